Context: an optimization exercise on an open-source flow, tuned for small area. The choices shown serve that exercise and are no tape-out recipe. At most, simulation tests tie the RTL to the original design; equivalence was not proved. The runs stand in the order in which they began. Some may have run side by side, so a run need not build on the results above it, and the first need not be the original design. Some runs may be left out. An edit can pass the tests and still lose a function that they never use. For run 1, only the layout was checked, not whether the RTL still works. Power figures rest on the tool's default switching activity, not on a simulated workload.

$ cat flow/config.mk
export PLATFORM = sky130hd
export DESIGN_NAME = pc_rx_deframe
export DESIGN_NICKNAME = pc_rx_deframe
export VERILOG_FILES = /design/flow/design.v
export SDC_FILE = /design/flow/constraint.sdc
export NUM_CORES = 4
export LEC_CHECK = 0
export CAP_MARGIN = 20
export CORE_MARGIN = 2
export CORE_UTILIZATION = 40
export PLACE_DENSITY = 0.6
export SLEW_MARGIN = 20
$ cat flow/constraint.sdc
create_clock -name core_clock -period 6.0 [get_ports {clk_sys}]
set_input_delay 1.2000 -clock core_clock [delete_from_list [all_inputs] [get_ports {clk_sys}]]
set_output_delay 1.2000 -clock core_clock [all_outputs]
set_load 0.01 [all_outputs]
$ cat flow/design.v
`timescale 1ns/1ns
module cb_crc32 #
(
    parameter               U_DLY = 1
)
(
    input                           clk_sys                     , 
    input                           rst_n                       , 
    input                           crc_clear                   , 
    input                     [7:0] src_data                    , 
    input                           src_data_valid              , 
    output reg               [31:0] crc_data                    , 
    output reg                      crc_data_valid                
);
reg                          [31:0] lfsr_c                      ; 
reg                          [31:0] lfsr_q                      ; 
always @ (*)
begin
    lfsr_c[0] = lfsr_q[24] ^ lfsr_q[30] ^ src_data[0] ^ src_data[6];
    lfsr_c[1] = lfsr_q[24] ^ lfsr_q[25] ^ lfsr_q[30] ^ lfsr_q[31] ^ src_data[0] ^ src_data[1] ^ src_data[6] ^ src_data[7];
    lfsr_c[2] = lfsr_q[24] ^ lfsr_q[25] ^ lfsr_q[26] ^ lfsr_q[30] ^ lfsr_q[31] ^ src_data[0] ^ src_data[1] ^ src_data[2] ^ src_data[6] ^ src_data[7];
    lfsr_c[3] = lfsr_q[25] ^ lfsr_q[26] ^ lfsr_q[27] ^ lfsr_q[31] ^ src_data[1] ^ src_data[2] ^ src_data[3] ^ src_data[7];
    lfsr_c[4] = lfsr_q[24] ^ lfsr_q[26] ^ lfsr_q[27] ^ lfsr_q[28] ^ lfsr_q[30] ^ src_data[0] ^ src_data[2] ^ src_data[3] ^ src_data[4] ^ src_data[6];
    lfsr_c[5] = lfsr_q[24] ^ lfsr_q[25] ^ lfsr_q[27] ^ lfsr_q[28] ^ lfsr_q[29] ^ lfsr_q[30] ^ lfsr_q[31] ^ src_data[0] ^ src_data[1] ^ src_data[3] ^ src_data[4] ^ src_data[5] ^ src_data[6] ^ src_data[7];
    lfsr_c[6] = lfsr_q[25] ^ lfsr_q[26] ^ lfsr_q[28] ^ lfsr_q[29] ^ lfsr_q[30] ^ lfsr_q[31] ^ src_data[1] ^ src_data[2] ^ src_data[4] ^ src_data[5] ^ src_data[6] ^ src_data[7];
    lfsr_c[7] = lfsr_q[24] ^ lfsr_q[26] ^ lfsr_q[27] ^ lfsr_q[29] ^ lfsr_q[31] ^ src_data[0] ^ src_data[2] ^ src_data[3] ^ src_data[5] ^ src_data[7];
    lfsr_c[8] = lfsr_q[0] ^ lfsr_q[24] ^ lfsr_q[25] ^ lfsr_q[27] ^ lfsr_q[28] ^ src_data[0] ^ src_data[1] ^ src_data[3] ^ src_data[4];
    lfsr_c[9] = lfsr_q[1] ^ lfsr_q[25] ^ lfsr_q[26] ^ lfsr_q[28] ^ lfsr_q[29] ^ src_data[1] ^ src_data[2] ^ src_data[4] ^ src_data[5];
    lfsr_c[10] = lfsr_q[2] ^ lfsr_q[24] ^ lfsr_q[26] ^ lfsr_q[27] ^ lfsr_q[29] ^ src_data[0] ^ src_data[2] ^ src_data[3] ^ src_data[5];
    lfsr_c[11] = lfsr_q[3] ^ lfsr_q[24] ^ lfsr_q[25] ^ lfsr_q[27] ^ lfsr_q[28] ^ src_data[0] ^ src_data[1] ^ src_data[3] ^ src_data[4];
    lfsr_c[12] = lfsr_q[4] ^ lfsr_q[24] ^ lfsr_q[25] ^ lfsr_q[26] ^ lfsr_q[28] ^ lfsr_q[29] ^ lfsr_q[30] ^ src_data[0] ^ src_data[1] ^ src_data[2] ^ src_data[4] ^ src_data[5] ^ src_data[6];
    lfsr_c[13] = lfsr_q[5] ^ lfsr_q[25] ^ lfsr_q[26] ^ lfsr_q[27] ^ lfsr_q[29] ^ lfsr_q[30] ^ lfsr_q[31] ^ src_data[1] ^ src_data[2] ^ src_data[3] ^ src_data[5] ^ src_data[6] ^ src_data[7];
    lfsr_c[14] = lfsr_q[6] ^ lfsr_q[26] ^ lfsr_q[27] ^ lfsr_q[28] ^ lfsr_q[30] ^ lfsr_q[31] ^ src_data[2] ^ src_data[3] ^ src_data[4] ^ src_data[6] ^ src_data[7];
    lfsr_c[15] = lfsr_q[7] ^ lfsr_q[27] ^ lfsr_q[28] ^ lfsr_q[29] ^ lfsr_q[31] ^ src_data[3] ^ src_data[4] ^ src_data[5] ^ src_data[7];
    lfsr_c[16] = lfsr_q[8] ^ lfsr_q[24] ^ lfsr_q[28] ^ lfsr_q[29] ^ src_data[0] ^ src_data[4] ^ src_data[5];
    lfsr_c[17] = lfsr_q[9] ^ lfsr_q[25] ^ lfsr_q[29] ^ lfsr_q[30] ^ src_data[1] ^ src_data[5] ^ src_data[6];
    lfsr_c[18] = lfsr_q[10] ^ lfsr_q[26] ^ lfsr_q[30] ^ lfsr_q[31] ^ src_data[2] ^ src_data[6] ^ src_data[7];
    lfsr_c[19] = lfsr_q[11] ^ lfsr_q[27] ^ lfsr_q[31] ^ src_data[3] ^ src_data[7];
    lfsr_c[20] = lfsr_q[12] ^ lfsr_q[28] ^ src_data[4];
    lfsr_c[21] = lfsr_q[13] ^ lfsr_q[29] ^ src_data[5];
    lfsr_c[22] = lfsr_q[14] ^ lfsr_q[24] ^ src_data[0];
    lfsr_c[23] = lfsr_q[15] ^ lfsr_q[24] ^ lfsr_q[25] ^ lfsr_q[30] ^ src_data[0] ^ src_data[1] ^ src_data[6];
    lfsr_c[24] = lfsr_q[16] ^ lfsr_q[25] ^ lfsr_q[26] ^ lfsr_q[31] ^ src_data[1] ^ src_data[2] ^ src_data[7];
    lfsr_c[25] = lfsr_q[17] ^ lfsr_q[26] ^ lfsr_q[27] ^ src_data[2] ^ src_data[3];
    lfsr_c[26] = lfsr_q[18] ^ lfsr_q[24] ^ lfsr_q[27] ^ lfsr_q[28] ^ lfsr_q[30] ^ src_data[0] ^ src_data[3] ^ src_data[4] ^ src_data[6];
    lfsr_c[27] = lfsr_q[19] ^ lfsr_q[25] ^ lfsr_q[28] ^ lfsr_q[29] ^ lfsr_q[31] ^ src_data[1] ^ src_data[4] ^ src_data[5] ^ src_data[7];
    lfsr_c[28] = lfsr_q[20] ^ lfsr_q[26] ^ lfsr_q[29] ^ lfsr_q[30] ^ src_data[2] ^ src_data[5] ^ src_data[6];
    lfsr_c[29] = lfsr_q[21] ^ lfsr_q[27] ^ lfsr_q[30] ^ lfsr_q[31] ^ src_data[3] ^ src_data[6] ^ src_data[7];
    lfsr_c[30] = lfsr_q[22] ^ lfsr_q[28] ^ lfsr_q[31] ^ src_data[4] ^ src_data[7];
    lfsr_c[31] = lfsr_q[23] ^ lfsr_q[29] ^ src_data[5];
end 
always @ (posedge clk_sys or negedge rst_n)
begin
    if(rst_n == 1'b0)
        lfsr_q <= {32{1'b1}};
    else
        begin
            if(crc_clear == 1'b1)
                lfsr_q <= {32{1'b1}};
            else if(src_data_valid == 1'b1)
                lfsr_q <= lfsr_c;
            else
                ;
        end
end
always @ (posedge clk_sys or negedge rst_n)
begin
    if(rst_n == 1'b0)
        crc_data <= 32'd0;
    else
        begin
            if(src_data_valid == 1'b1)
                crc_data <= lfsr_c;
            else
                ;
        end
end
always @ (posedge clk_sys or negedge rst_n)
begin
    if(rst_n == 1'b0)
        crc_data_valid <= 1'b0;
    else
        crc_data_valid <= src_data_valid;
end
endmodule
`timescale 1ns/1ns
module pc_rx_deframe #
(
    parameter                       U_DLY = 1
)
(
    input                           clk_sys                     , 
    input                           rst_n                       , 
    input                     [7:0] pc_rx_data                  , 
    input                           pc_rx_data_valid            , 
    output reg                      fdram_wr_en                 , 
    output reg               [11:0] fdram_wr_addr               , 
    output reg                [7:0] fdram_wr_data               , 
    output reg                [3:0] fififo_wr_en                , 
    output reg               [71:0] fififo_wr_data              , 
    output reg               [19:0] resp_info                   , 
    output reg                      resp_info_valid               
);
reg                           [7:0] pc_rx_data_1dly             ; 
reg                                 pc_rx_data_valid_1dly       ; 
reg                           [7:0] pc_rx_data_2dly             ; 
reg                                 pc_rx_data_valid_2dly       ; 
reg                          [31:0] rx_shift_reg                ; 
reg                                 frame_busy                  ; 
reg                          [31:0] frame_cnt                   ; 
reg                          [11:0] frame_start_addr            ; 
reg                          [31:0] frame_length                ; 
reg                           [3:0] frame_type                  ; 
reg                          [15:0] frame_function              ; 
reg                                 crc_clear                   ; 
wire                         [31:0] crc_data_tmp                ; 
reg                                 crc_data_latch              ; 
reg                          [31:0] crc_data                    ; 
always @ (posedge clk_sys or negedge rst_n)
begin
    if(rst_n == 1'b0)
        begin
            pc_rx_data_1dly <= 8'd0;
            pc_rx_data_2dly <= 8'd0;
        end
    else
        begin
            pc_rx_data_1dly <= pc_rx_data;
            pc_rx_data_2dly <= pc_rx_data_1dly;
        end
end
always @ (posedge clk_sys or negedge rst_n)
begin
    if(rst_n == 1'b0)
        begin
            pc_rx_data_valid_1dly <= 1'b0;
            pc_rx_data_valid_2dly <= 1'b0;
        end
    else
        begin
            pc_rx_data_valid_1dly <= pc_rx_data_valid;
            pc_rx_data_valid_2dly <= pc_rx_data_valid_1dly;
        end
end
always @ (posedge clk_sys or negedge rst_n)
begin
    if(rst_n == 1'b0)
        rx_shift_reg <= 32'd0;
    else
        begin
            if(pc_rx_data_valid == 1'b1)
                rx_shift_reg <= {rx_shift_reg[23:0],pc_rx_data};
            else
                ;
        end
end
always @ (posedge clk_sys or  negedge rst_n)
begin
    if(rst_n == 1'b0)
        frame_busy <= 1'b0;
    else
        begin
            if((pc_rx_data_valid == 1'b1) && ({rx_shift_reg[23:0],pc_rx_data} == 32'hef9119fe))
                frame_busy <= 1'b1;
            else if((frame_cnt >= 32'd9) && (frame_cnt >= frame_length))
                frame_busy <= 1'b0;
            else
                ;
        end
end
always @ (posedge clk_sys or  negedge rst_n)
begin
    if(rst_n == 1'b0)
        frame_cnt <= 32'd0;
    else
        begin
            if(frame_busy == 1'b1)
                begin
                    if(pc_rx_data_valid == 1'b1)
                        frame_cnt <= frame_cnt + 32'd1;
                    else
                        ;
                end 
            else
                frame_cnt <= 32'd0;
        end
end
always @ (posedge clk_sys or  negedge rst_n)
begin
    if(rst_n == 1'b0)
        frame_start_addr <= 12'd0;
    else
        begin
            if((frame_busy == 1'b1) && (pc_rx_data_valid == 1'b1) && (frame_cnt == 32'd10))
                frame_start_addr <= fdram_wr_addr;
            else
                ;
        end
end
always @ (posedge clk_sys or  negedge rst_n)
begin
    if(rst_n == 1'b0)
        frame_length <= 32'd0;
    else
        begin
            if((pc_rx_data_valid == 1'b1) && (frame_cnt == 32'd5))
                frame_length <= {rx_shift_reg[27:0],pc_rx_data};
            else
                ;
        end
end
always @ (posedge clk_sys or negedge rst_n)
begin
    if(rst_n == 1'b0)
        frame_type <= 4'd0;
    else
        begin
            if((pc_rx_data_valid == 1'b1) && (frame_cnt == 32'd1))
                case({rx_shift_reg[7:0],pc_rx_data})
                    16'h0001    : frame_type <= 4'b0010;
                    16'h0002    : frame_type <= 4'b0100;
                    16'h0003    : frame_type <= 4'b0100;
                    default     : frame_type <= 4'b0;
                endcase
            else
                ;
        end
end
always @ (posedge clk_sys or  negedge rst_n)
begin
    if(rst_n == 1'b0)
        frame_function <= 16'd0;
    else
        begin
            if((frame_cnt == 32'd11) && (pc_rx_data_valid == 1'b1))
                frame_function <= {rx_shift_reg[7:0],pc_rx_data};
            else
                ;
        end
end
always @ (posedge clk_sys or negedge rst_n)
begin
    if(rst_n == 1'b0)
        crc_data_latch <= 1'b0;
    else
        begin
            if((pc_rx_data_valid_2dly == 1'b1) && (frame_cnt == frame_length - 32'd4))
                crc_data_latch <= 1'b1;
            else
                crc_data_latch <= 1'b0;
        end
end
always @ (posedge clk_sys or negedge rst_n)
begin
    if(rst_n == 1'b0)
        crc_data <= 32'd0;
    else
        begin
            if(crc_data_latch==1'b1)
                crc_data <= crc_data_tmp;
            else
                ;
        end
end
always @ (posedge clk_sys or negedge rst_n)
begin
    if(rst_n == 1'b0)
        fdram_wr_en <= 1'b0;
    else
        begin
            if((pc_rx_data_valid == 1'b1) && (frame_cnt >= 32'd10) && (frame_cnt < frame_length - 32'd4))
                fdram_wr_en <= 1'b1;
            else
                fdram_wr_en <= 1'b0;
        end
end
always @ (posedge clk_sys or negedge rst_n)
begin
    if(rst_n == 1'b0)
        fdram_wr_addr <= 12'd0;
    else
        begin
            if(fdram_wr_en == 1'b1)
                fdram_wr_addr <= fdram_wr_addr + 12'd1;
            else
                ;
        end
end
always @ (posedge clk_sys or negedge rst_n)
begin
    if(rst_n == 1'b0)
        fdram_wr_data <= 8'd0;
    else
        fdram_wr_data <= pc_rx_data;
end
always @ (posedge clk_sys or negedge rst_n)
begin
    if(rst_n == 1'b0)
        fififo_wr_data <= 72'd0;
    else
        begin
            if((frame_busy == 1'b1) && (pc_rx_data_valid == 1'b1) && (frame_cnt == frame_length - 32'd1))
                begin
                    fififo_wr_data[71:56] <= frame_function;
                    fififo_wr_data[55:40] <= frame_start_addr;
                    if(crc_data == {rx_shift_reg[23:0],pc_rx_data})
                        fififo_wr_data[39:32] <= 8'h80;
                    else
                        fififo_wr_data[39:32] <= 8'h00;
                    fififo_wr_data[31:0] <= frame_length;
                end
            else
                ;
        end
end
always @ (posedge clk_sys or negedge rst_n)
begin
    if(rst_n == 1'b0)
        fififo_wr_en <= 4'd0;
    else
        begin
            if((frame_busy == 1'b1) && (pc_rx_data_valid == 1'b1) && (frame_cnt == frame_length - 1'b1) && ((crc_data == {rx_shift_reg[23:0],pc_rx_data})))
                fififo_wr_en <= frame_type;
            else
                fififo_wr_en <= 4'd0;
        end
end
always @ (posedge clk_sys or negedge rst_n)
begin
    if(rst_n == 1'b0)
        resp_info <= 20'd0;
    else
        begin
            if((frame_busy == 1'b1) && (pc_rx_data_valid == 1'b1) && (frame_cnt == frame_length - 32'd1))
                begin
                    resp_info[15:0] <= frame_function;  
                    if(crc_data == {rx_shift_reg[23:0],pc_rx_data})
                        resp_info[18:16] <= 3'd1;
                    else
                        resp_info[18:16] <= 3'd0;
                end
            else
                ;
        end
end
always @ (posedge clk_sys or negedge rst_n)
begin
    if(rst_n == 1'b0)
        resp_info_valid <= 1'b0;
    else
        begin
            if((frame_busy == 1'b1) && (pc_rx_data_valid == 1'b1) && (frame_cnt == frame_length - 32'd1) && (|frame_type == 1'b1))
                resp_info_valid <= 1'b1;
            else
                resp_info_valid <= 1'b0;
        end
end
always @ (posedge clk_sys or negedge rst_n)
begin
    if(rst_n == 1'b0)
        crc_clear <= 1'b0;
    else
        begin
            if((frame_busy == 1'b0) && (pc_rx_data_valid == 1'b1) && (pc_rx_data == 8'hef))
                crc_clear <= 1'b1;
            else
                crc_clear <= 1'b0;
        end
end
cb_crc32 #
(
    .U_DLY                          (U_DLY                      )  
)
u_cb_crc32
(
    .clk_sys                        (clk_sys                    ),  
    .rst_n                          (rst_n                      ),  
    .crc_clear                      (crc_clear                  ),  
    .src_data                       (pc_rx_data_2dly[7:0]       ),  
    .src_data_valid                 (pc_rx_data_valid_2dly      ),  
    .crc_data                       (crc_data_tmp[31:0]         ),  
    .crc_data_valid                 (                           )   
);
endmodule
$ cat flow/run.sh
#!/bin/bash
# synth_recipe.tcl (not shown) runs the flow's synth.tcl, then flattens the netlist and writes it again
# the make line also repeats each setting of config.mk as NAME=value (left out here)
make -C /OpenROAD-flow-scripts/flow DESIGN_CONFIG=/design/flow/config.mk WORK_HOME=/design/flow/orfs CLKGATE_MAP_FILE= SYNTH_SCRIPT=/design/flow/synth_recipe.tcl finish
==> results of run 1 <==
## through the flow
stage	util [%]	area, sq um
after floorplan	-	16700
after global placement	44.0	18000
after detailed placement	44.0	18000
after CTS	46.9	19200
after global routing	46.9	19200
final	46.9	19200
## final cells by class
class,count,area share [%]
Clock inverter,10,0.495
Sequential cell,312,40.9
Inverter,69,1.35
Timing Repair Buffer,128,6.49
Clock buffer,56,5.77
Tap cell,532,3.47
Multi-Input combinational cell,1004,41.6
## path summary, 6_finish.rpt
check | endpoint | slack (ns)
worst min register to register | pc_rx_data_valid_2dly$_DFF_PN0_ | 0.35
min in group asynchronous | fififo_wr_data[21]$_DFFE_PN0P_ | 0.66
worst max register to register | fififo_wr_data[12]$_DFFE_PN0P_ | 1.85
worst max-delay path | fififo_wr_data[12]$_DFFE_PN0P_ | 1.85
max in group asynchronous | pc_rx_data_2dly[3]$_DFF_PN0_ | 3.99
worst min-delay path | pc_rx_data_valid_2dly$_DFF_PN0_ | 0.35
## per-layer routing
layer	wire, um	part of all wire, %	GRT usage [%]
met5	0	0	0
met1	19200	46	26.6
met4	877	2.1	5.36
met3	1760	4.2	3.48
met2	19700	47	31.5
## power by group
group	total (uW)	internal, uW	switching, uW
combinational	3180	1470	1710
sequential	3330	2660	673
clock	2200	1320	882
## placed cells by master, fill, tap and decap left out, drive strengths merged, types with 5 or more instances in the layout
| cell type | count |
|---|---|
| a211oi | 5 |
| a21boi | 8 |
| a21o | 20 |
| a21oi | 50 |
| and2 | 27 |
| and3 | 17 |
| buf | 17 |
| clkbuf | 56 |
| clkdlybuf4s50 | 111 |
| clkinv | 7 |
| conb | 16 |
| dfrtp | 280 |
| dfstp | 32 |
| ha | 69 |
| inv | 69 |
| mux2 | 175 |
| nand2 | 103 |
| nand2b | 11 |
| nand3 | 31 |
| nand4 | 40 |
| nor2 | 34 |
| nor2b | 7 |
| nor3 | 24 |
| nor4 | 34 |
| o21a | 10 |
| o21ai | 62 |
| or3 | 10 |
| or4 | 6 |
| xnor2 | 150 |
| xor2 | 59 |
## Yosys cell counts (5+ instances only)
cell type    n  share of area (%)
dfrtp_1    280                 42
xnor2_1    150                7.9
mux2_2     116                7.9
nand2_1    103                2.3
ha_1        69                5.2
inv_1       68                1.5
o21ai_0     62                1.9
mux2_4      59                5.3
xor2_1      59                3.1
clkbuf_1    54                1.2
a21oi_1     50                1.5
nand4_1     38                1.4
buf_4       34                1.5
nor2_1      34               0.77
dfstp_2     32                5.1
nand3_1     30               0.90
nor4_1      30                1.1
and2_1      26               0.98
nor3_1      21               0.63
a21o_1      20               0.90
and3_1      17               0.64
nand2b_1    11               0.41
o21a_1      10               0.45
a21boi_0     8               0.36
or3_1        8               0.30
buf_6        7               0.47
nor2b_1      7               0.26
or4_1        6               0.27
a211oi_1     5               0.23
buf_1        5               0.11
## cell families (layout without fill, tap and decap cells)
kind of cell	after synthesis	count (layout)	synth area share, %
flip-flops	312	312	47.2
multiplexers	177	177	13.3
AND/OR/NAND/NOR	364	364	12.2
XOR/XNOR	209	209	11.0
adder cells (fa/ha/maj)	69	69	5.20
AO/OA/AOI/OAI	169	169	6.00
other	1	16	0.0226
buffers and inverters	173	263	5.02
==> results.py, run 1 <==
metrics = {
    "cells_and_area": {
        "largest-register": "fififo_wr_data",
        "instances_no_fill": 2111,
        "fill_cells": 3845,
        "register_area_sq_mm": 0.00785,
        "area_growth_pct": 15.6,
        "nNetsFinal": 1631,
        "n_antenna_cell": 0,
        "largest_reg_flops": 45,
        "multi_input_area_sq_mm": 0.00798,
        "final_layout_size_suffix_gt1_share_pct": 19.1,
    },
    "logic_synthesis": {
        "netlist_instances": 1474,
        "yosys_warnings": 2,
        "ys_types": 61,
        "synth_edf_count": 0,
        "seq_area_frac_synth_pct": 47.2,
        "synth.cell_area_sq_mm": 0.0166,
        "synthFlopType": "dfrtp_1",
        "syn_avg_cell_area_sq_um": 11.3,
        "async_flop_share_pct": 100,
        "ys_seq_elements": 312,
    },
    "route": {
        "drtIter0Drc": 704,
        "postRouteAntennaNets": 0,
        "remaining_drc_errors": 0,
        "via_per_inst": 5.26,
        "num_vias": 11100,
        "firstDrtPassIters": 5,
        "routed_wl_mm": 41.6,
        "detail_route.wl_per_cell_um": 19.7,
    },
    "setup_path": {
        "crit_type": "register to register",
        "cp_top_family": "simple AND/OR/NAND/NOR gates",
        "reg2reg_from": "frame_length[15]$_DFFE_PN0P_",
        "crit_top_cell": "nor4_4",
        "reg2regPathDepth": 9,
        "critPathCaptureType": "register",
        "crit_path_start": "frame_length[15]$_DFFE_PN0P_",
        "cp-start-kind": "register",
        "crit_arrival_ns": 4.57,
        "cp_data_required_time_ns": 6.42,
        "crit_cells": 9,
        "worstPathCellList": "nor4_1 -> and4_1 -> nand2_1 -> nor4_4 -> xnor2_1 -> a31oi_2 -> nor4_4 -> buf_4 -> mux2_2",
        "cp_max_fo": 47,
        "crit_buf_inv": 1,
        "max_stage_delay_ns": 0.77,
        "slowest_stage": "buf_4",
    },
    "global_route": {
        "grt_pass1_wl_mm": 66.2,
        "overflow": 0,
        "grt_pass1_vias": 11200,
        "track_usage_pct": 19.4,
        "antenna_found_initial": 0,
        "grt_max_degree": 117,
    },
    "place": {
        "dp.cells": 2045,
        "dpl.hpwl_mm": 29.3,
        "port-buffer-count": 112,
        "pre_cts_slack_ns": 1.46,
        "place_congestion": 0.861,
    },
    "pwr": {
        "total_power_uw": 8710,
        "powerDensity_mw_per_mm2": 454,
        "leakage_uw": 0.00859,
        "peakVddDrop_mv": 0.372,
    },
    "cts": {
        "worstSkewPairLatency_ns": 0.55,
        "cts.clk_slew.worst_paths_ns": 0.06,
        "cts_tree": "built",
        "postCtsResizedCells": 0,
        "clockRootBuffer": "clkbuf_16",
        "cts_setup_buffers": 0,
        "ctsHoldBuffers": 0,
        "clockBufferDepth": 3,
        "htree_num_levels": 2,
        "numCtsBuffers": 36,
        "clock-sinks": 312,
    },
    "flow_run": {
        "drv_cap": 0,
    },
    "timing": {
        "finalHoldViolCount": 0,
        "final_max_slew_viol_count": 0,
        "fin_crit_ns": 4.15,
        "timing.fmax_ghz": 0.241,
        "worstMarginPinSlew_ns": 1.00,
        "fin_ws_ns": 1.85,
        "hold_slack_ns": 0.353,
        "period_share_pct": 69.2,
        "clock_skew_ns": 0.0124,
        "slew_headroom_pct": 32.9,
        "fin_tns_setup_ns": 0,
        "setup_viol": 0,
        "rsz0062_at_grt": "no",
    },
    "min_path": {
        "hold_start": "pc_rx_data_valid_1dly$_DFF_PN0_",
        "hold_path_depth": 0,
        "hp-class": "register to register",
    },
    "outcome": {
        "status": "no timing/DRC/antenna violations",
    },
    "die": {
        "die_h_um": 208,
        "start_util_pct": 40.6,
        "core-area_sq_mm": 0.0409,
        "io_pins": 129,
        "die_x_um": 208,
        "die-area_sq_mm": 0.0432,
        "rows": 74,
    },
}
==> inputs of run 2 (changes only) <==
==> flow/design.v (replaced) <==
`timescale 1ns/1ns
module cb_crc32
(
    input                    [31:0] q                           ,
    input                     [7:0] d                           ,
    output                   [31:0] c
);
    assign c[0] = q[24] ^ q[30] ^ d[0] ^ d[6];
    assign c[1] = q[24] ^ q[25] ^ q[30] ^ q[31] ^ d[0] ^ d[1] ^ d[6] ^ d[7];
    assign c[2] = q[24] ^ q[25] ^ q[26] ^ q[30] ^ q[31] ^ d[0] ^ d[1] ^ d[2] ^ d[6] ^ d[7];
    assign c[3] = q[25] ^ q[26] ^ q[27] ^ q[31] ^ d[1] ^ d[2] ^ d[3] ^ d[7];
    assign c[4] = q[24] ^ q[26] ^ q[27] ^ q[28] ^ q[30] ^ d[0] ^ d[2] ^ d[3] ^ d[4] ^ d[6];
    assign c[5] = q[24] ^ q[25] ^ q[27] ^ q[28] ^ q[29] ^ q[30] ^ q[31] ^ d[0] ^ d[1] ^ d[3] ^ d[4] ^ d[5] ^ d[6] ^ d[7];
    assign c[6] = q[25] ^ q[26] ^ q[28] ^ q[29] ^ q[30] ^ q[31] ^ d[1] ^ d[2] ^ d[4] ^ d[5] ^ d[6] ^ d[7];
    assign c[7] = q[24] ^ q[26] ^ q[27] ^ q[29] ^ q[31] ^ d[0] ^ d[2] ^ d[3] ^ d[5] ^ d[7];
    assign c[8] = q[0] ^ q[24] ^ q[25] ^ q[27] ^ q[28] ^ d[0] ^ d[1] ^ d[3] ^ d[4];
    assign c[9] = q[1] ^ q[25] ^ q[26] ^ q[28] ^ q[29] ^ d[1] ^ d[2] ^ d[4] ^ d[5];
    assign c[10] = q[2] ^ q[24] ^ q[26] ^ q[27] ^ q[29] ^ d[0] ^ d[2] ^ d[3] ^ d[5];
    assign c[11] = q[3] ^ q[24] ^ q[25] ^ q[27] ^ q[28] ^ d[0] ^ d[1] ^ d[3] ^ d[4];
    assign c[12] = q[4] ^ q[24] ^ q[25] ^ q[26] ^ q[28] ^ q[29] ^ q[30] ^ d[0] ^ d[1] ^ d[2] ^ d[4] ^ d[5] ^ d[6];
    assign c[13] = q[5] ^ q[25] ^ q[26] ^ q[27] ^ q[29] ^ q[30] ^ q[31] ^ d[1] ^ d[2] ^ d[3] ^ d[5] ^ d[6] ^ d[7];
    assign c[14] = q[6] ^ q[26] ^ q[27] ^ q[28] ^ q[30] ^ q[31] ^ d[2] ^ d[3] ^ d[4] ^ d[6] ^ d[7];
    assign c[15] = q[7] ^ q[27] ^ q[28] ^ q[29] ^ q[31] ^ d[3] ^ d[4] ^ d[5] ^ d[7];
    assign c[16] = q[8] ^ q[24] ^ q[28] ^ q[29] ^ d[0] ^ d[4] ^ d[5];
    assign c[17] = q[9] ^ q[25] ^ q[29] ^ q[30] ^ d[1] ^ d[5] ^ d[6];
    assign c[18] = q[10] ^ q[26] ^ q[30] ^ q[31] ^ d[2] ^ d[6] ^ d[7];
    assign c[19] = q[11] ^ q[27] ^ q[31] ^ d[3] ^ d[7];
    assign c[20] = q[12] ^ q[28] ^ d[4];
    assign c[21] = q[13] ^ q[29] ^ d[5];
    assign c[22] = q[14] ^ q[24] ^ d[0];
    assign c[23] = q[15] ^ q[24] ^ q[25] ^ q[30] ^ d[0] ^ d[1] ^ d[6];
    assign c[24] = q[16] ^ q[25] ^ q[26] ^ q[31] ^ d[1] ^ d[2] ^ d[7];
    assign c[25] = q[17] ^ q[26] ^ q[27] ^ d[2] ^ d[3];
    assign c[26] = q[18] ^ q[24] ^ q[27] ^ q[28] ^ q[30] ^ d[0] ^ d[3] ^ d[4] ^ d[6];
    assign c[27] = q[19] ^ q[25] ^ q[28] ^ q[29] ^ q[31] ^ d[1] ^ d[4] ^ d[5] ^ d[7];
    assign c[28] = q[20] ^ q[26] ^ q[29] ^ q[30] ^ d[2] ^ d[5] ^ d[6];
    assign c[29] = q[21] ^ q[27] ^ q[30] ^ q[31] ^ d[3] ^ d[6] ^ d[7];
    assign c[30] = q[22] ^ q[28] ^ q[31] ^ d[4] ^ d[7];
    assign c[31] = q[23] ^ q[29] ^ d[5];
endmodule
`timescale 1ns/1ns
module pc_rx_deframe #
(
    parameter                       U_DLY = 1
)
(
    input                           clk_sys                     ,
    input                           rst_n                       ,
    input                     [7:0] pc_rx_data                  ,
    input                           pc_rx_data_valid            ,
    output reg                      fdram_wr_en                 ,
    output reg               [11:0] fdram_wr_addr               ,
    output reg                [7:0] fdram_wr_data               ,
    output                    [3:0] fififo_wr_en                ,
    output                   [71:0] fififo_wr_data              ,
    output                   [19:0] resp_info                   ,
    output reg                      resp_info_valid
);
wire                                v = pc_rx_data_valid        ;
wire                          [7:0] d = pc_rx_data              ;
reg                                 v1                          ;
reg                                 v2                          ;
reg                          [23:8] sr_hi                       ;
reg                           [7:0] sr_lo                       ;
wire                         [23:0] sr = {sr_hi, sr_lo}         ;
wire                         [31:0] w = {sr, d}                 ;
reg                                 busy                        ;
reg                           [3:0] s                           ;
reg                          [31:0] r                           ;
reg                          [31:0] len                         ;
reg                                 type1                       ;
reg                                 type2                       ;
reg                          [15:0] func                        ;
reg                                 p11                         ;
reg                          [11:0] start                       ;
reg                                 latch                       ;
reg                          [31:0] crcd                        ;
reg                                 clear                       ;
reg                                 pc                          ;
reg                          [31:0] lfsr                        ;
wire                         [31:0] lfsr_c                      ;
reg                           [1:0] ffen                        ;
reg                                 m                           ;
wire                                rz4  = ~|r[31:4]            ;
wire                                r7   = rz4 & (r[3:0] == 4'd7);
wire                                r10  = rz4 & (r[3:0] == 4'd10);
wire                                rle6 = rz4 & ~r[3] & ~&r[2:0];
wire                                rgt10 = ~(rz4 & (r[3:0] <= 4'd10));
wire                                lz4  = ~|len[31:4]          ;
wire                                lz3  = lz4 & ~len[3]        ;
wire                                llt4 = lz3 & ~len[2]        ;
wire                                llt6 = lz3 & ~(len[2] & len[1]);
wire                                leq4 = lz3 & (len[2:0] == 3'd4);
wire                                reg1 = (s <= 4'd5)          ;
wire                                e1 = reg1 ? (lz4 & (len[3:0] == s + 4'd1)) : r7;
wire                                e4 = reg1 ? (lz4 & (len[3:0] == s + 4'd4)) : r10;
wire                                ge = rle6 | llt6            ;
wire                                lt4 = llt4 | (~leq4 & rgt10);
wire                                sync = v & (w == 32'hef9119fe);
wire                                chk = busy & v & e1         ;
wire                                match = (crcd == w)         ;
always @ (posedge clk_sys or negedge rst_n)
begin
    if(rst_n == 1'b0)
        begin
            v1 <= 1'b0;
            v2 <= 1'b0;
            fdram_wr_data <= 8'd0;
            sr_lo <= 8'd0;
        end
    else
        begin
            v1 <= v;
            v2 <= v1;
            fdram_wr_data <= d;
            if(v == 1'b1)
                sr_lo <= d;
        end
end
always @ (posedge clk_sys)
begin
    if(v == 1'b1)
        sr_hi <= sr[15:0];
end
always @ (posedge clk_sys or negedge rst_n)
begin
    if(rst_n == 1'b0)
        begin
            busy <= 1'b0;
            s <= 4'd0;
        end
    else
        begin
            if(sync == 1'b1)
                busy <= 1'b1;
            else if((s >= 4'd9) && (ge == 1'b1))
                busy <= 1'b0;
            if(busy == 1'b0)
                s <= 4'd0;
            else if((v == 1'b1) && (s != 4'd15))
                s <= s + 4'd1;
        end
end
always @ (posedge clk_sys)
begin
    if((v == 1'b1) && (s == 4'd5))
        r <= w;
    else if((busy == 1'b1) && (v == 1'b1))
        r <= r - 32'd1;
end
always @ (posedge clk_sys)
begin
    if((v == 1'b1) && (s == 4'd1))
        begin
            type1 <= (w[15:0] == 16'h0001);
            type2 <= (w[15:0] == 16'h0002) | (w[15:0] == 16'h0003);
        end
end
always @ (posedge clk_sys or negedge rst_n)
begin
    if(rst_n == 1'b0)
        begin
            len <= 32'd0;
            p11 <= 1'b0;
            func <= 16'd0;
            start <= 12'd0;
        end
    else
        begin
            if((v1 == 1'b1) && (s == 4'd6))
                len <= r;
            p11 <= v & (s == 4'd11);
            if(p11 == 1'b1)
                func <= sr[15:0];
            if((v1 == 1'b1) && (s == 4'd11))
                start <= fdram_wr_addr;
        end
end
cb_crc32 u_cb_crc32
(
    .q                              (lfsr | {32{pc}}            ),
    .d                              (v1 ? sr[15:8] : sr[7:0]    ),
    .c                              (lfsr_c                     )
);
always @ (posedge clk_sys)
begin
    if(v2 == 1'b1)
        lfsr <= lfsr_c;
end
always @ (posedge clk_sys or negedge rst_n)
begin
    if(rst_n == 1'b0)
        begin
            clear <= 1'b0;
            pc <= 1'b1;
            latch <= 1'b0;
            crcd <= 32'd0;
        end
    else
        begin
            clear <= ~busy & v & (d == 8'hef);
            if(clear == 1'b1)
                pc <= 1'b1;
            else if(v2 == 1'b1)
                pc <= 1'b0;
            latch <= v2 & e4;
            if(latch == 1'b1)
                crcd <= lfsr;
        end
end
always @ (posedge clk_sys or negedge rst_n)
begin
    if(rst_n == 1'b0)
        begin
            fdram_wr_en <= 1'b0;
            fdram_wr_addr <= 12'd0;
            ffen <= 2'd0;
            resp_info_valid <= 1'b0;
            m <= 1'b0;
        end
    else
        begin
            fdram_wr_en <= v & (s >= 4'd10) & lt4;
            if(fdram_wr_en == 1'b1)
                fdram_wr_addr <= fdram_wr_addr + 12'd1;
            ffen <= {chk & match & type2, chk & match & type1};
            resp_info_valid <= chk & (type1 | type2);
            m <= match;
        end
end
assign fififo_wr_en = {1'b0, ffen, 1'b0};
assign fififo_wr_data = {func, 4'd0, start, m, 7'd0, len};
assign resp_info = {3'd0, m, func};
endmodule
==> run 2 against run 1 <==
Flip-flop and latch count is 94 lower; design area is 32% lower; first-iteration DRC count is 31% lower; still clean; register-to-register slack gained 1.0 ns; largest power group is now combinational logic.
==> results.py, run 2 <==
metrics = {
    "setup_path": {
        "cp_data_required_time_ns": 6.20,
        "crit_buf_inv": 3,
        "crit_top_cell": "buf_4",
        "worstPathCellList": "clkdlybuf4s50_1 -> buf_4 -> nand3_1 -> nand2_1 -> buf_4",
        "cp_top_family": "simple AND/OR/NAND/NOR gates",
        "crit_type": "input pin to register",
        "crit_arrival_ns": 3.72,
        "slowest_stage": "nand2_1",
        "cp-start-kind": "input pin",
        "cp_max_fo": 35,
        "max_stage_delay_ns": 0.76,
        "critPathCaptureType": "register",
    },
    "timing": {
        "setup_viol": 0,
        "clock_skew_ns": 0.0229,
        "slew_headroom_pct": 25.3,
        "fin_crit_ns": 3.52,
        "timing.fmax_ghz": 0.284,
        "worstMarginPinSlew_ns": 1.09,
        "fin_tns_setup_ns": 0,
        "period_share_pct": 58.7,
        "hold_slack_ns": 0.445,
        "finalHoldViolCount": 0,
        "rsz0062_at_grt": "no",
        "final_max_slew_viol_count": 0,
    },
    "pwr": {
        "combPwrFrac_pct": 41.9,
        "switching_power_uw": 2550,
        "netSwitchingFraction_pct": 34.7,
        "peakVddDrop_mv": 0.406,
        "leakage_uw": 0.00512,
        "clockPowerShare_pct": 19.5,
        "p_seq_share_pct": 38.6,
        "powerDensity_mw_per_mm2": 561,
        "p_int_uw": 4790,
    },
    "route": {
        "via_per_inst": 5.20,
        "drtIter0Drc": 484,
        "remaining_drc_errors": 0,
        "firstDrtPassIters": 4,
        "routed_wl_mm": 27.4,
        "detail_route.wl_per_cell_um": 20.2,
        "num_vias": 7042,
        "postRouteAntennaNets": 0,
    },
    "cts": {
        "clock-sinks": 218,
        "ctsHoldBuffers": 0,
        "cts.clk_slew.worst_paths_ns": 0.06,
        "cts_setup_buffers": 0,
        "numCtsBuffers": 25,
        "postCtsResizedCells": 0,
        "clockBufferDepth": 3,
        "clockRootBuffer": "clkbuf_16",
        "cts_tree": "built",
        "worstSkewPairLatency_ns": 0.53,
        "htree_num_levels": 1,
    },
    "logic_synthesis": {
        "yosys.area.top_type": "dfrtp_1",
        "synth_fa_ha_area_share_pct": 1.36,
        "synth_top_family_by_area": "XOR/XNOR gates",
        "synth_common_cells": "160 x xnor2_1, 135 x dfrtp_1, 101 x mux2_2",
        "ys_seq_elements": 218,
        "yosys_warnings": 1,
        "synth-simple-area-share_pct": 9.80,
        "synth_xor_area_share_pct": 17.3,
        "synth_mux_area_share_pct": 11.2,
        "synth_top_area_share_pct": 30.5,
        "synth_compound_area_share_pct": 3.00,
        "async_flop_share_pct": 62.4,
        "synthFlopType": "dfrtp_1",
        "ys_types": 53,
        "synth_area_leaders": "dfrtp_1 31%, edfxtp_1 22%, xnor2_1 13%, mux2_2 10%, xor2_1 3.8%",
        "synth.cell_area_sq_mm": 0.0111,
        "synth.most_common_cell": "xnor2_1",
        "syn_avg_cell_area_sq_um": 12.2,
        "netlist_instances": 909,
        "synth_edf_count": 82,
        "seq_area_frac_synth_pct": 53.0,
    },
    "global_route": {
        "grt_pass1_wl_mm": 42.0,
        "grt_pass1_vias": 6972,
        "track_usage_pct": 18.8,
        "antenna_found_initial": 0,
        "overflow": 0,
        "grt_max_degree": 57,
    },
    "cells_and_area": {
        "final_layout_size_suffix_gt1_share_pct": 15.1,
        "area_growth_pct": 18.2,
        "n_antenna_cell": 0,
        "final_cell_mix": "160 x xnor2_1, 134 x dfrtp_1, 111 x clkdlybuf4s50_1",
        "nNetsFinal": 1018,
        "mostFrequentLayoutCell": "xnor2_1",
        "fill_cells": 2412,
        "instances_no_fill": 1355,
    },
    "place": {
        "port-buffer-count": 112,
        "dpl.hpwl_mm": 19.0,
        "place_congestion": 0.810,
        "dp.cells": 1309,
    },
    "die": {
        "die_h_um": 170,
        "core-area_sq_mm": 0.0270,
        "start_util_pct": 41.0,
        "die_x_um": 170,
        "die-area_sq_mm": 0.0290,
        "io_pins": 129,
        "rows": 60,
    },
    "outcome": {
        "status": "no timing/DRC/antenna violations",
    },
    "flow_run": {
        "drv_cap": 0,
    },
    "min_path": {
        "hp-class": "register to register",
    },
}
run 2: final timing paths:
kind                             startpoint                  end  slack (ns)  cells past startpoint
max reg2reg                    v1$_DFF_PN0_    lfsr[5]$_DFFE_PP_        2.88                      5
max in group asynchronous             rst_n         v2$_DFF_PN0_        4.25                      2
min in group asynchronous             rst_n  len[19]$_DFFE_PN0P_        0.64                      1
max                        pc_rx_data_valid      r[27]$_DFFE_PP_        2.48                      5
min                         clear$_DFF_PN0_       pc$_DFFE_PN1P_        0.45                      1
min reg2reg                 clear$_DFF_PN0_       pc$_DFFE_PN1P_        0.45                      1
run 2: cell type report:
type,instances,area (sq um),share of cell area [%]
clock inverter,5,32.5,0.249
tap,341,427,3.26
clock buffer,41,736,5.62
timing repair buffer,122,1200,9.15
multi-input combinational,616,4780,36.5
inverter,12,45.0,0.344
sequential,218,5870,44.9
run 2: stage by stage:
| stage | util, % | cell area (sq um) | setup WS [ns] | power (uW) |
|---|---|---|---|---|
| 2_1_floorplan | - | 11100 | 2.96 | 4950 |
| 3_3_place_gp | 45.6 | 12300 | 2.01 | 5880 |
| 3_5_place_dp | 45.6 | 12300 | 1.98 | 5940 |
| 4_1_cts | 48.4 | 13100 | 2.52 | 7410 |
| 5_1_grt | 48.4 | 13100 | 2.27 | 7810 |
| 6_report | 48.4 | 13100 | 2.48 | 7340 |
run 2: layer usage:
| metal | vias to the layer above | part of all wire (%) | global-route usage (%) |
|---|---|---|---|
| li1 | 3278 | - | - |
| met1 | 3537 | 46 | 26.4 |
| met2 | 175 | 48 | 30.8 |
| met3 | 52 | 4.3 | 2.26 |
| met4 | 0 | 2.5 | 5.24 |
| met5 | - | 0 | 0 |
run 2: kinds of logic after synthesis:
family                     after synthesis
AOI/OAI and AO/OA                       58
xor gates and xnor gates               212
adders and majority gates               12
buffers and inverters                   90
DFF                                    218
muxes                                  111
other                                    1
and+or+nand+nor                        207
run 2: power groups by stage:
stage | logic [uW] | registers, uW | clock network (uW)
6_report | 3080 | 2830 | 1430
5_1_grt | 3380 | 2910 | 1520
3_3_place_gp | 3030 | 2850 | 0
2_1_floorplan | 2320 | 2640 | 0
3_5_place_dp | 3080 | 2870 | 0
4_1_cts | 3100 | 2840 | 1470
==> inputs of run 3 (changes only) <==
--- a/flow/config.mk
+++ b/flow/config.mk
@@ -8,5 +8,8 @@
 export CAP_MARGIN = 20
 export CORE_MARGIN = 2
 export CORE_UTILIZATION = 40
+export CTS_BUF_LIST = sky130_fd_sc_hd__clkbuf_8
+export CTS_CLUSTER_DIAMETER = 60
+export CTS_CLUSTER_SIZE = 18
 export PLACE_DENSITY = 0.6
 export SLEW_MARGIN = 20
==> run 3 against run 2 <==
Register-to-register slack better by 0.06 ns; clock-buffer cell count down 15; fmax increased by 1.8%; design area fell by 1.4%; setup slack better by 0.062 ns; core utilization fell by 0.69 points; sequential power is essentially flat; wire length down 0.64%; non-clock buffer count did not move; global-route usage hardly changed; synthesized cell count is the same; critical endpoint is now r[4]$_DFFE_PP_.
==> results.py, run 3 <==
metrics = {
    "timing": {
        "final_max_slew_viol_count": 0,
        "finalHoldViolCount": 0,
        "setup_viol": 0,
        "hold_slack_ns": 0.455,
        "rsz0062_at_grt": "no",
        "clock_skew_ns": 0.0435,
        "worstMarginPinSlew_ns": 1.10,
        "fin_ws_ns": 2.54,
        "period_share_pct": 57.7,
        "fin_tns_setup_ns": 0,
        "slew_headroom_pct": 24.9,
        "fin_crit_ns": 3.46,
        "timing.fmax_ghz": 0.289,
    },
    "pwr": {
        "peakVddDrop_mv": 0.433,
        "leakage_uw": 0.00503,
        "powerDensity_mw_per_mm2": 549,
    },
    "global_route": {
        "grt_pass1_vias": 6963,
        "grt_pass1_wl_mm": 41.9,
        "antenna_found_initial": 0,
        "grt_max_degree": 57,
        "overflow": 0,
        "track_usage_pct": 18.8,
    },
    "place": {
        "dpl.hpwl_mm": 19.0,
        "pre_cts_slack_ns": 1.98,
        "port-buffer-count": 112,
        "place_congestion": 0.810,
    },
    "setup_path": {
        "reg2regPathDepth": 5,
        "worstPathCellList": "clkdlybuf4s50_1 -> buf_4 -> nand3_1 -> nand2_1 -> buf_4",
        "cp_max_fo": 35,
        "crit_path_start": "pc_rx_data_valid",
        "cp_data_required_time_ns": 6.25,
        "max_stage_delay_ns": 0.74,
        "r2r_end": "lfsr[5]$_DFFE_PP_",
        "critPathCaptureType": "register",
        "cp-start-kind": "input pin",
        "crit_top_cell": "buf_4",
        "reg2reg_from": "v1$_DFF_PN0_",
        "slowest_stage": "nand2_1",
        "endpoint": "r[4]$_DFFE_PP_",
        "r2r_slack_ns": 2.94,
        "crit_arrival_ns": 3.70,
        "crit_buf_inv": 3,
        "cp_top_family": "simple AND/OR/NAND/NOR gates",
        "crit_type": "input pin to register",
        "crit_cells": 5,
    },
    "logic_synthesis": {
        "yosys_warnings": 1,
        "ys_types": 53,
        "seq_area_frac_synth_pct": 53.0,
        "synth_common_cells": "160 x xnor2_1, 135 x dfrtp_1, 101 x mux2_2",
        "synth_mux_area_share_pct": 11.2,
        "synth.cell_area_sq_mm": 0.0111,
        "synthFlopType": "dfrtp_1",
        "netlist_instances": 909,
        "synth_area_leaders": "dfrtp_1 31%, edfxtp_1 22%, xnor2_1 13%, mux2_2 10%, xor2_1 3.8%",
        "synth_top_area_share_pct": 30.5,
        "synth_compound_area_share_pct": 3.00,
        "ys_seq_elements": 218,
        "synth.most_common_cell": "xnor2_1",
        "synth_xor_area_share_pct": 17.3,
        "async_flop_share_pct": 62.4,
        "syn_avg_cell_area_sq_um": 12.2,
        "yosys.area.top_type": "dfrtp_1",
        "synth-simple-area-share_pct": 9.80,
        "synth_top_family_by_area": "XOR/XNOR gates",
        "synth_fa_ha_area_share_pct": 1.36,
        "synth_edf_count": 82,
    },
    "die": {
        "rows": 60,
        "core-area_sq_mm": 0.0270,
        "die-area_sq_mm": 0.0290,
        "die_x_um": 170,
        "io_pins": 129,
        "die_h_um": 170,
        "start_util_pct": 41.0,
    },
    "route": {
        "postRouteAntennaNets": 0,
        "detail_route.wl_per_cell_um": 20.1,
        "num_vias": 7059,
        "remaining_drc_errors": 0,
        "routed_wl_mm": 27.2,
        "firstDrtPassIters": 5,
        "drtIter0Drc": 482,
        "via_per_inst": 5.21,
    },
    "cells_and_area": {
        "area_growth_pct": 16.5,
        "final_layout_size_suffix_gt1_share_pct": 16.2,
        "multi_input_area_sq_mm": 0.00478,
        "fill_cells": 2432,
        "register_area_sq_mm": 0.00587,
        "nNetsFinal": 1018,
        "final_cell_mix": "160 x xnor2_1, 134 x dfrtp_1, 111 x clkdlybuf4s50_1",
        "mostFrequentLayoutCell": "xnor2_1",
        "n_antenna_cell": 0,
    },
    "cts": {
        "worstSkewPairLatency_ns": 0.57,
        "cts.clk_slew.worst_paths_ns": 0.10,
        "cts_setup_buffers": 0,
        "clock-sinks": 218,
        "cts_tree": "built",
        "htree_num_levels": 1,
        "postCtsResizedCells": 0,
        "numCtsBuffers": 25,
        "clockBufferDepth": 3,
        "clockRootBuffer": "clkbuf_8",
        "ctsHoldBuffers": 0,
    },
    "min_path": {
        "hp-class": "register to register",
        "hold_path_depth": 1,
    },
    "outcome": {
        "status": "no timing/DRC/antenna violations",
    },
    "flow_run": {
        "drv_cap": 0,
    },
}
## run 3: final cells by class
type                            count  area share (%)
Sequential cell                   218            45.5
Timing Repair Buffer              122            9.28
Multi-Input combinational cell    616            37.0
Tap cell                          341            3.31
Clock inverter                     20            1.75
Clock buffer                       26            2.77
Inverter                           12           0.349
## run 3: cell families (layout without fill, tap and decap cells)
logic type                 after synthesis  in the layout
DFF                                    218            218
muxes                                  111            111
and+or+nand+nor                        207            207
xor gates and xnor gates               212            212
AOI/OAI and AO/OA                       58             58
other                                    1             16
adders and majority gates               12             12
buffers and inverters                   90            180
## run 3: routing by layer
layer / GRT usage (%) / share of wire, %
met5: 0 / 0
met1: 26.2 / 45
met3: 2.51 / 5.3
met4: 5.28 / 2.0
met2: 30.7 / 48
## run 3: worst register-to-register path: stages (launching register included)
cell	delay [ns]
dfrtp_1	0.84
mux2i_1	0.72
xnor2_1	0.39
xor2_1	0.26
xnor2_1	0.40
xnor2_1	0.16
## run 3: where the power goes
part | internal [uW] | switching, uW | total, uW | leakage (uW)
registers | 2230 | 597 | 2830 | 0.00256
clock network | 509 | 670 | 1180 | 0.000289
logic | 1720 | 1350 | 3070 | 0.00217
total | 4460 | 2620 | 7080 | 0.00503
## run 3: stage by stage
stage	cells	cell area (sq um)	util, %	power (uW)
after CTS	1355	12900	47.7	7150
after detailed placement	1309	12300	45.6	5940
after global routing	1355	12900	47.7	7540
final	1355	12900	47.7	7080
after global placement	1309	12300	45.6	5880
after floorplan	924	11100	-	4950
## run 3: how the worst min path moves through the flow
| stage | startpoint | endpoint | slack, ns |
|---|---|---|---|
| floorplan | v1$_DFF_PN0_ | v2$_DFF_PN0_ | 0.35 |
| global placement | clear$_DFF_PN0_ | pc$_DFFE_PN1P_ | 0.42 |
| detailed placement | clear$_DFF_PN0_ | pc$_DFFE_PN1P_ | 0.42 |
| CTS | clear$_DFF_PN0_ | pc$_DFFE_PN1P_ | 0.45 |
| global route | clear$_DFF_PN0_ | pc$_DFFE_PN1P_ | 0.47 |
| finish | clear$_DFF_PN0_ | pc$_DFFE_PN1P_ | 0.46 |
==> inputs of run 4 (changes only) <==
--- a/flow/config.mk
+++ b/flow/config.mk
@@ -8,8 +8,8 @@
 export CAP_MARGIN = 20
 export CORE_MARGIN = 2
 export CORE_UTILIZATION = 40
-export CTS_BUF_LIST = sky130_fd_sc_hd__clkbuf_8
-export CTS_CLUSTER_DIAMETER = 60
-export CTS_CLUSTER_SIZE = 18
+export CTS_BUF_LIST = sky130_fd_sc_hd__clkbuf_4
+export CTS_CLUSTER_DIAMETER = 50
+export CTS_CLUSTER_SIZE = 10
 export PLACE_DENSITY = 0.6
 export SLEW_MARGIN = 20
==> run 4 against run 3 <==
Synthesized cell count is the same; critical path depth unchanged; via count up 0.16%; flip-flop and latch count is the same; final cell count is 0.37% higher; sequential share of layout area is 0.74 points higher; clock-buffer cell count grew 15; total power fell by 4.4%; largest cell class unchanged.
==> results.py, run 4 <==
metrics = {
    "flow_run": {
        "drv_cap": 0,
    },
    "route": {
        "num_vias": 7070,
        "via_per_inst": 5.20,
        "remaining_drc_errors": 0,
        "firstDrtPassIters": 5,
        "drtIter0Drc": 434,
        "detail_route.wl_per_cell_um": 19.9,
        "routed_wl_mm": 27.1,
        "postRouteAntennaNets": 0,
    },
    "logic_synthesis": {
        "synth_area_leaders": "dfrtp_1 31%, edfxtp_1 22%, xnor2_1 13%, mux2_2 10%, xor2_1 3.8%",
        "seq_area_frac_synth_pct": 53.0,
        "synth_fa_ha_area_share_pct": 1.36,
        "synthFlopType": "dfrtp_1",
        "synth_compound_area_share_pct": 3.00,
        "ys_seq_elements": 218,
        "synth.cell_area_sq_mm": 0.0111,
        "netlist_instances": 909,
        "synth_xor_area_share_pct": 17.3,
        "yosys.area.top_type": "dfrtp_1",
        "syn_avg_cell_area_sq_um": 12.2,
        "synth_common_cells": "160 x xnor2_1, 135 x dfrtp_1, 101 x mux2_2",
        "synth_top_area_share_pct": 30.5,
        "synth_mux_area_share_pct": 11.2,
        "synth_top_family_by_area": "XOR/XNOR gates",
        "ys_types": 53,
        "async_flop_share_pct": 62.4,
        "yosys_warnings": 1,
        "synth.most_common_cell": "xnor2_1",
        "synth_edf_count": 82,
        "synth-simple-area-share_pct": 9.80,
    },
    "timing": {
        "timing.fmax_ghz": 0.305,
        "period_share_pct": 54.7,
        "clock_skew_ns": 0.106,
        "setup_viol": 0,
        "slew_headroom_pct": 24.4,
        "finalHoldViolCount": 0,
        "fin_tns_setup_ns": 0,
        "rsz0062_at_grt": "no",
        "fin_crit_ns": 3.28,
        "final_max_slew_viol_count": 0,
        "worstMarginPinSlew_ns": 1.10,
    },
    "setup_path": {
        "slowest_stage": "nand2_1",
        "cp_data_required_time_ns": 6.43,
        "crit_arrival_ns": 3.71,
        "crit_top_cell": "buf_4",
        "worstPathCellList": "clkdlybuf4s50_1 -> buf_4 -> nand3_1 -> nand2_1 -> buf_4",
        "max_stage_delay_ns": 0.75,
        "crit_type": "input pin to register",
        "cp-start-kind": "input pin",
        "critPathCaptureType": "register",
        "crit_buf_inv": 3,
        "cp_max_fo": 35,
        "cp_top_family": "simple AND/OR/NAND/NOR gates",
    },
    "global_route": {
        "grt_max_degree": 57,
        "antenna_found_initial": 1,
        "grt_pass1_vias": 7003,
        "overflow": 0,
        "grt_pass1_wl_mm": 41.7,
        "track_usage_pct": 18.7,
    },
    "cts": {
        "cts.clk_slew.worst_paths_ns": 0.12,
        "worstSkewPairLatency_ns": 0.74,
        "clockBufferDepth": 3,
        "cts_setup_buffers": 0,
        "ctsHoldBuffers": 0,
        "numCtsBuffers": 29,
        "postCtsResizedCells": 0,
        "clock-sinks": 218,
        "clockRootBuffer": "clkbuf_4",
        "cts_tree": "built",
        "htree_num_levels": 1,
    },
    "outcome": {
        "status": "no timing/DRC/antenna violations",
    },
    "pwr": {
        "powerDensity_mw_per_mm2": 533,
        "peakVddDrop_mv": 0.409,
        "leakage_uw": 0.00496,
    },
    "place": {
        "port-buffer-count": 112,
        "dpl.hpwl_mm": 19.0,
        "place_congestion": 0.810,
        "place_area_sq_mm": 0.0123,
    },
    "die": {
        "start_util_pct": 41.0,
        "die_x_um": 170,
        "rows": 60,
        "core-area_sq_mm": 0.0270,
        "die-area_sq_mm": 0.0290,
        "die_h_um": 170,
        "io_pins": 129,
    },
    "cells_and_area": {
        "nNetsFinal": 1022,
        "mostFrequentLayoutCell": "xnor2_1",
        "final_cell_mix": "160 x xnor2_1, 134 x dfrtp_1, 111 x clkdlybuf4s50_1",
        "fill_cells": 2460,
        "final_layout_size_suffix_gt1_share_pct": 16.5,
        "area_growth_pct": 14.6,
        "fin_area_sq_mm": 0.0127,
    },
    "min_path": {
        "hp-class": "input pin to asynchronous set/reset pin",
    },
}
-- run 4: cell types whose count changed in the layout (fill, tap and decap cells not counted), moves of 2 or more --
cell / before / now
inv_8: 7 / 0
inv_6: 6 / 2
clkbuf_8: 26 / 0
inv_4: 0 / 2
clkinvlp_4: 3 / 1
clkbuf_4: 0 / 41
clkinv_2: 0 / 2
-- run 4: stage by stage --
stage / hold WS [ns] / instances / utilization (%) / power (uW) / setup WS [ns]
5_1_grt: 0.412 / 1360 / 47.0 / 7230 / 2.54
4_1_cts: 0.407 / 1359 / 46.9 / 6830 / 2.77
3_5_place_dp: 0.417 / 1309 / 45.6 / 5940 / 1.98
6_report: 0.421 / 1360 / 47.0 / 6770 / 2.72
2_1_floorplan: 0.349 / 924 / - / 4950 / 2.96
3_3_place_gp: 0.417 / 1309 / 45.6 / 5880 / 2.01
-- run 4: per-layer routing --
layer / up-vias / track usage (%) / share of wire [%]
li1: 3286 / - / -
met1: 3553 / 25.8 / 45
met2: 178 / 30.6 / 47
met3: 53 / 2.81 / 4.7
met4: 0 / 5.28 / 2.4
met5: - / 0 / 0
-- run 4: power by group --
group | total, uW | switching [uW] | internal (uW)
registers | 2830 | 598 | 2230
clock network | 863 | 535 | 328
logic | 3080 | 1350 | 1720
total | 6770 | 2490 | 4280
-- run 4: cell type report --
| cell class | instances | area, sq um | area share [%] |
|---|---|---|---|
| Clock inverter | 9 | 65.1 | 0.513 |
| Antenna cell | 1 | 2.50 | 0.0197 |
| Multi-Input combinational cell | 616 | 4780 | 37.6 |
| Timing Repair Buffer | 122 | 1200 | 9.44 |
| Sequential cell | 218 | 5870 | 46.2 |
| Clock buffer | 41 | 308 | 2.43 |
| Tap cell | 341 | 427 | 3.36 |
| Inverter | 12 | 45.0 | 0.355 |
-- run 4: cells by family (layout without fill, tap and decap cells) --
kind of cell / Yosys count / after routing
and+or+nand+nor: 207 / 207
adders and majority gates: 12 / 12
DFF: 218 / 218
AOI/OAI and AO/OA: 58 / 58
buffers and inverters: 90 / 184
xor gates and xnor gates: 212 / 212
other: 1 / 17
muxes: 111 / 111
-- run 4: path summary, 6_finish.rpt --
check / start / endpoint / slack [ns] / depth (start not counted)
worst max-delay path: pc_rx_data_valid / r[20]$_DFFE_PP_ / 2.72 / 5
worst min-delay path: rst_n / len[7]$_DFFE_PN0P_ / 0.42 / 1
worst max register to register: v1$_DFF_PN0_ / lfsr[5]$_DFFE_PP_ / 2.83 / 5
worst min register to register: clear$_DFF_PN0_ / pc$_DFFE_PN1P_ / 0.45 / 1
max in group asynchronous: rst_n / v2$_DFF_PN0_ / 4.41 / 2
min in group core_clock: clear$_DFF_PN0_ / pc$_DFFE_PN1P_ / 0.45 / 1
==> inputs of run 5 (changes only) <==
--- a/flow/design.v
+++ b/flow/design.v
@@ -5,38 +5,63 @@
     input                     [7:0] d                           ,
     output                   [31:0] c
 );
-    assign c[0] = q[24] ^ q[30] ^ d[0] ^ d[6];
-    assign c[1] = q[24] ^ q[25] ^ q[30] ^ q[31] ^ d[0] ^ d[1] ^ d[6] ^ d[7];
-    assign c[2] = q[24] ^ q[25] ^ q[26] ^ q[30] ^ q[31] ^ d[0] ^ d[1] ^ d[2] ^ d[6] ^ d[7];
-    assign c[3] = q[25] ^ q[26] ^ q[27] ^ q[31] ^ d[1] ^ d[2] ^ d[3] ^ d[7];
-    assign c[4] = q[24] ^ q[26] ^ q[27] ^ q[28] ^ q[30] ^ d[0] ^ d[2] ^ d[3] ^ d[4] ^ d[6];
-    assign c[5] = q[24] ^ q[25] ^ q[27] ^ q[28] ^ q[29] ^ q[30] ^ q[31] ^ d[0] ^ d[1] ^ d[3] ^ d[4] ^ d[5] ^ d[6] ^ d[7];
-    assign c[6] = q[25] ^ q[26] ^ q[28] ^ q[29] ^ q[30] ^ q[31] ^ d[1] ^ d[2] ^ d[4] ^ d[5] ^ d[6] ^ d[7];
-    assign c[7] = q[24] ^ q[26] ^ q[27] ^ q[29] ^ q[31] ^ d[0] ^ d[2] ^ d[3] ^ d[5] ^ d[7];
-    assign c[8] = q[0] ^ q[24] ^ q[25] ^ q[27] ^ q[28] ^ d[0] ^ d[1] ^ d[3] ^ d[4];
-    assign c[9] = q[1] ^ q[25] ^ q[26] ^ q[28] ^ q[29] ^ d[1] ^ d[2] ^ d[4] ^ d[5];
-    assign c[10] = q[2] ^ q[24] ^ q[26] ^ q[27] ^ q[29] ^ d[0] ^ d[2] ^ d[3] ^ d[5];
-    assign c[11] = q[3] ^ q[24] ^ q[25] ^ q[27] ^ q[28] ^ d[0] ^ d[1] ^ d[3] ^ d[4];
-    assign c[12] = q[4] ^ q[24] ^ q[25] ^ q[26] ^ q[28] ^ q[29] ^ q[30] ^ d[0] ^ d[1] ^ d[2] ^ d[4] ^ d[5] ^ d[6];
-    assign c[13] = q[5] ^ q[25] ^ q[26] ^ q[27] ^ q[29] ^ q[30] ^ q[31] ^ d[1] ^ d[2] ^ d[3] ^ d[5] ^ d[6] ^ d[7];
-    assign c[14] = q[6] ^ q[26] ^ q[27] ^ q[28] ^ q[30] ^ q[31] ^ d[2] ^ d[3] ^ d[4] ^ d[6] ^ d[7];
-    assign c[15] = q[7] ^ q[27] ^ q[28] ^ q[29] ^ q[31] ^ d[3] ^ d[4] ^ d[5] ^ d[7];
-    assign c[16] = q[8] ^ q[24] ^ q[28] ^ q[29] ^ d[0] ^ d[4] ^ d[5];
-    assign c[17] = q[9] ^ q[25] ^ q[29] ^ q[30] ^ d[1] ^ d[5] ^ d[6];
-    assign c[18] = q[10] ^ q[26] ^ q[30] ^ q[31] ^ d[2] ^ d[6] ^ d[7];
-    assign c[19] = q[11] ^ q[27] ^ q[31] ^ d[3] ^ d[7];
-    assign c[20] = q[12] ^ q[28] ^ d[4];
-    assign c[21] = q[13] ^ q[29] ^ d[5];
-    assign c[22] = q[14] ^ q[24] ^ d[0];
-    assign c[23] = q[15] ^ q[24] ^ q[25] ^ q[30] ^ d[0] ^ d[1] ^ d[6];
-    assign c[24] = q[16] ^ q[25] ^ q[26] ^ q[31] ^ d[1] ^ d[2] ^ d[7];
-    assign c[25] = q[17] ^ q[26] ^ q[27] ^ d[2] ^ d[3];
-    assign c[26] = q[18] ^ q[24] ^ q[27] ^ q[28] ^ q[30] ^ d[0] ^ d[3] ^ d[4] ^ d[6];
-    assign c[27] = q[19] ^ q[25] ^ q[28] ^ q[29] ^ q[31] ^ d[1] ^ d[4] ^ d[5] ^ d[7];
-    assign c[28] = q[20] ^ q[26] ^ q[29] ^ q[30] ^ d[2] ^ d[5] ^ d[6];
-    assign c[29] = q[21] ^ q[27] ^ q[30] ^ q[31] ^ d[3] ^ d[6] ^ d[7];
-    assign c[30] = q[22] ^ q[28] ^ q[31] ^ d[4] ^ d[7];
-    assign c[31] = q[23] ^ q[29] ^ d[5];
+    wire t0 = q[24] ^ d[0];
+    wire t1 = q[25] ^ d[1];
+    wire t2 = q[26] ^ d[2];
+    wire t3 = q[27] ^ d[3];
+    wire t4 = q[28] ^ d[4];
+    wire t5 = q[29] ^ d[5];
+    wire t6 = q[30] ^ d[6];
+    wire t7 = q[31] ^ d[7];
+    wire x0 = t2 ^ t7;
+    wire x1 = t0 ^ t6;
+    wire x2 = t1 ^ t4;
+    wire x3 = t5 ^ x2;
+    wire x4 = t0 ^ t3;
+    wire x5 = t3 ^ t7;
+    wire x6 = t1 ^ x0;
+    wire x7 = t6 ^ x0;
+    wire x8 = t3 ^ t4;
+    wire x9 = t5 ^ t6;
+    wire x10 = t3 ^ x6;
+    wire x11 = x1 ^ x8;
+    wire x12 = t2 ^ x3;
+    wire x13 = x2 ^ x4;
+    wire x14 = t4 ^ t5;
+    wire x15 = t5 ^ x4;
+    wire x16 = t1 ^ x1;
+    assign c[0] = x1;
+    assign c[1] = t7 ^ x16;
+    assign c[2] = x1 ^ x6;
+    assign c[3] = x10;
+    assign c[4] = t2 ^ x11;
+    assign c[5] = x1 ^ x3 ^ x5;
+    assign c[6] = x3 ^ x7;
+    assign c[7] = x0 ^ x15;
+    assign c[8] = q[0] ^ x13;
+    assign c[9] = q[1] ^ x12;
+    assign c[10] = q[2] ^ t2 ^ x15;
+    assign c[11] = q[3] ^ x13;
+    assign c[12] = q[4] ^ x1 ^ x12;
+    assign c[13] = q[5] ^ x10 ^ x9;
+    assign c[14] = q[6] ^ x7 ^ x8;
+    assign c[15] = q[7] ^ x14 ^ x5;
+    assign c[16] = q[8] ^ t0 ^ x14;
+    assign c[17] = q[9] ^ t1 ^ x9;
+    assign c[18] = q[10] ^ x7;
+    assign c[19] = q[11] ^ x5;
+    assign c[20] = q[12] ^ t4;
+    assign c[21] = q[13] ^ t5;
+    assign c[22] = q[14] ^ t0;
+    assign c[23] = q[15] ^ x16;
+    assign c[24] = q[16] ^ x6;
+    assign c[25] = q[17] ^ t2 ^ t3;
+    assign c[26] = q[18] ^ x11;
+    assign c[27] = q[19] ^ t7 ^ x3;
+    assign c[28] = q[20] ^ t2 ^ x9;
+    assign c[29] = q[21] ^ t6 ^ x5;
+    assign c[30] = q[22] ^ t4 ^ t7;
+    assign c[31] = q[23] ^ t5;
 endmodule
 `timescale 1ns/1ns
 module pc_rx_deframe #
@@ -50,7 +75,7 @@
     input                           pc_rx_data_valid            ,
     output reg                      fdram_wr_en                 ,
     output reg               [11:0] fdram_wr_addr               ,
-    output reg                [7:0] fdram_wr_data               ,
+    output                    [7:0] fdram_wr_data               ,
     output                    [3:0] fififo_wr_en                ,
     output                   [71:0] fififo_wr_data              ,
     output                   [19:0] resp_info                   ,
@@ -75,6 +100,7 @@
 reg                          [11:0] start                       ;
 reg                                 latch                       ;
 reg                          [31:0] crcd                        ;
+reg                                 cv                          ;
 reg                                 clear                       ;
 reg                                 pc                          ;
 reg                          [31:0] lfsr                        ;
@@ -98,21 +124,19 @@
 wire                                lt4 = llt4 | (~leq4 & rgt10);
 wire                                sync = v & (w == 32'hef9119fe);
 wire                                chk = busy & v & e1         ;
-wire                                match = (crcd == w)         ;
+wire                                match = cv ? (crcd == w) : (w == 32'd0);
 always @ (posedge clk_sys or negedge rst_n)
 begin
     if(rst_n == 1'b0)
         begin
             v1 <= 1'b0;
             v2 <= 1'b0;
-            fdram_wr_data <= 8'd0;
             sr_lo <= 8'd0;
         end
     else
         begin
             v1 <= v;
             v2 <= v1;
-            fdram_wr_data <= d;
             if(v == 1'b1)
                 sr_lo <= d;
         end
@@ -194,7 +218,7 @@
             clear <= 1'b0;
             pc <= 1'b1;
             latch <= 1'b0;
-            crcd <= 32'd0;
+            cv <= 1'b0;
         end
     else
         begin
@@ -205,8 +229,13 @@
                 pc <= 1'b0;
             latch <= v2 & e4;
             if(latch == 1'b1)
-                crcd <= lfsr;
-        end
+                cv <= 1'b1;
+        end
+end
+always @ (posedge clk_sys)
+begin
+    if(latch == 1'b1)
+        crcd <= lfsr;
 end
 always @ (posedge clk_sys or negedge rst_n)
 begin
@@ -228,6 +257,7 @@
             m <= match;
         end
 end
+assign fdram_wr_data = sr_lo;
 assign fififo_wr_en = {1'b0, ffen, 1'b0};
 assign fififo_wr_data = {func, 4'd0, start, m, 7'd0, len};
 assign resp_info = {3'd0, m, func};
--- a/flow/config.mk
+++ b/flow/config.mk
@@ -8,8 +8,8 @@
 export CAP_MARGIN = 20
 export CORE_MARGIN = 2
 export CORE_UTILIZATION = 40
-export CTS_BUF_LIST = sky130_fd_sc_hd__clkbuf_4
-export CTS_CLUSTER_DIAMETER = 50
-export CTS_CLUSTER_SIZE = 10
+export CTS_BUF_LIST = sky130_fd_sc_hd__clkbuf_8
+export CTS_CLUSTER_DIAMETER = 60
+export CTS_CLUSTER_SIZE = 18
 export PLACE_DENSITY = 0.6
 export SLEW_MARGIN = 20
==> run 5 against run 4 <==
Area after synthesis down 7.1%; critical path depth down 4; hold slack better by 0.024 ns; flip-flop and latch count down 7; setup slack better by 0.17 ns; die area down 6.9%; wire length down 11%; via count down 10%; clock-buffer cell count down 20; critical endpoint is now fdram_wr_data[0]; largest power group is now registers.
==> results.py, run 5 <==
metrics = {
    "outcome": {
        "status": "no timing/DRC/antenna violations",
    },
    "global_route": {
        "antenna_found_initial": 0,
        "grt_pass1_wl_mm": 37.3,
        "grt_pass1_vias": 6296,
        "track_usage_pct": 18.1,
        "grt_max_degree": 72,
        "overflow": 0,
    },
    "place": {
        "port-buffer-count": 112,
        "place_congestion": 0.832,
        "dpl.hpwl_mm": 17.1,
        "dp.cells": 1199,
        "pre_cts_slack_ns": 2.40,
    },
    "die": {
        "rows": 58,
        "start_util_pct": 40.9,
        "die_x_um": 164,
        "io_pins": 129,
        "core-area_sq_mm": 0.0252,
        "die-area_sq_mm": 0.0270,
        "die_h_um": 164,
    },
    "setup_path": {
        "reg2reg_from": "v1$_DFF_PN0_",
        "r2r_end": "lfsr[12]$_DFFE_PP_",
        "critPathCaptureType": "output port",
        "cp-start-kind": "register",
        "crit_buf_inv": 1,
        "crit_type": "register to output port",
        "reg2regPathDepth": 5,
        "slowest_stage": "dfrtp_1",
        "cp_top_family": "flip-flops",
        "crit_arrival_ns": 1.91,
        "r2r_slack_ns": 2.97,
        "cp_data_required_time_ns": 4.80,
        "max_stage_delay_ns": 0.72,
        "worstPathCellList": "clkdlybuf4s50_1",
        "cp_max_fo": 9,
    },
    "min_path": {
        "hold_start": "lfsr[16]$_DFFE_PP_",
        "hold_end": "crcd[16]$_DFFE_PP_",
        "hold_path_depth": 0,
        "hp-class": "register to register",
    },
    "cells_and_area": {
        "n_antenna_cell": 0,
        "final_cell_mix": "114 x edfxtp_1, 111 x clkdlybuf4s50_1, 101 x xnor2_1",
        "nNetsFinal": 914,
        "instances_no_fill": 1235,
        "area_growth_pct": 16.6,
        "mostFrequentLayoutCell": "edfxtp_1",
        "final_layout_size_suffix_gt1_share_pct": 15.1,
    },
    "timing": {
        "final_max_slew_viol_count": 0,
        "worstMarginPinSlew_ns": 1.07,
        "clock_skew_ns": 0.0391,
        "period_share_pct": 51.9,
        "rsz0062_at_grt": "no",
        "fin_crit_ns": 3.11,
        "finalHoldViolCount": 0,
        "hold_slack_ns": 0.445,
        "timing.fmax_ghz": 0.321,
        "fin_ws_ns": 2.89,
        "slew_headroom_pct": 27.8,
        "setup_viol": 0,
        "fin_tns_setup_ns": 0,
    },
    "logic_synthesis": {
        "synth_area_leaders": "edfxtp_1 33%, dfrtp_1 23%, xnor2_1 8.6%, mux2_2 7.2%, buf_4 3.1%",
        "yosys.area.top_type": "edfxtp_1",
        "synth.most_common_cell": "edfxtp_1",
        "async_flop_share_pct": 46.0,
        "syn_avg_cell_area_sq_um": 12.8,
        "netlist_instances": 802,
        "synth.cell_area_sq_mm": 0.0103,
        "synth_top_area_share_pct": 33.3,
        "ys_types": 59,
        "ys_seq_elements": 211,
        "synthFlopType": "edfxtp_1",
        "synth_common_cells": "114 x edfxtp_1, 101 x xnor2_1, 96 x dfrtp_1",
        "yosys_warnings": 1,
        "seq_area_frac_synth_pct": 56.9,
        "synth_edf_count": 114,
    },
    "pwr": {
        "total_power_uw": 6170,
        "netSwitchingFraction_pct": 34.8,
        "clockPowerShare_pct": 16.9,
        "powerDensity_mw_per_mm2": 514,
        "switching_power_uw": 2150,
        "peakVddDrop_mv": 0.424,
        "combPwrFrac_pct": 40.9,
        "p_int_uw": 4020,
        "p_seq_share_pct": 42.2,
        "leakage_uw": 0.00444,
    },
    "route": {
        "postRouteAntennaNets": 0,
        "via_per_inst": 5.14,
        "detail_route.wl_per_cell_um": 19.6,
        "routed_wl_mm": 24.2,
        "firstDrtPassIters": 4,
        "drtIter0Drc": 481,
        "remaining_drc_errors": 0,
        "num_vias": 6350,
    },
    "cts": {
        "htree_num_levels": 1,
        "numCtsBuffers": 20,
        "clockBufferDepth": 3,
        "cts.clk_slew.worst_paths_ns": 0.12,
        "clockRootBuffer": "clkbuf_8",
        "clock-sinks": 211,
        "ctsHoldBuffers": 0,
        "cts_tree": "built",
        "postCtsResizedCells": 0,
        "cts_setup_buffers": 0,
        "worstSkewPairLatency_ns": 0.54,
    },
    "flow_run": {
        "drv_cap": 0,
    },
}
[run 5: layout make-up]
type | instances | area, sq um
clock buffer | 21 | 289
clock inverter | 15 | 200
fill | 2252 | 13200
inverter | 14 | 52.6
multi-input combinational | 526 | 4030
sequential | 211 | 5850
tap | 330 | 413
timing repair buffer | 118 | 1160
[run 5: per-layer routing]
layer	routed length, um	track usage [%]	up-vias	part of all wire, %
met5	0	0	-	0
met4	472	4.51	0	1.9
met3	1110	2.39	43	4.6
met2	11900	30.5	182	49
met1	10700	24.9	3167	44
li1	-	-	2958	-
[run 5: power groups by stage]
| stage | clock, uW | combinational, uW | sequential (uW) |
|---|---|---|---|
| after floorplan | 0 | 1740 | 2560 |
| after global placement | 0 | 2500 | 2630 |
| after detailed placement | 0 | 2540 | 2640 |
| after CTS | 1080 | 2550 | 2610 |
| after global routing | 1130 | 2770 | 2670 |
| final | 1040 | 2520 | 2600 |
[run 5: per-stage QoR]
| step | cell area [sq um] | util (%) |
|---|---|---|
| floorplan | 10300 | - |
| finish | 12000 | 47.6 |
| global route | 12000 | 47.6 |
| CTS | 12000 | 47.6 |
| detailed placement | 11500 | 45.7 |
| global placement | 11500 | 45.7 |
[run 5: kinds of logic (layout without fill, tap and decap cells)]
logic type                 count (synthesis)  after routing  share of synthesized area, %
other                                      1             16                        0.0365
buffers and inverters                     80            168                          4.54
DFF                                      211            211                          56.9
adders and majority gates                 12             12                          1.46
AOI/OAI and AO/OA                         63             63                          3.65
xor gates and xnor gates                 147            147                          14.4
and+or+nand+nor                          214            214                          10.7
muxes                                     74             74                          8.39
[run 5: worst max-delay path by stage]
stage	start	end	cells after the start
3_5_place_dp	pc_rx_data_valid	r[25]$_DFFE_PP_	4
4_1_cts	sr_lo[3]$_DFFE_PN0P_	fdram_wr_data[3]	1
3_3_place_gp	pc_rx_data_valid	r[17]$_DFFE_PP_	4
2_1_floorplan	pc_rx_data_valid	r[0]$_DFFE_PP_	4
6_report	sr_lo[0]$_DFFE_PN0P_	fdram_wr_data[0]	1
5_1_grt	sr_lo[3]$_DFFE_PN0P_	fdram_wr_data[3]	1
==> inputs of run 6 (changes only) <==
==> flow/flow/run.sh (new file) <==
#!/bin/bash
# Standard ORFS layout with smaller port buffers and a lighter clock tree.
set -euo pipefail
cat >> config.mk <<'EOC'
export BUFFER_PORTS_ARGS = -buffer_cell sky130_fd_sc_hd__buf_1
export CTS_ARGS = -sink_clustering_enable -repair_clock_nets -buf_list sky130_fd_sc_hd__clkbuf_8 -sink_clustering_size 18 -sink_clustering_max_diameter 60 -dont_use_dummy_load
EOC
bash standard.sh finish > flow.log 2>&1
==> flow/standard.sh (new file) <==
#!/bin/bash
# synth_recipe.tcl (not shown) runs the flow's synth.tcl, then flattens the netlist and writes it again
# the make line also repeats each setting of config.mk as NAME=value (left out here)
make -C /OpenROAD-flow-scripts/flow DESIGN_CONFIG=/design/flow/config.mk WORK_HOME=/design/flow/orfs CLKGATE_MAP_FILE= SYNTH_SCRIPT=/design/flow/synth_recipe.tcl "${@:-finish}"
--- a/flow/config.mk
+++ b/flow/config.mk
@@ -8,8 +8,7 @@
 export CAP_MARGIN = 20
 export CORE_MARGIN = 2
 export CORE_UTILIZATION = 40
-export CTS_BUF_LIST = sky130_fd_sc_hd__clkbuf_8
-export CTS_CLUSTER_DIAMETER = 60
-export CTS_CLUSTER_SIZE = 18
 export PLACE_DENSITY = 0.6
 export SLEW_MARGIN = 20
+export BUFFER_PORTS_ARGS = -buffer_cell sky130_fd_sc_hd__buf_1
+export CTS_ARGS = -sink_clustering_enable -repair_clock_nets -buf_list sky130_fd_sc_hd__clkbuf_8 -sink_clustering_size 18 -sink_clustering_max_diameter 60 -dont_use_dummy_load
removed: flow/run.sh
==> run 6 against run 5 <==
Critical path depth rose by 4; design area fell by 7.7%; wire length fell by 1.7%; clock-buffer cell count fell by 3; combinational power fell by 12%; clock skew rose by 0.020 ns; final cell count fell by 1.4%; total power fell by 10%; largest cell class unchanged; sequential share of layout area rose by 4.1 points; non-clock buffer count rose by 1; hold slack improved by 0.0051 ns; critical path type is now input pin to register.
==> results.py, run 6 <==
metrics = {
    "outcome": {
        "status": "no timing/DRC/antenna violations",
    },
    "cells_and_area": {
        "fill_cells": 2382,
        "area_growth_pct": 7.59,
        "final_layout_size_suffix_gt1_share_pct": 13.7,
        "instances_no_fill": 1218,
        "final_cell_mix": "114 x edfxtp_1, 111 x buf_1, 101 x xnor2_1",
        "mostFrequentLayoutCell": "edfxtp_1",
        "nNetsFinal": 913,
        "n_antenna_cell": 0,
    },
    "cts": {
        "htree_num_levels": 1,
        "ctsHoldBuffers": 0,
        "cts_tree": "built",
        "cts.clk_slew.worst_paths_ns": 0.11,
        "cts_setup_buffers": 0,
        "worstSkewPairLatency_ns": 0.54,
        "clockRootBuffer": "clkbuf_8",
        "postCtsResizedCells": 0,
        "clock-sinks": 211,
        "clockBufferDepth": 3,
        "numCtsBuffers": 18,
    },
    "setup_path": {
        "crit_path_start": "pc_rx_data_valid",
        "worstPathCellList": "buf_1 -> buf_4 -> and3_2 -> nand2b_1 -> buf_4",
        "critPathCaptureType": "register",
        "cp_max_fo": 65,
        "reg2reg_from": "s[3]$_DFFE_PN0P_",
        "crit_type": "input pin to register",
        "crit_top_cell": "buf_4",
        "crit_arrival_ns": 3.57,
        "slowest_stage": "and3_2",
        "max_stage_delay_ns": 0.91,
        "cp_data_required_time_ns": 6.16,
        "cp-start-kind": "input pin",
    },
    "die": {
        "io_pins": 129,
        "start_util_pct": 40.9,
        "core-area_sq_mm": 0.0252,
        "rows": 58,
        "die_h_um": 164,
        "die_x_um": 164,
        "die-area_sq_mm": 0.0270,
    },
    "logic_synthesis": {
        "synth_area_leaders": "edfxtp_1 33%, dfrtp_1 23%, xnor2_1 8.6%, mux2_2 7.2%, buf_4 3.1%",
        "yosys_warnings": 1,
        "synth_top_area_share_pct": 33.3,
        "synthFlopType": "edfxtp_1",
        "synth_common_cells": "114 x edfxtp_1, 101 x xnor2_1, 96 x dfrtp_1",
        "synth.cell_area_sq_mm": 0.0103,
        "seq_area_frac_synth_pct": 56.9,
        "ys_types": 59,
        "async_flop_share_pct": 46.0,
        "ys_seq_elements": 211,
        "synth_edf_count": 114,
        "yosys.area.top_type": "edfxtp_1",
        "synth.most_common_cell": "edfxtp_1",
        "netlist_instances": 802,
        "syn_avg_cell_area_sq_um": 12.8,
    },
    "timing": {
        "slew_headroom_pct": 35.6,
        "period_share_pct": 56.8,
        "finalHoldViolCount": 0,
        "fin_crit_ns": 3.41,
        "hold_slack_ns": 0.450,
        "fin_ws_ns": 2.59,
        "final_max_slew_viol_count": 0,
        "setup_viol": 0,
        "timing.fmax_ghz": 0.293,
        "fin_tns_setup_ns": 0,
        "worstMarginPinSlew_ns": 0.966,
        "clock_skew_ns": 0.0592,
        "rsz0062_at_grt": "no",
    },
    "route": {
        "num_vias": 6305,
        "dr_wl_met2_mm": 11.4,
        "top_layer": "met4",
        "wl_met3_mm": 1.05,
        "postRouteAntennaNets": 0,
        "routed_wl_mm": 23.8,
        "detail_route.wl_per_cell_um": 19.6,
        "firstDrtPassIters": 5,
        "via_per_inst": 5.18,
        "remaining_drc_errors": 0,
        "drtIter0Drc": 482,
        "met1_length_mm": 10.8,
    },
    "global_route": {
        "overflow": 0,
        "grt_pass1_wl_mm": 36.3,
        "grt_max_degree": 66,
        "track_usage_pct": 17.5,
        "grt_pass1_vias": 6150,
        "antenna_found_initial": 0,
    },
    "pwr": {
        "combPwrFrac_pct": 40.0,
        "leakage_uw": 0.00404,
        "p_int_uw": 3510,
        "clockPowerShare_pct": 13.1,
        "powerDensity_mw_per_mm2": 501,
        "peakVddDrop_mv": 0.255,
        "p_seq_share_pct": 46.9,
        "switching_power_uw": 2040,
        "netSwitchingFraction_pct": 36.8,
    },
    "min_path": {
        "hold_start": "clear$_DFF_PN0_",
        "hp-class": "register to register",
    },
    "place": {
        "dp.cells": 1200,
        "pre_cts_slack_ns": 2.09,
        "dpl.hpwl_mm": 16.7,
        "place_congestion": 0.834,
        "port-buffer-count": 112,
    },
    "flow_run": {
        "drv_cap": 0,
    },
}
run 6: changes by cell type in the layout (fill, tap and decap cells not counted), sizes merged:
cell	before	now
clkinv	4	0
buf	7	118
clkbuf	21	19
inv	22	14
bufinv	3	0
clkdlybuf4s50	111	0
run 6: power groups by stage:
stage / clock (uW) / sequential, uW / combinational, uW
floorplan: 0 / 2560 / 1740
finish: 724 / 2600 / 2220
global placement: 0 / 2620 / 2200
detailed placement: 0 / 2640 / 2220
global route: 807 / 2660 / 2460
CTS: 748 / 2600 / 2240
run 6: area by class of cell:
cell class,count,area [sq um],area share (%)
clock buffers,18,248,2.24
inverters,14,52.6,0.475
multi-input cells,526,4030,36.4
flip-flops and latches,211,5850,52.9
well taps,330,413,3.73
repair buffers,119,477,4.31
run 6: worst paths after layout:
path                                      endpoint  slack (ns)  cells after the start
worst min register to register      pc$_DFFE_PN1P_        0.45                      1
worst min-delay path                pc$_DFFE_PN1P_        0.45                      1
worst max-delay path               r[27]$_DFFE_PP_        2.59                      5
min in group asynchronous       len[3]$_DFFE_PN0P_        0.72                      1
worst max register to register     r[27]$_DFFE_PP_        2.90                      5
max in group asynchronous         s[2]$_DFFE_PN0P_        4.15                      2
run 6: worst max-delay path: cells and delay by family:
kind	cells	cell delay, ns
simple gates	2	1.50
buf+inv	3	0.83
run 6: kinds of logic (layout without fill, tap and decap cells):
family | Yosys count | count (layout) | share of synthesized area, %
buf+inv | 80 | 151 | 4.54
xor+xnor | 147 | 147 | 14.4
compound gates | 63 | 63 | 3.65
fa+ha+maj | 12 | 12 | 1.46
flops | 211 | 211 | 56.9
mux | 74 | 74 | 8.39
other cells | 1 | 16 | 0.0365
simple gates | 214 | 214 | 10.7
run 6: metal layers:
metal / vias to the layer above / GRT usage, %
met5: - / 0
met3: 39 / 2.66
met2: 155 / 28.8
li1: 2953 / -
met1: 3158 / 23.9
met4: 0 / 5.65
run 6: through the flow:
stage / utilization, % / power [uW] / instance area (sq um)
floorplan: - / 4300 / 10300
global placement: 43.0 / 4820 / 10800
detailed placement: 43.0 / 4860 / 10800
CTS: 44.0 / 5590 / 11100
global route: 44.0 / 5930 / 11100
finish: 44.0 / 5540 / 11100
==> inputs of run 7 (changes only) <==
==> flow/flow/run.sh (replaced) <==
#!/bin/bash
# Standard ORFS layout with smaller port buffers, a lighter clock tree and
# combinational cells taken down to their smallest drive after floorplan.
set -euo pipefail
HERE=$(pwd)
cat >> config.mk <<EOC
export BUFFER_PORTS_ARGS = -buffer_cell sky130_fd_sc_hd__buf_1
export CTS_ARGS = -sink_clustering_enable -repair_clock_nets -buf_list sky130_fd_sc_hd__clkbuf_16 -sink_clustering_size 34 -sink_clustering_max_diameter 100 -dont_use_dummy_load
export POST_FLOORPLAN_TCL = $HERE/flow/downsize.tcl
EOC
bash standard.sh finish > flow.log 2>&1
==> flow/flow/downsize.tcl (new file) <==
# Swap every combinational cell to the smallest drive strength of the same
# function (the later repair steps size up again where timing needs it).
set dont_use [split $::env(DONT_USE_CELLS)]
set db [ord::get_db]
array set best {}
foreach lib [$db getLibs] {
  foreach m [$lib getMasters] {
    set n [$m getName]
    if {[$m getType] ne "CORE"} { continue }
    if {[lsearch -exact $dont_use $n] >= 0} { continue }
    if {![regexp {^(sky130_fd_sc_hd__[a-z0-9]+)_([0-9]+)$} $n -> base drive]} { continue }
    set a [expr {[$m getWidth] * [$m getHeight]}]
    if {![info exists best($base)] || $a < [lindex $best($base) 0]} {
      set best($base) [list $a $m]
    }
  }
}
set n 0
foreach inst [[ord::get_db_block] getInsts] {
  set m [$inst getMaster]
  set name [$m getName]
  if {![regexp {^(sky130_fd_sc_hd__([a-z0-9]+))_([0-9]+)$} $name -> base short drive]} { continue }
  if {[regexp {^(df|edf|sdf|sedf|dl|conb|tap|fill|decap|clkdly|dlygate)} $short]} { continue }
  if {![info exists best($base)]} { continue }
  set bm [lindex $best($base) 1]
  if {$bm eq $m} { continue }
  if {[lindex $best($base) 0] < [expr {[$m getWidth] * [$m getHeight]}]} {
    $inst swapMaster $bm
    incr n
  }
}
puts "downsize: swapped $n cells"
--- a/flow/config.mk
+++ b/flow/config.mk
@@ -11,4 +11,5 @@
 export PLACE_DENSITY = 0.6
 export SLEW_MARGIN = 20
 export BUFFER_PORTS_ARGS = -buffer_cell sky130_fd_sc_hd__buf_1
-export CTS_ARGS = -sink_clustering_enable -repair_clock_nets -buf_list sky130_fd_sc_hd__clkbuf_8 -sink_clustering_size 18 -sink_clustering_max_diameter 60 -dont_use_dummy_load
+export CTS_ARGS = -sink_clustering_enable -repair_clock_nets -buf_list sky130_fd_sc_hd__clkbuf_16 -sink_clustering_size 34 -sink_clustering_max_diameter 100 -dont_use_dummy_load
+export POST_FLOORPLAN_TCL = /design/flow/flow/downsize.tcl
==> run 7 against run 6 <==
Still clean on timing, DRC and antenna; final cell count decreased by 0.49%; setup slack got worse by 0.047 ns; fmax decreased by 1.3%; core utilization decreased by 0.72 points; register-to-register slack got worse by 0.20 ns; wire length decreased by 3.4%; largest cell class unchanged; highest routed layer unchanged.
==> results.py, run 7 <==
metrics = {
    "cts": {
        "htree_num_levels": 1,
        "clockRootBuffer": "clkbuf_16",
        "cts_tree": "built",
        "ctsHoldBuffers": 0,
        "clock-sinks": 211,
        "worstSkewPairLatency_ns": 0.48,
        "postCtsResizedCells": 0,
        "cts.clk_slew.worst_paths_ns": 0.12,
        "cts_setup_buffers": 0,
        "clockBufferDepth": 3,
        "numCtsBuffers": 11,
    },
    "timing": {
        "final_max_slew_viol_count": 0,
        "fin_crit_ns": 3.46,
        "clock_skew_ns": 0.0479,
        "setup_viol": 0,
        "fin_tns_setup_ns": 0,
        "hold_slack_ns": 0.415,
        "rsz0062_at_grt": "no",
        "timing.fmax_ghz": 0.289,
        "period_share_pct": 57.6,
        "worstMarginPinSlew_ns": 0.951,
        "finalHoldViolCount": 0,
        "slew_headroom_pct": 36.0,
    },
    "pwr": {
        "p_seq_share_pct": 47.5,
        "clockPowerShare_pct": 14.1,
        "combPwrFrac_pct": 38.4,
        "netSwitchingFraction_pct": 35.7,
        "p_int_uw": 3510,
        "powerDensity_mw_per_mm2": 501,
        "peakVddDrop_mv": 0.353,
        "switching_power_uw": 1950,
        "leakage_uw": 0.00402,
    },
    "die": {
        "io_pins": 129,
        "die_x_um": 164,
        "rows": 58,
        "core-area_sq_mm": 0.0252,
        "start_util_pct": 40.9,
        "die_h_um": 164,
        "die-area_sq_mm": 0.0270,
    },
    "cells_and_area": {
        "final_cell_mix": "114 x edfxtp_1, 111 x buf_1, 103 x xnor2_1",
        "mostFrequentLayoutCell": "edfxtp_1",
        "area_growth_pct": 5.83,
        "n_antenna_cell": 0,
        "nNetsFinal": 907,
        "fill_cells": 2406,
        "fin_area_sq_mm": 0.0109,
        "instances_no_fill": 1212,
        "final_layout_size_suffix_gt1_share_pct": 10.4,
    },
    "setup_path": {
        "crit_arrival_ns": 3.57,
        "slowest_stage": "and3_2",
        "critPathCaptureType": "register",
        "max_stage_delay_ns": 0.91,
        "crit_top_cell": "buf_4",
        "cp_data_required_time_ns": 6.12,
        "worstPathCellList": "buf_1 -> buf_4 -> and3_2 -> nand2b_1 -> buf_4",
        "cp_top_family": "simple AND/OR/NAND/NOR gates",
        "crit_buf_inv": 3,
        "cp-start-kind": "input pin",
        "cp_max_fo": 65,
        "crit_type": "input pin to register",
    },
    "logic_synthesis": {
        "synth_area_leaders": "edfxtp_1 33%, dfrtp_1 23%, xnor2_1 8.6%, mux2_2 7.2%, buf_4 3.1%",
        "synth.most_common_cell": "edfxtp_1",
        "synth.cell_area_sq_mm": 0.0103,
        "synth_edf_count": 114,
        "synth_top_area_share_pct": 33.3,
        "yosys.area.top_type": "edfxtp_1",
        "synth_common_cells": "114 x edfxtp_1, 101 x xnor2_1, 96 x dfrtp_1",
        "syn_avg_cell_area_sq_um": 12.8,
        "yosys_warnings": 1,
        "seq_area_frac_synth_pct": 56.9,
        "ys_seq_elements": 211,
        "async_flop_share_pct": 46.0,
        "ys_types": 59,
        "synthFlopType": "edfxtp_1",
        "netlist_instances": 802,
    },
    "global_route": {
        "grt_pass1_vias": 5929,
        "overflow": 0,
        "grt_max_degree": 71,
        "grt_pass1_wl_mm": 35.1,
        "antenna_found_initial": 0,
        "track_usage_pct": 16.9,
    },
    "route": {
        "num_vias": 6249,
        "via_per_inst": 5.16,
        "remaining_drc_errors": 0,
        "detail_route.wl_per_cell_um": 19.0,
        "drtIter0Drc": 540,
        "postRouteAntennaNets": 0,
        "firstDrtPassIters": 4,
        "routed_wl_mm": 23.0,
    },
    "flow_run": {
        "drv_cap": 0,
    },
    "place": {
        "place_congestion": 0.816,
        "place_area_sq_mm": 0.0106,
        "dpl.hpwl_mm": 16.5,
        "dp.cells": 1201,
        "port-buffer-count": 112,
    },
    "min_path": {
        "hp-class": "register to register",
    },
    "outcome": {
        "status": "no timing/DRC/antenna violations",
    },
}
==> run 7: cell counts after synthesis <==
No cell type changed its count.
==> run 7: power by group through the flow <==
stage          logic (uW)  registers [uW]  clock network (uW)
2_1_floorplan        1740            2560                   0
3_3_place_gp         2070            2610                   0
3_5_place_dp         2110            2630                   0
4_1_cts              2120            2590                 794
5_1_grt              2330            2650                 833
6_report             2090            2590                 768
==> run 7: kinds of logic after synthesis <==
| logic type | synth area share (%) |
|---|---|
| adder cells (fa/ha/maj) | 1.46 |
| flip-flops | 56.9 |
| buffers and inverters | 4.54 |
| multiplexers | 8.39 |
| AO/OA/AOI/OAI | 3.65 |
| AND/OR/NAND/NOR | 10.7 |
| XOR/XNOR | 14.4 |
| other | 0.0365 |
==> run 7: through the flow <==
step | utilization (%) | worst slack [ns] | total power (uW)
after global routing | 43.2 | 2.33 | 5820
after floorplan | - | 2.89 | 4300
after detailed placement | 42.1 | 2.09 | 4740
after CTS | 43.2 | 2.56 | 5510
after global placement | 42.1 | 2.11 | 4680
final | 43.2 | 2.54 | 5450
==> run 7: final timing paths <==
kind	start	end	slack (ns)	cells past startpoint
setup reg to reg	pc$_DFFE_PN1P_	lfsr[12]$_DFFE_PP_	2.70	5
setup / recovery	pc_rx_data_valid	r[28]$_DFFE_PP_	2.54	5
hold / removal	lfsr[27]$_DFFE_PP_	crcd[27]$_DFFE_PP_	0.42	0
min in group asynchronous	rst_n	len[31]$_DFFE_PN0P_	0.66	1
hold reg to reg	lfsr[27]$_DFFE_PP_	crcd[27]$_DFFE_PP_	0.42	0
max in group asynchronous	rst_n	func[12]$_DFFE_PN0P_	4.10	2
==> run 7: cell type report <==
class	instances	area [sq um]	share of cell area, %
Clock buffer	11	275	2.53
Multi-Input combinational cell	526	3810	35.0
Timing Repair Buffer	120	484	4.45
Inverter	14	52.6	0.483
Sequential cell	211	5850	53.8
Tap cell	330	413	3.79
==> run 7: per-layer routing <==
metal / up-vias / global-route usage, % / part of all wire, %
met4: 0 / 4.11 / 1.9
met2: 140 / 28.3 / 49
met5: - / 0 / 0
met3: 28 / 1.66 / 3.6
met1: 3142 / 23.7 / 46
li1: 2939 / - / -
==> run 7: worst reg2reg max path, stage by stage (launching register included) <==
cell     delay (ns)
dfstp_2        0.96
nor2_1         0.14
xor2_1         0.62
xor2_1         0.22
xnor2_1        0.69
xnor3_1        0.44
==> inputs of run 8 (changes only) <==
==> flow/flow/run.sh (replaced) <==
#!/bin/bash
# Standard ORFS layout with smaller port buffers, a lighter clock tree and
# combinational cells taken down to their smallest drive after floorplan.
set -euo pipefail
HERE=$(pwd)
cat >> config.mk <<EOC
export BUFFER_PORTS_ARGS = -buffer_cell sky130_fd_sc_hd__buf_1
export CTS_ARGS = -sink_clustering_enable -repair_clock_nets -buf_list sky130_fd_sc_hd__clkbuf_4 -sink_clustering_size 9 -sink_clustering_max_diameter 40 -dont_use_dummy_load
export POST_FLOORPLAN_TCL = $HERE/flow/downsize.tcl
EOC
bash standard.sh finish > flow.log 2>&1
--- a/flow/config.mk
+++ b/flow/config.mk
@@ -11,5 +11,5 @@
 export PLACE_DENSITY = 0.6
 export SLEW_MARGIN = 20
 export BUFFER_PORTS_ARGS = -buffer_cell sky130_fd_sc_hd__buf_1
-export CTS_ARGS = -sink_clustering_enable -repair_clock_nets -buf_list sky130_fd_sc_hd__clkbuf_16 -sink_clustering_size 34 -sink_clustering_max_diameter 100 -dont_use_dummy_load
+export CTS_ARGS = -sink_clustering_enable -repair_clock_nets -buf_list sky130_fd_sc_hd__clkbuf_4 -sink_clustering_size 9 -sink_clustering_max_diameter 40 -dont_use_dummy_load
 export POST_FLOORPLAN_TCL = /design/flow/flow/downsize.tcl
==> run 8 against run 7 <==
Still clean; hold slack improved by 0.026 ns; core utilization down 0.070 points; non-clock buffer count stayed put; first-iteration DRC count is 10% lower; design area decreased by 0.16%; register-to-register slack lost 0.07 ns; area after synthesis did not move; flip-flop and latch count stayed put; global-route usage rose by 0.47 points; critical path depth unchanged; clock skew up 0.062 ns; final cell count up 2.0%; critical path type is now register to register; largest power group unchanged; highest routed layer unchanged.
==> results.py, run 8 <==
metrics = {
    "outcome": {
        "status": "no timing/DRC/antenna violations",
    },
    "setup_path": {
        "cp_data_required_time_ns": 6.34,
        "critPathCaptureType": "register",
        "cp-start-kind": "register",
        "cp_max_fo": 33,
        "max_stage_delay_ns": 0.96,
        "crit_arrival_ns": 3.72,
        "slowest_stage": "dfstp_2",
        "worstPathCellList": "nor2_1 -> xor2_1 -> xor2_1 -> xnor2_1 -> xnor3_1",
        "crit_type": "register to register",
        "crit_top_cell": "xor2_1",
    },
    "cells_and_area": {
        "fin_area_sq_mm": 0.0109,
        "register_area_sq_mm": 0.00585,
        "multi_input_area_sq_mm": 0.00381,
        "mostFrequentLayoutCell": "edfxtp_1",
        "final_cell_mix": "114 x edfxtp_1, 111 x buf_1, 103 x xnor2_1",
        "final_layout_size_suffix_gt1_share_pct": 12.7,
        "instances_no_fill": 1236,
        "fill_cells": 2419,
        "area_growth_pct": 5.66,
        "nNetsFinal": 930,
    },
    "min_path": {
        "hp-class": "register to register",
    },
    "route": {
        "via_per_inst": 5.11,
        "postRouteAntennaNets": 0,
        "num_vias": 6313,
        "routed_wl_mm": 23.3,
        "drtIter0Drc": 486,
        "detail_route.wl_per_cell_um": 18.8,
        "firstDrtPassIters": 4,
        "remaining_drc_errors": 0,
    },
    "logic_synthesis": {
        "synth.cell_area_sq_mm": 0.0103,
        "synth_top_area_share_pct": 33.3,
        "synth_top_family_by_area": "XOR/XNOR gates",
        "synth_common_cells": "114 x edfxtp_1, 101 x xnor2_1, 96 x dfrtp_1",
        "ys_types": 59,
        "synth_mux_area_share_pct": 8.39,
        "async_flop_share_pct": 46.0,
        "yosys_warnings": 1,
        "netlist_instances": 802,
        "synth_fa_ha_area_share_pct": 1.46,
        "synth.most_common_cell": "edfxtp_1",
        "synthFlopType": "edfxtp_1",
        "synth-simple-area-share_pct": 10.7,
        "syn_avg_cell_area_sq_um": 12.8,
        "seq_area_frac_synth_pct": 56.9,
        "synth_xor_area_share_pct": 14.4,
        "synth_edf_count": 114,
        "synth_compound_area_share_pct": 3.65,
        "ys_seq_elements": 211,
        "yosys.area.top_type": "edfxtp_1",
        "synth_area_leaders": "edfxtp_1 33%, dfrtp_1 23%, xnor2_1 8.6%, mux2_2 7.2%, buf_4 3.1%",
    },
    "cts": {
        "cts_setup_buffers": 0,
        "clockBufferDepth": 3,
        "clock-sinks": 211,
        "htree_num_levels": 2,
        "numCtsBuffers": 34,
        "clockRootBuffer": "clkbuf_4",
        "postCtsResizedCells": 0,
        "cts_tree": "built",
        "cts.clk_slew.worst_paths_ns": 0.10,
        "ctsHoldBuffers": 0,
        "worstSkewPairLatency_ns": 0.65,
    },
    "global_route": {
        "track_usage_pct": 17.4,
        "grt_pass1_vias": 6142,
        "grt_max_degree": 71,
        "overflow": 0,
        "busiest_layer": "met2",
        "grt_pass1_wl_mm": 35.6,
        "use_met3_pct": 3.01,
        "antenna_found_initial": 1,
        "use_met1_pct": 23.6,
        "met2_usage_pct": 27.9,
    },
    "timing": {
        "finalHoldViolCount": 0,
        "timing.fmax_ghz": 0.296,
        "hold_slack_ns": 0.441,
        "setup_viol": 0,
        "period_share_pct": 56.2,
        "fin_tns_setup_ns": 0,
        "worstMarginPinSlew_ns": 0.945,
        "fin_crit_ns": 3.37,
        "rsz0062_at_grt": "no",
        "slew_headroom_pct": 37.0,
        "clock_skew_ns": 0.110,
        "final_max_slew_viol_count": 0,
    },
    "pwr": {
        "total_power_uw": 5410,
        "leakage_uw": 0.00404,
        "peakVddDrop_mv": 0.321,
        "powerDensity_mw_per_mm2": 497,
    },
    "place": {
        "port-buffer-count": 112,
        "place_area_sq_mm": 0.0106,
        "place_congestion": 0.816,
        "dp.cells": 1201,
        "dpl.hpwl_mm": 16.5,
    },
    "die": {
        "start_util_pct": 40.9,
        "die_h_um": 164,
        "die_x_um": 164,
        "rows": 58,
        "core-area_sq_mm": 0.0252,
        "io_pins": 129,
        "die-area_sq_mm": 0.0270,
    },
    "flow_run": {
        "drv_cap": 0,
    },
}
## run 8: metrics by stage
step	setup WS [ns]	utilization, %
2_1_floorplan	2.89	-
3_3_place_gp	2.11	42.1
3_5_place_dp	2.09	42.1
4_1_cts	2.54	43.2
5_1_grt	2.36	43.2
6_report	2.63	43.2
## run 8: final timing paths
path                                        start                   to  slack (ns)  depth (start not counted)
worst max-delay path               pc$_DFFE_PN1P_   lfsr[12]$_DFFE_PP_        2.63                          5
worst min-delay path            lfsr[6]$_DFFE_PP_    crcd[6]$_DFFE_PP_        0.44                          0
worst max register to register     pc$_DFFE_PN1P_   lfsr[12]$_DFFE_PP_        2.63                          5
worst min register to register  lfsr[6]$_DFFE_PP_    crcd[6]$_DFFE_PP_        0.44                          0
max in group asynchronous                   rst_n       cv$_DFFE_PN0P_        4.25                          2
min in group asynchronous                   rst_n  len[17]$_DFFE_PN0P_        0.49                          1
## run 8: layout make-up
cell class	count	share of cell area, %
flip-flops and latches	211	53.8
diodes	1	0.0230
clock buffers	34	2.35
inverters	14	0.483
multi-input cells	526	35.1
repair buffers	120	4.45
well taps	330	3.80
## run 8: cells by family after synthesis
| kind of cell | after synthesis |
|---|---|
| compound gates | 63 |
| xor+xnor | 147 |
| fa+ha+maj | 12 |
| buf+inv | 80 |
| flops | 211 |
| mux | 74 |
| other cells | 1 |
| simple gates | 214 |
## run 8: worst max-delay path, delay by kind of cell, from the launching register on
kind / cells / cell delay, ns
flops: 1 / 0.96
xor+xnor: 4 / 1.97
simple gates: 1 / 0.13
## run 8: power breakdown
group,switching [uW],internal [uW]
clock,462,261
sequential,409,2180
combinational,1100,993
## run 8: routing by layer
layer | vias to the layer above | share of wire [%]
li1 | 3000 | -
met1 | 3109 | 45
met2 | 164 | 48
met3 | 40 | 4.4
met4 | 0 | 2.5
met5 | - | 0
==> inputs of run 9 (changes only) <==
==> flow/flow/run.sh (replaced) <==
#!/bin/bash
# Standard ORFS layout with smaller port buffers, a lighter clock tree and
# combinational cells taken down to their smallest drive after floorplan.
set -euo pipefail
HERE=$(pwd)
cat >> config.mk <<EOC
export BUFFER_PORTS_ARGS = -buffer_cell sky130_fd_sc_hd__buf_1
export CTS_ARGS = -sink_clustering_enable -repair_clock_nets -buf_list sky130_fd_sc_hd__clkbuf_8 -sink_clustering_size 18 -sink_clustering_max_diameter 60 -dont_use_dummy_load
export POST_FLOORPLAN_TCL = $HERE/flow/downsize.tcl
EOC
bash standard.sh finish > flow.log 2>&1
--- a/flow/config.mk
+++ b/flow/config.mk
@@ -11,5 +11,5 @@
 export PLACE_DENSITY = 0.6
 export SLEW_MARGIN = 20
 export BUFFER_PORTS_ARGS = -buffer_cell sky130_fd_sc_hd__buf_1
-export CTS_ARGS = -sink_clustering_enable -repair_clock_nets -buf_list sky130_fd_sc_hd__clkbuf_4 -sink_clustering_size 9 -sink_clustering_max_diameter 40 -dont_use_dummy_load
+export CTS_ARGS = -sink_clustering_enable -repair_clock_nets -buf_list sky130_fd_sc_hd__clkbuf_8 -sink_clustering_size 18 -sink_clustering_max_diameter 60 -dont_use_dummy_load
 export POST_FLOORPLAN_TCL = /design/flow/flow/downsize.tcl
==> run 9 against run 8 <==
Still clean; synthesized cell count unchanged; clock skew down 0.025 ns; sequential power about the same; sequential share of layout area about the same; clock power down 2%; final cell count down 1.4%; clock-buffer cell count down 16; flip-flop and latch count unchanged; wire length down 1.0%; critical endpoint unchanged; largest cell class unchanged; largest power group unchanged; highest routed layer unchanged.
==> results.py, run 9 <==
metrics = {
    "cells_and_area": {
        "fin_area_sq_mm": 0.0109,
        "final_cell_mix": "114 x edfxtp_1, 111 x buf_1, 103 x xnor2_1",
        "n_antenna_cell": 0,
        "final_layout_size_suffix_gt1_share_pct": 11.1,
        "area_growth_pct": 5.56,
        "fill_cells": 2417,
        "multi_input_area_sq_mm": 0.00381,
        "mostFrequentLayoutCell": "edfxtp_1",
        "nNetsFinal": 914,
        "register_area_sq_mm": 0.00585,
    },
    "global_route": {
        "overflow": 0,
        "grt_pass1_wl_mm": 35.3,
        "grt_pass1_vias": 5997,
        "grt_max_degree": 71,
        "antenna_found_initial": 0,
        "track_usage_pct": 17.1,
    },
    "min_path": {
        "hold_end": "crcd[7]$_DFFE_PP_",
        "hp-class": "register to register",
        "hold_start": "lfsr[7]$_DFFE_PP_",
        "hold_path_depth": 0,
    },
    "timing": {
        "timing.fmax_ghz": 0.293,
        "finalHoldViolCount": 0,
        "worstMarginPinSlew_ns": 0.969,
        "final_max_slew_viol_count": 0,
        "rsz0062_at_grt": "no",
        "hold_slack_ns": 0.371,
        "period_share_pct": 56.9,
        "fin_ws_ns": 2.59,
        "setup_viol": 0,
        "fin_tns_setup_ns": 0,
        "slew_headroom_pct": 34.8,
        "fin_crit_ns": 3.41,
        "clock_skew_ns": 0.0852,
    },
    "place": {
        "port-buffer-count": 112,
        "dpl.hpwl_mm": 16.5,
        "place_congestion": 0.816,
        "place_area_sq_mm": 0.0106,
        "pre_cts_slack_ns": 2.09,
    },
    "logic_synthesis": {
        "synth_edf_count": 114,
        "syn_avg_cell_area_sq_um": 12.8,
        "yosys_warnings": 1,
        "ys_seq_elements": 211,
        "synthFlopType": "edfxtp_1",
        "netlist_instances": 802,
        "async_flop_share_pct": 46.0,
        "synth_area_leaders": "edfxtp_1 33%, dfrtp_1 23%, xnor2_1 8.6%, mux2_2 7.2%, buf_4 3.1%",
        "yosys.area.top_type": "edfxtp_1",
        "synth_common_cells": "114 x edfxtp_1, 101 x xnor2_1, 96 x dfrtp_1",
        "synth.cell_area_sq_mm": 0.0103,
        "synth_top_area_share_pct": 33.3,
        "seq_area_frac_synth_pct": 56.9,
        "ys_types": 59,
        "synth.most_common_cell": "edfxtp_1",
    },
    "setup_path": {
        "cp_max_fo": 33,
        "r2r_slack_ns": 2.59,
        "reg2reg_from": "pc$_DFFE_PN1P_",
        "crit_type": "register to register",
        "reg2regPathDepth": 5,
        "cp-start-kind": "register",
        "cp_data_required_time_ns": 6.18,
        "r2r_end": "lfsr[12]$_DFFE_PP_",
        "critPathCaptureType": "register",
        "crit_arrival_ns": 3.60,
    },
    "route": {
        "detail_route.wl_per_cell_um": 18.9,
        "postRouteAntennaNets": 0,
        "drtIter0Drc": 568,
        "remaining_drc_errors": 0,
        "routed_wl_mm": 23.1,
        "via_per_inst": 5.14,
        "firstDrtPassIters": 4,
        "num_vias": 6261,
    },
    "cts": {
        "postCtsResizedCells": 0,
        "clockBufferDepth": 3,
        "clockRootBuffer": "clkbuf_8",
        "htree_num_levels": 1,
        "numCtsBuffers": 18,
        "cts_tree": "built",
        "worstSkewPairLatency_ns": 0.53,
        "cts_setup_buffers": 0,
        "ctsHoldBuffers": 0,
        "cts.clk_slew.worst_paths_ns": 0.11,
        "clock-sinks": 211,
    },
    "outcome": {
        "status": "no timing/DRC/antenna violations",
    },
    "die": {
        "core-area_sq_mm": 0.0252,
        "die_h_um": 164,
        "die_x_um": 164,
        "rows": 58,
        "io_pins": 129,
        "die-area_sq_mm": 0.0270,
        "start_util_pct": 40.9,
    },
    "pwr": {
        "peakVddDrop_mv": 0.316,
        "leakage_uw": 0.00401,
        "powerDensity_mw_per_mm2": 496,
    },
    "flow_run": {
        "drv_cap": 0,
    },
}
## run 9: cell count changes in the layout (fill, tap and decap cells not counted)
cell      previous run  this run
clkbuf_4            35         1
clkbuf_8             0        18
diode_2              1         0
## run 9: power by group
group	switching, uW	internal [uW]
clock network	441	270
registers	408	2180
logic	1100	993
## run 9: logic make-up after synthesis
kind of cell	after synthesis	share of synthesized area, %
fa+ha+maj	12	1.46
flops	211	56.9
mux	74	8.39
compound gates	63	3.65
buf+inv	80	4.54
xor+xnor	147	14.4
other cells	1	0.0365
simple gates	214	10.7
## run 9: worst max path at each step
stage                     startpoint            endpoint  slack (ns)  cells after the start
floorplan           pc_rx_data_valid      r[0]$_DFFE_PP_        2.89                      4
finish                pc$_DFFE_PN1P_  lfsr[12]$_DFFE_PP_        2.59                      5
CTS                   pc$_DFFE_PN1P_  lfsr[12]$_DFFE_PP_        2.51                      5
global placement    pc_rx_data_valid      r[0]$_DFFE_PP_        2.11                      5
detailed placement  pc_rx_data_valid      r[0]$_DFFE_PP_        2.09                      5
global route          pc$_DFFE_PN1P_  lfsr[12]$_DFFE_PP_        2.33                      5
## run 9: layout make-up
type                    count  share of cell area [%]
flip-flops and latches    211                    53.9
multi-input cells         526                    35.1
repair buffers            120                    4.46
well taps                 330                    3.80
clock buffers              18                    2.28
inverters                  14                   0.484
## run 9: stage by stage
step                      utilization, %  total power [uW]  std cells
final                               43.1              5390       1219
after global routing                43.1              5780       1219
after CTS                           43.1              5460       1219
after detailed placement            42.1              4740       1201
after global placement              42.1              4680       1201
after floorplan                        -              4300        817
## run 9: metal layers
metal | GRT usage, % | vias to the layer above | wire (um)
met4 | 4.66 | 0 | 534
met1 | 23.8 | 3117 | 10400
met3 | 2.39 | 38 | 1060
li1 | - | 2947 | -
met5 | 0 | - | 0
met2 | 28.0 | 159 | 11100
## run 9: worst max-delay path: stages (launching register included)
cell and delay, ns:
dfstp_2 0.95, nor2_1 0.13, xor2_1 0.62, xor2_1 0.22
xnor2_1 0.69, xnor3_1 0.44
==> inputs of run 10 (changes only) <==
--- a/flow/config.mk
+++ b/flow/config.mk
@@ -7,8 +7,8 @@
 export LEC_CHECK = 0
 export CAP_MARGIN = 20
 export CORE_MARGIN = 2
-export CORE_UTILIZATION = 40
-export PLACE_DENSITY = 0.6
+export CORE_UTILIZATION = 65
+export PLACE_DENSITY = 0.8
 export SLEW_MARGIN = 20
 export BUFFER_PORTS_ARGS = -buffer_cell sky130_fd_sc_hd__buf_1
 export CTS_ARGS = -sink_clustering_enable -repair_clock_nets -buf_list sky130_fd_sc_hd__clkbuf_8 -sink_clustering_size 18 -sink_clustering_max_diameter 60 -dont_use_dummy_load
==> run 10 against run 9 <==
Total power decreased by 0.25%; hold slack better by 0.046 ns; clock-buffer cell count is 2 lower; combinational power about the same; global-route usage increased by 9.4 points; wire length shrank 4.7%; register-to-register slack gained 0.20 ns; final cell count down 10%; critical path type is now input pin to register.
==> results.py, run 10 <==
metrics = {
    "outcome": {
        "status": "no timing/DRC/antenna violations",
    },
    "cts": {
        "cts.clk_slew.worst_paths_ns": 0.11,
        "clock-sinks": 211,
        "numCtsBuffers": 16,
        "htree_num_levels": 1,
        "cts_setup_buffers": 0,
        "postCtsResizedCells": 0,
        "ctsHoldBuffers": 0,
        "cts_tree": "built",
        "clockBufferDepth": 3,
        "clockRootBuffer": "clkbuf_8",
        "worstSkewPairLatency_ns": 0.50,
    },
    "logic_synthesis": {
        "ys_seq_elements": 211,
        "netlist_instances": 802,
        "syn_avg_cell_area_sq_um": 12.8,
        "synth_edf_count": 114,
        "synth.most_common_cell": "edfxtp_1",
        "synthFlopType": "edfxtp_1",
        "ys_types": 59,
        "synth_top_area_share_pct": 33.3,
        "async_flop_share_pct": 46.0,
        "synth_mux_area_share_pct": 8.39,
        "synth_common_cells": "114 x edfxtp_1, 101 x xnor2_1, 96 x dfrtp_1",
        "seq_area_frac_synth_pct": 56.9,
        "synth_compound_area_share_pct": 3.65,
        "synth_top_family_by_area": "XOR/XNOR gates",
        "yosys.area.top_type": "edfxtp_1",
        "yosys_warnings": 1,
        "synth_fa_ha_area_share_pct": 1.46,
        "synth_xor_area_share_pct": 14.4,
        "synth_area_leaders": "edfxtp_1 33%, dfrtp_1 23%, xnor2_1 8.6%, mux2_2 7.2%, buf_4 3.1%",
        "synth-simple-area-share_pct": 10.7,
        "synth.cell_area_sq_mm": 0.0103,
    },
    "timing": {
        "timing.fmax_ghz": 0.291,
        "fin_crit_ns": 3.44,
        "finalHoldViolCount": 0,
        "period_share_pct": 57.4,
        "final_max_slew_viol_count": 0,
        "fin_tns_setup_ns": 0,
        "clock_skew_ns": 0.0408,
        "worstMarginPinSlew_ns": 0.950,
        "setup_viol": 0,
        "slew_headroom_pct": 36.7,
        "rsz0062_at_grt": "no",
    },
    "die": {
        "io_pins": 129,
        "start_util_pct": 67.2,
        "core-area_sq_mm": 0.0153,
        "die-area_sq_mm": 0.0168,
        "die_x_um": 130,
        "die_h_um": 130,
        "rows": 45,
    },
    "route": {
        "remaining_drc_errors": 0,
        "postRouteAntennaNets": 0,
        "via_per_inst": 5.86,
        "drtIter0Drc": 511,
        "detail_route.wl_per_cell_um": 20.0,
        "firstDrtPassIters": 5,
        "routed_wl_mm": 22.0,
        "num_vias": 6425,
    },
    "setup_path": {
        "slowest_stage": "and3_2",
        "cp_max_fo": 65,
        "crit_type": "input pin to register",
        "crit_arrival_ns": 3.59,
        "cp_data_required_time_ns": 6.15,
        "crit_top_cell": "buf_4",
        "max_stage_delay_ns": 0.91,
        "cp-start-kind": "input pin",
        "critPathCaptureType": "register",
        "worstPathCellList": "buf_1 -> buf_4 -> and3_2 -> nand2b_1 -> buf_4",
    },
    "pwr": {
        "peakVddDrop_mv": 0.741,
        "clockPowerShare_pct": 12.3,
        "switching_power_uw": 1960,
        "netSwitchingFraction_pct": 36.5,
        "powerDensity_mw_per_mm2": 504,
        "total_power_uw": 5380,
        "leakage_uw": 0.00399,
        "p_int_uw": 3420,
        "combPwrFrac_pct": 39.3,
        "p_seq_share_pct": 48.4,
    },
    "global_route": {
        "antenna_found_initial": 0,
        "grt_max_degree": 69,
        "grt_pass1_wl_mm": 34.5,
        "track_usage_pct": 26.5,
        "grt_pass1_vias": 6375,
        "overflow": 0,
    },
    "cells_and_area": {
        "n_antenna_cell": 0,
        "mostFrequentLayoutCell": "edfxtp_1",
        "nNetsFinal": 910,
        "final_util_pct": 69.7,
        "fill_cells": 1099,
        "area_growth_pct": 3.70,
        "final_cell_mix": "114 x edfxtp_1, 111 x buf_1, 103 x xnor2_1",
        "final_layout_size_suffix_gt1_share_pct": 10.7,
    },
    "place": {
        "port-buffer-count": 112,
        "dpl.hpwl_mm": 15.7,
        "place_congestion": 0.911,
    },
    "min_path": {
        "hp-class": "register to register",
    },
    "flow_run": {
        "drv_cap": 0,
    },
}
-- run 10: cell counts after synthesis --
No cell type changed its count.
-- run 10: layout make-up --
class / instances / area, sq um / area share (%)
Timing Repair Buffer: 118 / 469 / 4.40
Clock buffer: 16 / 220 / 2.06
Multi-Input combinational cell: 526 / 3810 / 35.7
Sequential cell: 211 / 5850 / 54.9
Tap cell: 211 / 264 / 2.47
Inverter: 14 / 52.6 / 0.493
-- run 10: cell families after synthesis --
logic type,after synthesis
adder cells (fa/ha/maj),12
multiplexers,74
XOR/XNOR,147
other,1
AO/OA/AOI/OAI,63
AND/OR/NAND/NOR,214
flip-flops,211
buffers and inverters,80
-- run 10: stage by stage --
| stage | hold WS, ns | std cells | area (sq um) | worst slack [ns] |
|---|---|---|---|---|
| final | 0.417 | 1096 | 10700 | 2.56 |
| after global routing | 0.431 | 1096 | 10700 | 2.37 |
| after CTS | 0.425 | 1096 | 10700 | 2.60 |
| after detailed placement | 0.436 | 1080 | 10400 | 2.11 |
| after global placement | 0.437 | 1080 | 10400 | 2.16 |
| after floorplan | 0.374 | 817 | 10300 | 2.89 |
-- run 10: worst paths after layout --
path,from,to,slack (ns),depth (start not counted)
worst max-delay path,pc_rx_data_valid,r[17]$_DFFE_PP_,2.56,5
worst min-delay path,lfsr[25]$_DFFE_PP_,crcd[25]$_DFFE_PP_,0.42,0
worst max register to register,pc$_DFFE_PN1P_,lfsr[12]$_DFFE_PP_,2.79,5
worst min register to register,lfsr[25]$_DFFE_PP_,crcd[25]$_DFFE_PP_,0.42,0
max in group asynchronous,rst_n,func[4]$_DFFE_PN0P_,4.15,2
min in group asynchronous,rst_n,len[3]$_DFFE_PN0P_,0.65,1
-- run 10: worst max-delay path: cells and delay by family --
kind	cells	cell delay (ns)
buf+inv	3	0.82
simple gates	2	1.56
-- run 10: layer usage --
layer  global-route usage [%]  share of wire (%)  up-vias
li1                         -                  -     2938
met5                        0                  0        -
met4                     8.10                2.9        0
met2                     45.0                 50      271
met3                     3.94                6.9       40
met1                     35.7                 40     3176
-- run 10: power groups by stage --
stage / Combinational [uW] / Clock [uW] / Sequential [uW]
floorplan: 1740 / 0 / 2560
global placement: 2040 / 0 / 2590
detailed placement: 2100 / 0 / 2620
CTS: 2130 / 680 / 2590
global route: 2350 / 727 / 2650
finish: 2110 / 664 / 2600
==> inputs of run 11 (changes only) <==
--- a/flow/config.mk
+++ b/flow/config.mk
@@ -7,8 +7,8 @@
 export LEC_CHECK = 0
 export CAP_MARGIN = 20
 export CORE_MARGIN = 2
-export CORE_UTILIZATION = 65
-export PLACE_DENSITY = 0.8
+export CORE_UTILIZATION = 80
+export PLACE_DENSITY = 0.9
 export SLEW_MARGIN = 20
 export BUFFER_PORTS_ARGS = -buffer_cell sky130_fd_sc_hd__buf_1
 export CTS_ARGS = -sink_clustering_enable -repair_clock_nets -buf_list sky130_fd_sc_hd__clkbuf_8 -sink_clustering_size 18 -sink_clustering_max_diameter 60 -dont_use_dummy_load
==> run 11 against run 10 <==
Clock skew is 0.012 ns higher; hold slack better by 0.045 ns; combinational power is 3% higher; total power is 1.5% higher; sequential power hardly changed; final cell count is 3.4% lower; via count is 4.7% higher; largest power group unchanged.
==> results.py, run 11 <==
metrics = {
    "outcome": {
        "status": "no timing/DRC/antenna violations",
    },
    "flow_run": {
        "drv_cap": 0,
    },
    "logic_synthesis": {
        "synth-simple-area-share_pct": 10.7,
        "syn_avg_cell_area_sq_um": 12.8,
        "synth_top_area_share_pct": 33.3,
        "synth_edf_count": 114,
        "yosys.area.top_type": "edfxtp_1",
        "synthFlopType": "edfxtp_1",
        "synth.cell_area_sq_mm": 0.0103,
        "synth_xor_area_share_pct": 14.4,
        "synth_top_family_by_area": "XOR/XNOR gates",
        "synth_common_cells": "114 x edfxtp_1, 101 x xnor2_1, 96 x dfrtp_1",
        "synth_area_leaders": "edfxtp_1 33%, dfrtp_1 23%, xnor2_1 8.6%, mux2_2 7.2%, buf_4 3.1%",
        "ys_seq_elements": 211,
        "yosys_warnings": 1,
        "seq_area_frac_synth_pct": 56.9,
        "synth_fa_ha_area_share_pct": 1.46,
        "ys_types": 59,
        "async_flop_share_pct": 46.0,
        "synth.most_common_cell": "edfxtp_1",
        "synth_mux_area_share_pct": 8.39,
        "netlist_instances": 802,
        "synth_compound_area_share_pct": 3.65,
    },
    "place": {
        "dpl.hpwl_mm": 16.5,
        "place_congestion": 0.922,
        "place_area_sq_mm": 0.0104,
        "port-buffer-count": 112,
    },
    "cts": {
        "cts.clk_slew.worst_paths_ns": 0.11,
        "clock-sinks": 211,
        "worstSkewPairLatency_ns": 0.52,
        "htree_num_levels": 1,
        "postCtsResizedCells": 0,
        "cts_tree": "built",
        "cts_setup_buffers": 0,
        "clockBufferDepth": 3,
        "clockRootBuffer": "clkbuf_8",
        "numCtsBuffers": 16,
        "ctsHoldBuffers": 0,
    },
    "min_path": {
        "hold_end": "crcd[2]$_DFFE_PP_",
        "hp-class": "register to register",
        "hold_start": "lfsr[2]$_DFFE_PP_",
        "hold_path_depth": 0,
    },
    "pwr": {
        "leakage_uw": 0.00400,
        "peakVddDrop_mv": 0.688,
        "powerDensity_mw_per_mm2": 513,
    },
    "route": {
        "postRouteAntennaNets": 0,
        "top_layer": "met4",
        "via_per_inst": 6.35,
        "routed_wl_mm": 23.1,
        "drtIter0Drc": 672,
        "firstDrtPassIters": 6,
        "wl_met3_mm": 2.09,
        "num_vias": 6725,
        "remaining_drc_errors": 0,
        "dr_wl_met2_mm": 11.3,
        "met1_length_mm": 8.94,
        "detail_route.wl_per_cell_um": 21.8,
    },
    "timing": {
        "slew_headroom_pct": 37.3,
        "timing.fmax_ghz": 0.313,
        "clock_skew_ns": 0.0528,
        "final_max_slew_viol_count": 0,
        "worstMarginPinSlew_ns": 0.933,
        "fin_tns_setup_ns": 0,
        "hold_slack_ns": 0.462,
        "setup_viol": 0,
        "period_share_pct": 53.3,
        "finalHoldViolCount": 0,
        "fin_crit_ns": 3.20,
        "rsz0062_at_grt": "no",
    },
    "setup_path": {
        "cp-start-kind": "register",
        "crit_type": "register to register",
        "cp_max_fo": 33,
        "crit_buf_inv": 0,
        "r2r_slack_ns": 2.80,
        "worstPathCellList": "nor2_1 -> xor2_1 -> xor2_1 -> xnor2_1 -> xnor3_1",
        "max_stage_delay_ns": 0.92,
        "r2r_end": "lfsr[12]$_DFFE_PP_",
        "cp_data_required_time_ns": 6.25,
        "critPathCaptureType": "register",
        "slowest_stage": "dfstp_2",
        "cp_top_family": "XOR/XNOR gates",
        "reg2regPathDepth": 5,
        "crit_top_cell": "xor2_1",
        "crit_arrival_ns": 3.45,
        "crit_path_start": "pc$_DFFE_PN1P_",
        "reg2reg_from": "pc$_DFFE_PN1P_",
    },
    "die": {
        "core-area_sq_mm": 0.0126,
        "io_pins": 129,
        "rows": 41,
        "die-area_sq_mm": 0.0138,
        "die_x_um": 117,
        "start_util_pct": 81.9,
        "die_h_um": 117,
    },
    "cells_and_area": {
        "final_layout_size_suffix_gt1_share_pct": 10.8,
        "multi_input_area_sq_mm": 0.00381,
        "area_growth_pct": 3.36,
        "final_cell_mix": "114 x edfxtp_1, 111 x buf_1, 103 x xnor2_1",
        "n_antenna_cell": 0,
        "register_area_sq_mm": 0.00585,
        "fill_cells": 704,
        "mostFrequentLayoutCell": "edfxtp_1",
        "fin_area_sq_mm": 0.0106,
        "nNetsFinal": 912,
    },
    "global_route": {
        "grt_max_degree": 73,
        "track_usage_pct": 34.0,
        "antenna_found_initial": 0,
        "overflow": 0,
        "grt_pass1_wl_mm": 36.6,
        "grt_pass1_vias": 6575,
    },
}
run 11: cell counts after synthesis:
Identical to the previous run, type by type.
run 11: how the worst max path moves through the flow:
| stage | to | slack, ns | depth (start not counted) |
|---|---|---|---|
| floorplan | r[0]$_DFFE_PP_ | 2.89 | 4 |
| global placement | r[21]$_DFFE_PP_ | 2.80 | 6 |
| detailed placement | r[22]$_DFFE_PP_ | 2.79 | 6 |
| CTS | lfsr[12]$_DFFE_PP_ | 2.79 | 5 |
| global route | lfsr[12]$_DFFE_PP_ | 2.65 | 5 |
| finish | lfsr[12]$_DFFE_PP_ | 2.80 | 5 |
run 11: cell families after synthesis:
| family | Yosys count |
|---|---|
| other | 1 |
| flip-flops | 211 |
| multiplexers | 74 |
| buffers and inverters | 80 |
| AO/OA/AOI/OAI | 63 |
| XOR/XNOR | 147 |
| adder cells (fa/ha/maj) | 12 |
| AND/OR/NAND/NOR | 214 |
run 11: area by class of cell:
cell class / count / area share, %
sequential: 211 / 55.0
multi-input combinational: 526 / 35.8
timing repair buffer: 120 / 4.55
clock buffer: 16 / 2.07
tap: 172 / 2.02
inverter: 14 / 0.494
run 11: through the flow:
| step | total power (uW) | util, % | setup WS (ns) | instances |
|---|---|---|---|---|
| CTS | 5440 | 84.6 | 2.79 | 1059 |
| global route | 5730 | 84.6 | 2.65 | 1059 |
| global placement | 4630 | 82.8 | 2.80 | 1043 |
| finish | 5460 | 84.6 | 2.80 | 1059 |
| floorplan | 4300 | - | 2.89 | 817 |
| detailed placement | 4780 | 82.8 | 2.79 | 1043 |
run 11: power by group:
group | internal, uW | switching, uW | total, uW
clock network | 242 | 427 | 669
logic | 996 | 1180 | 2170
registers | 2180 | 433 | 2610
total | 3420 | 2040 | 5460
run 11: routing by layer:
| metal | GRT usage, % | vias up |
|---|---|---|
| met3 | 4.77 | 68 |
| met1 | 47.8 | 3289 |
| met5 | 0 | - |
| met4 | 11.2 | 0 |
| li1 | - | 2952 |
| met2 | 55.8 | 416 |
run 11: worst register-to-register path, delay by kind of cell, from the launching register on:
family | cells | cell delay, ns
XOR/XNOR | 4 | 1.89
flip-flops | 1 | 0.92
AND/OR/NAND/NOR | 1 | 0.16
==> inputs of run 12 (changes only) <==
--- a/flow/design.v
+++ b/flow/design.v
@@ -165,13 +165,32 @@
                 s <= s + 4'd1;
         end
 end
-always @ (posedge clk_sys)
-begin
-    if((v == 1'b1) && (s == 4'd5))
-        r <= w;
-    else if((busy == 1'b1) && (v == 1'b1))
-        r <= r - 32'd1;
-end
+genvar gi;
+wire                         [11:0] fa_t                        ;
+assign fa_t[0] = 1'b1;
+generate
+    for (gi = 1; gi < 12; gi = gi + 1) begin : g_fa
+        assign fa_t[gi] = fa_t[gi-1] & fdram_wr_addr[gi-1];
+    end
+endgenerate
+wire                                r_ld = v & (s == 4'd5)      ;
+wire                                r_dec = busy & v            ;
+wire                         [31:0] rzc                         ;
+assign rzc[0] = 1'b1;
+generate
+    for (gi = 1; gi < 32; gi = gi + 1) begin : g_rz
+        assign rzc[gi] = rzc[gi-1] & ~r[gi-1];
+    end
+    for (gi = 0; gi < 32; gi = gi + 1) begin : g_r
+        always @ (posedge clk_sys)
+        begin
+            if(r_ld == 1'b1)
+                r[gi] <= w[gi];
+            else if((r_dec == 1'b1) && (rzc[gi] == 1'b1))
+                r[gi] <= ~r[gi];
+        end
+    end
+endgenerate
 always @ (posedge clk_sys)
 begin
     if((v == 1'b1) && (s == 4'd1))
@@ -250,8 +269,7 @@
     else
         begin
             fdram_wr_en <= v & (s >= 4'd10) & lt4;
-            if(fdram_wr_en == 1'b1)
-                fdram_wr_addr <= fdram_wr_addr + 12'd1;
+            fdram_wr_addr <= fdram_wr_addr ^ (fa_t & {12{fdram_wr_en}});
             ffen <= {chk & match & type2, chk & match & type1};
             resp_info_valid <= chk & (type1 | type2);
             m <= match;
--- a/flow/config.mk
+++ b/flow/config.mk
@@ -7,8 +7,8 @@
 export LEC_CHECK = 0
 export CAP_MARGIN = 20
 export CORE_MARGIN = 2
-export CORE_UTILIZATION = 80
-export PLACE_DENSITY = 0.9
+export CORE_UTILIZATION = 40
+export PLACE_DENSITY = 0.6
 export SLEW_MARGIN = 20
 export BUFFER_PORTS_ARGS = -buffer_cell sky130_fd_sc_hd__buf_1
 export CTS_ARGS = -sink_clustering_enable -repair_clock_nets -buf_list sky130_fd_sc_hd__clkbuf_8 -sink_clustering_size 18 -sink_clustering_max_diameter 60 -dont_use_dummy_load
==> run 12 against run 11 <==
Still clean; fmax down 0.77%; clock skew up 0.027 ns; core utilization down 41 points; hold slack worse by 0.033 ns; global-route usage down 17 points; area after synthesis down 4.1%; critical path depth up 2.
==> results.py, run 12 <==
metrics = {
    "setup_path": {
        "crit_path_start": "pc_rx_data_valid",
        "cp-start-kind": "input pin",
        "crit_buf_inv": 2,
        "r2r_end": "lfsr[4]$_DFFE_PP_",
        "endpoint": "r[22]$_DFFE_PP_",
        "cp_data_required_time_ns": 6.24,
        "crit_type": "input pin to register",
        "reg2reg_from": "pc$_DFFE_PN1P_",
        "reg2regPathDepth": 5,
        "crit_arrival_ns": 3.46,
        "cp_top_family": "simple AND/OR/NAND/NOR gates",
        "max_stage_delay_ns": 0.55,
        "cp_max_fo": 34,
        "r2r_slack_ns": 2.92,
        "critPathCaptureType": "register",
        "crit_cells": 7,
        "slowest_stage": "or4b_1",
        "worstPathCellList": "buf_1 -> buf_4 -> nand2_1 -> or3_1 -> or2_0 -> or4b_1 -> o21ai_0",
    },
    "cells_and_area": {
        "final_cell_mix": "114 x edfxtp_1, 111 x buf_1, 96 x dfrtp_1",
        "fin_area_sq_mm": 0.0106,
        "nNetsFinal": 883,
        "mostFrequentLayoutCell": "edfxtp_1",
        "instances_no_fill": 1185,
        "n_antenna_cell": 0,
        "area_growth_pct": 7.28,
        "final_layout_size_suffix_gt1_share_pct": 11.7,
    },
    "cts": {
        "numCtsBuffers": 18,
        "cts_tree": "built",
        "clockBufferDepth": 3,
        "worstSkewPairLatency_ns": 0.53,
        "cts.clk_slew.worst_paths_ns": 0.11,
        "ctsHoldBuffers": 0,
        "clockRootBuffer": "clkbuf_8",
        "clock-sinks": 211,
        "postCtsResizedCells": 0,
        "cts_setup_buffers": 0,
        "htree_num_levels": 1,
    },
    "logic_synthesis": {
        "synth_compound_area_share_pct": 4.56,
        "ys_seq_elements": 211,
        "synth_xor_area_share_pct": 11.9,
        "synth.cell_area_sq_mm": 0.00987,
        "synth.most_common_cell": "edfxtp_1",
        "netlist_instances": 770,
        "synth_area_leaders": "edfxtp_1 35%, dfrtp_1 24%, mux2_2 7.6%, xnor2_1 7.2%, buf_4 3.2%",
        "synth-simple-area-share_pct": 9.94,
        "ys_types": 54,
        "async_flop_share_pct": 46.0,
        "synth_common_cells": "114 x edfxtp_1, 96 x dfrtp_1, 82 x nor2_1",
        "syn_avg_cell_area_sq_um": 12.8,
        "synth_edf_count": 114,
        "seq_area_frac_synth_pct": 59.3,
        "synth_top_area_share_pct": 34.7,
        "synth_mux_area_share_pct": 8.49,
        "yosys.area.top_type": "edfxtp_1",
        "synth_top_family_by_area": "XOR/XNOR gates",
        "yosys_warnings": 1,
        "synth_fa_ha_area_share_pct": 1.14,
        "synthFlopType": "edfxtp_1",
    },
    "global_route": {
        "antenna_found_initial": 0,
        "grt_max_degree": 64,
        "overflow": 0,
        "grt_pass1_vias": 5814,
        "track_usage_pct": 16.6,
        "grt_pass1_wl_mm": 33.8,
    },
    "timing": {
        "setup_viol": 0,
        "fin_tns_setup_ns": 0,
        "final_max_slew_viol_count": 0,
        "worstMarginPinSlew_ns": 0.848,
        "finalHoldViolCount": 0,
        "period_share_pct": 53.7,
        "fin_crit_ns": 3.22,
        "rsz0062_at_grt": "no",
        "timing.fmax_ghz": 0.310,
        "clock_skew_ns": 0.0803,
        "slew_headroom_pct": 43.3,
    },
    "route": {
        "firstDrtPassIters": 5,
        "via_per_inst": 5.06,
        "drtIter0Drc": 485,
        "routed_wl_mm": 21.3,
        "remaining_drc_errors": 0,
        "num_vias": 5998,
        "detail_route.wl_per_cell_um": 18.0,
        "postRouteAntennaNets": 0,
    },
    "flow_run": {
        "drv_cap": 0,
    },
    "pwr": {
        "peakVddDrop_mv": 0.201,
        "leakage_uw": 0.00406,
        "powerDensity_mw_per_mm2": 480,
    },
    "die": {
        "rows": 57,
        "io_pins": 129,
        "die-area_sq_mm": 0.0259,
        "start_util_pct": 40.7,
        "core-area_sq_mm": 0.0242,
        "die_h_um": 161,
        "die_x_um": 161,
    },
    "place": {
        "port-buffer-count": 112,
        "dpl.hpwl_mm": 15.1,
        "place_area_sq_mm": 0.0103,
        "place_congestion": 0.834,
        "dp.cells": 1167,
    },
    "outcome": {
        "status": "no timing/DRC/antenna violations",
    },
    "min_path": {
        "hp-class": "register to register",
    },
}
## run 12: cell count changes in the layout (fill, tap and decap cells not counted), moves of 12 or more
cell	change
nand2_1	-31
xnor2_1	-20
nor2_1	+37
nor4_1	-12
o21ai_0	-22
a21oi_1	+38
## run 12: metal layers
layer	part of all wire [%]	track usage [%]	wire (um)	vias up
met5	0	0	0	-
met4	1.8	3.94	383	0
met3	4.6	2.21	972	27
met2	47	26.9	10100	160
met1	46	23.7	9850	2965
li1	-	-	-	2846
## run 12: cell type report
cell class | instances | area (sq um)
tap | 324 | 405
sequential | 211 | 5850
fill | 2313 | 13700
inverter | 12 | 45.0
clock buffer | 18 | 248
multi-input combinational | 498 | 3540
timing repair buffer | 122 | 499
## run 12: power breakdown
part / total, uW / internal [uW] / switching (uW)
clock: 712 / 270 / 442
sequential: 2410 / 2100 / 310
combinational: 1960 / 927 / 1030
## run 12: worst min-delay path by stage
stage | slack, ns | start | cells past startpoint | end
global route | 0.46 | lfsr[10]$_DFFE_PP_ | 0 | crcd[10]$_DFFE_PP_
floorplan | 0.37 | v1$_DFF_PN0_ | 0 | v2$_DFF_PN0_
CTS | 0.44 | lfsr[26]$_DFFE_PP_ | 0 | crcd[26]$_DFFE_PP_
global placement | 0.43 | lfsr[5]$_DFFE_PP_ | 0 | crcd[5]$_DFFE_PP_
finish | 0.43 | lfsr[26]$_DFFE_PP_ | 0 | crcd[26]$_DFFE_PP_
detailed placement | 0.43 | clear$_DFF_PN0_ | 1 | pc$_DFFE_PN1P_
## run 12: kinds of logic (layout without fill, tap and decap cells)
group | Yosys count | after routing
flip-flops | 211 | 211
AND/OR/NAND/NOR | 198 | 198
XOR/XNOR | 123 | 123
AO/OA/AOI/OAI | 77 | 77
buffers and inverters | 76 | 152
multiplexers | 75 | 75
adder cells (fa/ha/maj) | 9 | 9
other | 1 | 16
## run 12: metrics by stage
stage	util, %	setup WS (ns)	power, uW	hold slack, ns
5_1_grt	43.7	2.68	5450	0.455
4_1_cts	43.7	2.81	5160	0.436
3_5_place_dp	42.6	2.23	4430	0.426
2_1_floorplan	-	2.88	3970	0.374
6_report	43.7	2.78	5080	0.429
3_3_place_gp	42.6	2.25	4390	0.430
## run 12: worst reg2reg max path: stages (launching register included)
cell,delay (ns)
dfstp_2,0.95
nor2_1,0.15
xor2_1,0.51
xor2_1,0.68
xnor2_1,0.31
xnor2_1,0.20
==> inputs of run 13 (changes only) <==
--- a/flow/design.v
+++ b/flow/design.v
@@ -183,12 +183,7 @@
     end
     for (gi = 0; gi < 32; gi = gi + 1) begin : g_r
         always @ (posedge clk_sys)
-        begin
-            if(r_ld == 1'b1)
-                r[gi] <= w[gi];
-            else if((r_dec == 1'b1) && (rzc[gi] == 1'b1))
-                r[gi] <= ~r[gi];
-        end
+            r[gi] <= r_ld ? w[gi] : (r[gi] ^ (r_dec & rzc[gi]));
     end
 endgenerate
 always @ (posedge clk_sys)
==> run 13 against run 12 <==
Sequential share of layout area shrank 2.5 points; first-iteration DRC count is 3.1% higher; hold slack lost 0.011 ns; via count grew 3.6%; sequential power decreased by 13%; design area decreased by 1.0%; synthesized cell count rose by 3.6%; wire length rose by 2.0%; clock power rose by 0.6%; critical endpoint is now lfsr[2]$_DFFE_PP_.
==> results.py, run 13 <==
metrics = {
    "outcome": {
        "status": "no timing/DRC/antenna violations",
    },
    "setup_path": {
        "critPathCaptureType": "register",
        "reg2reg_from": "pc$_DFFE_PN1P_",
        "cp_max_fo": 33,
        "reg2regPathDepth": 5,
        "r2r_end": "lfsr[2]$_DFFE_PP_",
        "cp_top_family": "XOR/XNOR gates",
        "crit_arrival_ns": 3.31,
        "r2r_slack_ns": 2.93,
        "crit_path_start": "pc$_DFFE_PN1P_",
        "endpoint": "lfsr[2]$_DFFE_PP_",
        "cp_data_required_time_ns": 6.24,
        "slowest_stage": "dfstp_2",
        "crit_type": "register to register",
        "cp-start-kind": "register",
        "crit_cells": 5,
        "worstPathCellList": "nor2_1 -> xor2_1 -> xor2_1 -> xnor2_1 -> xnor2_1",
        "crit_buf_inv": 0,
        "max_stage_delay_ns": 0.94,
    },
    "logic_synthesis": {
        "ys_types": 62,
        "synthFlopType": "dfrtp_1",
        "synth.cell_area_sq_mm": 0.00979,
        "seq_area_frac_synth_pct": 56.5,
        "async_flop_share_pct": 46.0,
        "synth_edf_count": 82,
        "synth_top_area_share_pct": 25.2,
        "synth_common_cells": "96 x dfrtp_1, 88 x xnor2_1, 82 x edfxtp_1",
        "ys_seq_elements": 211,
        "synth_area_leaders": "edfxtp_1 25%, dfrtp_1 25%, xnor2_1 7.9%, mux2_2 7.4%, dfxtp_1 6.5%",
        "syn_avg_cell_area_sq_um": 12.3,
        "synth.most_common_cell": "dfrtp_1",
        "yosys.area.top_type": "edfxtp_1",
        "yosys_warnings": 1,
        "netlist_instances": 798,
    },
    "timing": {
        "final_max_slew_viol_count": 0,
        "finalHoldViolCount": 0,
        "clock_skew_ns": 0.0680,
        "slew_headroom_pct": 33.4,
        "worstMarginPinSlew_ns": 0.990,
        "fin_crit_ns": 3.07,
        "timing.fmax_ghz": 0.326,
        "period_share_pct": 51.2,
        "rsz0062_at_grt": "no",
        "setup_viol": 0,
        "fin_tns_setup_ns": 0,
    },
    "route": {
        "drtIter0Drc": 500,
        "remaining_drc_errors": 0,
        "postRouteAntennaNets": 0,
        "firstDrtPassIters": 4,
        "detail_route.wl_per_cell_um": 18.0,
        "via_per_inst": 5.15,
        "routed_wl_mm": 21.7,
        "num_vias": 6211,
    },
    "cts": {
        "clockRootBuffer": "clkbuf_8",
        "numCtsBuffers": 18,
        "clockBufferDepth": 3,
        "ctsHoldBuffers": 0,
        "cts_tree": "built",
        "postCtsResizedCells": 0,
        "worstSkewPairLatency_ns": 0.53,
        "cts_setup_buffers": 0,
        "clock-sinks": 211,
        "cts.clk_slew.worst_paths_ns": 0.11,
        "htree_num_levels": 1,
    },
    "global_route": {
        "grt_max_degree": 54,
        "antenna_found_initial": 0,
        "grt_pass1_wl_mm": 34.2,
        "grt_pass1_vias": 5981,
        "overflow": 0,
        "track_usage_pct": 16.8,
    },
    "die": {
        "io_pins": 129,
        "die-area_sq_mm": 0.0257,
        "die_h_um": 160,
        "die_x_um": 160,
        "core-area_sq_mm": 0.0242,
        "start_util_pct": 40.5,
        "rows": 57,
    },
    "cells_and_area": {
        "n_antenna_cell": 0,
        "final_cell_mix": "110 x buf_1, 96 x dfrtp_1, 89 x xnor2_1",
        "final_layout_size_suffix_gt1_share_pct": 11.2,
        "area_growth_pct": 7.10,
        "nNetsFinal": 904,
        "mostFrequentLayoutCell": "buf_1",
    },
    "flow_run": {
        "drv_cap": 0,
    },
    "place": {
        "port-buffer-count": 112,
        "place_congestion": 0.795,
        "dpl.hpwl_mm": 15.2,
    },
    "pwr": {
        "total_power_uw": 4200,
        "powerDensity_mw_per_mm2": 401,
        "peakVddDrop_mv": 0.225,
        "leakage_uw": 0.00421,
    },
    "min_path": {
        "hp-class": "register to register",
    },
}
==> run 13: cells by family (layout without fill, tap and decap cells) <==
logic type,Yosys count,count (layout),share of synthesized area [%]
and+or+nand+nor,206,206,11.0
other,1,16,0.0383
adders and majority gates,10,10,1.28
AOI/OAI and AO/OA,82,82,5.38
muxes,72,72,8.18
xor gates and xnor gates,133,133,12.4
buffers and inverters,83,151,5.15
DFF,211,211,56.5
==> run 13: layout make-up <==
cell class	count	area [sq um]
sequential	211	5530
tap	324	405
multi-input combinational	519	3760
fill	2269	13700
timing repair buffer	119	478
inverter	14	52.6
clock buffer	18	248
==> run 13: worst min path at each step <==
stage                            start                 end  slack (ns)  depth (start not counted)
finish              lfsr[22]$_DFFE_PP_  crcd[22]$_DFFE_PP_        0.42                          0
global placement       clear$_DFF_PN0_      pc$_DFFE_PN1P_        0.42                          1
detailed placement     clear$_DFF_PN0_      pc$_DFFE_PN1P_        0.43                          1
floorplan                 v1$_DFF_PN0_        v2$_DFF_PN0_        0.37                          0
CTS                 lfsr[22]$_DFFE_PP_  crcd[22]$_DFFE_PP_        0.43                          0
global route        lfsr[22]$_DFFE_PP_  crcd[22]$_DFFE_PP_        0.43                          0
==> run 13: worst reg2reg max path: stages, from the launching register on <==
cell and delay (ns):
dfstp_2 0.94, nor2_1 0.12, xor2_1 0.61, xor2_1 0.66
xnor2_1 0.30, xnor2_1 0.19
==> run 13: routing by layer <==
metal / track usage (%) / vias to the layer above / wire (um)
met3: 2.56 / 30 / 1150
met4: 4.79 / 0 / 473
met2: 27.7 / 169 / 10400
li1: - / 2951 / -
met1: 23.2 / 3061 / 9700
met5: 0 / - / 0
==> run 13: per-stage QoR <==
stage / util, % / cells / area [sq um] / hold WS, ns / setup slack, ns
after global routing: 43.3 / 1205 / 10500 / 0.432 / 2.67
after detailed placement: 42.3 / 1187 / 10200 / 0.428 / 2.40
after global placement: 42.3 / 1187 / 10200 / 0.423 / 2.47
after CTS: 43.3 / 1205 / 10500 / 0.428 / 2.84
after floorplan: - / 813 / 9840 / 0.374 / 3.00
final: 43.3 / 1205 / 10500 / 0.418 / 2.93
==> run 13: power breakdown <==
| group | internal [uW] | total [uW] | leakage [uW] | switching, uW |
|---|---|---|---|---|
| sequential | 1900 | 2090 | 0.00235 | 184 |
| clock | 270 | 716 | 0.000129 | 445 |
| combinational | 652 | 1400 | 0.00172 | 744 |
==> inputs of run 14 (changes only) <==
--- a/flow/design.v
+++ b/flow/design.v
@@ -13,54 +13,70 @@
     wire t5 = q[29] ^ d[5];
     wire t6 = q[30] ^ d[6];
     wire t7 = q[31] ^ d[7];
-    wire x0 = t2 ^ t7;
-    wire x1 = t0 ^ t6;
-    wire x2 = t1 ^ t4;
-    wire x3 = t5 ^ x2;
-    wire x4 = t0 ^ t3;
-    wire x5 = t3 ^ t7;
-    wire x6 = t1 ^ x0;
-    wire x7 = t6 ^ x0;
-    wire x8 = t3 ^ t4;
-    wire x9 = t5 ^ t6;
-    wire x10 = t3 ^ x6;
-    wire x11 = x1 ^ x8;
-    wire x12 = t2 ^ x3;
-    wire x13 = x2 ^ x4;
-    wire x14 = t4 ^ t5;
-    wire x15 = t5 ^ x4;
-    wire x16 = t1 ^ x1;
-    assign c[0] = x1;
-    assign c[1] = t7 ^ x16;
-    assign c[2] = x1 ^ x6;
-    assign c[3] = x10;
-    assign c[4] = t2 ^ x11;
-    assign c[5] = x1 ^ x3 ^ x5;
-    assign c[6] = x3 ^ x7;
-    assign c[7] = x0 ^ x15;
-    assign c[8] = q[0] ^ x13;
-    assign c[9] = q[1] ^ x12;
-    assign c[10] = q[2] ^ t2 ^ x15;
-    assign c[11] = q[3] ^ x13;
-    assign c[12] = q[4] ^ x1 ^ x12;
-    assign c[13] = q[5] ^ x10 ^ x9;
-    assign c[14] = q[6] ^ x7 ^ x8;
-    assign c[15] = q[7] ^ x14 ^ x5;
-    assign c[16] = q[8] ^ t0 ^ x14;
-    assign c[17] = q[9] ^ t1 ^ x9;
-    assign c[18] = q[10] ^ x7;
-    assign c[19] = q[11] ^ x5;
+    wire x0 = t2 ^ t3;
+    wire x1 = t1 ^ t7;
+    wire x2 = t4 ^ t5;
+    wire x3 = t0 ^ t6;
+    wire x4 = t2 ^ x2;
+    wire x5 = x0 ^ x1;
+    wire x6 = t1 ^ x4;
+    wire x7 = t6 ^ t7;
+    wire x8 = t0 ^ t5;
+    wire x9 = x0 ^ x8;
+    wire x10 = x1 ^ x3;
+    wire x11 = t1 ^ x3;
+    wire x12 = t4 ^ x3;
+    wire x13 = x5 ^ x6;
+    wire x14 = x6 ^ x9;
+    wire x15 = t2 ^ x10;
+    wire x16 = x14 ^ x15;
+    wire x17 = x9 ^ x10;
+    wire x18 = t0 ^ x2;
+    wire x19 = x13 ^ x16;
+    wire x20 = x0 ^ x12;
+    wire x21 = x1 ^ x2;
+    wire x22 = x4 ^ x21;
+    wire x23 = t3 ^ x7;
+    wire x24 = t6 ^ x23;
+    wire x25 = t2 ^ x20;
+    wire x26 = x11 ^ x17;
+    wire x27 = x15 ^ x18;
+    wire x28 = x8 ^ x11;
+    wire x29 = x4 ^ x11;
+    wire x30 = t2 ^ x7;
+    wire x31 = x11 ^ x13;
+    wire x32 = t4 ^ t7;
+    assign c[0] = x3;
+    assign c[1] = x10;
+    assign c[2] = x15;
+    assign c[3] = x5;
+    assign c[4] = x20;
+    assign c[5] = x31;
+    assign c[6] = x27;
+    assign c[7] = x26;
+    assign c[8] = q[0] ^ x14;
+    assign c[9] = q[1] ^ x6;
+    assign c[10] = q[2] ^ x9;
+    assign c[11] = q[3] ^ x14;
+    assign c[12] = q[4] ^ x29;
+    assign c[13] = q[5] ^ x17;
+    assign c[14] = q[6] ^ x16;
+    assign c[15] = q[7] ^ x13;
+    assign c[16] = q[8] ^ x18;
+    assign c[17] = q[9] ^ x28;
+    assign c[18] = q[10] ^ x30;
+    assign c[19] = q[11] ^ x24;
     assign c[20] = q[12] ^ t4;
     assign c[21] = q[13] ^ t5;
     assign c[22] = q[14] ^ t0;
-    assign c[23] = q[15] ^ x16;
-    assign c[24] = q[16] ^ x6;
-    assign c[25] = q[17] ^ t2 ^ t3;
-    assign c[26] = q[18] ^ x11;
-    assign c[27] = q[19] ^ t7 ^ x3;
-    assign c[28] = q[20] ^ t2 ^ x9;
-    assign c[29] = q[21] ^ t6 ^ x5;
-    assign c[30] = q[22] ^ t4 ^ t7;
+    assign c[23] = q[15] ^ x11;
+    assign c[24] = q[16] ^ x22;
+    assign c[25] = q[17] ^ x0;
+    assign c[26] = q[18] ^ x25;
+    assign c[27] = q[19] ^ x21;
+    assign c[28] = q[20] ^ x19;
+    assign c[29] = q[21] ^ x23;
+    assign c[30] = q[22] ^ x32;
     assign c[31] = q[23] ^ t5;
 endmodule
 `timescale 1ns/1ns
@@ -230,17 +246,14 @@
     if(rst_n == 1'b0)
         begin
             clear <= 1'b0;
-            pc <= 1'b1;
+            pc <= 1'b0;
             latch <= 1'b0;
             cv <= 1'b0;
         end
     else
         begin
             clear <= ~busy & v & (d == 8'hef);
-            if(clear == 1'b1)
-                pc <= 1'b1;
-            else if(v2 == 1'b1)
-                pc <= 1'b0;
+            pc <= clear;
             latch <= v2 & e4;
             if(latch == 1'b1)
                 cv <= 1'b1;
==> run 14 against run 13 <==
Hold slack worse by 0.0094 ns; design area down 1.3%; core utilization down 0.43 points; clock power down 2%; global-route usage down 0.18 points; final cell count down 1.5%; critical path depth up 1; sequential share of layout area up 0.67 points; sequential power up 19%; wire length down 1.5%; fmax down 4.1%.
==> results.py, run 14 <==
metrics = {
    "logic_synthesis": {
        "synth.most_common_cell": "dfrtp_1",
        "synth_top_area_share_pct": 25.3,
        "synth-simple-area-share_pct": 11.2,
        "synth_compound_area_share_pct": 3.30,
        "synth_edf_count": 82,
        "ys_seq_elements": 211,
        "synth_mux_area_share_pct": 8.51,
        "synth_xor_area_share_pct": 14.1,
        "ys_types": 56,
        "synthFlopType": "dfrtp_1",
        "synth.cell_area_sq_mm": 0.00972,
        "synth_common_cells": "97 x dfrtp_1, 84 x xnor2_1, 82 x edfxtp_1",
        "yosys_warnings": 1,
        "synth_fa_ha_area_share_pct": 1.29,
        "netlist_instances": 774,
        "synth_area_leaders": "edfxtp_1 25%, dfrtp_1 25%, mux2_2 7.6%, xnor2_1 7.6%, dfxtp_1 6.6%",
        "async_flop_share_pct": 46.0,
        "yosys.area.top_type": "edfxtp_1",
        "seq_area_frac_synth_pct": 56.9,
        "syn_avg_cell_area_sq_um": 12.6,
        "synth_top_family_by_area": "XOR/XNOR gates",
    },
    "pwr": {
        "switching_power_uw": 1950,
        "combPwrFrac_pct": 39.7,
        "p_int_uw": 3350,
        "total_power_uw": 5300,
        "p_seq_share_pct": 47.0,
        "clockPowerShare_pct": 13.2,
        "peakVddDrop_mv": 0.234,
        "powerDensity_mw_per_mm2": 512,
        "netSwitchingFraction_pct": 36.8,
        "leakage_uw": 0.00410,
    },
    "setup_path": {
        "r2r_end": "lfsr[14]$_DFFE_PP_",
        "critPathCaptureType": "register",
        "cp_top_family": "XOR/XNOR gates",
        "r2r_slack_ns": 2.80,
        "reg2regPathDepth": 6,
        "crit_type": "register to register",
        "slowest_stage": "dfrtp_1",
        "cp_max_fo": 11,
        "crit_path_start": "v1$_DFF_PN0_",
        "worstPathCellList": "mux2i_1 -> xor2_1 -> xnor3_1 -> xnor2_1 -> xor2_1 -> xnor2_1",
        "cp_data_required_time_ns": 6.24,
        "crit_arrival_ns": 3.45,
        "endpoint": "lfsr[14]$_DFFE_PP_",
        "crit_cells": 6,
        "cp-start-kind": "register",
        "max_stage_delay_ns": 0.72,
        "reg2reg_from": "v1$_DFF_PN0_",
        "crit_buf_inv": 0,
    },
    "cells_and_area": {
        "final_cell_mix": "110 x buf_1, 97 x dfrtp_1, 85 x xnor2_1",
        "fill_cells": 2335,
        "instances_no_fill": 1187,
        "nNetsFinal": 886,
        "final_util_pct": 42.9,
        "mostFrequentLayoutCell": "buf_1",
        "n_antenna_cell": 0,
        "final_layout_size_suffix_gt1_share_pct": 11.1,
        "area_growth_pct": 6.48,
        "multi_input_area_sq_mm": 0.00365,
        "register_area_sq_mm": 0.00553,
    },
    "timing": {
        "final_max_slew_viol_count": 0,
        "timing.fmax_ghz": 0.312,
        "setup_viol": 0,
        "slew_headroom_pct": 43.8,
        "fin_tns_setup_ns": 0,
        "rsz0062_at_grt": "no",
        "hold_slack_ns": 0.408,
        "finalHoldViolCount": 0,
        "worstMarginPinSlew_ns": 0.840,
        "period_share_pct": 53.4,
        "fin_crit_ns": 3.20,
        "clock_skew_ns": 0.0781,
    },
    "route": {
        "firstDrtPassIters": 4,
        "detail_route.wl_per_cell_um": 18.0,
        "remaining_drc_errors": 0,
        "routed_wl_mm": 21.4,
        "postRouteAntennaNets": 0,
        "num_vias": 5891,
        "drtIter0Drc": 388,
        "via_per_inst": 4.96,
    },
    "flow_run": {
        "drv_cap": 0,
    },
    "cts": {
        "numCtsBuffers": 17,
        "cts_setup_buffers": 0,
        "clock-sinks": 211,
        "worstSkewPairLatency_ns": 0.54,
        "postCtsResizedCells": 0,
        "clockRootBuffer": "clkbuf_8",
        "htree_num_levels": 1,
        "cts_tree": "built",
        "ctsHoldBuffers": 0,
        "clockBufferDepth": 3,
        "cts.clk_slew.worst_paths_ns": 0.10,
    },
    "outcome": {
        "status": "no timing/DRC/antenna violations",
    },
    "min_path": {
        "hold_path_depth": 0,
        "hp-class": "register to register",
    },
    "global_route": {
        "grt_max_degree": 57,
        "overflow": 0,
        "grt_pass1_wl_mm": 33.7,
        "track_usage_pct": 16.6,
        "grt_pass1_vias": 5806,
        "antenna_found_initial": 0,
    },
    "die": {
        "die_x_um": 160,
        "start_util_pct": 40.3,
        "io_pins": 129,
        "die_h_um": 160,
        "rows": 57,
        "die-area_sq_mm": 0.0256,
        "core-area_sq_mm": 0.0241,
    },
    "place": {
        "dpl.hpwl_mm": 15.0,
        "dp.cells": 1170,
        "port-buffer-count": 112,
        "place_congestion": 0.812,
    },
}
run 14: logic make-up (layout without fill, tap and decap cells):
group,Yosys count,in the layout
buf+inv,73,147
compound gates,56,56
simple gates,204,204
other cells,1,16
fa+ha+maj,10,10
xor+xnor,145,145
mux,74,74
flops,211,211
run 14: metal layers:
metal | GRT usage [%] | vias to the layer above | share of wire [%]
met3 | 2.05 | 38 | 3.8
met4 | 4.42 | 0 | 2.2
met1 | 22.7 | 2906 | 45
met5 | 0 | - | 0
met2 | 28.2 | 138 | 49
li1 | - | 2809 | -
run 14: through the flow:
step | area (sq um) | setup WS, ns
floorplan | 9770 | 3.05
global placement | 10100 | 2.68
detailed placement | 10100 | 2.66
CTS | 10300 | 2.82
global route | 10300 | 2.53
finish | 10300 | 2.80
run 14: final cells by class:
class                      count  area share, %
sequential                   211           53.5
multi-input combinational    505           35.3
timing repair buffer         121           4.76
tap                          324           3.92
clock buffer                  17           2.26
inverter                       9          0.327
run 14: how the worst min path moves through the flow:
stage | startpoint | end | slack, ns
3_3_place_gp | clear$_DFF_PN0_ | pc$_DFF_PN0_ | 0.37
2_1_floorplan | clear$_DFF_PN0_ | pc$_DFF_PN0_ | 0.33
5_1_grt | lfsr[14]$_DFFE_PP_ | crcd[14]$_DFFE_PP_ | 0.41
6_report | lfsr[21]$_DFFE_PP_ | crcd[21]$_DFFE_PP_ | 0.41
4_1_cts | lfsr[14]$_DFFE_PP_ | crcd[14]$_DFFE_PP_ | 0.42
3_5_place_dp | clear$_DFF_PN0_ | pc$_DFF_PN0_ | 0.35
run 14: power groups by stage:
| stage | registers (uW) | clock network [uW] | logic [uW] |
|---|---|---|---|
| after detailed placement | 2530 | 0 | 2110 |
| after global routing | 2550 | 778 | 2320 |
| final | 2490 | 701 | 2100 |
| after global placement | 2520 | 0 | 2090 |
| after floorplan | 2450 | 0 | 1720 |
| after CTS | 2500 | 728 | 2130 |
run 14: worst reg2reg max path, cell delays in order, from the launching register on:
cell and delay (ns):
dfrtp_1 0.72, mux2i_1 0.28, xor2_1 0.66, xnor3_1 0.58
xnor2_1 0.33, xor2_1 0.29, xnor2_1 0.11
==> inputs of run 15 (changes only) <==
--- a/flow/config.mk
+++ b/flow/config.mk
@@ -7,8 +7,9 @@
 export LEC_CHECK = 0
 export CAP_MARGIN = 20
 export CORE_MARGIN = 2
-export CORE_UTILIZATION = 40
-export PLACE_DENSITY = 0.6
+export CORE_UTILIZATION = 70
+export GPL_TIMING_DRIVEN = 0
+export PLACE_DENSITY = 0.85
 export SLEW_MARGIN = 20
 export BUFFER_PORTS_ARGS = -buffer_cell sky130_fd_sc_hd__buf_1
 export CTS_ARGS = -sink_clustering_enable -repair_clock_nets -buf_list sky130_fd_sc_hd__clkbuf_8 -sink_clustering_size 18 -sink_clustering_max_diameter 60 -dont_use_dummy_load
==> run 15 against run 14 <==
Still clean on timing, DRC and antenna; flip-flop and latch count unchanged; area after synthesis unchanged; setup slack got worse by 0.66 ns; clock skew decreased by 0.064 ns; core utilization increased by 33 points; via count up 6.5%; critical path depth up 3; critical path type is now input pin to register; largest cell class unchanged; largest power group unchanged.
==> results.py, run 15 <==
metrics = {
    "route": {
        "drtIter0Drc": 603,
        "num_vias": 6274,
        "routed_wl_mm": 20.5,
        "postRouteAntennaNets": 0,
        "detail_route.wl_per_cell_um": 18.6,
        "firstDrtPassIters": 5,
        "via_per_inst": 5.71,
        "remaining_drc_errors": 0,
    },
    "cells_and_area": {
        "final_util_pct": 75.6,
        "register_area_sq_mm": 0.00553,
        "mostFrequentLayoutCell": "buf_1",
        "fill_cells": 915,
        "nNetsFinal": 942,
        "final_layout_size_suffix_gt1_share_pct": 9.68,
        "n_antenna_cell": 0,
        "final_cell_mix": "161 x buf_1, 95 x dfrtp_1, 85 x xnor2_1",
        "area_growth_pct": 6.72,
        "multi_input_area_sq_mm": 0.00365,
    },
    "logic_synthesis": {
        "ys_seq_elements": 211,
        "synthFlopType": "dfrtp_1",
        "synth_area_leaders": "edfxtp_1 25%, dfrtp_1 25%, mux2_2 7.6%, xnor2_1 7.6%, dfxtp_1 6.6%",
        "synth.cell_area_sq_mm": 0.00972,
        "synth_edf_count": 82,
        "synth.most_common_cell": "dfrtp_1",
        "synth_top_area_share_pct": 25.3,
        "yosys.area.top_type": "edfxtp_1",
        "seq_area_frac_synth_pct": 56.9,
        "synth_common_cells": "97 x dfrtp_1, 84 x xnor2_1, 82 x edfxtp_1",
        "async_flop_share_pct": 46.0,
        "yosys_warnings": 1,
        "syn_avg_cell_area_sq_um": 12.6,
        "ys_types": 56,
        "netlist_instances": 774,
    },
    "die": {
        "start_util_pct": 70.8,
        "die_h_um": 122,
        "rows": 43,
        "core-area_sq_mm": 0.0137,
        "die-area_sq_mm": 0.0148,
        "die_x_um": 122,
        "io_pins": 129,
    },
    "timing": {
        "rsz0062_at_grt": "no",
        "worstMarginPinSlew_ns": 0.926,
        "finalHoldViolCount": 0,
        "final_max_slew_viol_count": 0,
        "slew_headroom_pct": 38.2,
        "fin_crit_ns": 3.86,
        "timing.fmax_ghz": 0.259,
        "hold_slack_ns": 0.373,
        "fin_ws_ns": 2.14,
        "setup_viol": 0,
        "period_share_pct": 64.4,
        "clock_skew_ns": 0.0145,
    },
    "cts": {
        "ctsHoldBuffers": 0,
        "clockRootBuffer": "clkbuf_8",
        "worstSkewPairLatency_ns": 0.49,
        "htree_num_levels": 1,
        "postCtsResizedCells": 0,
        "cts_tree": "built",
        "clock-sinks": 211,
        "clockBufferDepth": 3,
        "cts_setup_buffers": 0,
        "numCtsBuffers": 15,
        "cts.clk_slew.worst_paths_ns": 0.11,
    },
    "pwr": {
        "peakVddDrop_mv": 0.728,
        "combPwrFrac_pct": 40.7,
        "leakage_uw": 0.00414,
        "p_seq_share_pct": 47.3,
        "netSwitchingFraction_pct": 36.9,
        "p_int_uw": 3340,
        "switching_power_uw": 1950,
        "powerDensity_mw_per_mm2": 510,
        "clockPowerShare_pct": 12.0,
    },
    "global_route": {
        "grt_max_degree": 34,
        "antenna_found_initial": 0,
        "grt_pass1_wl_mm": 32.2,
        "track_usage_pct": 28.2,
        "grt_pass1_vias": 6141,
        "overflow": 0,
    },
    "flow_run": {
        "drv_cap": 0,
    },
    "setup_path": {
        "reg2regPathDepth": 7,
        "critPathCaptureType": "register",
        "cp-start-kind": "input pin",
        "cp_data_required_time_ns": 6.37,
        "crit_arrival_ns": 4.23,
        "crit_type": "input pin to register",
        "cp_max_fo": 18,
    },
    "place": {
        "place_congestion": 0.881,
        "port-buffer-count": 112,
        "pre_cts_slack_ns": 1.69,
        "dpl.hpwl_mm": 14.8,
    },
    "min_path": {
        "hold_path_depth": 0,
        "hp-class": "register to register",
    },
    "outcome": {
        "status": "no timing/DRC/antenna violations",
    },
}
==> run 15: cell counts after synthesis <==
Identical to the previous run, type by type.
==> run 15: path summary, 6_finish.rpt <==
path,slack [ns],end,from
setup / recovery,2.14,r[26]$_DFF_P_,pc_rx_data_valid
hold / removal,0.37,pc$_DFF_PN0_,clear$_DFF_PN0_
setup reg to reg,2.56,lfsr[14]$_DFFE_PP_,v1$_DFF_PN0_
hold reg to reg,0.37,pc$_DFF_PN0_,clear$_DFF_PN0_
max in group asynchronous,4.73,func[3]$_DFFE_PN0P_,rst_n
min in group asynchronous,0.57,len[15]$_DFFE_PN0P_,rst_n
==> run 15: cell type report <==
| class | instances | area share (%) |
|---|---|---|
| Clock buffer | 15 | 1.99 |
| Tap cell | 180 | 2.17 |
| Multi-Input combinational cell | 505 | 35.2 |
| Timing Repair Buffer | 115 | 4.65 |
| Sequential cell | 211 | 53.4 |
| Buffer | 64 | 2.32 |
| Inverter | 9 | 0.326 |
==> run 15: power by group through the flow <==
stage               Combinational, uW  Clock, uW  Sequential, uW
floorplan                        1720          0            2450
global placement                 2050          0            2500
detailed placement               2140          0            2530
CTS                              2150        644            2490
global route                     2360        693            2550
finish                           2150        636            2500
==> run 15: worst max-delay path, cell delays in order <==
cell and delay (ns):
buf_1 0.67, clkbuf_1 0.38, nor4bb_1 0.58, nand4_1 0.20, or3_1 0.37, buf_1 0.23, nor3_1 0.35, xnor2_1 0.18
o21ai_1 0.08
==> run 15: metal layers <==
layer | vias up | global-route usage (%) | wire length, um
li1 | 2920 | - | -
met1 | 3040 | 38.0 | 8370
met2 | 252 | 46.6 | 10000
met3 | 62 | 3.93 | 1310
met4 | 0 | 10.8 | 735
met5 | - | 1.39 | 0
==> run 15: per-stage QoR <==
step | std cells | power (uW) | cell area [sq um] | setup TNS [ns]
floorplan | 789 | 4170 | 9770 | 0
CTS | 1099 | 5290 | 10400 | 0
global placement | 1081 | 4550 | 10100 | -17.12
detailed placement | 1084 | 4660 | 10200 | 0
finish | 1099 | 5290 | 10400 | 0
global route | 1099 | 5600 | 10400 | 0
==> run 15: cell families (layout without fill, tap and decap cells) <==
logic type                 count (synthesis)  in the layout  share of synthesized area, %
DFF                                      211            211                          56.9
muxes                                     74             74                          8.51
AOI/OAI and AO/OA                         56             56                          3.30
xor gates and xnor gates                 145            145                          14.1
and+or+nand+nor                          204            204                          11.2
buffers and inverters                     73            203                          4.61
adders and majority gates                 10             10                          1.29
other                                      1             16                        0.0386
==> inputs of run 16 (changes only) <==
--- a/flow/config.mk
+++ b/flow/config.mk
@@ -7,9 +7,8 @@
 export LEC_CHECK = 0
 export CAP_MARGIN = 20
 export CORE_MARGIN = 2
-export CORE_UTILIZATION = 70
-export GPL_TIMING_DRIVEN = 0
-export PLACE_DENSITY = 0.85
+export CORE_UTILIZATION = 60
+export PLACE_DENSITY = 0.75
 export SLEW_MARGIN = 20
 export BUFFER_PORTS_ARGS = -buffer_cell sky130_fd_sc_hd__buf_1
 export CTS_ARGS = -sink_clustering_enable -repair_clock_nets -buf_list sky130_fd_sc_hd__clkbuf_8 -sink_clustering_size 18 -sink_clustering_max_diameter 60 -dont_use_dummy_load
==> run 16 against run 15 <==
Setup slack improved by 0.29 ns; fmax rose by 8.2%; hold slack improved by 0.041 ns.
==> results.py, run 16 <==
metrics = {
    "outcome": {
        "status": "no timing/DRC/antenna violations",
    },
    "timing": {
        "fin_tns_setup_ns": 0,
        "final_max_slew_viol_count": 0,
        "fin_crit_ns": 3.57,
        "worstMarginPinSlew_ns": 1.07,
        "setup_viol": 0,
        "clock_skew_ns": 0.0228,
        "finalHoldViolCount": 0,
        "period_share_pct": 59.5,
        "timing.fmax_ghz": 0.280,
        "rsz0062_at_grt": "no",
        "slew_headroom_pct": 28.9,
    },
    "logic_synthesis": {
        "syn_avg_cell_area_sq_um": 12.6,
        "yosys.area.top_type": "edfxtp_1",
        "synth-simple-area-share_pct": 11.2,
        "synth.most_common_cell": "dfrtp_1",
        "seq_area_frac_synth_pct": 56.9,
        "synth_xor_area_share_pct": 14.1,
        "synth_area_leaders": "edfxtp_1 25%, dfrtp_1 25%, mux2_2 7.6%, xnor2_1 7.6%, dfxtp_1 6.6%",
        "synth_top_family_by_area": "XOR/XNOR gates",
        "netlist_instances": 774,
        "synth_mux_area_share_pct": 8.51,
        "synth_fa_ha_area_share_pct": 1.29,
        "synth_top_area_share_pct": 25.3,
        "synth_compound_area_share_pct": 3.30,
        "synth_common_cells": "97 x dfrtp_1, 84 x xnor2_1, 82 x edfxtp_1",
        "ys_types": 56,
        "yosys_warnings": 1,
        "synthFlopType": "dfrtp_1",
        "async_flop_share_pct": 46.0,
        "synth.cell_area_sq_mm": 0.00972,
        "synth_edf_count": 82,
        "ys_seq_elements": 211,
    },
    "die": {
        "core-area_sq_mm": 0.0159,
        "rows": 46,
        "io_pins": 129,
        "die_x_um": 131,
        "die_h_um": 131,
        "die-area_sq_mm": 0.0172,
        "start_util_pct": 61.2,
    },
    "setup_path": {
        "crit_buf_inv": 2,
        "critPathCaptureType": "register",
        "crit_path_start": "pc_rx_data_valid",
        "cp-start-kind": "input pin",
        "worstPathCellList": "buf_1 -> buf_4 -> nor4bb_1 -> nand4_1 -> or3_1 -> nor3_1 -> xnor2_1 -> o21ai_1",
        "max_stage_delay_ns": 0.63,
        "cp_max_fo": 35,
        "cp_top_family": "simple AND/OR/NAND/NOR gates",
        "cp_data_required_time_ns": 6.37,
        "reg2regPathDepth": 6,
        "crit_type": "input pin to register",
        "slowest_stage": "or3_1",
        "reg2reg_from": "pc$_DFF_PN0_",
        "r2r_slack_ns": 2.57,
        "r2r_end": "lfsr[28]$_DFFE_PP_",
        "crit_arrival_ns": 3.94,
    },
    "cts": {
        "clock-sinks": 211,
        "clockBufferDepth": 3,
        "cts.clk_slew.worst_paths_ns": 0.11,
        "cts_tree": "built",
        "ctsHoldBuffers": 0,
        "htree_num_levels": 1,
        "numCtsBuffers": 15,
        "worstSkewPairLatency_ns": 0.50,
        "postCtsResizedCells": 0,
        "clockRootBuffer": "clkbuf_8",
        "cts_setup_buffers": 0,
    },
    "route": {
        "postRouteAntennaNets": 0,
        "via_per_inst": 5.67,
        "num_vias": 6090,
        "routed_wl_mm": 20.4,
        "firstDrtPassIters": 5,
        "detail_route.wl_per_cell_um": 19.0,
        "remaining_drc_errors": 0,
        "drtIter0Drc": 524,
    },
    "cells_and_area": {
        "final_layout_size_suffix_gt1_share_pct": 10.5,
        "n_antenna_cell": 0,
        "nNetsFinal": 881,
        "final_cell_mix": "111 x buf_1, 97 x dfrtp_1, 85 x xnor2_1",
        "mostFrequentLayoutCell": "buf_1",
        "fill_cells": 1260,
        "area_growth_pct": 4.56,
    },
    "pwr": {
        "p_int_uw": 3320,
        "switching_power_uw": 1940,
        "leakage_uw": 0.00407,
        "clockPowerShare_pct": 12.3,
        "total_power_uw": 5250,
        "peakVddDrop_mv": 0.577,
        "powerDensity_mw_per_mm2": 517,
        "combPwrFrac_pct": 40.3,
        "netSwitchingFraction_pct": 36.9,
        "p_seq_share_pct": 47.4,
    },
    "min_path": {
        "hp-class": "register to register",
        "hold_path_depth": 0,
        "hold_end": "pc$_DFF_PN0_",
        "hold_start": "clear$_DFF_PN0_",
    },
    "global_route": {
        "antenna_found_initial": 0,
        "grt_pass1_vias": 6109,
        "overflow": 0,
        "grt_pass1_wl_mm": 33.2,
        "track_usage_pct": 24.0,
        "grt_max_degree": 79,
    },
    "place": {
        "dpl.hpwl_mm": 14.6,
        "port-buffer-count": 112,
        "place_congestion": 0.874,
    },
    "flow_run": {
        "drv_cap": 0,
    },
}
run 16: cell counts after synthesis:
Identical to the previous run, type by type.
run 16: kinds of logic (layout without fill, tap and decap cells):
kind of cell	after synthesis	count (layout)
flops	211	211
simple gates	204	204
xor+xnor	145	145
mux	74	74
buf+inv	73	142
compound gates	56	56
fa+ha+maj	10	10
other cells	1	16
run 16: layer usage:
| metal | up-vias | GRT usage (%) | part of all wire (%) |
|---|---|---|---|
| met4 | 0 | 8.45 | 3.7 |
| met3 | 56 | 3.01 | 5.5 |
| met2 | 231 | 40.6 | 49 |
| met5 | - | 0 | 0 |
| li1 | 2799 | - | - |
| met1 | 3004 | 32.3 | 42 |
run 16: area by class of cell:
cell class                 count  area [sq um]  area share [%]
timing repair buffer         118           469            4.62
clock buffer                  15           206            2.03
sequential                   211          5530            54.4
tap                          216           270            2.66
multi-input combinational    505          3650            35.9
inverter                       9          33.8           0.333
run 16: worst reg2reg max path, cell delays in order (launching register included):
cell and delay, ns:
dfrtp_1 1.06, nor2_1 0.15, xor2_1 0.65, xnor3_1 0.57, xnor2_1 0.33, xor2_1 0.29
xnor2_1 0.12
run 16: how the worst max path moves through the flow:
stage | endpoint | slack [ns] | cells after the start
after detailed placement | r[26]$_DFF_P_ | 1.94 | 8
after floorplan | r[20]$_DFF_P_ | 3.05 | 8
final | r[26]$_DFF_P_ | 2.43 | 8
after CTS | r[26]$_DFF_P_ | 2.48 | 8
after global placement | r[26]$_DFF_P_ | 2.13 | 8
after global routing | r[26]$_DFF_P_ | 2.20 | 8
run 16: per-stage QoR:
step / std cells / util (%) / hold slack (ns) / cell area (sq um) / setup slack, ns
finish: 1074 / 64.0 / 0.414 / 10200 / 2.43
global route: 1074 / 64.0 / 0.428 / 10200 / 2.20
CTS: 1074 / 64.0 / 0.417 / 10200 / 2.48
detailed placement: 1059 / 62.7 / 0.369 / 9950 / 1.94
global placement: 1059 / 62.7 / 0.388 / 9950 / 2.13
floorplan: 789 / - / 0.331 / 9770 / 3.05
run 16: power groups by stage:
stage / clock network [uW] / logic [uW] / registers, uW
finish: 646 / 2120 / 2490
global route: 705 / 2340 / 2550
CTS: 659 / 2120 / 2490
detailed placement: 0 / 2100 / 2520
global placement: 0 / 2040 / 2490
floorplan: 0 / 1720 / 2450
==> inputs of run 17 (changes only) <==
==> flow/config.mk (replaced) <==
export PLATFORM = sky130hd
export DESIGN_NAME = pc_rx_deframe
export DESIGN_NICKNAME = pc_rx_deframe
export VERILOG_FILES = /design/flow/design.v
export SDC_FILE = /design/flow/constraint.sdc
export NUM_CORES = 4
export LEC_CHECK = 0
export CAP_MARGIN = 0
export CORE_MARGIN = 2
export CORE_UTILIZATION = 40
export PLACE_DENSITY = 0.6
export SLEW_MARGIN = 0
export BUFFER_PORTS_ARGS = -buffer_cell sky130_fd_sc_hd__buf_1
export CTS_ARGS = -sink_clustering_enable -repair_clock_nets -buf_list sky130_fd_sc_hd__clkbuf_8 -sink_clustering_size 18 -sink_clustering_max_diameter 60 -dont_use_dummy_load
export POST_FLOORPLAN_TCL = /design/flow/flow/downsize.tcl
==> run 17 against run 16 <==
Highest routed layer unchanged; sequential power barely moved; first-iteration DRC count fell by 26%; final cell count grew 11%; sequential share of layout area down 0.98 points; register-to-register slack better by 0.23 ns; critical path type is now register to register; setup slack gained 0.36 ns; via count shrank 3.3%; die area grew 48%; critical endpoint is now lfsr[14]$_DFFE_PP_; non-clock buffer count increased by 3; combinational power about the same; synthesized cell count stayed put; clock skew increased by 0.055 ns.
==> results.py, run 17 <==
metrics = {
    "cts": {
        "clockBufferDepth": 3,
        "ctsHoldBuffers": 0,
        "worstSkewPairLatency_ns": 0.54,
        "htree_num_levels": 1,
        "cts_setup_buffers": 0,
        "cts_tree": "built",
        "clock-sinks": 211,
        "numCtsBuffers": 17,
        "cts.clk_slew.worst_paths_ns": 0.10,
        "postCtsResizedCells": 0,
        "clockRootBuffer": "clkbuf_8",
    },
    "setup_path": {
        "worstPathCellList": "mux2i_1 -> xor2_1 -> xnor3_1 -> xnor2_1 -> xor2_1 -> xnor2_1",
        "cp_max_fo": 11,
        "cp_data_required_time_ns": 6.24,
        "cp_top_family": "XOR/XNOR gates",
        "reg2reg_from": "v1$_DFF_PN0_",
        "r2r_end": "lfsr[14]$_DFFE_PP_",
        "crit_type": "register to register",
        "cp-start-kind": "register",
        "reg2regPathDepth": 6,
        "slowest_stage": "dfrtp_1",
        "r2r_slack_ns": 2.80,
        "crit_buf_inv": 0,
        "crit_arrival_ns": 3.45,
        "critPathCaptureType": "register",
        "max_stage_delay_ns": 0.72,
    },
    "logic_synthesis": {
        "synth.most_common_cell": "dfrtp_1",
        "synth.cell_area_sq_mm": 0.00972,
        "async_flop_share_pct": 46.0,
        "synthFlopType": "dfrtp_1",
        "seq_area_frac_synth_pct": 56.9,
        "yosys.area.top_type": "edfxtp_1",
        "synth_area_leaders": "edfxtp_1 25%, dfrtp_1 25%, mux2_2 7.6%, xnor2_1 7.6%, dfxtp_1 6.6%",
        "ys_types": 56,
        "ys_seq_elements": 211,
        "syn_avg_cell_area_sq_um": 12.6,
        "yosys_warnings": 1,
        "synth_top_area_share_pct": 25.3,
        "synth_common_cells": "97 x dfrtp_1, 84 x xnor2_1, 82 x edfxtp_1",
        "synth_edf_count": 82,
        "netlist_instances": 774,
    },
    "route": {
        "postRouteAntennaNets": 0,
        "drtIter0Drc": 388,
        "remaining_drc_errors": 0,
        "detail_route.wl_per_cell_um": 18.0,
        "firstDrtPassIters": 4,
        "num_vias": 5891,
        "routed_wl_mm": 21.4,
        "via_per_inst": 4.96,
    },
    "cells_and_area": {
        "final_cell_mix": "110 x buf_1, 97 x dfrtp_1, 85 x xnor2_1",
        "n_antenna_cell": 0,
        "mostFrequentLayoutCell": "buf_1",
        "final_layout_size_suffix_gt1_share_pct": 11.1,
        "area_growth_pct": 6.48,
        "fill_cells": 2335,
        "instances_no_fill": 1187,
        "nNetsFinal": 886,
    },
    "timing": {
        "clock_skew_ns": 0.0781,
        "rsz0062_at_grt": "no",
        "fin_crit_ns": 3.20,
        "worstMarginPinSlew_ns": 0.840,
        "period_share_pct": 53.4,
        "timing.fmax_ghz": 0.312,
        "slew_headroom_pct": 43.8,
        "fin_tns_setup_ns": 0,
        "setup_viol": 0,
        "hold_slack_ns": 0.408,
        "finalHoldViolCount": 0,
        "final_max_slew_viol_count": 0,
    },
    "outcome": {
        "status": "no timing/DRC/antenna violations",
    },
    "die": {
        "io_pins": 129,
        "die_h_um": 160,
        "core-area_sq_mm": 0.0241,
        "die-area_sq_mm": 0.0256,
        "start_util_pct": 40.3,
        "rows": 57,
        "die_x_um": 160,
    },
    "pwr": {
        "total_power_uw": 5300,
        "leakage_uw": 0.00410,
        "powerDensity_mw_per_mm2": 512,
        "peakVddDrop_mv": 0.234,
    },
    "global_route": {
        "antenna_found_initial": 0,
        "overflow": 0,
        "track_usage_pct": 16.6,
        "grt_max_degree": 57,
        "grt_pass1_wl_mm": 33.7,
        "grt_pass1_vias": 5806,
    },
    "place": {
        "dp.cells": 1170,
        "dpl.hpwl_mm": 15.0,
        "port-buffer-count": 112,
        "place_congestion": 0.812,
    },
    "min_path": {
        "hold_end": "crcd[21]$_DFFE_PP_",
        "hold_path_depth": 0,
        "hp-class": "register to register",
        "hold_start": "lfsr[21]$_DFFE_PP_",
    },
    "flow_run": {
        "drv_cap": 0,
    },
}
run 17: cell counts after synthesis:
Identical to the previous run, type by type.
run 17: cell families after synthesis:
| logic type | Yosys count | share of synthesized area (%) |
|---|---|---|
| AOI/OAI and AO/OA | 56 | 3.30 |
| adders and majority gates | 10 | 1.29 |
| other | 1 | 0.0386 |
| and+or+nand+nor | 204 | 11.2 |
| xor gates and xnor gates | 145 | 14.1 |
| buffers and inverters | 73 | 4.61 |
| muxes | 74 | 8.51 |
| DFF | 211 | 56.9 |
run 17: layer usage:
metal	vias to the layer above	global-route usage (%)	wire length [um]
met5	-	0	0
met4	0	4.42	464
met3	38	2.05	823
met2	138	28.2	10400
met1	2906	22.7	9700
li1	2809	-	-
run 17: cell type report:
cell class / instances / area, sq um / share of cell area, %
clock buffer: 17 / 234 / 2.26
inverter: 9 / 33.8 / 0.327
multi-input combinational: 505 / 3650 / 35.3
sequential: 211 / 5530 / 53.5
tap: 324 / 405 / 3.92
timing repair buffer: 121 / 493 / 4.76
run 17: worst max path at each step:
stage | cells after the start | slack, ns | start | to
final | 6 | 2.80 | v1$_DFF_PN0_ | lfsr[14]$_DFFE_PP_
after detailed placement | 8 | 2.66 | pc_rx_data_valid | r[27]$_DFF_P_
after CTS | 6 | 2.82 | v1$_DFF_PN0_ | lfsr[14]$_DFFE_PP_
after global placement | 8 | 2.68 | pc_rx_data_valid | r[26]$_DFF_P_
after floorplan | 8 | 3.05 | pc_rx_data_valid | r[20]$_DFF_P_
after global routing | 6 | 2.53 | v1$_DFF_PN0_ | lfsr[28]$_DFFE_PP_
run 17: power breakdown:
part	switching, uW	leakage, uW	total, uW	internal (uW)
Combinational	1140	0.00162	2100	967
Clock	445	0.000122	701	256
Sequential	365	0.00236	2490	2120
Total	1950	0.00410	5300	3350
run 17: stage by stage:
stage                     cell area, sq um  worst slack (ns)  utilization, %
final                                10300              2.80            42.9
after global routing                 10300              2.53            42.9
after CTS                            10300              2.82            42.9
after detailed placement             10100              2.66            41.9
after global placement               10100              2.68            41.9
after floorplan                       9770              3.05               -

## what the ideal ports hide
Ports are ideal in the flow. The routed layouts listed here were re-timed in OpenROAD. Step 1: set_driving_cell puts a clkbuf_16 on clk_sys and a buf_2 on each other input, an assumption about the parent block. Step 2, shift: input delay + t, output delay - t, t = (earliest + latest rising clock arrival at the registers) / 2. This alone moves slack from input paths to output paths. a / b / c = no drivers / after step 1 / after step 2; a / b = the first two.
run | shift t [ns] | setup slack, ns | hold slack, ns | cell pins on the clock port's net
run 1 | 0.590 | 1.851 / 1.851 / 1.390 | 0.353 / 0.353 / 0.353 | 1
run 2 | 0.564 | 2.478 / 2.493 / 1.929 | 0.445 / 0.445 / 0.445 | 1
run 3 | 0.599 | 2.540 / 2.554 / 1.955 | 0.455 / 0.455 / 0.455 | 1
run 4 | 0.725 | 2.718 / 2.726 / 2.001 | 0.421 / 0.420 / 0.455 | 1
run 5 | 0.567 | 2.887 / 2.845 / 2.419 | 0.445 / 0.445 / 0.445 | 1
run 6 | 0.552 | 2.590 / 2.608 / 2.056 | 0.450 / 0.450 / 0.450 | 1
run 7 | 0.499 | 2.544 / 2.565 / 2.065 | 0.415 / 0.415 / 0.415 | 1
run 8 | 0.643 | 2.626 / 2.626 / 2.052 | 0.441 / 0.441 / 0.441 | 1
run 9 | 0.528 | 2.586 / 2.586 / 2.094 | 0.371 / 0.371 / 0.371 | 1
run 10 | 0.522 | 2.558 / 2.566 / 2.043 | 0.417 / 0.417 / 0.417 | 1
run 11 | 0.536 | 2.803 / 2.803 / 2.705 | 0.462 / 0.462 / 0.462 | 1
run 12 | 0.522 | 2.778 / 2.787 / 2.264 | 0.429 / 0.429 / 0.429 | 1
run 13 | 0.540 | 2.929 / 2.929 / 2.404 | 0.418 / 0.418 / 0.418 | 1
run 14 | 0.547 | 2.796 / 2.796 / 2.672 | 0.408 / 0.408 / 0.408 | 1
run 15 | 0.522 | 2.137 / 2.136 / 1.615 | 0.373 / 0.373 / 0.373 | 1
run 16 | 0.534 | 2.432 / 2.448 / 1.914 | 0.414 / 0.414 / 0.414 | 1
run 17 | 0.547 | 2.796 / 2.796 / 2.672 | 0.408 / 0.408 / 0.408 | 1
After both steps every run listed still meets setup and hold. The setup slack of run 4, which loses most, moves by +0.008 ns with the drivers and by -0.717 ns with both steps.
